Source: an optimization exercise on an open RTL-to-GDS flow (aim: small area). Production flows keep margins and buffers that such runs may drop. At most, simulation tests tie the RTL to the original design; equivalence was not proved. Order is by start time. A run may have started before the one above it ended, and the first run may already hold edits. Some runs may be left out. An edit can pass the tests and still lose a function that they never use. The RTL of runs 3, 4 and 6 was laid out without a check of its function. No activity file was given, so power comes from the tool's default toggle rates.

==> flow/design.v <==
`timescale 1ns / 1ps
module RTL_crypto_hashblocks_sha256(
												input wire 			CLK,
                                    input	wire			RST,
                                    input	wire			start_in,
                                    input	wire	[511:0]	message_in,
                                    input	wire	[255:0]	digest_in,
                                    output	reg		[255:0]	digest_out,
                                    output	reg            	valid_out
);
    reg  [6:0] 		round_reg;
    reg				round_add;
    reg [511:0] 	message_reg;	
    wire [31:0] 	W0_wr, W1_wr, W2_wr, W3_wr, W4_wr, W5_wr, W6_wr, W7_wr, W8_wr, W9_wr, W10_wr, W11_wr, W12_wr, W13_wr, W14_wr, W15_wr, W16_wr;
    wire [31:0] 	a_wr, b_wr, c_wr, d_wr, e_wr, f_wr, g_wr, h_wr, a_new_wr, e_new_wr;
    reg [255:0] 	digest_reg;	
    reg [255:0] 	digest_init_reg;
    wire [31:0] 	sigma0_wr;
	wire [31:0] 	sigma1_wr;
	wire [31:0] 	SIGMA0_wr;
	wire [31:0] 	SIGMA1_wr;
	wire [31:0]  	Ch_wr;
	wire [31:0]  	Maj_wr;
    reg	 [31:0]		K_reg;
    always @ (posedge CLK)
    begin 
        if(RST == 1'b0) begin
            round_reg 			<= 7'b0;
            round_add			<= 1'b0;
        end
        else begin
            if(start_in) begin
                round_add			<= 1'b1;
                round_reg 			<= round_reg + 1'b1;
            end
            else if (round_reg == 7'd65) begin
                round_reg  		<= 7'b0;
                round_add		<= 1'b0;
            end
            else begin
                round_add			<= round_add;
                round_reg 			<= round_reg + round_add;
            end
        end
	end
	assign W0_wr  = (start_in) ? message_in[511:480] : message_reg[511:480];
	assign W1_wr  = (start_in) ? message_in[479:448] : message_reg[479:448];
	assign W2_wr  = (start_in) ? message_in[447:416] : message_reg[447:416];
	assign W3_wr  = (start_in) ? message_in[415:384] : message_reg[415:384];
	assign W4_wr  = (start_in) ? message_in[383:352] : message_reg[383:352];
	assign W5_wr  = (start_in) ? message_in[351:320] : message_reg[351:320];
	assign W6_wr  = (start_in) ? message_in[319:288] : message_reg[319:288];
	assign W7_wr  = (start_in) ? message_in[287:256] : message_reg[287:256];
	assign W8_wr  = (start_in) ? message_in[255:224] : message_reg[255:224];
	assign W9_wr  = (start_in) ? message_in[223:192] : message_reg[223:192];
	assign W10_wr = (start_in) ? message_in[191:160] : message_reg[191:160];
	assign W11_wr = (start_in) ? message_in[159:128] : message_reg[159:128];
	assign W12_wr = (start_in) ? message_in[127:96 ] : message_reg[127:96 ];
	assign W13_wr = (start_in) ? message_in[95:64  ] : message_reg[95:64  ];
	assign W14_wr = (start_in) ? message_in[63:32  ] : message_reg[63:32  ];
	assign W15_wr = (start_in) ? message_in[31:0   ] : message_reg[31:0   ];
    assign sigma0_wr = {W1_wr[6:0],W1_wr[31:7],W1_wr[6:0],W1_wr[31:7]}^{W1_wr[17:0],W1_wr[31:18],W1_wr[17:0],W1_wr[31:18]}^{3'b000,W1_wr[31:3],3'b000,W1_wr[31:3]};
	assign sigma1_wr = {W14_wr[16:0],W14_wr[31:17],W14_wr[16:0],W14_wr[31:17]}^{W14_wr[18:0],W14_wr[31:19],W14_wr[18:0],W14_wr[31:19]}^{10'b0000000000,W14_wr[31:10],10'b0000000000,W14_wr[31:10]};
	assign W16_wr = sigma0_wr + sigma1_wr + W0_wr + W9_wr; 
   always @(posedge CLK or negedge RST) 
	begin
		if(RST == 1'b0) begin
			message_reg 	<= 512'b0;
		end
		else begin
			message_reg <= {W1_wr, W2_wr, W3_wr, W4_wr, W5_wr, W6_wr, W7_wr, W8_wr, W9_wr, W10_wr, W11_wr, W12_wr, W13_wr, W14_wr, W15_wr, W16_wr};
		end
	end
    assign a_wr = (start_in) ? digest_in[255:224] : digest_reg[255:224];
	assign b_wr = (start_in) ? digest_in[223:192] : digest_reg[223:192];
	assign c_wr = (start_in) ? digest_in[191:160] : digest_reg[191:160];
	assign d_wr = (start_in) ? digest_in[159:128] : digest_reg[159:128];
	assign e_wr = (start_in) ? digest_in[127:96 ] : digest_reg[127:96 ];
	assign f_wr = (start_in) ? digest_in[95:64  ] : digest_reg[95:64  ];
	assign g_wr = (start_in) ? digest_in[63:32  ] : digest_reg[63:32  ];
	assign h_wr = (start_in) ? digest_in[31:0   ] : digest_reg[31:0   ];
    assign SIGMA1_wr 	= {e_wr[5:0],e_wr[31:6]} ^ {e_wr[10:0], e_wr[31:11]} ^ {e_wr[24:0], e_wr[31:25]};
	assign SIGMA0_wr 	= {a_wr[1:0], a_wr[31:2]} ^ {a_wr[12:0], a_wr[31:13]} ^ {a_wr[21:0], a_wr[31:22]};
	assign Ch_wr   	 	= (e_wr & f_wr) ^ ((~e_wr) & g_wr);
	assign Maj_wr	 	= (a_wr & b_wr) ^ (a_wr & c_wr) ^ (b_wr & c_wr);
	assign a_new_wr 		= SIGMA0_wr + Maj_wr + K_reg + W0_wr + h_wr + SIGMA1_wr + Ch_wr;
	assign e_new_wr 		= K_reg + W0_wr + h_wr + SIGMA1_wr + Ch_wr + d_wr;
    always @(posedge CLK or negedge RST)	
	begin
		if(RST == 1'b0) begin
			digest_reg			<= 256'h0;
			digest_init_reg	    <= 256'h0;
			digest_out			<= 256'h0;
			valid_out			<= 1'b0;
		end
		else begin
			digest_reg		<= {a_new_wr,a_wr,b_wr,c_wr,e_new_wr,e_wr,f_wr,g_wr};
			if(start_in) begin								
				digest_init_reg	    <= digest_in;
				digest_out			<= 256'h0;
				valid_out			<= 1'b0;
			end
			else if(round_reg == 7'd64) begin
				digest_out[255:224] <= digest_init_reg[255:224] + digest_reg[255:224];
				digest_out[223:192] <= digest_init_reg[223:192] + digest_reg[223:192];
				digest_out[191:160] <= digest_init_reg[191:160] + digest_reg[191:160];
				digest_out[159:128] <= digest_init_reg[159:128] + digest_reg[159:128];
				digest_out[127:96] 	<= digest_init_reg[127:96]  + digest_reg[127:96];
				digest_out[95:64] 	<= digest_init_reg[95:64]   + digest_reg[95:64];  
				digest_out[63:32]	<= digest_init_reg[63:32]   + digest_reg[63:32];  
				digest_out[31:0] 	<= digest_init_reg[31:0]    + digest_reg[31:0];   
				valid_out			<= 1'b1;
			end
			else begin				
				digest_init_reg	    <= digest_init_reg;				
				digest_out			<= digest_out;
				valid_out			<= 1'b0;
			end
		end
	end
    always @*
    begin
        case(round_reg)
            7'd00: K_reg <= 32'h428a2f98;
            7'd01: K_reg <= 32'h71374491;
            7'd02: K_reg <= 32'hb5c0fbcf;
            7'd03: K_reg <= 32'he9b5dba5;
            7'd04: K_reg <= 32'h3956c25b;
            7'd05: K_reg <= 32'h59f111f1;
            7'd06: K_reg <= 32'h923f82a4;
            7'd07: K_reg <= 32'hab1c5ed5;
            7'd08: K_reg <= 32'hd807aa98;
            7'd09: K_reg <= 32'h12835b01;
            7'd10: K_reg <= 32'h243185be;
            7'd11: K_reg <= 32'h550c7dc3;
            7'd12: K_reg <= 32'h72be5d74;
            7'd13: K_reg <= 32'h80deb1fe;
            7'd14: K_reg <= 32'h9bdc06a7;
            7'd15: K_reg <= 32'hc19bf174;
            7'd16: K_reg <= 32'he49b69c1;
            7'd17: K_reg <= 32'hefbe4786;
            7'd18: K_reg <= 32'h0fc19dc6;
            7'd19: K_reg <= 32'h240ca1cc;
            7'd20: K_reg <= 32'h2de92c6f;
            7'd21: K_reg <= 32'h4a7484aa;
            7'd22: K_reg <= 32'h5cb0a9dc;
            7'd23: K_reg <= 32'h76f988da;
            7'd24: K_reg <= 32'h983e5152;
            7'd25: K_reg <= 32'ha831c66d;
            7'd26: K_reg <= 32'hb00327c8;
            7'd27: K_reg <= 32'hbf597fc7;
            7'd28: K_reg <= 32'hc6e00bf3;
            7'd29: K_reg <= 32'hd5a79147;
            7'd30: K_reg <= 32'h06ca6351;
            7'd31: K_reg <= 32'h14292967;
            7'd32: K_reg <= 32'h27b70a85;
            7'd33: K_reg <= 32'h2e1b2138;
            7'd34: K_reg <= 32'h4d2c6dfc;
            7'd35: K_reg <= 32'h53380d13;
            7'd36: K_reg <= 32'h650a7354;
            7'd37: K_reg <= 32'h766a0abb;
            7'd38: K_reg <= 32'h81c2c92e;
            7'd39: K_reg <= 32'h92722c85;
            7'd40: K_reg <= 32'ha2bfe8a1;
            7'd41: K_reg <= 32'ha81a664b;
            7'd42: K_reg <= 32'hc24b8b70;
            7'd43: K_reg <= 32'hc76c51a3;
            7'd44: K_reg <= 32'hd192e819;
            7'd45: K_reg <= 32'hd6990624;
            7'd46: K_reg <= 32'hf40e3585;
            7'd47: K_reg <= 32'h106aa070;
            7'd48: K_reg <= 32'h19a4c116;
            7'd49: K_reg <= 32'h1e376c08;
            7'd50: K_reg <= 32'h2748774c;
            7'd51: K_reg <= 32'h34b0bcb5;
            7'd52: K_reg <= 32'h391c0cb3;
            7'd53: K_reg <= 32'h4ed8aa4a;
            7'd54: K_reg <= 32'h5b9cca4f;
            7'd55: K_reg <= 32'h682e6ff3;
            7'd56: K_reg <= 32'h748f82ee;
            7'd57: K_reg <= 32'h78a5636f;
            7'd58: K_reg <= 32'h84c87814;
            7'd59: K_reg <= 32'h8cc70208;
            7'd60: K_reg <= 32'h90befffa;
            7'd61: K_reg <= 32'ha4506ceb;
            7'd62: K_reg <= 32'hbef9a3f7;
            7'd63: K_reg <= 32'hc67178f2;
            default: K_reg <= 32'b0;
        endcase
    end
endmodule
`timescale 1ns/1ps
module sphincs_randomizer_R (
  input  wire         CLK,
  input  wire         RST,         
  input  wire         start,       
  input  wire [127:0] sk_prf,      
  input  wire [127:0] optrand,     
  input  wire [263:0] msg,         
  output reg  [127:0] R,           
  output reg          valid        
);
  localparam [255:0] SHA256_IV = {
    32'h6a09e667, 32'hbb67ae85, 32'h3c6ef372, 32'ha54ff53a,
    32'h510e527f, 32'h9b05688c, 32'h1f83d9ab, 32'h5be0cd19
  };
  localparam [511:0] IPAD64 = {64{8'h36}};
  localparam [511:0] OPAD64 = {64{8'h5c}};
  wire [511:0] Kp = {sk_prf, 384'b0};
  wire [511:0] inner_blk0 = Kp ^ IPAD64;
  wire [511:0] outer_blk0 = Kp ^ OPAD64;
  localparam [63:0] INNER_LEN_BITS = 64'd904;  
  wire [511:0] inner_blk1 = {optrand, msg, 8'h80, 48'h00_0000_0000_00, 64'h0000_0000_0000_0388};
  localparam [63:0] OUTER_LEN_BITS = 64'd768;  
  reg  [511:0] outer_blk1;
  reg         core_start;
  reg  [511:0] core_msg;
  reg  [255:0] core_digest_in;
  wire [255:0] core_digest_out;
  wire        core_valid_out;
  RTL_crypto_hashblocks_sha256 core (
    .CLK(CLK),
    .RST(RST),
    .start_in(core_start),
    .message_in(core_msg),
    .digest_in(core_digest_in),
    .digest_out(core_digest_out),
    .valid_out(core_valid_out)
  );
  localparam S_IDLE    = 4'd0;
  localparam S_I0_P    = 4'd1;   
  localparam S_I0_W    = 4'd2;   
  localparam S_I1_P    = 4'd3;   
  localparam S_I1_W    = 4'd4;   
  localparam S_O0_P    = 4'd5;   
  localparam S_O0_W    = 4'd6;   
  localparam S_O1_P    = 4'd7;   
  localparam S_O1_W    = 4'd8;   
  localparam S_DONE    = 4'd9;
  reg [3:0] state, state_n;
  reg [255:0] inner_digest;
  reg [255:0] outer_mid;
  always @* begin
    outer_blk1 = {inner_digest, 8'h80, 184'h0, 64'h0000_0000_0000_0300};
  end
  always @(posedge CLK or negedge RST) begin
    if (RST == 1'b0) begin
      state <= S_IDLE;
      inner_digest <= 256'b0;
      outer_mid    <= 256'b0;
      R            <= 128'b0;
      valid        <= 1'b0;
    end else begin
      state <= state_n;
      if (state == S_I1_W && core_valid_out) begin
        inner_digest <= core_digest_out;
      end
      if (state == S_O0_W && core_valid_out) begin
        outer_mid <= core_digest_out;
      end
      if (state == S_O1_W && core_valid_out) begin
        R     <= core_digest_out[255:128];
        valid <= 1'b1;
      end else begin
        valid <= 1'b0;
      end
    end
  end
  always @* begin
    state_n        = state;
    core_start     = 1'b0;
    core_msg       = 512'b0;
    core_digest_in = 256'b0;
    case (state)
      S_IDLE: begin
        if (start) begin
          core_start     = 1'b1;
          core_msg       = inner_blk0;
          core_digest_in = SHA256_IV;
          state_n        = S_I0_W;
        end
      end
      S_I0_W: begin
        if (core_valid_out) begin
          state_n        = S_I1_P;
        end
      end
      S_I1_P: begin
        core_start     = 1'b1;
        core_msg       = inner_blk1;
        core_digest_in = core_digest_out;  
        state_n        = S_I1_W;
      end
      S_I1_W: begin
        if (core_valid_out) begin
          state_n = S_O0_P;
        end
      end
      S_O0_P: begin
        core_start     = 1'b1;
        core_msg       = outer_blk0;
        core_digest_in = SHA256_IV;
        state_n        = S_O0_W;
      end
      S_O0_W: begin
        if (core_valid_out) begin
          state_n = S_O1_P;
        end
      end
      S_O1_P: begin
        core_start     = 1'b1;
        core_msg       = outer_blk1;       
        core_digest_in = core_digest_out;  
        state_n        = S_O1_W;
      end
      S_O1_W: begin
        if (core_valid_out) begin
          state_n = S_DONE;
        end
      end
      S_DONE: begin
        if (start) begin
          core_start     = 1'b1;
          core_msg       = inner_blk0;
          core_digest_in = SHA256_IV;
          state_n        = S_I0_W;
        end
      end
      default: begin
        state_n = S_IDLE;
      end
    endcase
  end
endmodule
==> flow/run.sh <==
#!/bin/bash
# synth_recipe.tcl (not shown) runs the flow's synth.tcl, then flattens the netlist and writes it again
# the make line also repeats each setting of config.mk as NAME=value (left out here)
make -C /OpenROAD-flow-scripts/flow DESIGN_CONFIG=/design/flow/config.mk WORK_HOME=/design/flow/orfs CLKGATE_MAP_FILE= SYNTH_SCRIPT=/design/flow/synth_recipe.tcl finish
==> flow/config.mk <==
export PLATFORM = sky130hd
export DESIGN_NAME = sphincs_randomizer_R
export DESIGN_NICKNAME = sphincs_randomizer_R
export VERILOG_FILES = /design/flow/design.v
export SDC_FILE = /design/flow/constraint.sdc
export NUM_CORES = 4
export LEC_CHECK = 0
export CAP_MARGIN = 20
export CORE_MARGIN = 2
export CORE_UTILIZATION = 40
export SLEW_MARGIN = 20
==> flow/constraint.sdc <==
create_clock -name core_clock -period 10.0 [get_ports {CLK}]
set_input_delay 2.0000 -clock core_clock [delete_from_list [all_inputs] [get_ports {CLK}]]
set_output_delay 2.0000 -clock core_clock [all_outputs]
set_load 0.01 [all_outputs]
==> qor.log, run 1 <==
qor: sta.fin_setup_tns 0 ns
qor: layout.net_count_final 11240
qor: cts.clkTransAtPathRegs 0.07 ns
qor: worst_setup_path.crit_type in2reg
qor: layout.fillers 21770
qor: detailed_routing.wire_per_inst 34.92 um
qor: worst_setup_path.worstSetupEndpointType flop
qor: floorplan.floorplan.die.width 488.7 um
qor: global_route.grt_pass1_wl 636300 um
qor: worst_setup_path.cp.arrival 9.52 ns
qor: global_route.grt.overflow.total 0
qor: layout.fin_area 112100 sq um
qor: sta.worst_clock_skew 0.06839 ns
qor: cts.cts_root_buffer sky130_fd_sc_hd__clkbuf_16
qor: cts.clock_sinks 1710
qor: detailed_routing.postRouteWirelength 465800 um
qor: placed_design.weighted_congestion_at_the_end_of_routability_driven_global_placement 1.018
qor: detailed_routing.detail_route.iter0.violations 10720
qor: floorplan.chipHeight 488.7 um
qor: cts.h-tree-depth 4
qor: layout.mostFrequentLayoutCells 1768 x sky130_fd_sc_hd__nand2_1, 1670 x sky130_fd_sc_hd__dfrtp_1, 650 x sky130_fd_sc_hd__clkdlybuf4s50_1
qor: placed_design.post-place-ws 0.5715 ns
qor: yosys.synth_seq_area_share 0.4532
qor: yosys.ys_ff_latch 1710
qor: yosys.syn_area 93970 sq um
qor: cts.numCtsBuffers 193
qor: sta.timing.final.ws_setup 1.297 ns
qor: yosys.async_reset_ff_frac 0.9766
qor: yosys.synth_top_cells_by_area sky130_fd_sc_hd__dfrtp_1 44%, sky130_fd_sc_hd__fa_1 7.3%, sky130_fd_sc_hd__nand2_1 7.1%
qor: yosys.synthDominantAreaCellType sky130_fd_sc_hd__dfrtp_1
qor: layout.stdcell_count 13340
qor: sta.worst_slew_pin_slew 1.276 ns
qor: cts.tritoncts_clock_tree yes
qor: global_route.via_count_of_the_first_global_routing_pass 78240
qor: floorplan.initial_utilization 0.4030
qor: yosys.synth_cells 9374
qor: layout.flow.area_growth_from_synthesis 19.29%
qor: sta.hold_violations 0
qor: layout.largest_reg_flops 512
qor: sta.layout_worst_path_cycle_share 0.8703
qor: cts.worst_skew_pair.late_latency 0.90 ns
qor: detailed_routing.firstDrtPassIters 10
qor: placed_design.post-dp-hpwl 363400 um
qor: yosys.synth_top_flop_cell sky130_fd_sc_hd__dfrtp_1
qor: layout.multi_input_area 47280 sq um
qor: worst_setup_path.cp.buffers_inverters 6
qor: floorplan.top_level_ports 652
qor: floorplan.fp.dieArea 238800 sq um
qor: yosys.yosysTopAreaCellShare 0.4447
qor: yosys.yosysUniqueCellTypes 94
qor: cts.post_cts_hold_buffer_count 0
qor: detailed_routing.ant_nets 0
qor: worst_setup_path.critical_path.top_delay_family adder cells
qor: worst_setup_path.crit_path_start_kind input port
qor: worst_setup_path.required 10.81 ns
qor: sta.slew-limit-headroom 0.1490
qor: sta.setup_viol 0
qor: cts.postCtsSetupRepairBufs 0
qor: layout.ratio_of_cells_with_drive_above_1_in_the_final_layout 0.09525
qor: global_route.grt_antenna_before_repair 57
qor: detailed_routing.via_per_inst 6.054
qor: placed_design.port_buffers 651
qor: sta.drv_slew 0
qor: worst_setup_path.cp_max_fo 13
qor: yosys.yosysWarningCount 2
qor: global_route.grt_max_degree 182
qor: yosys.edff_count_synth 0
qor: detailed_routing.routed-via-count 80750
qor: layout.leading_cell_type_in_the_layout_fill_and_taps_excluded sky130_fd_sc_hd__nand2_1
qor: sta.max_freq 0.1149 GHz
qor: worst_setup_path.crit_path_top_delay_cell sky130_fd_sc_hd__xnor2_1
qor: run.drv.max_cap_violation_count 0
qor: placed_design.dp_cells 12940
qor: detailed_routing.remaining_drc_errors 0
qor: sta.layout_min_cycle_time 8.703 ns
qor: run_status.status timing/DRC/antenna clean
qor: yosys.syn_area_per_cell 10.02 sq um
qor: placed_design.placedInstanceArea 105200 sq um
qor: global_route.grt_use_total 0.3842
qor: worst_setup_path.highest_cell_delay_on_the_worst_timing_path 0.63 ns
qor: sta.rsz0062_at_grt false
qor: layout.layout.area.seq 42590 sq um
qor: cts.clk_path_buf_depth 3
qor: cts.post_cts.resized_instances 0
qor: floorplan.rows 177
qor: hold_path.hp-class reg2reg
qor: floorplan.floorplan.core_area 233200 sq um
[layout make-up]
type | count | share of cell area
Antenna cell | 44 | 0.0009822
Clock buffer | 263 | 0.04892
Clock inverter | 89 | 0.01098
Inverter | 589 | 0.01975
Multi-Input combinational cell | 6548 | 0.4217
Sequential cell | 1710 | 0.3799
Tap cell | 3132 | 0.03496
Timing Repair Buffer | 964 | 0.08279
[metal layers]
| layer | global-route usage | vias to the layer above | routed length [um] |
|---|---|---|---|
| met5 | 0 | - | 130 |
| met4 | 0.2343 | 20 | 33540 |
| met3 | 0.1047 | 908 | 49740 |
| met2 | 0.5470 | 4557 | 193900 |
| met1 | 0.5191 | 41330 | 188500 |
| li1 | - | 33940 | - |
[through the flow]
| stage | utilization | hold WS, ns |
|---|---|---|
| global route | 0.4805 | 0.4574 |
| CTS | 0.4799 | 0.4176 |
| finish | 0.4807 | 0.4371 |
| floorplan | - | 0.4143 |
| detailed placement | 0.4511 | 0.4308 |
| global placement | 0.4511 | 0.4255 |
[cell usage after synthesis, types with 75 or more instances]
library cell,n
sky130_fd_sc_hd__a211oi_1,75
sky130_fd_sc_hd__a21o_1,220
sky130_fd_sc_hd__a21oi_1,611
sky130_fd_sc_hd__a221o_1,115
sky130_fd_sc_hd__a221oi_1,125
sky130_fd_sc_hd__a222oi_1,89
sky130_fd_sc_hd__a22o_1,225
sky130_fd_sc_hd__a22oi_1,107
sky130_fd_sc_hd__buf_1,90
sky130_fd_sc_hd__clkbuf_1,389
sky130_fd_sc_hd__dfrtp_1,1670
sky130_fd_sc_hd__fa_1,345
sky130_fd_sc_hd__ha_1,364
sky130_fd_sc_hd__inv_1,581
sky130_fd_sc_hd__mux2_2,265
sky130_fd_sc_hd__nand2_1,1773
sky130_fd_sc_hd__nand3_1,195
sky130_fd_sc_hd__nor2_1,325
sky130_fd_sc_hd__o211ai_1,87
sky130_fd_sc_hd__o21ai_0,251
sky130_fd_sc_hd__xnor2_1,394
sky130_fd_sc_hd__xor2_1,142
[tightest hold or removal path, cell delays in order (launching register included)]
cell and delay, ns:
sky130_fd_sc_hd__dfrtp_1 0.32, sky130_fd_sc_hd__nand2_1 0.05, sky130_fd_sc_hd__nand2_1 0.06
[path summary, 6_finish.rpt]
kind	startpoint	endpoint	slack (ns)	cells after the start
min reg2reg	core.message_reg[25]	core.message_reg[57]	0.44	2
max reg2reg	state[3]	core.digest_reg[251]	1.42	27
min in group asynchronous	RST	R[85]	1.01	1
max	start	core.digest_reg[251]	1.30	26
max in group asynchronous	RST	core.digest_init_reg[66]	5.05	6
min	core.message_reg[25]	core.message_reg[57]	0.44	2
[cells by family (layout without fill, tap and decap cells)]
| logic type | count (synthesis) | after routing | share of synthesized area |
|---|---|---|---|
| DFF | 1710 | 1710 | 0.4532 |
| other | 0 | 44 | 0 |
| adders and majority gates | 721 | 721 | 0.1232 |
| xor gates and xnor gates | 539 | 539 | 0.05067 |
| muxes | 292 | 292 | 0.03463 |
| buffers and inverters | 1116 | 1905 | 0.04530 |
| AOI/OAI and AO/OA | 2361 | 2361 | 0.1763 |
| and+or+nand+nor | 2635 | 2635 | 0.1166 |
Power of run 1 is not shown: default switching activity piles up to over one toggle a cycle in this logic, so the estimate is an artifact.
==> run 2, diff against run 1 <==
==> flow/design.v (replaced) <==
`timescale 1ns / 1ps
`timescale 1ns/1ps
module sphincs_randomizer_R (
  input  wire         CLK,
  input  wire         RST,
  input  wire         start,
  input  wire [127:0] sk_prf,
  input  wire [127:0] optrand,
  input  wire [263:0] msg,
  output wire [127:0] R,
  output reg          valid
);
  reg [127:0] ra;
  reg [127:0] re;
  reg [511:0] rw;
  reg [255:0] rc;
  reg [3:0] step;
  reg [6:0] cnt;
  reg       busy;
  wire p = cnt[0];
  function [15:0] rot16;    
    input [31:0] x;
    input integer n;
    reg [63:0] xx;
    begin
      xx = {x, x} >> n;
      rot16 = xx[15:0];
    end
  endfunction
  function [31:0] kword;
    input [5:0] t;
    begin
      case (t)
        6'd00: kword = 32'h428a2f98; 6'd01: kword = 32'h71374491;
        6'd02: kword = 32'hb5c0fbcf; 6'd03: kword = 32'he9b5dba5;
        6'd04: kword = 32'h3956c25b; 6'd05: kword = 32'h59f111f1;
        6'd06: kword = 32'h923f82a4; 6'd07: kword = 32'hab1c5ed5;
        6'd08: kword = 32'hd807aa98; 6'd09: kword = 32'h12835b01;
        6'd10: kword = 32'h243185be; 6'd11: kword = 32'h550c7dc3;
        6'd12: kword = 32'h72be5d74; 6'd13: kword = 32'h80deb1fe;
        6'd14: kword = 32'h9bdc06a7; 6'd15: kword = 32'hc19bf174;
        6'd16: kword = 32'he49b69c1; 6'd17: kword = 32'hefbe4786;
        6'd18: kword = 32'h0fc19dc6; 6'd19: kword = 32'h240ca1cc;
        6'd20: kword = 32'h2de92c6f; 6'd21: kword = 32'h4a7484aa;
        6'd22: kword = 32'h5cb0a9dc; 6'd23: kword = 32'h76f988da;
        6'd24: kword = 32'h983e5152; 6'd25: kword = 32'ha831c66d;
        6'd26: kword = 32'hb00327c8; 6'd27: kword = 32'hbf597fc7;
        6'd28: kword = 32'hc6e00bf3; 6'd29: kword = 32'hd5a79147;
        6'd30: kword = 32'h06ca6351; 6'd31: kword = 32'h14292967;
        6'd32: kword = 32'h27b70a85; 6'd33: kword = 32'h2e1b2138;
        6'd34: kword = 32'h4d2c6dfc; 6'd35: kword = 32'h53380d13;
        6'd36: kword = 32'h650a7354; 6'd37: kword = 32'h766a0abb;
        6'd38: kword = 32'h81c2c92e; 6'd39: kword = 32'h92722c85;
        6'd40: kword = 32'ha2bfe8a1; 6'd41: kword = 32'ha81a664b;
        6'd42: kword = 32'hc24b8b70; 6'd43: kword = 32'hc76c51a3;
        6'd44: kword = 32'hd192e819; 6'd45: kword = 32'hd6990624;
        6'd46: kword = 32'hf40e3585; 6'd47: kword = 32'h106aa070;
        6'd48: kword = 32'h19a4c116; 6'd49: kword = 32'h1e376c08;
        6'd50: kword = 32'h2748774c; 6'd51: kword = 32'h34b0bcb5;
        6'd52: kword = 32'h391c0cb3; 6'd53: kword = 32'h4ed8aa4a;
        6'd54: kword = 32'h5b9cca4f; 6'd55: kword = 32'h682e6ff3;
        6'd56: kword = 32'h748f82ee; 6'd57: kword = 32'h78a5636f;
        6'd58: kword = 32'h84c87814; 6'd59: kword = 32'h8cc70208;
        6'd60: kword = 32'h90befffa; 6'd61: kword = 32'ha4506ceb;
        6'd62: kword = 32'hbef9a3f7; default: kword = 32'hc67178f2;
      endcase
    end
  endfunction
  function [15:0] ivdig;
    input [3:0] pos;
    reg [31:0] w;
    begin
      case (pos[3:1])
        3'd0: w = 32'h5be0cd19; 3'd1: w = 32'h1f83d9ab;
        3'd2: w = 32'h9b05688c; 3'd3: w = 32'h510e527f;
        3'd4: w = 32'ha54ff53a; 3'd5: w = 32'h3c6ef372;
        3'd6: w = 32'hbb67ae85; default: w = 32'h6a09e667;
      endcase
      ivdig = pos[0] ? w[31:16] : w[15:0];
    end
  endfunction
  wire is_round = step[0] & (step[2:0] != 3'd7);
  wire is_ff    = (step[1:0] == 2'd2) | (step[2:0] == 3'd7);
  wire rm       = busy & is_round;
  wire last     = is_round ? (cnt == 7'd127) : (cnt[3:0] == 4'd15);
  wire        wrap2  = is_round ? (cnt[6:1] == 6'd63) : (cnt[3:1] == 3'd7);
  wire [3:0]  step2  = wrap2 ? step + 4'd1 : step;
  wire        busy2  = busy & ~(wrap2 & (step == 4'd15));
  wire [6:0]  cnt2   = wrap2 ? {6'd0, cnt[0]} : cnt + 7'd2;
  wire        p2     = cnt2[0];
  wire [5:0]  t2     = cnt2[6:1];
  wire        round2 = step2[0] & (step2[2:0] != 3'd7);
  wire        fi2    = (step2[1:0] == 2'd2);
  wire        fc2    = (step2[2:0] == 3'd7);
  wire [15:0] ad = ra[111:96], bd = ra[79:64], cd = ra[47:32], dd = ra[15:0];
  wire [15:0] ed = re[111:96], fd = re[79:64], gd = re[47:32], hd = re[15:0];
  wire [31:0] av = {p ? ra[95:80] : ra[127:112], ad};
  wire [31:0] ev = {p ? re[95:80] : re[127:112], ed};
  wire [15:0] S0d = rot16(av, 2) ^ rot16(av, 13) ^ rot16(av, 22);
  wire [15:0] S1d = rot16(ev, 6) ^ rot16(ev, 11) ^ rot16(ev, 25);
  wire [15:0] Chd = (ed & fd) ^ (~ed & gd);
  wire [15:0] Mjd = (ad & bd) | (ad & cd) | (bd & cd);
  wire [31:0] kw  = kword(cnt[6:1]);
  wire [15:0] Kd  = rm ? (p ? kw[31:16] : kw[15:0]) : 16'd0;
  wire [15:0] Wd  = rw[495:480];
  wire [15:0] hg  = hd  & {16{rm}};
  wire [15:0] Chg = Chd & {16{rm}};
  wire [15:0] S1g = S1d & {16{rm}};
  wire [31:0] v0 = {p ? rw[31:16]   : rw[63:48],   rw[47:32]};    
  wire [31:0] v1 = {p ? rw[447:432] : rw[479:464], rw[463:448]};  
  wire [15:0] s0d = rot16(v0, 7) ^ rot16(v0, 18) ^ (v0[18:3] & (p ? 16'h1fff : 16'hffff));
  wire [15:0] s1d = rot16(v1, 17) ^ rot16(v1, 19) ^ (v1[25:10] & (p ? 16'h003f : 16'hffff));
  wire [15:0] w15 = rw[15:0];      
  wire [15:0] w6  = rw[303:288];   
  reg  [11:0] cf;    
  wire [15:0] s1 = hg ^ Kd ^ Wd;
  wire [15:0] m1 = (hg & Kd) | (hg & Wd) | (Kd & Wd);
  wire [15:0] c1 = {m1[14:0], cf[0]};
  wire [15:0] s2 = s1 ^ c1 ^ Chg;
  wire [15:0] m2 = (s1 & c1) | (s1 & Chg) | (c1 & Chg);
  wire [15:0] c2 = {m2[14:0], cf[1]};
  wire [15:0] s3 = s2 ^ c2 ^ S1g;
  wire [15:0] m3 = (s2 & c2) | (s2 & S1g) | (c2 & S1g);
  wire [15:0] c3 = {m3[14:0], cf[2]};
  wire [15:0] s4e = s3 ^ c3 ^ dd;
  wire [15:0] m4e = (s3 & c3) | (s3 & dd) | (c3 & dd);
  wire [15:0] c4e = {m4e[14:0], cf[3]};
  wire [15:0] s4a = s3 ^ c3 ^ S0d;
  wire [15:0] m4a = (s3 & c3) | (s3 & S0d) | (c3 & S0d);
  wire [15:0] c4a = {m4a[14:0], cf[5]};
  wire [15:0] s5a = s4a ^ c4a ^ Mjd;
  wire [15:0] m5a = (s4a & c4a) | (s4a & Mjd) | (c4a & Mjd);
  wire [15:0] c5a = {m5a[14:0], cf[6]};
  wire [15:0] s1s = s1d ^ w6 ^ s0d;
  wire [15:0] m1s = (s1d & w6) | (s1d & s0d) | (w6 & s0d);
  wire [15:0] c1s = {m1s[14:0], cf[8]};
  wire [15:0] s2s = s1s ^ c1s ^ w15;
  wire [15:0] m2s = (s1s & c1s) | (s1s & w15) | (c1s & w15);
  wire [15:0] c2s = {m2s[14:0], cf[9]};
  reg [15:0] e_new, a_new, w_new;
  reg [16:0] ce, ca, cs;
  integer i;
  always @* begin
    ce[0] = cf[4]; ca[0] = cf[7]; cs[0] = cf[10];
    for (i = 0; i < 16; i = i + 1) begin
      e_new[i]  = s4e[i] ^ c4e[i] ^ ce[i];
      ce[i+1]   = (s4e[i] & c4e[i]) | (s4e[i] & ce[i]) | (c4e[i] & ce[i]);
      a_new[i]  = s5a[i] ^ c5a[i] ^ ca[i];
      ca[i+1]   = (s5a[i] & c5a[i]) | (s5a[i] & ca[i]) | (c5a[i] & ca[i]);
      w_new[i]  = s2s[i] ^ c2s[i] ^ cs[i];
      cs[i+1]   = (s2s[i] & c2s[i]) | (s2s[i] & cs[i]) | (c2s[i] & cs[i]);
    end
  end
  wire [11:0] cout = {1'b0, cs[16], m2s[15], m1s[15], ca[16], m5a[15], m4a[15],
                      ce[16], m4e[15], m3[15], m2[15], m1[15]};
  wire [511:0] key_blk = {sk_prf, 384'd0};
  wire [511:0] in1_blk = {optrand, msg, 8'h80, 48'h0, 64'h388};
  reg [15:0] mdig;
  reg [31:0] mw;
  always @* begin
    mdig = 16'd0;
    mw   = 32'd0;
    if (!step2[1]) begin
      mw = key_blk[511 - 32*t2[3:0] -: 32] ^ (step2[3] ? {4{8'h5c}} : {4{8'h36}});
      mdig = p2 ? mw[31:16] : mw[15:0];
    end else if (!step2[3]) begin
      mw = in1_blk[511 - 32*t2[3:0] -: 32];
      mdig = p2 ? mw[31:16] : mw[15:0];
    end else begin
      if (t2[3] == 1'b0) begin
        case (t2[1:0])
          2'd0: mdig = rc[15:0];
          2'd1: mdig = rc[207:192];
          2'd2: mdig = rc[143:128];
          default: mdig = rc[79:64];
        endcase
      end else if (t2[3:0] == 4'd8)
        mdig = p2 ? 16'h8000 : 16'h0000;
      else if (t2[3:0] == 4'd15)
        mdig = p2 ? 16'h0000 : 16'h0300;
      else
        mdig = 16'd0;
    end
  end
  reg [15:0] w_in;
  always @* begin
    if (!busy2)
      w_in = 16'd0;
    else if (round2)
      w_in = (t2[5:4] != 2'd0) ? w_new : mdig;
    else if (fi2)
      w_in = ivdig(cnt2[3:0] + 4'd8);
    else if (fc2)
      w_in = rc[175:160];
    else
      w_in = 16'd0;
  end
  wire [15:0] a_in = is_round ? a_new : (is_ff ? hd : ivdig(cnt[3:0]));
  wire [15:0] e_in = e_new;
  wire [15:0] c_in = (!is_round && !is_ff) ? hd : rc[15:0];
  always @(posedge CLK) begin
    ra <= {a_in, ra[127:16]};
    re <= {e_in, re[127:16]};
    rw <= {w_in, rw[511:16]};
    rc <= {c_in, rc[255:16]};
    cf <= p ? 12'd0 : cout;
  end
  always @(posedge CLK or negedge RST) begin
    if (!RST) begin
      step  <= 4'd0;
      cnt   <= 7'd0;
      busy  <= 1'b0;
      valid <= 1'b0;
    end else begin
      valid <= 1'b0;
      if (busy) begin
        if (last) begin
          cnt  <= 7'd0;
          step <= step + 4'd1;
          if (step == 4'd15) begin
            busy  <= 1'b0;
            valid <= 1'b1;
          end
        end else
          cnt <= cnt + 7'd1;
      end else begin
        cnt <= cnt + 7'd1;
        if (start) begin
          busy <= 1'b1;
          step <= 4'd0;
          cnt  <= 7'd0;
        end
      end
    end
  end
  assign R = ra;
endmodule
==> qor.log, run 2 <==
qor: sta.rsz0062_at_grt true
qor: global_route.grt.overflow.total 0 [unchanged]
qor: floorplan.rows 114 [-36%]
qor: sta.layout_min_cycle_time 9.813 ns [+1.110 ns]
qor: hold_path.hold_path_startpoint rc[237]
qor: run.drv.max_cap_violation_count 0 [unchanged]
qor: layout.flow.area_growth_from_synthesis 31.31%
qor: cts.h-tree-depth 3 [-1]
qor: hold_path.min_delay_path_depth 0 [-2]
qor: worst_setup_path.cp_max_fo 4 [-9]
qor: layout.net_count_final 4812 [-57%]
qor: cts.clk_path_buf_depth 3 [unchanged]
qor: global_route.grt_pass1_wl 214700 um [-66%]
qor: layout.ratio_of_cells_with_drive_above_1_in_the_final_layout 0.1327 [+0.03741]
qor: yosys.yosysWarningCount 1 [-1]
qor: detailed_routing.via_per_inst 5.436 [-10%]
qor: worst_setup_path.ff2ff_path_depth 36 [+33%]
qor: detailed_routing.firstDrtPassIters 13 [+3]
qor: cts.worst_skew_pair.late_latency 0.69 ns [-0.21 ns]
qor: cts.clkTransAtPathRegs 0.06 ns [about the same]
qor: worst_setup_path.required 10.54 ns [-0.27 ns]
qor: worst_setup_path.worstSetupEndpointType flop
qor: detailed_routing.routed-via-count 29580 [-63%]
qor: cts.clock_sinks 1048 [-39%]
qor: detailed_routing.wire_per_inst 28.17 um [-19%]
qor: run_status.status timing/DRC/antenna clean
qor: floorplan.floorplan.die.width 315.9 um [-35%]
qor: sta.worst_clock_skew 0.05060 ns [-0.01779 ns]
qor: yosys.edff_count_synth 0 [unchanged]
qor: cts.tritoncts_clock_tree yes
qor: cts.cts_root_buffer sky130_fd_sc_hd__clkbuf_16
qor: yosys.ys_ff_latch 1048 [-39%]
qor: worst_setup_path.cp_depth 36 [+38%]
qor: sta.hold_violations 0 [unchanged]
qor: global_route.grt_max_degree 65 [-64%]
qor: layout.fillers 8498 [-61%]
qor: yosys.syn_area_per_cell 11.49 sq um [+15%]
qor: yosys.synth_cells 3388 [-64%]
qor: detailed_routing.postRouteWirelength 153300 um [-67%]
qor: sta.layout_worst_path_cycle_share 0.9813 [+0.1110]
qor: placed_design.weighted_congestion_at_the_end_of_routability_driven_global_placement 0.9993 [-1.8%]
qor: sta.drv_slew 0 [unchanged]
qor: layout.mostFrequentLayoutCells 1035 x sky130_fd_sc_hd__dfxtp_1, 651 x sky130_fd_sc_hd__clkdlybuf4s50_1, 261 x sky130_fd_sc_hd__nand2_1
qor: detailed_routing.remaining_drc_errors 0 [unchanged]
qor: detailed_routing.detail_route.iter0.violations 3381 [-68%]
qor: yosys.syn_area 38920 sq um [-59%]
qor: worst_setup_path.worst_r2r_endpoint ra[127]
qor: worst_setup_path.cp.arrival 10.35 ns [+0.83 ns]
qor: floorplan.initial_utilization 0.4030 [about the same]
qor: yosys.yosysUniqueCellTypes 78 [-17%]
qor: cts.post_cts_hold_buffer_count 0 [unchanged]
qor: sta.setup_viol 0 [unchanged]
qor: worst_setup_path.critical_path.top_delay_family adder cells
qor: yosys.synthDominantAreaCellType sky130_fd_sc_hd__dfxtp_1
qor: floorplan.fp.dieArea 99810 sq um [-58%]
qor: worst_setup_path.worstReg2RegStart cnt[2]
qor: global_route.via_count_of_the_first_global_routing_pass 28920 [-63%]
qor: worst_setup_path.crit_path_start_kind flop
qor: worst_setup_path.cp.buffers_inverters 7 [+1]
qor: yosys.async_reset_ff_frac 0.01240 [-0.9642]
qor: worst_setup_path.rrSetupSlack 0.19 ns [-1.23 ns]
qor: yosys.synth_top_cells_by_area sky130_fd_sc_hd__dfxtp_1 53%, sky130_fd_sc_hd__fa_1 9.1%, sky130_fd_sc_hd__mux4_2 4.8%
qor: cts.numCtsBuffers 95 [-51%]
qor: worst_setup_path.crit_type reg2reg
qor: placed_design.port_buffers 651 [unchanged]
qor: yosys.synth_seq_area_share 0.5407 [+0.08753]
qor: sta.max_freq 0.1019 GHz [-11%]
qor: worst_setup_path.crit_path_top_delay_cell sky130_fd_sc_hd__mux4_2
qor: global_route.grt_antenna_before_repair 17 [-70%]
qor: floorplan.top_level_ports 652 [unchanged]
qor: yosys.synth_most_common_cell sky130_fd_sc_hd__dfxtp_1
qor: sta.worst_slew_pin_slew 1.116 ns [-0.1601 ns]
qor: hold_path.hp-class reg2reg
qor: sta.timing.final.ws_setup 0.1870 ns [-1.110 ns]
qor: global_route.grt_use_total 0.3022 [-0.08191]
qor: layout.leading_cell_type_in_the_layout_fill_and_taps_excluded sky130_fd_sc_hd__dfxtp_1
qor: layout.reg_top3 rw (512), rc (256)
qor: sta.slew-limit-headroom 0.2365 [+0.08749]
qor: yosys.yosysTopAreaCellShare 0.5324 [+0.08769]
qor: placed_design.post-dp-hpwl 120400 um [-67%]
qor: layout.largest_reg_flops 512 [unchanged]
qor: yosys.synth_top_flop_cell sky130_fd_sc_hd__dfxtp_1
qor: hold_path.hold-path-endpoint rc[221]
qor: worst_setup_path.critPathMostFrequentCell sky130_fd_sc_hd__fa_2
qor: detailed_routing.ant_nets 0 [unchanged]
qor: floorplan.chipHeight 315.9 um [-35%]
qor: placed_design.placedInstanceArea 47420 sq um [-55%]
qor: floorplan.floorplan.core_area 96570 sq um [-59%]
qor: worst_setup_path.highest_cell_delay_on_the_worst_timing_path 0.53 ns [-0.10 ns]
qor: placed_design.post-place-ws -0.1291 ns [-0.7006 ns]
qor: yosys.most_frequent_cells_after_synthesis 1035 x sky130_fd_sc_hd__dfxtp_1, 263 x sky130_fd_sc_hd__nand2_1, 180 x sky130_fd_sc_hd__a21oi_1
qor: layout.fin_area 51110 sq um [-54%]
[run 2: changes by cell type in the layout (fill, tap and decap cells not counted), sizes merged, moves of 224 or more]
cell | previous run | this run
ha | 364 | 32
a22o | 225 | 1
a21oi | 612 | 180
inv | 593 | 176
nand2 | 1774 | 263
xnor2 | 394 | 114
dfxtp | 40 | 1035
dfrtp | 1670 | 13
[run 2: cell type report]
cell class | count | area [sq um] | share of cell area
diodes | 4 | 10.01 | 0.0001959
inverters | 172 | 655.6 | 0.01283
well taps | 1276 | 1597 | 0.03124
repair buffers | 804 | 7701 | 0.1507
multi-input cells | 1960 | 16530 | 0.3235
clock buffers | 121 | 2685 | 0.05254
flip-flops and latches | 1048 | 21060 | 0.4121
clock inverters | 56 | 865.8 | 0.01694
[run 2: routing by layer]
layer | global-route usage | share of wire | vias up
li1 | - | - | 13120
met5 | 0 | 0.00025 | -
met2 | 0.4609 | 0.44 | 1529
met1 | 0.4255 | 0.43 | 14710
met3 | 0.08146 | 0.10 | 212
met4 | 0.07518 | 0.026 | 6
[run 2: cell families (layout without fill, tap and decap cells)]
family / Yosys count / count (layout) / share of synthesized area
and+or+nand+nor: 651 / 651 / 0.07468
DFF: 1048 / 1048 / 0.5407
buffers and inverters: 380 / 1153 / 0.03999
muxes: 224 / 224 / 0.08658
xor gates and xnor gates: 176 / 176 / 0.03961
adders and majority gates: 213 / 213 / 0.1021
other: 0 / 4 / 0
AOI/OAI and AO/OA: 696 / 696 / 0.1163
[run 2: per-stage QoR]
stage          instances  hold slack, ns  utilization  TNS (ns)
2_1_floorplan       3388          0.3096            -  -0.01250
3_5_place_dp        5255          0.3121       0.4911   -0.1291
5_1_grt             5437          0.2910       0.5291   -0.1501
3_3_place_gp        5255          0.3095       0.4911   -0.1084
6_report            5441          0.2859       0.5292         0
4_1_cts             5434          0.2882       0.5284         0
[run 2: worst register-to-register path: cells and delay by family (launching register included)]
kind	cells	cell delay (ns)
multiplexers	1	0.53
flip-flops	1	0.41
AND/OR/NAND/NOR	2	0.28
adder cells (fa/ha/maj)	22	7.62
buffers and inverters	7	0.45
AO/OA/AOI/OAI	4	0.44
[run 2: repair_timing]
item,in CTS,in global routing
hold endpoints to repair,0,0
buffers inserted,2,3
endpoints found under the setup margin,2,6
resized for setup,14,20
pin swaps,16,10
[run 2: worst max path at each step]
stage,slack [ns],to,startpoint
2_1_floorplan,-0.01,re[127],cnt[1]
3_3_place_gp,-0.11,re[127],cnt[1]
3_5_place_dp,-0.13,re[127],cnt[1]
4_1_cts,0.007,re[127],cnt[1]
5_1_grt,-0.14,ra[127],cnt[2]
6_report,0.19,ra[127],cnt[2]
Power of run 2 is not shown: the default activity estimate is doubtful for this run.
==> run 3, diff against run 2 <==
--- a/flow/design.v
+++ b/flow/design.v
@@ -156,44 +156,44 @@
   wire [511:0] key_blk = {sk_prf, 384'd0};
   wire [511:0] in1_blk = {optrand, msg, 8'h80, 48'h0, 64'h388};
-  reg [15:0] mdig;
-  reg [31:0] mw;
+  wire        kb    = ~step2[1];               
+  wire        b1    = step2[1] & ~step2[3];    
+  wire        b3    = step2[1] &  step2[3];    
+  wire        msgph = busy2 & round2 & (t2[5:4] == 2'd0);
+  wire [4:0]  j2    = {~t2[3:0], p2};          
+  reg  [31:0] dj;
+  integer k;
   always @* begin
-    mdig = 16'd0;
-    mw   = 32'd0;
-    if (!step2[1]) begin
-      mw = key_blk[511 - 32*t2[3:0] -: 32] ^ (step2[3] ? {4{8'h5c}} : {4{8'h36}});
-      mdig = p2 ? mw[31:16] : mw[15:0];
-    end else if (!step2[3]) begin
-      mw = in1_blk[511 - 32*t2[3:0] -: 32];
-      mdig = p2 ? mw[31:16] : mw[15:0];
-    end else begin
-      if (t2[3] == 1'b0) begin
-        case (t2[1:0])
-          2'd0: mdig = rc[15:0];
-          2'd1: mdig = rc[207:192];
-          2'd2: mdig = rc[143:128];
-          default: mdig = rc[79:64];
-        endcase
-      end else if (t2[3:0] == 4'd8)
-        mdig = p2 ? 16'h8000 : 16'h0000;
-      else if (t2[3:0] == 4'd15)
-        mdig = p2 ? 16'h0000 : 16'h0300;
-      else
-        mdig = 16'd0;
-    end
-  end
-  reg [15:0] w_in;
+    for (k = 0; k < 32; k = k + 1)
+      dj[k] = msgph & (j2 == k);
+  end
+  reg [15:0] acc;
+  reg [15:0] cst;
   always @* begin
-    if (!busy2)
-      w_in = 16'd0;
-    else if (round2)
-      w_in = (t2[5:4] != 2'd0) ? w_new : mdig;
-    else if (fi2)
-      w_in = ivdig(cnt2[3:0] + 4'd8);
-    else if (fc2)
-      w_in = rc[175:160];
-    else
-      w_in = 16'd0;
-  end
+    acc = 16'd0;
+    for (k = 24; k < 32; k = k + 1)
+      acc = acc | ({16{dj[k] & kb}} & key_blk[16*k +: 16]);
+    for (k = 7; k < 32; k = k + 1)
+      acc = acc | ({16{dj[k] & b1}} & in1_blk[16*k +: 16] & (k == 7 ? 16'hff00 : 16'hffff));
+    acc = acc | ({16{msgph & b3 & ~t2[3] & (t2[1:0] == 2'd0)}} & rc[15:0]);
+    acc = acc | ({16{msgph & b3 & ~t2[3] & (t2[1:0] == 2'd1)}} & rc[207:192]);
+    acc = acc | ({16{msgph & b3 & ~t2[3] & (t2[1:0] == 2'd2)}} & rc[143:128]);
+    acc = acc | ({16{msgph & b3 & ~t2[3] & (t2[1:0] == 2'd3)}} & rc[79:64]);
+    acc = acc | ({16{busy2 & fc2}} & rc[175:160]);
+    acc = acc | ({16{busy2 & round2 & (t2[5:4] != 2'd0)}} & w_new);
+    cst = 16'd0;
+    if (msgph & kb)
+      cst = step2[3] ? 16'h5c5c : 16'h3636;
+    else if (msgph & b1 & (j2 == 5'd7))
+      cst = 16'h0080;
+    else if (msgph & b1 & (j2 == 5'd0))
+      cst = 16'h0388;
+    else if (msgph & b3 & (t2[3:0] == 4'd8) & p2)
+      cst = 16'h8000;
+    else if (msgph & b3 & (t2[3:0] == 4'd15) & ~p2)
+      cst = 16'h0300;
+    else if (busy2 & fi2)
+      cst = ivdig(cnt2[3:0] + 4'd8);
+  end
+  wire [15:0] w_in = acc ^ cst;
   wire [15:0] a_in = is_round ? a_new : (is_ff ? hd : ivdig(cnt[3:0]));
   wire [15:0] e_in = e_new;
--- a/flow/config.mk
+++ b/flow/config.mk
@@ -6,6 +6,7 @@
 export NUM_CORES = 4
 export LEC_CHECK = 0
-export CAP_MARGIN = 20
+export CAP_MARGIN = 0
 export CORE_MARGIN = 2
-export CORE_UTILIZATION = 40
-export SLEW_MARGIN = 20
+export CORE_UTILIZATION = 60
+export CTS_BUF_LIST = sky130_fd_sc_hd__clkbuf_4 sky130_fd_sc_hd__clkbuf_8
+export SLEW_MARGIN = 0
==> qor.log, run 3 <==
qor: run_status.status did not finish
qor: run_status.failing_step global routing (5_1_grt)
qor: run_status.error_message [ERROR GRT-0116] Global routing finished with congestion. Check the congestion regions in the DRC Viewer.
qor: yosys.yosysWarningCount 1 [unchanged]
qor: placed_design.dp_cells 4831 [-8.1%]
qor: global_route.grt_max_degree 112
qor: yosys.most_frequent_cells_after_synthesis 1035 x sky130_fd_sc_hd__dfxtp_1, 230 x sky130_fd_sc_hd__nand2_1, 221 x sky130_fd_sc_hd__inv_1
qor: yosys.yosysTopAreaCellShare 0.5494 [+0.01705]
qor: yosys.synth_top_cells_by_area sky130_fd_sc_hd__dfxtp_1 55%, sky130_fd_sc_hd__fa_1 9.3%, sky130_fd_sc_hd__xnor2_1 2.6%
qor: yosys.syn_area 37710 sq um [-3.1%]
qor: yosys.ys_ff_latch 1048 [unchanged]
qor: yosys.synth_cells 3379 [-0.27%]
qor: floorplan.rows 91 [-20%]
qor: placed_design.post-dp-hpwl 135300 um [+12%]
qor: global_route.via_count_of_the_first_global_routing_pass 41030
qor: yosys.synth_top_flop_cell sky130_fd_sc_hd__dfxtp_1
qor: placed_design.port_buffers 651 [unchanged]
qor: floorplan.top_level_ports 652 [unchanged]
qor: yosys.syn_area_per_cell 11.16 sq um [-2.8%]
qor: yosys.synth_seq_area_share 0.5581 [+0.01731]
qor: global_route.grt_pass1_wl 324400 um
qor: floorplan.initial_utilization 0.6088 [+0.2058]
qor: global_route.grt.overflow.total 109
qor: yosys.synth_most_common_cell sky130_fd_sc_hd__dfxtp_1
qor: global_route.grt_use_total 0.7212
qor: yosys.edff_count_synth 0 [unchanged]
qor: cts.numCtsBuffers 151 [+59%]
qor: cts.h-tree-depth 4 [+1]
qor: placed_design.placedInstanceArea 45990 sq um [-3.0%]
qor: cts.clock_sinks 1048 [unchanged]
qor: placed_design.weighted_congestion_at_the_end_of_routability_driven_global_placement 1.129 [+13%]
qor: cts.clk_path_buf_depth 3 [unchanged]
qor: cts.cts_root_buffer sky130_fd_sc_hd__clkbuf_8
qor: yosys.synthDominantAreaCellType sky130_fd_sc_hd__dfxtp_1
qor: floorplan.floorplan.die.width 254.7 um [-19%]
qor: yosys.yosysUniqueCellTypes 90 [+15%]
qor: floorplan.chipHeight 254.7 um [-19%]
qor: yosys.async_reset_ff_frac 0.01240 [unchanged]
run 3: cell types whose count changed after synthesis, moves of 23 or more:
cell	previous run	this run
sky130_fd_sc_hd__nand4_1	4	27
sky130_fd_sc_hd__mux4_2	83	6
sky130_fd_sc_hd__nand2_1	263	230
sky130_fd_sc_hd__a222oi_1	26	58
sky130_fd_sc_hd__a22o_1	1	28
sky130_fd_sc_hd__inv_1	167	221
sky130_fd_sc_hd__mux2i_1	82	41
sky130_fd_sc_hd__a221oi_1	7	34
sky130_fd_sc_hd__a22oi_1	15	91
run 3: worst min-delay path by stage:
stage,to,slack (ns),cells past startpoint
after floorplan,rc[0],0.31,0
after global placement,rw[143],0.31,0
after CTS,re[33],0.31,0
after detailed placement,rc[79],0.31,0
run 3: routing by layer:
metal / GRT overflow / track usage
met4: 51 / 0.6690
met5: 0 / 0.3917
met2: 55 / 0.8755
met3: 2 / 0.6118
met1: 1 / 0.7102
run 3: cells by family after synthesis:
logic type | count (synthesis) | synth area share
flip-flops | 1048 | 0.5581
AND/OR/NAND/NOR | 644 | 0.08003
AO/OA/AOI/OAI | 788 | 0.1451
buffers and inverters | 418 | 0.04330
XOR/XNOR | 184 | 0.04273
multiplexers | 87 | 0.02641
adder cells (fa/ha/maj) | 210 | 0.1044
run 3: what timing repair did:
item                                    4_1_cts
gates resized for setup                      32
pin swaps                                    24
gates cloned                                  0
endpoints found under the setup margin        5
buffers inserted                              3
hold buffers                                  0
run 3: per-stage QoR:
step / setup WS [ns] / TNS (ns) / hold slack [ns]
CTS: -0.2084 / -0.3772 / 0.3117
detailed placement: -0.2826 / -0.6025 / 0.3121
global placement: -0.003498 / -0.003498 / 0.3096
floorplan: -0.09161 / -0.1725 / 0.3096
==> run 4, diff against run 3 <==
==> flow/flow/run.sh (new file) <==
#!/bin/bash
export BUFFER_PORTS_ARGS="-buffer_cell sky130_fd_sc_hd__buf_1"
export CTS_ARGS="-sink_clustering_enable -repair_clock_nets -dont_use_dummy_load -sink_clustering_size 12 -sink_clustering_max_diameter 40 -buf_list {sky130_fd_sc_hd__clkbuf_4 sky130_fd_sc_hd__clkbuf_8}"
export RECOVER_POWER=100
bash standard.sh > standard.log 2>&1
==> flow/standard.sh (new file) <==
#!/bin/bash
# synth_recipe.tcl (not shown) runs the flow's synth.tcl, then flattens the netlist and writes it again
# the make line also repeats each setting of config.mk as NAME=value (left out here)
make -C /OpenROAD-flow-scripts/flow DESIGN_CONFIG=/design/flow/config.mk WORK_HOME=/design/flow/orfs CLKGATE_MAP_FILE= SYNTH_SCRIPT=/design/flow/synth_recipe.tcl "${@:-finish}"
--- a/flow/config.mk
+++ b/flow/config.mk
@@ -8,5 +8,4 @@
 export CAP_MARGIN = 0
 export CORE_MARGIN = 2
-export CORE_UTILIZATION = 60
-export CTS_BUF_LIST = sky130_fd_sc_hd__clkbuf_4 sky130_fd_sc_hd__clkbuf_8
+export CORE_UTILIZATION = 45
 export SLEW_MARGIN = 0
removed: flow/run.sh
==> qor.log, run 4 <==
qor: run_status.status failed layout checks
qor: run_status.layout.failed_checks slew limit
qor: yosys.synth_compound_area_frac 0.1451 [unchanged]
qor: worst_setup_path.worstSetupEndpointType flop
qor: cts.clock_sinks 1048 [unchanged]
qor: yosys.synthDominantAreaCellType sky130_fd_sc_hd__dfxtp_1
qor: sta.drv_slew 1
qor: worst_setup_path.ff2ff_path_depth 40
qor: worst_setup_path.critical_path.top_delay_family adder cells
qor: yosys.yosysWarningCount 1 [unchanged]
qor: yosys.syn_area 37710 sq um [unchanged]
qor: yosys.edff_count_synth 0 [unchanged]
qor: hold_path.hold-path-endpoint rc[79]
qor: layout.leading_cell_type_in_the_layout_fill_and_taps_excluded sky130_fd_sc_hd__dfxtp_1
qor: placed_design.post-dp-hpwl 128600 um [-4.9%]
qor: global_route.grt_pass1_wl 217700 um
qor: layout.largest_reg_flops 512
qor: sta.slew-limit-headroom -0.01760
qor: yosys.async_reset_ff_frac 0.01240 [unchanged]
qor: worst_setup_path.crit_type reg2reg
qor: yosys.synth_most_common_cell sky130_fd_sc_hd__dfxtp_1
qor: floorplan.top_level_ports 652 [unchanged]
qor: detailed_routing.wire_per_inst 30.75 um
qor: yosys.most_frequent_cells_after_synthesis 1035 x sky130_fd_sc_hd__dfxtp_1, 230 x sky130_fd_sc_hd__nand2_1, 221 x sky130_fd_sc_hd__inv_1
qor: yosys.synth-xor-area-share 0.04273 [unchanged]
qor: sta.fin_worst_hold_slack 0.2570 ns
qor: worst_setup_path.cp.buffers_inverters 9
qor: yosys.synth_top_family_by_area compound AO/OA/AOI/OAI gates
qor: detailed_routing.postRouteWirelength 161300 um
qor: cts.h-tree-depth 3 [-1]
qor: detailed_routing.ant_nets 0
qor: yosys.yosysUniqueCellTypes 90 [unchanged]
qor: layout.mostFrequentLayoutCells 1035 x sky130_fd_sc_hd__dfxtp_1, 651 x sky130_fd_sc_hd__buf_1, 229 x sky130_fd_sc_hd__nand2_1
qor: global_route.grt_max_degree 67
qor: hold_path.hp-class reg2reg
qor: yosys.yosys.area_share.adder 0.1044 [unchanged]
qor: layout.net_count_final 4882
qor: yosys.synth_seq_area_share 0.5581 [unchanged]
qor: sta.worst_clock_skew 0.1399 ns
qor: placed_design.weighted_congestion_at_the_end_of_routability_driven_global_placement 1.032 [-8.5%]
qor: floorplan.floorplan.core_area 83290 sq um
qor: global_route.grt_use_total 0.3629
qor: floorplan.chipHeight 293.5 um [+15%]
qor: yosys.yosysTopAreaCellShare 0.5494 [unchanged]
qor: detailed_routing.detail_route.iter0.violations 3728
qor: hold_path.hold_path_startpoint rc[95]
qor: cts.clk_path_buf_depth 3 [unchanged]
qor: cts.tritoncts_clock_tree yes
qor: yosys.syn_area_per_cell 11.16 sq um [unchanged]
qor: sta.rsz0062_at_grt true
qor: global_route.grt.overflow.total 0
qor: worst_setup_path.critical_path.startpoint cnt[2]
qor: sta.hold_violations 0
qor: worst_setup_path.cp_max_fo 3
qor: worst_setup_path.highest_cell_delay_on_the_worst_timing_path 0.53 ns
qor: detailed_routing.via_per_inst 5.809
qor: global_route.via_count_of_the_first_global_routing_pass 28640
qor: yosys.synth_cells 3379 [unchanged]
qor: worst_setup_path.worst_r2r_endpoint ra[127]
qor: worst_setup_path.rrSetupSlack 0.10 ns
qor: cts.numCtsBuffers 114 [-25%]
qor: sta.layout_min_cycle_time 9.896 ns
qor: yosys.synth_top_flop_cell sky130_fd_sc_hd__dfxtp_1
qor: hold_path.min_delay_path_depth 0
qor: placed_design.port_buffers 651 [unchanged]
qor: worst_setup_path.crit_path_start_kind flop
qor: sta.setup_viol 0
qor: layout.flow.area_growth_from_synthesis 17.23%
qor: layout.ratio_of_cells_with_drive_above_1_in_the_final_layout 0.1110
qor: cts.cts_root_buffer sky130_fd_sc_hd__clkbuf_8
qor: floorplan.rows 106 [+16%]
qor: detailed_routing.routed-via-count 30480
qor: detailed_routing.remaining_drc_errors 0
qor: detailed_routing.firstDrtPassIters 12
qor: worst_setup_path.required 10.53 ns
qor: worst_setup_path.cp.arrival 10.43 ns
qor: yosys.ys_ff_latch 1048 [unchanged]
qor: cts.clkTransAtPathRegs 0.08 ns
qor: global_route.grt_antenna_before_repair 24
qor: cts.post_cts_hold_buffer_count 0 [unchanged]
qor: run.drv.max_cap_violation_count 0
qor: yosys.synth_top_cells_by_area sky130_fd_sc_hd__dfxtp_1 55%, sky130_fd_sc_hd__fa_1 9.3%, sky130_fd_sc_hd__xnor2_1 2.6%
qor: layout.finish.utilization 0.5308
qor: floorplan.initial_utilization 0.4528 [-0.1561]
qor: sta.worst_slew_pin_slew 1.526 ns
qor: worst_setup_path.worstReg2RegStart cnt[2]
qor: worst_setup_path.crit_path_top_delay_cell sky130_fd_sc_hd__fa_1
qor: floorplan.fp.dieArea 86130 sq um
qor: sta.layout_worst_path_cycle_share 0.9896
qor: floorplan.floorplan.die.width 293.5 um [+15%]
qor: worst_setup_path.critPathMostFrequentCell sky130_fd_sc_hd__fa_2
qor: yosys.synth-simple-area-share 0.08003 [unchanged]
qor: yosys.yosys-mux-area-fraction 0.02641 [unchanged]
qor: sta.max_freq 0.1011 GHz
qor: layout.reg_top3 rw (512), rc (256)
qor: cts.worst_skew_pair.late_latency 0.76 ns
==> run 4: metal layers <==
layer / vias to the layer above / routed length, um / global-route usage / share of wire
met2: 1824 / 66490 / 0.5177 / 0.41
li1: 13180 / - / - / -
met3: 407 / 18560 / 0.1325 / 0.12
met1: 15050 / 66870 / 0.4864 / 0.41
met4: 26 / 8763 / 0.1645 / 0.054
met5: - / 651 / 0.04424 / 0.0040
==> run 4: how the worst max path moves through the flow <==
| stage | endpoint | slack, ns | cells after the start |
|---|---|---|---|
| floorplan | ra[127] | -0.09 | 41 |
| detailed placement | re[127] | -0.20 | 35 |
| global route | ra[127] | -0.16 | 38 |
| global placement | re[127] | -0.17 | 36 |
| CTS | re[127] | 0.03 | 34 |
| finish | ra[127] | 0.10 | 40 |
==> run 4: cell type report <==
class	instances	area, sq um
tap	1080	1351
multi-input combinational	1913	15310
antenna	15	37.54
clock buffer	114	1569
fill	7697	39080
timing repair buffer	851	4016
sequential	1048	21060
inverter	226	859.6
==> run 4: cells by family (layout without fill, tap and decap cells) <==
family	Yosys count	count (layout)
compound gates	788	788
buf+inv	418	1191
fa+ha+maj	210	210
xor+xnor	184	184
other cells	0	15
flops	1048	1048
mux	87	87
simple gates	644	644
==> run 4: repair_timing <==
action,4_1_cts,5_1_grt
gates resized for setup,9,28
pin swaps,7,14
buffers inserted,4,10
setup endpoints to repair,3,5
==> run 4: per-stage QoR <==
| stage | setup WS (ns) | cell area (sq um) | setup TNS (ns) | std cells |
|---|---|---|---|---|
| floorplan | -0.09161 | 37880 | -0.1725 | 3379 |
| global placement | -0.1680 | 42390 | -0.2615 | 5105 |
| detailed placement | -0.1984 | 42390 | -0.4158 | 5105 |
| CTS | 0.02597 | 44010 | 0 | 5223 |
| global route | -0.1635 | 44200 | -0.3287 | 5242 |
| finish | 0.1044 | 44210 | 0 | 5247 |
Power of run 4 is not shown: the default activity estimate is doubtful for this run.
==> run 5, diff against run 4 <==
--- a/flow/design.v
+++ b/flow/design.v
@@ -114,12 +114,12 @@
   wire [15:0] w6  = rw[303:288];   
   reg  [11:0] cf;    
-  wire [15:0] s1 = hg ^ Kd ^ Wd;
-  wire [15:0] m1 = (hg & Kd) | (hg & Wd) | (Kd & Wd);
+  wire [15:0] s1 = hg ^ Wd ^ Chg;
+  wire [15:0] m1 = (hg & Wd) | (hg & Chg) | (Wd & Chg);
   wire [15:0] c1 = {m1[14:0], cf[0]};
-  wire [15:0] s2 = s1 ^ c1 ^ Chg;
-  wire [15:0] m2 = (s1 & c1) | (s1 & Chg) | (c1 & Chg);
+  wire [15:0] s2 = s1 ^ c1 ^ S1g;
+  wire [15:0] m2 = (s1 & c1) | (s1 & S1g) | (c1 & S1g);
   wire [15:0] c2 = {m2[14:0], cf[1]};
-  wire [15:0] s3 = s2 ^ c2 ^ S1g;
-  wire [15:0] m3 = (s2 & c2) | (s2 & S1g) | (c2 & S1g);
+  wire [15:0] s3 = s2 ^ c2 ^ Kd;
+  wire [15:0] m3 = (s2 & c2) | (s2 & Kd) | (c2 & Kd);
   wire [15:0] c3 = {m3[14:0], cf[2]};
   wire [15:0] s4e = s3 ^ c3 ^ dd;
==> flow/flow/run.sh (replaced) <==
#!/bin/bash
# Own layout flow: the standard ORFS flow (standard.sh) with two changes
# that only affect how the layout is built:
#  - the port buffers that buffer_ports inserts on every input and output are
#    the smallest buffer cell (sky130_fd_sc_hd__buf_1) instead of the default
#    clkdlybuf4s50_1;
#  - clock tree synthesis uses clkbuf_4/clkbuf_8 with small sink clusters and
#    no dummy loads.
# Each tool's full output lands in the ORFS log folder; the make output is
# kept in standard.log.
export BUFFER_PORTS_ARGS="-buffer_cell sky130_fd_sc_hd__buf_1"
export CTS_ARGS="-sink_clustering_enable -repair_clock_nets -dont_use_dummy_load -sink_clustering_size 12 -sink_clustering_max_diameter 40 -buf_list {sky130_fd_sc_hd__clkbuf_4 sky130_fd_sc_hd__clkbuf_8}"
bash standard.sh > standard.log 2>&1
--- a/flow/config.mk
+++ b/flow/config.mk
@@ -6,6 +6,6 @@
 export NUM_CORES = 4
 export LEC_CHECK = 0
-export CAP_MARGIN = 0
+export CAP_MARGIN = 20
 export CORE_MARGIN = 2
 export CORE_UTILIZATION = 45
-export SLEW_MARGIN = 0
+export SLEW_MARGIN = 20
==> qor.log, run 5 <==
qor: run_status.status timing/DRC/antenna clean
qor: sta.slew-limit-headroom 0.09460 [+0.1122]
qor: hold_path.hp-class reg2reg
qor: yosys.edff_count_synth 0 [unchanged]
qor: cts.tritoncts_clock_tree yes
qor: global_route.grt_max_degree 60 [-10%]
qor: worst_setup_path.cp_max_fo 4 [+1]
qor: floorplan.floorplan.die.width 292.5 um [-0.35%]
qor: placed_design.post-dp-hpwl 133600 um [+3.8%]
qor: detailed_routing.ant_nets 0 [unchanged]
qor: floorplan.chipHeight 292.5 um [-0.35%]
qor: global_route.via_count_of_the_first_global_routing_pass 29550 [+3.2%]
qor: worst_setup_path.worstSetupEndpointType flop
qor: layout.largest_reg_flops 512 [unchanged]
qor: detailed_routing.wire_per_inst 32.70 um [+6.3%]
qor: yosys.synth_top_flop_cell sky130_fd_sc_hd__dfxtp_1
qor: placed_design.port_buffers 651 [unchanged]
qor: sta.fin_setup_tns 0 ns [unchanged]
qor: global_route.grt_antenna_before_repair 44 [+83%]
qor: detailed_routing.routed-via-count 30460 [-0.066%]
qor: placed_design.placedInstanceArea 41960 sq um [-1.0%]
qor: yosys.synthDominantAreaCellType sky130_fd_sc_hd__dfxtp_1
qor: worst_setup_path.crit_type reg2reg
qor: global_route.grt_use_total 0.3856 [+0.02265]
qor: cts.worst_skew_pair.late_latency 0.79 ns [+0.03 ns]
qor: worst_setup_path.crit_path_top_delay_cell sky130_fd_sc_hd__fa_1
qor: sta.setup_viol 0 [unchanged]
qor: floorplan.initial_utilization 0.4553 [+0.002562]
qor: layout.fin_area 43630 sq um [-1.3%]
qor: sta.hold_violations 0 [unchanged]
qor: worst_setup_path.highest_cell_delay_on_the_worst_timing_path 0.56 ns [+0.03 ns]
qor: worst_setup_path.crit_path_start_kind flop
qor: layout.flow.area_growth_from_synthesis 16.50%
qor: yosys.most_frequent_cells_after_synthesis 1035 x sky130_fd_sc_hd__dfxtp_1, 207 x sky130_fd_sc_hd__inv_1, 206 x sky130_fd_sc_hd__nand2_1
qor: layout.reg_top3 rw (512), rc (256)
qor: sta.timing.final.ws_setup 0.2607 ns [+0.1563 ns]
qor: yosys.yosysTopAreaCellShare 0.5533 [+0.003874]
qor: yosys.synth_top_cells_by_area sky130_fd_sc_hd__dfxtp_1 55%, sky130_fd_sc_hd__fa_1 9.4%, sky130_fd_sc_hd__xnor2_1 2.7%
qor: sta.worst_clock_skew 0.1543 ns [+0.01434 ns]
qor: yosys.ys_ff_latch 1048 [unchanged]
qor: sta.fin_worst_hold_slack 0.2268 ns [-0.03020 ns]
qor: cts.clock_sinks 1048 [unchanged]
qor: layout.fillers 7438 [-3.4%]
qor: cts.clk_path_buf_depth 3 [unchanged]
qor: global_route.grt_pass1_wl 229500 um [+5.4%]
qor: sta.layout_min_cycle_time 9.739 ns [-0.1563 ns]
qor: worst_setup_path.critPathMostFrequentCell sky130_fd_sc_hd__fa_2
qor: detailed_routing.detail_route.iter0.violations 3844 [+3.1%]
qor: yosys.yosysUniqueCellTypes 90 [unchanged]
qor: floorplan.rows 105 [-0.94%]
qor: floorplan.fp.dieArea 85540 sq um [-0.69%]
qor: detailed_routing.via_per_inst 5.905 [+1.6%]
qor: detailed_routing.postRouteWirelength 168700 um [+4.6%]
qor: yosys.synth_most_common_cell sky130_fd_sc_hd__dfxtp_1
qor: yosys.syn_area 37450 sq um [-0.70%]
qor: cts.numCtsBuffers 112 [-1.8%]
qor: yosys.yosysWarningCount 1 [unchanged]
qor: worst_setup_path.cp.arrival 10.31 ns [-0.12 ns]
qor: sta.layout_worst_path_cycle_share 0.9739 [-0.01563]
qor: cts.h-tree-depth 3 [unchanged]
qor: yosys.syn_area_per_cell 11.27 sq um [+1.0%]
qor: placed_design.weighted_congestion_at_the_end_of_routability_driven_global_placement 1.031 [about the same]
qor: worst_setup_path.required 10.57 ns [+0.04 ns]
qor: layout.ratio_of_cells_with_drive_above_1_in_the_final_layout 0.09727 [-0.01376]
qor: yosys.synth_seq_area_share 0.5620 [+0.003934]
qor: layout.net_count_final 4791 [-1.9%]
qor: layout.mostFrequentLayoutCells 1035 x sky130_fd_sc_hd__dfxtp_1, 650 x sky130_fd_sc_hd__buf_1, 204 x sky130_fd_sc_hd__nand2_1
qor: cts.clkTransAtPathRegs 0.08 ns [about the same]
qor: placed_design.post-place-ws 0.02392 ns [+0.2223 ns]
qor: floorplan.top_level_ports 652 [unchanged]
qor: global_route.grt.overflow.total 0 [unchanged]
qor: detailed_routing.firstDrtPassIters 9 [-3]
qor: yosys.synth_cells 3322 [-1.7%]
qor: detailed_routing.remaining_drc_errors 0 [unchanged]
qor: sta.drv_slew 0 [-1]
qor: run.drv.max_cap_violation_count 0 [unchanged]
qor: cts.cts_root_buffer sky130_fd_sc_hd__clkbuf_8
qor: floorplan.floorplan.core_area 82240 sq um [-1.3%]
qor: yosys.async_reset_ff_frac 0.01240 [unchanged]
qor: sta.max_freq 0.1027 GHz [+1.6%]
qor: layout.leading_cell_type_in_the_layout_fill_and_taps_excluded sky130_fd_sc_hd__dfxtp_1
qor: sta.worst_slew_pin_slew 1.358 ns [-0.1683 ns]
-- run 5: changes by cell type after synthesis, sizes merged, moves of 11 or more --
cell / previous run / this run
a22oi: 91 / 76
a32oi: 18 / 6
and3: 19 / 35
clkbuf: 138 / 126
inv: 223 / 210
mux2: 40 / 22
mux2i: 41 / 53
nand2: 230 / 206
nand3: 57 / 71
o211ai: 34 / 23
o311ai: 4 / 23
-- run 5: layer usage --
layer,track usage,routed length (um),part of all wire,vias to the layer above
li1,-,-,-,13030
met1,0.5049,68350,0.41,15000
met2,0.5879,73900,0.44,1964
met3,0.08491,15710,0.093,457
met4,0.2260,10650,0.063,8
met5,0,63,0.00037,-
-- run 5: area by class of cell --
type                            instances  area, sq um  area share
Sequential cell                      1048        21060      0.4827
Multi-Input combinational cell       1880        15130      0.3468
Timing Repair Buffer                  808         3686     0.08449
Clock buffer                          112         1541     0.03533
Tap cell                             1070         1339     0.03069
Inverter                              213        802.0     0.01838
Antenna cell                           28        70.07    0.001606
-- run 5: cells by family (layout without fill, tap and decap cells) --
group	Yosys count	after routing	share of synthesized area
other cells	0	28	0
xor+xnor	184	184	0.04304
simple gates	649	649	0.08363
mux	80	80	0.02379
compound gates	760	760	0.1424
fa+ha+maj	207	207	0.1043
flops	1048	1048	0.5620
buf+inv	394	1133	0.04080
-- run 5: worst paths after layout --
path	slack, ns	to	depth (start not counted)	startpoint
setup / recovery	0.26	re[127]	30	step[1]
setup reg to reg	0.26	re[127]	30	step[1]
hold reg to reg	0.23	rw[226]	0	rw[242]
max in group asynchronous	8.28	cnt[4]	1	RST
hold / removal	0.23	rw[226]	0	rw[242]
min in group asynchronous	1.29	step[2]	1	RST
-- run 5: timing repair --
action,CTS,global route
resized for setup,0,15
pin swaps,1,23
setup buffers,0,2
setup endpoints to repair,1,3
hold buffers,0,0
-- run 5: per-stage QoR --
step	utilization	std cells
after floorplan	-	3322
after global placement	0.5101	5017
after detailed placement	0.5102	5017
after CTS	0.5289	5129
after global routing	0.5302	5150
final	0.5305	5159
-- run 5: worst max-delay path, delay by kind of cell (launching register included) --
| family | cells | cell delay [ns] |
|---|---|---|
| adder cells (fa/ha/maj) | 22 | 8.54 |
| flip-flops | 1 | 0.39 |
| AND/OR/NAND/NOR | 3 | 0.39 |
| buffers and inverters | 5 | 0.33 |
Power of run 5 is not shown: the default activity estimate is doubtful for this run.
==> run 6, diff against run 5 <==
--- a/flow/design.v
+++ b/flow/design.v
@@ -18,4 +18,5 @@
   reg [6:0] cnt;
   reg       busy;
+  reg       rmr;      
   wire p = cnt[0];
   function [15:0] rot16;    
@@ -80,7 +81,10 @@
     end
   endfunction
-  wire is_round = step[0] & (step[2:0] != 3'd7);
+  function rnd;
+    input [3:0] s;
+    begin rnd = s[0] & (s[2:0] != 3'd7); end
+  endfunction
+  wire is_round = rnd(step);
   wire is_ff    = (step[1:0] == 2'd2) | (step[2:0] == 3'd7);
-  wire rm       = busy & is_round;
   wire last     = is_round ? (cnt == 7'd127) : (cnt[3:0] == 4'd15);
   wire        wrap2  = is_round ? (cnt[6:1] == 6'd63) : (cnt[3:1] == 3'd7);
@@ -101,10 +105,10 @@
   wire [15:0] Chd = (ed & fd) ^ (~ed & gd);
   wire [15:0] Mjd = (ad & bd) | (ad & cd) | (bd & cd);
-  wire [31:0] kw  = kword(cnt[6:1]);
-  wire [15:0] Kd  = rm ? (p ? kw[31:16] : kw[15:0]) : 16'd0;
+  wire [31:0] kw  = kword(t2);
+  wire [15:0] Kx  = (busy2 & round2) ? (p2 ? kw[31:16] : kw[15:0]) : 16'd0;
   wire [15:0] Wd  = rw[495:480];
-  wire [15:0] hg  = hd  & {16{rm}};
-  wire [15:0] Chg = Chd & {16{rm}};
-  wire [15:0] S1g = S1d & {16{rm}};
+  wire [15:0] hg  = hd  & {16{rmr}};
+  wire [15:0] Chg = Chd & {16{rmr}};
+  wire [15:0] S1g = S1d & {16{rmr}};
   wire [31:0] v0 = {p ? rw[31:16]   : rw[63:48],   rw[47:32]};    
   wire [31:0] v1 = {p ? rw[447:432] : rw[479:464], rw[463:448]};  
@@ -117,10 +121,7 @@
   wire [15:0] m1 = (hg & Wd) | (hg & Chg) | (Wd & Chg);
   wire [15:0] c1 = {m1[14:0], cf[0]};
-  wire [15:0] s2 = s1 ^ c1 ^ S1g;
-  wire [15:0] m2 = (s1 & c1) | (s1 & S1g) | (c1 & S1g);
-  wire [15:0] c2 = {m2[14:0], cf[1]};
-  wire [15:0] s3 = s2 ^ c2 ^ Kd;
-  wire [15:0] m3 = (s2 & c2) | (s2 & Kd) | (c2 & Kd);
-  wire [15:0] c3 = {m3[14:0], cf[2]};
+  wire [15:0] s3 = s1 ^ c1 ^ S1g;
+  wire [15:0] m3 = (s1 & c1) | (s1 & S1g) | (c1 & S1g);
+  wire [15:0] c3 = {m3[14:0], cf[1]};
   wire [15:0] s4e = s3 ^ c3 ^ dd;
   wire [15:0] m4e = (s3 & c3) | (s3 & dd) | (c3 & dd);
@@ -139,19 +140,44 @@
   wire [15:0] c2s = {m2s[14:0], cf[9]};
   reg [15:0] e_new, a_new, w_new;
-  reg [16:0] ce, ca, cs;
+  reg [15:0] gk;
+  reg [16:0] ce, ca, cs, ck;
+  reg [16:8] ce0, ce1, ca0, ca1;    
+  reg [15:8] e0, e1, a0, a1;
   integer i;
   always @* begin
-    ce[0] = cf[4]; ca[0] = cf[7]; cs[0] = cf[10];
+    ce[0] = cf[4]; ca[0] = cf[7]; cs[0] = cf[10]; ck[0] = cf[2];
     for (i = 0; i < 16; i = i + 1) begin
+      w_new[i]  = s2s[i] ^ c2s[i] ^ cs[i];
+      cs[i+1]   = (s2s[i] & c2s[i]) | (s2s[i] & cs[i]) | (c2s[i] & cs[i]);
+      gk[i]     = re[32+i] ^ Kx[i] ^ ck[i];
+      ck[i+1]   = (re[32+i] & Kx[i]) | (re[32+i] & ck[i]) | (Kx[i] & ck[i]);
+    end
+    for (i = 0; i < 8; i = i + 1) begin
       e_new[i]  = s4e[i] ^ c4e[i] ^ ce[i];
       ce[i+1]   = (s4e[i] & c4e[i]) | (s4e[i] & ce[i]) | (c4e[i] & ce[i]);
       a_new[i]  = s5a[i] ^ c5a[i] ^ ca[i];
       ca[i+1]   = (s5a[i] & c5a[i]) | (s5a[i] & ca[i]) | (c5a[i] & ca[i]);
-      w_new[i]  = s2s[i] ^ c2s[i] ^ cs[i];
-      cs[i+1]   = (s2s[i] & c2s[i]) | (s2s[i] & cs[i]) | (c2s[i] & cs[i]);
+    end
+    ce0[8] = 1'b0; ce1[8] = 1'b1; ca0[8] = 1'b0; ca1[8] = 1'b1;
+    for (i = 8; i < 16; i = i + 1) begin
+      e0[i]     = s4e[i] ^ c4e[i] ^ ce0[i];
+      ce0[i+1]  = (s4e[i] & c4e[i]) | (s4e[i] & ce0[i]) | (c4e[i] & ce0[i]);
+      e1[i]     = s4e[i] ^ c4e[i] ^ ce1[i];
+      ce1[i+1]  = (s4e[i] & c4e[i]) | (s4e[i] & ce1[i]) | (c4e[i] & ce1[i]);
+      a0[i]     = s5a[i] ^ c5a[i] ^ ca0[i];
+      ca0[i+1]  = (s5a[i] & c5a[i]) | (s5a[i] & ca0[i]) | (c5a[i] & ca0[i]);
+      a1[i]     = s5a[i] ^ c5a[i] ^ ca1[i];
+      ca1[i+1]  = (s5a[i] & c5a[i]) | (s5a[i] & ca1[i]) | (c5a[i] & ca1[i]);
+    end
+    e_new[15:8] = ce[8] ? e1 : e0;
+    ce[16]      = ce[8] ? ce1[16] : ce0[16];
+    a_new[15:8] = ca[8] ? a1 : a0;
+    ca[16]      = ca[8] ? ca1[16] : ca0[16];
+    for (i = 9; i < 16; i = i + 1) begin
+      ce[i] = 1'b0; ca[i] = 1'b0;
     end
   end
   wire [11:0] cout = {1'b0, cs[16], m2s[15], m1s[15], ca[16], m5a[15], m4a[15],
-                      ce[16], m4e[15], m3[15], m2[15], m1[15]};
+                      ce[16], m4e[15], ck[16], m3[15], m1[15]};
   wire [511:0] key_blk = {sk_prf, 384'd0};
   wire [511:0] in1_blk = {optrand, msg, 8'h80, 48'h0, 64'h388};
@@ -167,18 +193,33 @@
       dj[k] = msgph & (j2 == k);
   end
-  reg [15:0] acc;
+  localparam NSRC = 8 + 25 + 4 + 1 + 1;
+  reg  [NSRC-1:0]    msel;
+  wire [16*NSRC-1:0] mdat;
+  genvar g;
+  generate
+    for (g = 0; g < 8; g = g + 1) begin : g_key
+      assign mdat[16*g +: 16] = key_blk[16*(g+24) +: 16];
+    end
+    for (g = 0; g < 25; g = g + 1) begin : g_in1
+      assign mdat[16*(g+8) +: 16] = in1_blk[16*(g+7) +: 16] & (g == 0 ? 16'hff00 : 16'hffff);
+    end
+  endgenerate
+  assign mdat[16*33 +: 16] = rc[15:0];
+  assign mdat[16*34 +: 16] = rc[207:192];
+  assign mdat[16*35 +: 16] = rc[143:128];
+  assign mdat[16*36 +: 16] = rc[79:64];
+  assign mdat[16*37 +: 16] = rc[175:160];
+  assign mdat[16*38 +: 16] = w_new;
+  always @* begin
+    for (k = 0; k < 8; k = k + 1)  msel[k]     = dj[k+24] & kb;
+    for (k = 0; k < 25; k = k + 1) msel[k+8]   = dj[k+7] & b1;
+    for (k = 0; k < 4; k = k + 1)  msel[k+33]  = msgph & b3 & ~t2[3] & (t2[1:0] == k);
+    msel[37] = busy2 & fc2;
+    msel[38] = busy2 & round2 & (t2[5:4] != 2'd0);
+  end
+  wire [15:0] acc;
+  sel_andor #(.N(NSRC)) u_msg (.sel(msel), .dat(mdat), .y(acc));
   reg [15:0] cst;
   always @* begin
-    acc = 16'd0;
-    for (k = 24; k < 32; k = k + 1)
-      acc = acc | ({16{dj[k] & kb}} & key_blk[16*k +: 16]);
-    for (k = 7; k < 32; k = k + 1)
-      acc = acc | ({16{dj[k] & b1}} & in1_blk[16*k +: 16] & (k == 7 ? 16'hff00 : 16'hffff));
-    acc = acc | ({16{msgph & b3 & ~t2[3] & (t2[1:0] == 2'd0)}} & rc[15:0]);
-    acc = acc | ({16{msgph & b3 & ~t2[3] & (t2[1:0] == 2'd1)}} & rc[207:192]);
-    acc = acc | ({16{msgph & b3 & ~t2[3] & (t2[1:0] == 2'd2)}} & rc[143:128]);
-    acc = acc | ({16{msgph & b3 & ~t2[3] & (t2[1:0] == 2'd3)}} & rc[79:64]);
-    acc = acc | ({16{busy2 & fc2}} & rc[175:160]);
-    acc = acc | ({16{busy2 & round2 & (t2[5:4] != 2'd0)}} & w_new);
     cst = 16'd0;
     if (msgph & kb)
@@ -201,5 +242,5 @@
   always @(posedge CLK) begin
     ra <= {a_in, ra[127:16]};
-    re <= {e_in, re[127:16]};
+    re <= {e_in, re[127:48], gk, re[31:16]};
     rw <= {w_in, rw[511:16]};
     rc <= {c_in, rc[255:16]};
@@ -212,4 +253,5 @@
       busy  <= 1'b0;
       valid <= 1'b0;
+      rmr   <= 1'b0;
     end else begin
       valid <= 1'b0;
@@ -218,4 +260,5 @@
           cnt  <= 7'd0;
           step <= step + 4'd1;
+          rmr  <= rnd(step + 4'd1);
           if (step == 4'd15) begin
             busy  <= 1'b0;
@@ -236,2 +279,14 @@
   assign R = ra;
 endmodule
+module sel_andor #(parameter N = 2) (
+  input  wire [N-1:0]    sel,
+  input  wire [16*N-1:0] dat,
+  output reg  [15:0]     y
+);
+  integer i;
+  always @* begin
+    y = 16'd0;
+    for (i = 0; i < N; i = i + 1)
+      y = y | ({16{sel[i]}} & dat[16*i +: 16]);
+  end
+endmodule
==> flow/flow/run.sh (replaced) <==
#!/bin/bash
# Own layout flow: the standard ORFS flow (standard.sh) with two changes
# that only affect how the layout is built:
#  - the port buffers that buffer_ports inserts on every input and output are
#    the smallest buffer cell (sky130_fd_sc_hd__buf_1) instead of the default
#    clkdlybuf4s50_1;
#  - clock tree synthesis uses clkbuf_4 with small sink clusters and
#    no dummy loads.
# Each tool's full output lands in the ORFS log folder; the make output is
# kept in standard.log.
export BUFFER_PORTS_ARGS="-buffer_cell sky130_fd_sc_hd__buf_1"
export CTS_ARGS="-sink_clustering_enable -repair_clock_nets -dont_use_dummy_load -sink_clustering_size 10 -sink_clustering_max_diameter 40 -buf_list {sky130_fd_sc_hd__clkbuf_4}"
bash standard.sh > standard.log 2>&1
--- a/flow/config.mk
+++ b/flow/config.mk
@@ -9,3 +9,5 @@
 export CORE_MARGIN = 2
 export CORE_UTILIZATION = 45
+export SETUP_SLACK_MARGIN = 0.2
 export SLEW_MARGIN = 20
+export SYNTH_HIERARCHICAL = 1
==> qor.log, run 6 <==
qor: placed_design.post-dp-hpwl 142900 um [+7.0%]
qor: yosys.async_reset_ff_frac 0.01335 [+0.0009415]
qor: cts.clock_sinks 1049 [+0.095%]
qor: global_route.grt_use_total 0.4201 [+0.03458]
qor: layout.fin_area 42760 sq um [-2.0%]
qor: placed_design.weighted_congestion_at_the_end_of_routability_driven_global_placement 1.044 [+1.2%]
qor: placed_design.placedInstanceArea 41460 sq um [-1.2%]
qor: sta.worst_clock_skew 0.1325 ns [-0.02176 ns]
qor: cts.cts_root_buffer sky130_fd_sc_hd__clkbuf_4
qor: global_route.via_count_of_the_first_global_routing_pass 29170 [-1.3%]
qor: run.drv.max_cap_violation_count 0 [unchanged]
qor: layout.stdcell_count 5034 [-2.4%]
qor: global_route.grt_max_degree 52 [-13%]
qor: layout.leading_cell_type_in_the_layout_fill_and_taps_excluded sky130_fd_sc_hd__dfxtp_1
qor: worst_setup_path.critPathMostFrequentCell sky130_fd_sc_hd__fa_2
qor: power.power.density 147.1 nW/um^2
qor: layout.net_count_final 4664 [-2.7%]
qor: detailed_routing.via_per_inst 6.067 [+2.7%]
qor: run_status.status timing/DRC/antenna clean
qor: layout.mostFrequentLayoutCells 1035 x sky130_fd_sc_hd__dfxtp_1, 651 x sky130_fd_sc_hd__buf_1, 195 x sky130_fd_sc_hd__a22oi_1
qor: power.p_leak 16.90 nW
qor: yosys.synth_cells 3164 [-4.8%]
qor: global_route.grt.overflow.total 0 [unchanged]
qor: sta.hold_violations 0 [unchanged]
qor: yosys.most_frequent_cells_after_synthesis 1035 x sky130_fd_sc_hd__dfxtp_1, 196 x sky130_fd_sc_hd__a22oi_1, 160 x sky130_fd_sc_hd__fa_1
qor: sta.layout_worst_path_cycle_share 0.9572 [-0.01677]
qor: cts.tritoncts_clock_tree yes
qor: worst_setup_path.required 10.91 ns [+0.34 ns]
qor: detailed_routing.wire_per_inst 36.14 um [+11%]
qor: yosys.yosysWarningCount 8 [+7]
qor: layout.fillers 7578 [+1.9%]
qor: detailed_routing.ant_nets 0 [unchanged]
qor: sta.fin_worst_hold_slack 0.2219 ns [-0.004863 ns]
qor: placed_design.post-place-ws 0.1094 ns [+0.08552 ns]
qor: detailed_routing.routed-via-count 30540 [+0.26%]
qor: yosys.synth_top_flop_cell sky130_fd_sc_hd__dfxtp_1
qor: floorplan.initial_utilization 0.4536 [-0.001706]
qor: worst_setup_path.crit_type reg2reg
qor: layout.flow.area_growth_from_synthesis 15.18%
qor: detailed_routing.firstDrtPassIters 8 [-1]
qor: power.vdd_ir_drop_max 0.1165 mV
qor: hold_path.hp-class reg2reg
qor: cts.clk_path_buf_depth 3 [unchanged]
qor: yosys.syn_area_per_cell 11.73 sq um [+4.1%]
qor: yosys.edff_count_synth 0 [unchanged]
qor: worst_setup_path.crit_path_top_delay_cell sky130_fd_sc_hd__or4_1
qor: worst_setup_path.highest_cell_delay_on_the_worst_timing_path 0.55 ns [about the same]
qor: floorplan.rows 105 [unchanged]
qor: yosys.synth_most_common_cell sky130_fd_sc_hd__dfxtp_1
qor: layout.ratio_of_cells_with_drive_above_1_in_the_final_layout 0.1112 [+0.01396]
qor: worst_setup_path.worstSetupEndpointType flop
qor: sta.timing.final.ws_setup 0.4284 ns [+0.1677 ns]
qor: yosys.synthDominantAreaCellType sky130_fd_sc_hd__dfxtp_1
qor: yosys.syn_area 37130 sq um [-0.85%]
qor: cts.clkTransAtPathRegs 0.10 ns [+0.02 ns]
qor: detailed_routing.remaining_drc_errors 0 [unchanged]
qor: sta.worst_slew_pin_slew 1.356 ns [-0.002444 ns]
qor: global_route.grt_pass1_wl 241900 um [+5.4%]
qor: floorplan.chipHeight 291.2 um [-0.42%]
qor: global_route.grt_antenna_before_repair 46 [+4.5%]
qor: sta.rsz0062_at_grt false
qor: worst_setup_path.cp.arrival 10.48 ns [+0.17 ns]
qor: yosys.yosysUniqueCellTypes 90 [unchanged]
qor: floorplan.fp.dieArea 84820 sq um [-0.84%]
qor: layout.multi_input_area 15260 sq um [+0.88%]
qor: floorplan.floorplan.core_area 81850 sq um [-0.48%]
qor: sta.drv_slew 0 [unchanged]
qor: floorplan.floorplan.die.width 291.2 um [-0.42%]
qor: layout.reg_top3 rw (512), rc (256)
qor: detailed_routing.postRouteWirelength 182000 um [+7.9%]
qor: yosys.yosysTopAreaCellShare 0.5581 [+0.004755]
qor: layout.largest_reg_flops 512 [unchanged]
qor: sta.setup_viol 0 [unchanged]
qor: placed_design.port_buffers 651 [unchanged]
qor: worst_setup_path.cp_max_fo 5 [+1]
qor: yosys.synth_top_cells_by_area sky130_fd_sc_hd__dfxtp_1 56%, sky130_fd_sc_hd__fa_1 8.6%, sky130_fd_sc_hd__a22oi_1 4.0%
qor: sta.layout_min_cycle_time 9.572 ns [-0.1677 ns]
qor: sta.fin_setup_tns 0 ns [unchanged]
qor: cts.worst_skew_pair.late_latency 1.06 ns [+0.27 ns]
qor: cts.h-tree-depth 4 [+1]
qor: sta.max_freq 0.1045 GHz [+1.8%]
qor: yosys.ys_ff_latch 1049 [+0.095%]
qor: detailed_routing.detail_route.iter0.violations 3626 [-5.7%]
qor: worst_setup_path.crit_path_start_kind flop
qor: floorplan.top_level_ports 652 [unchanged]
qor: layout.layout.area.seq 21070 sq um [about the same]
qor: cts.numCtsBuffers 140 [+25%]
qor: sta.slew-limit-headroom 0.09623 [+0.001630]
qor: placed_design.dp_cells 4849 [-3.3%]
qor: yosys.synth_seq_area_share 0.5675 [+0.005503]
[run 6: cell types whose count changed after synthesis, moves of 24 or more]
cell                       delta
sky130_fd_sc_hd__a22oi_1    +121
sky130_fd_sc_hd__nand2_1     -81
sky130_fd_sc_hd__a21oi_1     -42
sky130_fd_sc_hd__a222oi_1    -45
sky130_fd_sc_hd__and2_1      +24
sky130_fd_sc_hd__o21ai_0     -40
sky130_fd_sc_hd__nand4_1     +48
sky130_fd_sc_hd__inv_1      -156
[run 6: path summary, 6_finish.rpt]
check	start	to	slack (ns)	cells past startpoint
max in group asynchronous	RST	cnt[5]	8.77	2
min in group asynchronous	RST	cnt[0]	0.93	2
worst max-delay path	cnt[0]	rw[511]	0.43	28
worst max register to register	cnt[0]	rw[511]	0.43	28
worst min-delay path	rw[496]	rw[480]	0.22	0
worst min register to register	rw[496]	rw[480]	0.22	0
[run 6: through the flow]
stage / util / power, mW
finish: 0.5225 / 6.291
global route: 0.5222 / 6.489
CTS: 0.5196 / 6.301
detailed placement: 0.5066 / 4.417
global placement: 0.5065 / 4.418
floorplan: - / 4.273
[run 6: cell type report]
class                   instances  area share
diodes                         35    0.002048
clock buffers                 140     0.02458
inverters                      54    0.004886
multi-input cells            1864      0.3569
flip-flops and latches       1049      0.4928
well taps                    1070     0.03131
repair buffers                822     0.08754
[run 6: power breakdown]
group          leakage [nW]  internal [mW]  switching [mW]
clock                 0.644          0.643            1.31
combinational          7.53         0.0461           0.115
sequential             8.73           4.18               0
total                  16.9           4.86            1.43
[run 6: cells by family after synthesis]
logic type,after synthesis,synth area share
xor gates and xnor gates,205,0.04856
muxes,66,0.01847
and+or+nand+nor,583,0.07791
DFF,1049,0.5675
other,1,0.0001010
adders and majority gates,226,0.1074
AOI/OAI and AO/OA,776,0.1498
buffers and inverters,258,0.03023
[run 6: timing repair]
item	CTS	global route
resized for setup	5	14
endpoints found under the setup margin	2	3
buffers inserted	0	8
hold buffers	0	0
pin swaps	0	8
gates cloned	0	0
[run 6: routing by layer]
metal	part of all wire	wire length [um]	vias to the layer above	GRT usage
met3	0.12	21990	579	0.1524
met5	0.0010	187	-	0
met4	0.085	15490	28	0.3127
met2	0.42	76320	2202	0.6006
met1	0.37	67970	14920	0.5191
li1	-	-	12820	-
[run 6: worst max-delay path: cells and delay by family (launching register included)]
| kind | cells | cell delay [ns] |
|---|---|---|
| and+or+nand+nor | 3 | 0.70 |
| AOI/OAI and AO/OA | 2 | 0.31 |
| DFF | 1 | 0.52 |
| xor gates and xnor gates | 2 | 0.27 |
| adders and majority gates | 18 | 7.46 |
| buffers and inverters | 3 | 0.19 |
==> run 7, diff against run 6 <==
--- a/flow/design.v
+++ b/flow/design.v
@@ -142,38 +142,16 @@
   reg [15:0] gk;
   reg [16:0] ce, ca, cs, ck;
-  reg [16:8] ce0, ce1, ca0, ca1;    
-  reg [15:8] e0, e1, a0, a1;
   integer i;
   always @* begin
     ce[0] = cf[4]; ca[0] = cf[7]; cs[0] = cf[10]; ck[0] = cf[2];
     for (i = 0; i < 16; i = i + 1) begin
+      e_new[i]  = s4e[i] ^ c4e[i] ^ ce[i];
+      ce[i+1]   = (s4e[i] & c4e[i]) | (s4e[i] & ce[i]) | (c4e[i] & ce[i]);
+      a_new[i]  = s5a[i] ^ c5a[i] ^ ca[i];
+      ca[i+1]   = (s5a[i] & c5a[i]) | (s5a[i] & ca[i]) | (c5a[i] & ca[i]);
       w_new[i]  = s2s[i] ^ c2s[i] ^ cs[i];
       cs[i+1]   = (s2s[i] & c2s[i]) | (s2s[i] & cs[i]) | (c2s[i] & cs[i]);
       gk[i]     = re[32+i] ^ Kx[i] ^ ck[i];
       ck[i+1]   = (re[32+i] & Kx[i]) | (re[32+i] & ck[i]) | (Kx[i] & ck[i]);
-    end
-    for (i = 0; i < 8; i = i + 1) begin
-      e_new[i]  = s4e[i] ^ c4e[i] ^ ce[i];
-      ce[i+1]   = (s4e[i] & c4e[i]) | (s4e[i] & ce[i]) | (c4e[i] & ce[i]);
-      a_new[i]  = s5a[i] ^ c5a[i] ^ ca[i];
-      ca[i+1]   = (s5a[i] & c5a[i]) | (s5a[i] & ca[i]) | (c5a[i] & ca[i]);
-    end
-    ce0[8] = 1'b0; ce1[8] = 1'b1; ca0[8] = 1'b0; ca1[8] = 1'b1;
-    for (i = 8; i < 16; i = i + 1) begin
-      e0[i]     = s4e[i] ^ c4e[i] ^ ce0[i];
-      ce0[i+1]  = (s4e[i] & c4e[i]) | (s4e[i] & ce0[i]) | (c4e[i] & ce0[i]);
-      e1[i]     = s4e[i] ^ c4e[i] ^ ce1[i];
-      ce1[i+1]  = (s4e[i] & c4e[i]) | (s4e[i] & ce1[i]) | (c4e[i] & ce1[i]);
-      a0[i]     = s5a[i] ^ c5a[i] ^ ca0[i];
-      ca0[i+1]  = (s5a[i] & c5a[i]) | (s5a[i] & ca0[i]) | (c5a[i] & ca0[i]);
-      a1[i]     = s5a[i] ^ c5a[i] ^ ca1[i];
-      ca1[i+1]  = (s5a[i] & c5a[i]) | (s5a[i] & ca1[i]) | (c5a[i] & ca1[i]);
-    end
-    e_new[15:8] = ce[8] ? e1 : e0;
-    ce[16]      = ce[8] ? ce1[16] : ce0[16];
-    a_new[15:8] = ca[8] ? a1 : a0;
-    ca[16]      = ca[8] ? ca1[16] : ca0[16];
-    for (i = 9; i < 16; i = i + 1) begin
-      ce[i] = 1'b0; ca[i] = 1'b0;
     end
   end
--- a/flow/config.mk
+++ b/flow/config.mk
@@ -6,8 +6,9 @@
 export NUM_CORES = 4
 export LEC_CHECK = 0
-export CAP_MARGIN = 20
+export CAP_MARGIN = 5
 export CORE_MARGIN = 2
 export CORE_UTILIZATION = 45
+export GPL_TIMING_DRIVEN = 0
 export SETUP_SLACK_MARGIN = 0.2
-export SLEW_MARGIN = 20
+export SLEW_MARGIN = 5
 export SYNTH_HIERARCHICAL = 1
==> qor.log, run 7 <==
qor: yosys.syn_area 36700 sq um [-1.2%]
qor: yosys.synth_most_common_cell sky130_fd_sc_hd__dfxtp_1
qor: worst_setup_path.highest_cell_delay_on_the_worst_timing_path 0.63 ns [+0.08 ns]
qor: sta.fin_worst_hold_slack 0.2548 ns [+0.03283 ns]
qor: yosys.most_frequent_cells_after_synthesis 1035 x sky130_fd_sc_hd__dfxtp_1, 199 x sky130_fd_sc_hd__a22oi_1, 176 x sky130_fd_sc_hd__fa_1
qor: layout.reg_top3 rw (512), rc (256)
qor: floorplan.initial_utilization 0.4548 [+0.001212]
qor: placed_design.post-dp-hpwl 157400 um [+10%]
qor: worst_setup_path.crit_path_top_delay_cell sky130_fd_sc_hd__or4_4
qor: sta.fin_setup_tns 0 ns [unchanged]
qor: worst_setup_path.cp_max_fo 10 [+5]
qor: yosys.ys_ff_latch 1049 [unchanged]
qor: worst_setup_path.worstReg2RegStart cnt[0]
qor: floorplan.fp.dieArea 83850 sq um [-1.2%]
qor: sta.rsz0062_at_grt true
qor: worst_setup_path.ff2ff_path_depth 29 [+3.6%]
qor: cts.worst_skew_pair.late_latency 1.08 ns [+0.02 ns]
qor: sta.max_freq 0.1035 GHz [-0.97%]
qor: layout.leading_cell_type_in_the_layout_fill_and_taps_excluded sky130_fd_sc_hd__dfxtp_1
qor: floorplan.top_level_ports 652 [unchanged]
qor: yosys.async_reset_ff_frac 0.01335 [unchanged]
qor: global_route.grt.overflow.total 0 [unchanged]
qor: yosys.synthDominantAreaCellType sky130_fd_sc_hd__dfxtp_1
qor: layout.largest_reg_flops 512 [unchanged]
qor: cts.clock_sinks 1049 [unchanged]
qor: worst_setup_path.required 10.89 ns [-0.02 ns]
qor: sta.drv_slew 8 [+8]
qor: global_route.grt_use_total 0.4615 [+0.04138]
qor: layout.finish.utilization 0.5285 [+0.006010]
qor: hold_path.hp-class reg2reg
qor: worst_setup_path.cp-endpoint rw[511]
qor: detailed_routing.postRouteWirelength 198000 um [+8.8%]
qor: yosys.synth_cells 3070 [-3.0%]
qor: yosys.yosysWarningCount 8 [unchanged]
qor: worst_setup_path.worst_r2r_endpoint rw[511]
qor: floorplan.floorplan.core_area 80680 sq um [-1.4%]
qor: placed_design.port_buffers 651 [unchanged]
qor: detailed_routing.routed-via-count 31570 [+3.4%]
qor: cts.numCtsBuffers 138 [-1.4%]
qor: floorplan.chipHeight 289.6 um [-0.58%]
qor: layout.mostFrequentLayoutCells 1034 x sky130_fd_sc_hd__dfxtp_1, 658 x sky130_fd_sc_hd__buf_1, 199 x sky130_fd_sc_hd__a22oi_1
qor: detailed_routing.firstDrtPassIters 10 [+2]
qor: run_status.layout.failed_checks capacitance limit, slew limit
qor: floorplan.floorplan.die.width 289.6 um [-0.58%]
qor: detailed_routing.ant_nets 0 [unchanged]
qor: worst_setup_path.worstSetupEndpointType flop
qor: floorplan.rows 104 [-0.95%]
qor: cts.tritoncts_clock_tree yes
qor: layout.fillers 7301 [-3.7%]
qor: sta.hold_violations 0 [unchanged]
qor: worst_setup_path.cp.arrival 10.56 ns [+0.08 ns]
qor: layout.ratio_of_cells_with_drive_above_1_in_the_final_layout 0.1072 [-0.004026]
qor: yosys.synth_top_cells_by_area sky130_fd_sc_hd__dfxtp_1 56%, sky130_fd_sc_hd__fa_1 9.6%, sky130_fd_sc_hd__a22oi_1 4.1%
qor: yosys.yosysUniqueCellTypes 96 [+6.7%]
qor: detailed_routing.via_per_inst 6.338 [+4.5%]
qor: layout.layout.area.seq 21080 sq um [about the same]
qor: global_route.grt_max_degree 17 [-67%]
qor: worst_setup_path.critical_path.startpoint cnt[0]
qor: worst_setup_path.crit_type reg2reg
qor: cts.cts_root_buffer sky130_fd_sc_hd__clkbuf_4
qor: yosys.synth_top_flop_cell sky130_fd_sc_hd__dfxtp_1
qor: detailed_routing.remaining_drc_errors 0 [unchanged]
qor: sta.slew-limit-headroom -0.01023 [-0.1065]
qor: layout.multi_input_area 14980 sq um [-1.8%]
qor: global_route.grt_antenna_before_repair 43 [-6.5%]
qor: yosys.yosysTopAreaCellShare 0.5646 [+0.006584]
qor: yosys.edff_count_synth 0 [unchanged]
qor: detailed_routing.wire_per_inst 39.75 um [+10%]
qor: cts.clkTransAtPathRegs 0.11 ns [about the same]
qor: run.drv.max_cap_violation_count 2 [+2]
qor: placed_design.weighted_congestion_at_the_end_of_routability_driven_global_placement 1.089 [+4.3%]
qor: layout.net_count_final 4622 [-0.90%]
qor: layout.flow.area_growth_from_synthesis 16.20%
qor: global_route.via_count_of_the_first_global_routing_pass 30030 [+2.9%]
qor: run_status.status failed layout checks
qor: global_route.grt_pass1_wl 256200 um [+5.9%]
qor: worst_setup_path.critPathMostFrequentCell sky130_fd_sc_hd__fa_2
qor: yosys.synth_seq_area_share 0.5742 [+0.006695]
qor: sta.worst_clock_skew 0.1443 ns [+0.01175 ns]
qor: worst_setup_path.crit_path_start_kind flop
qor: worst_setup_path.rrSetupSlack 0.33 ns [-0.09 ns]
qor: cts.h-tree-depth 4 [unchanged]
qor: sta.layout_min_cycle_time 9.665 ns [+0.09351 ns]
qor: sta.setup_viol 0 [unchanged]
qor: detailed_routing.detail_route.iter0.violations 4412 [+22%]
qor: cts.clk_path_buf_depth 3 [unchanged]
qor: worst_setup_path.cp_depth 29 [+3.6%]
qor: cts.post_cts_hold_buffer_count 0 [unchanged]
qor: sta.layout_worst_path_cycle_share 0.9665 [+0.009351]
qor: worst_setup_path.cp.buffers_inverters 5 [+2]
qor: yosys.syn_area_per_cell 11.95 sq um [+1.9%]
qor: sta.worst_slew_pin_slew 1.510 ns [+0.1541 ns]
qor: worst_setup_path.critical_path.top_delay_family adder cells
[run 7: worst min-delay path by stage]
| stage | start | to | slack, ns | depth (start not counted) |
|---|---|---|---|---|
| 2_1_floorplan | rc[16] | rc[0] | 0.31 | 0 |
| 3_3_place_gp | rw[419] | rw[403] | 0.31 | 0 |
| 3_5_place_dp | rc[50] | rc[34] | 0.31 | 0 |
| 4_1_cts | rc[218] | rc[202] | 0.24 | 0 |
| 5_1_grt | rw[358] | rw[342] | 0.25 | 0 |
| 6_report | rc[218] | rc[202] | 0.25 | 0 |
[run 7: cell families after synthesis]
family | share of synthesized area
buffers and inverters | 0.03018
AO/OA/AOI/OAI | 0.1492
other | 0.0001022
flip-flops | 0.5742
AND/OR/NAND/NOR | 0.07331
multiplexers | 0.01698
XOR/XNOR | 0.04511
adder cells (fa/ha/maj) | 0.1110
[run 7: layout make-up]
cell class	instances	share of cell area
sequential	1049	0.4943
multi-input combinational	1778	0.3514
timing repair buffer	676	0.06209
tap	1060	0.03111
buffer	202	0.03043
clock buffer	138	0.02430
inverter	47	0.004548
antenna	31	0.001819
[run 7: repair_timing]
action / 4_1_cts / 5_1_grt
setup endpoints to repair: 19 / 8
gates resized for setup: 172 / 34
buffers inserted: 20 / 4
pin swaps: 23 / 35
[run 7: through the flow]
stage	instances	worst slack (ns)	instance area, sq um
6_report	4981	0.3349	42640
5_1_grt	4969	0.1910	42610
4_1_cts	4946	0.1991	42460
3_5_place_dp	4789	-2.287	40650
3_3_place_gp	4788	-2.466	40630
2_1_floorplan	3077	0.2047	36860
[run 7: routing by layer]
| layer | GRT usage | vias up | share of wire |
|---|---|---|---|
| met2 | 0.6447 | 2622 | 0.41 |
| met3 | 0.2380 | 715 | 0.15 |
| li1 | - | 12610 | - |
| met1 | 0.5505 | 15600 | 0.37 |
| met5 | 0.04375 | - | 0.0023 |
| met4 | 0.3023 | 32 | 0.079 |
Power of run 7 is not shown: default switching activity piles up to over one toggle a cycle in this logic, so the estimate is an artifact.
==> run 8, diff against run 7 <==
--- a/flow/config.mk
+++ b/flow/config.mk
@@ -6,9 +6,8 @@
 export NUM_CORES = 4
 export LEC_CHECK = 0
-export CAP_MARGIN = 5
+export CAP_MARGIN = 20
 export CORE_MARGIN = 2
-export CORE_UTILIZATION = 45
-export GPL_TIMING_DRIVEN = 0
+export CORE_UTILIZATION = 55
 export SETUP_SLACK_MARGIN = 0.2
-export SLEW_MARGIN = 5
+export SLEW_MARGIN = 20
 export SYNTH_HIERARCHICAL = 1
==> qor.log, run 8 <==
qor: yosys.synth_top_flop_cell sky130_fd_sc_hd__dfxtp_1
qor: detailed_routing.postRouteWirelength 188200 um [-5.0%]
qor: detailed_routing.detail_route.iter0.violations 5695 [+29%]
qor: detailed_routing.ant_nets 0 [unchanged]
qor: global_route.grt_pass1_wl 250600 um [-2.2%]
qor: yosys.async_reset_ff_frac 0.01335 [unchanged]
qor: worst_setup_path.worstSetupEndpointType flop
qor: yosys.synth_cells 3070 [unchanged]
qor: worst_setup_path.required 10.91 ns [+0.02 ns]
qor: cts.tritoncts_clock_tree yes
qor: yosys.syn_area 36700 sq um [unchanged]
qor: sta.slew-limit-headroom 0.1080 [+0.1182]
qor: layout.reg_top3 rw (512), rc (256)
qor: sta.worst_clock_skew 0.1424 ns [-0.001884 ns]
qor: placed_design.weighted_congestion_at_the_end_of_routability_driven_global_placement 1.140 [+4.7%]
qor: worst_setup_path.crit_type reg2reg
qor: detailed_routing.via_per_inst 6.765 [+6.7%]
qor: sta.rsz0062_at_grt true
qor: layout.multi_input_area 14890 sq um [-0.65%]
qor: yosys.synth_top_cells_by_area sky130_fd_sc_hd__dfxtp_1 56%, sky130_fd_sc_hd__fa_1 9.6%, sky130_fd_sc_hd__a22oi_1 4.1%
qor: layout.leading_cell_type_in_the_layout_fill_and_taps_excluded sky130_fd_sc_hd__dfxtp_1
qor: placed_design.port_buffers 651 [unchanged]
qor: sta.fin_setup_tns 0 ns [unchanged]
qor: floorplan.initial_utilization 0.5571 [+0.1023]
qor: layout.fin_area 42210 sq um [-1.0%]
qor: detailed_routing.remaining_drc_errors 0 [unchanged]
qor: detailed_routing.wire_per_inst 39.64 um [-0.26%]
qor: placed_design.post-dp-hpwl 143500 um [-8.8%]
qor: cts.post_cts_hold_buffer_count 0 [unchanged]
qor: yosys.edff_count_synth 0 [unchanged]
qor: cts.h-tree-depth 4 [unchanged]
qor: yosys.yosysTopAreaCellShare 0.5646 [unchanged]
qor: sta.setup_viol 0 [unchanged]
qor: cts.clock_sinks 1049 [unchanged]
qor: yosys.synthDominantAreaCellType sky130_fd_sc_hd__dfxtp_1
qor: sta.worst_slew_pin_slew 1.338 ns [-0.1717 ns]
qor: run_status.status timing/DRC/antenna clean
qor: layout.net_count_final 4579 [-0.93%]
qor: cts.worst_skew_pair.late_latency 1.11 ns [+0.03 ns]
qor: sta.hold_violations 0 [unchanged]
qor: cts.numCtsBuffers 137 [-0.72%]
qor: yosys.ys_ff_latch 1049 [unchanged]
qor: worst_setup_path.cp_max_fo 3 [-7]
qor: hold_path.hp-class reg2reg
qor: layout.largest_reg_flops 512 [unchanged]
qor: floorplan.floorplan.core_area 65860 sq um [-18%]
qor: layout.fillers 5117 [-30%]
qor: floorplan.floorplan.die.width 262.3 um [-9.4%]
qor: cts.clk_path_buf_depth 3 [unchanged]
qor: cts.clkTransAtPathRegs 0.10 ns [about the same]
qor: worst_setup_path.cp.arrival 10.54 ns [-0.02 ns]
qor: yosys.yosysUniqueCellTypes 96 [unchanged]
qor: global_route.grt_antenna_before_repair 47 [+9.3%]
qor: detailed_routing.firstDrtPassIters 10 [unchanged]
qor: floorplan.chipHeight 262.3 um [-9.4%]
qor: yosys.syn_area_per_cell 11.95 sq um [unchanged]
qor: layout.ratio_of_cells_with_drive_above_1_in_the_final_layout 0.1217 [+0.01446]
qor: global_route.grt_use_total 0.5327 [+0.07122]
qor: layout.layout.area.seq 21080 sq um [unchanged]
qor: run.drv.max_cap_violation_count 0 [-2]
qor: global_route.grt.overflow.total 0 [unchanged]
qor: floorplan.fp.dieArea 68800 sq um [-18%]
qor: sta.max_freq 0.1038 GHz [+0.34%]
qor: cts.cts_root_buffer sky130_fd_sc_hd__clkbuf_4
qor: placed_design.placedInstanceArea 40800 sq um [+0.39%]
qor: layout.flow.area_growth_from_synthesis 15.03%
qor: sta.fin_worst_hold_slack 0.1800 ns [-0.07474 ns]
qor: yosys.synth_most_common_cell sky130_fd_sc_hd__dfxtp_1
qor: detailed_routing.routed-via-count 32110 [+1.7%]
qor: global_route.grt_max_degree 53 [+36]
qor: floorplan.top_level_ports 652 [unchanged]
qor: sta.layout_min_cycle_time 9.632 ns [-0.03303 ns]
qor: yosys.yosysWarningCount 8 [unchanged]
qor: sta.drv_slew 0 [-8]
qor: floorplan.rows 94 [-9.6%]
qor: yosys.most_frequent_cells_after_synthesis 1035 x sky130_fd_sc_hd__dfxtp_1, 199 x sky130_fd_sc_hd__a22oi_1, 176 x sky130_fd_sc_hd__fa_1
qor: yosys.synth_seq_area_share 0.5742 [unchanged]
qor: sta.layout_worst_path_cycle_share 0.9632 [-0.003303]
qor: worst_setup_path.crit_path_start_kind flop
qor: layout.mostFrequentLayoutCells 1034 x sky130_fd_sc_hd__dfxtp_1, 651 x sky130_fd_sc_hd__buf_1, 198 x sky130_fd_sc_hd__a22oi_1
qor: global_route.via_count_of_the_first_global_routing_pass 31020 [+3.3%]
==> run 8: cell count changes in the layout (fill, tap and decap cells not counted), moves of 8 or more <==
cell	delta
sky130_fd_sc_hd__buf_4	+138
sky130_fd_sc_hd__clkbuf_1	-89
sky130_fd_sc_hd__buf_2	-45
sky130_fd_sc_hd__nor2_2	+32
sky130_fd_sc_hd__nor2_1	-25
sky130_fd_sc_hd__fa_1	+14
sky130_fd_sc_hd__fa_2	-14
sky130_fd_sc_hd__clkbuf_2	-9
sky130_fd_sc_hd__clkbuf_8	-8
==> run 8: stage by stage <==
| step | util | instances | setup slack [ns] |
|---|---|---|---|
| CTS | 0.6365 | 4699 | 0.2048 |
| floorplan | - | 3077 | 0.2047 |
| global placement | 0.6192 | 4559 | 0.08263 |
| finish | 0.6409 | 4746 | 0.3679 |
| detailed placement | 0.6195 | 4561 | -0.07066 |
| global route | 0.6399 | 4720 | 0.09505 |
==> run 8: logic make-up (layout without fill, tap and decap cells) <==
family	Yosys count	in the layout	synth area share
AOI/OAI and AO/OA	754	754	0.1492
xor gates and xnor gates	189	189	0.04511
adders and majority gates	223	223	0.1110
and+or+nand+nor	544	544	0.07331
DFF	1049	1049	0.5742
buffers and inverters	250	1020	0.03018
other	1	43	0.0001022
muxes	60	60	0.01698
==> run 8: cell type report <==
type | count | share of cell area
antenna | 35 | 0.002075
clock buffer | 137 | 0.02437
inverter | 47 | 0.004298
multi-input combinational | 1778 | 0.3527
sequential | 1049 | 0.4993
tap | 864 | 0.02561
timing repair buffer | 836 | 0.09168
==> run 8: per-layer routing <==
| layer | vias to the layer above | GRT usage | wire (um) |
|---|---|---|---|
| met5 | - | 0.05336 | 966 |
| met1 | 15450 | 0.5951 | 60340 |
| li1 | 12480 | - | - |
| met2 | 3183 | 0.7514 | 76480 |
| met4 | 48 | 0.4260 | 19770 |
| met3 | 947 | 0.2805 | 30590 |
==> run 8: final timing paths <==
check	endpoint	slack [ns]	cells after the start	startpoint
worst min-delay path	rw[378]	0.18	0	rw[394]
worst max register to register	cf[4]	0.37	25	cnt[0]
worst max-delay path	cf[4]	0.37	25	cnt[0]
min in group asynchronous	cnt[2]	1.07	1	RST
worst min register to register	rw[378]	0.18	0	rw[394]
max in group asynchronous	cnt[0]	8.23	1	RST
==> run 8: timing repair <==
action | in CTS | in global routing
resized for setup | 22 | 32
endpoints found under the hold margin | 0 | 0
endpoints found under the setup margin | 6 | 7
gates cloned | 0 | 0
buffers inserted | 1 | 4
pin swaps | 3 | 7
==> run 8: worst max-delay path, cell delays in order, from the launching register on <==
cell	delay, ns
sky130_fd_sc_hd__dfrtp_4	0.55
sky130_fd_sc_hd__buf_4	0.19
sky130_fd_sc_hd__mux2i_1	0.18
sky130_fd_sc_hd__xnor2_1	0.10
sky130_fd_sc_hd__and2_1	0.21
sky130_fd_sc_hd__fa_1	0.59
sky130_fd_sc_hd__inv_1	0.07
sky130_fd_sc_hd__fa_1	0.47
sky130_fd_sc_hd__inv_1	0.05
sky130_fd_sc_hd__fa_1	0.40
sky130_fd_sc_hd__fa_1	0.48
sky130_fd_sc_hd__fa_2	0.43
sky130_fd_sc_hd__fa_2	0.42
sky130_fd_sc_hd__fa_1	0.47
sky130_fd_sc_hd__fa_2	0.43
sky130_fd_sc_hd__fa_1	0.47
sky130_fd_sc_hd__fa_2	0.42
sky130_fd_sc_hd__fa_1	0.46
sky130_fd_sc_hd__fa_2	0.42
sky130_fd_sc_hd__fa_2	0.41
sky130_fd_sc_hd__fa_2	0.41
sky130_fd_sc_hd__fa_1	0.47
sky130_fd_sc_hd__fa_2	0.42
sky130_fd_sc_hd__fa_1	0.45
sky130_fd_sc_hd__fa_1	0.43
sky130_fd_sc_hd__nor2b_1	0.14
Power of run 8 is left out for the same reason.
==> run 9, diff against run 8 <==
--- a/flow/config.mk
+++ b/flow/config.mk
@@ -8,5 +8,5 @@
 export CAP_MARGIN = 20
 export CORE_MARGIN = 2
-export CORE_UTILIZATION = 55
+export CORE_UTILIZATION = 45
 export SETUP_SLACK_MARGIN = 0.2
 export SLEW_MARGIN = 20
==> qor.log, run 9 <==
qor: run_status.status timing/DRC/antenna clean
qor: placed_design.weighted_congestion_at_the_end_of_routability_driven_global_placement 1.056 [-7.3%]
qor: worst_setup_path.critical_path.top_delay_family adder cells
qor: sta.fin_setup_tns 0 ns [unchanged]
qor: cts.tritoncts_clock_tree yes
qor: placed_design.post-dp-hpwl 145700 um [+1.5%]
qor: worst_setup_path.required 10.91 ns [about the same]
qor: global_route.grt_max_degree 51 [-3.8%]
qor: yosys.synth_seq_area_share 0.5742 [unchanged]
qor: sta.setup_viol 0 [unchanged]
qor: detailed_routing.wire_per_inst 36.79 um [-7.2%]
qor: detailed_routing.ant_nets 0 [unchanged]
qor: sta.layout_min_cycle_time 9.592 ns [-0.04017 ns]
qor: worst_setup_path.worstSetupEndpointType flop
qor: layout.reg_top3 rw (512), rc (256)
qor: layout.mostFrequentLayoutCells 1033 x sky130_fd_sc_hd__dfxtp_1, 651 x sky130_fd_sc_hd__buf_1, 199 x sky130_fd_sc_hd__a22oi_1
qor: global_route.grt_antenna_before_repair 46 [-2.1%]
qor: yosys.synth_top_flop_cell sky130_fd_sc_hd__dfxtp_1
qor: worst_setup_path.crit_path_top_delay_cell sky130_fd_sc_hd__or4_4
qor: floorplan.initial_utilization 0.4548 [-0.1023]
qor: layout.fin_area 42580 sq um [+0.87%]
qor: worst_setup_path.critPathMostFrequentCell sky130_fd_sc_hd__fa_2
qor: worst_setup_path.cp_max_fo 4 [+1]
qor: yosys.most_frequent_cells_after_synthesis 1035 x sky130_fd_sc_hd__dfxtp_1, 199 x sky130_fd_sc_hd__a22oi_1, 176 x sky130_fd_sc_hd__fa_1
qor: yosys.edff_count_synth 0 [unchanged]
qor: sta.fin_worst_hold_slack 0.2481 ns [+0.06804 ns]
qor: run.drv.max_cap_violation_count 0 [unchanged]
qor: detailed_routing.postRouteWirelength 182400 um [-3.1%]
qor: detailed_routing.detail_route.iter0.violations 4062 [-29%]
qor: hold_path.hold_path_startpoint rw[342]
qor: worst_setup_path.cp.buffers_inverters 2 [-1]
qor: worst_setup_path.rrSetupSlack 0.41 ns [+0.04 ns]
qor: cts.clock_sinks 1049 [unchanged]
qor: sta.layout_worst_path_cycle_share 0.9592 [-0.004017]
qor: layout.ratio_of_cells_with_drive_above_1_in_the_final_layout 0.1251 [+0.003444]
qor: hold_path.hold-path-endpoint rw[326]
qor: yosys.synth_top_cells_by_area sky130_fd_sc_hd__dfxtp_1 56%, sky130_fd_sc_hd__fa_1 9.6%, sky130_fd_sc_hd__a22oi_1 4.1%
qor: worst_setup_path.crit_path_start_kind flop
qor: yosys.synthDominantAreaCellType sky130_fd_sc_hd__dfxtp_1
qor: floorplan.floorplan.core_area 80680 sq um [+22%]
qor: yosys.synth_cells 3070 [unchanged]
qor: cts.clk_path_buf_depth 3 [unchanged]
qor: placed_design.placedInstanceArea 41260 sq um [+1.1%]
qor: worst_setup_path.worstReg2RegStart cnt[0]
qor: global_route.grt.overflow.total 0 [unchanged]
qor: layout.largest_reg_flops 512 [unchanged]
qor: detailed_routing.via_per_inst 6.169 [-8.8%]
qor: hold_path.min_delay_path_depth 0 [unchanged]
qor: placed_design.port_buffers 651 [unchanged]
qor: sta.drv_slew 0 [unchanged]
qor: cts.worst_skew_pair.late_latency 1.02 ns [-0.09 ns]
qor: global_route.grt_use_total 0.4278 [-0.1049]
qor: detailed_routing.remaining_drc_errors 0 [unchanged]
qor: yosys.ys_ff_latch 1049 [unchanged]
qor: layout.net_count_final 4593 [+0.31%]
qor: layout.leading_cell_type_in_the_layout_fill_and_taps_excluded sky130_fd_sc_hd__dfxtp_1
qor: cts.clkTransAtPathRegs 0.11 ns [about the same]
qor: sta.rsz0062_at_grt true
qor: sta.worst_clock_skew 0.1223 ns [-0.02006 ns]
qor: floorplan.floorplan.die.width 289.6 um [+10%]
qor: sta.slew-limit-headroom 0.1583 [+0.05032]
qor: floorplan.rows 104 [+11%]
qor: floorplan.chipHeight 289.6 um [+10%]
qor: floorplan.fp.dieArea 83850 sq um [+22%]
qor: worst_setup_path.ff2ff_path_depth 26 [+4.0%]
qor: yosys.yosysTopAreaCellShare 0.5646 [unchanged]
qor: yosys.synth_most_common_cell sky130_fd_sc_hd__dfxtp_1
qor: yosys.syn_area 36700 sq um [unchanged]
qor: sta.max_freq 0.1043 GHz [+0.42%]
qor: detailed_routing.routed-via-count 30580 [-4.8%]
qor: cts.cts_root_buffer sky130_fd_sc_hd__clkbuf_4
qor: worst_setup_path.cp.arrival 10.50 ns [-0.04 ns]
qor: layout.finish.utilization 0.5277 [-0.1131]
qor: yosys.yosysUniqueCellTypes 96 [unchanged]
qor: cts.numCtsBuffers 137 [unchanged]
qor: layout.flow.area_growth_from_synthesis 16.03%
qor: worst_setup_path.crit_type reg2reg
qor: yosys.syn_area_per_cell 11.95 sq um [unchanged]
qor: detailed_routing.firstDrtPassIters 8 [-2]
qor: sta.hold_violations 0 [unchanged]
qor: cts.post_cts_hold_buffer_count 0 [unchanged]
qor: yosys.yosysWarningCount 8 [unchanged]
qor: floorplan.top_level_ports 652 [unchanged]
qor: worst_setup_path.worst_r2r_endpoint rw[511]
qor: worst_setup_path.highest_cell_delay_on_the_worst_timing_path 0.56 ns [-0.03 ns]
qor: cts.h-tree-depth 4 [unchanged]
qor: sta.worst_slew_pin_slew 1.263 ns [-0.07548 ns]
qor: global_route.grt_pass1_wl 240200 um [-4.1%]
qor: yosys.async_reset_ff_frac 0.01335 [unchanged]
qor: hold_path.hp-class reg2reg
qor: global_route.via_count_of_the_first_global_routing_pass 29230 [-5.7%]
run 9: layout make-up:
type / count / area, sq um
Multi-Input combinational cell: 1778 / 14890
Fill cell: 7350 / 38100
Tap cell: 1060 / 1326
Sequential cell: 1049 / 21080
Clock buffer: 137 / 1028
Inverter: 47 / 177.7
Antenna cell: 36 / 90.09
Timing Repair Buffer: 850 / 3991
run 9: logic make-up (layout without fill, tap and decap cells):
family | Yosys count | count (layout) | share of synthesized area
flip-flops | 1049 | 1049 | 0.5742
AO/OA/AOI/OAI | 754 | 754 | 0.1492
AND/OR/NAND/NOR | 544 | 544 | 0.07331
buffers and inverters | 250 | 1034 | 0.03018
adder cells (fa/ha/maj) | 223 | 223 | 0.1110
XOR/XNOR | 189 | 189 | 0.04511
multiplexers | 60 | 60 | 0.01698
other | 1 | 44 | 0.0001022
run 9: layer usage:
layer	vias up	global-route usage	wire length, um
met2	2412	0.6149	76570
met1	14980	0.5225	67950
met5	-	0.03636	525
li1	12560	-	-
met4	24	0.2844	13600
met3	603	0.1776	23720
run 9: worst max path at each step:
stage                        from  endpoint  cells past startpoint
after global routing      step[1]    re[31]                     30
after global placement     re[96]   ra[127]                     25
after detailed placement   re[96]   ra[127]                     25
final                      cnt[0]   rw[511]                     26
after CTS                  re[96]   ra[127]                     25
after floorplan            cnt[3]    re[31]                     31
run 9: metrics by stage:
stage          setup WS (ns)  cells
6_report              0.4081   4957
5_1_grt               0.1273   4945
4_1_cts               0.1997   4918
3_5_place_dp        0.001159   4779
3_3_place_gp          0.1107   4778
2_1_floorplan         0.2047   3077
run 9: timing repair:
item | CTS | global route
hold endpoints to repair | 0 | 0
pin swaps | 3 | 4
setup endpoints to repair | 6 | 8
gates resized for setup | 13 | 33
buffers inserted | 2 | 3
Power of run 9 is left out for the same reason.
==> run 10, diff against run 9 <==
--- a/flow/design.v
+++ b/flow/design.v
@@ -198,4 +198,6 @@
   wire [15:0] acc;
   sel_andor #(.N(NSRC)) u_msg (.sel(msel), .dat(mdat), .y(acc));
+  wire        xf_now = ~is_round & ~is_ff;
+  wire [15:0] ivd    = ivdig(xf_now ? cnt[3:0] : cnt2[3:0] + 4'd8);
   reg [15:0] cst;
   always @* begin
@@ -212,8 +214,8 @@
       cst = 16'h0300;
     else if (busy2 & fi2)
-      cst = ivdig(cnt2[3:0] + 4'd8);
+      cst = ivd;
   end
   wire [15:0] w_in = acc ^ cst;
-  wire [15:0] a_in = is_round ? a_new : (is_ff ? hd : ivdig(cnt[3:0]));
+  wire [15:0] a_in = is_round ? a_new : (is_ff ? hd : ivd);
   wire [15:0] e_in = e_new;
   wire [15:0] c_in = (!is_round && !is_ff) ? hd : rc[15:0];
==> qor.log, run 10 <==
qor: run_status.status timing/DRC/antenna clean
qor: yosys.synth_seq_area_share 0.5812 [+0.006975]
qor: worst_setup_path.crit_path_top_delay_cell sky130_fd_sc_hd__fa_1
qor: yosys.yosysTopAreaCellShare 0.5715 [+0.006859]
qor: yosys.syn_area 36250 sq um [-1.2%]
qor: cts.tritoncts_clock_tree yes
qor: sta.slew-limit-headroom 0.2270 [+0.06874]
qor: layout.leading_cell_type_in_the_layout_fill_and_taps_excluded sky130_fd_sc_hd__dfxtp_1
qor: detailed_routing.routed-via-count 29890 [-2.2%]
qor: cts.clkTransAtPathRegs 0.10 ns [about the same]
qor: placed_design.weighted_congestion_at_the_end_of_routability_driven_global_placement 1.094 [+3.6%]
qor: detailed_routing.ant_nets 0 [unchanged]
qor: global_route.grt_pass1_wl 236300 um [-1.6%]
qor: worst_setup_path.crit_path_start_kind flop
qor: worst_setup_path.required 10.87 ns [-0.04 ns]
qor: yosys.synth_top_cells_by_area sky130_fd_sc_hd__dfxtp_1 57%, sky130_fd_sc_hd__fa_1 9.7%, sky130_fd_sc_hd__a22oi_1 4.1%
qor: layout.fillers 7324 [-0.35%]
qor: yosys.ys_ff_latch 1049 [unchanged]
qor: yosys.synth_top_flop_cell sky130_fd_sc_hd__dfxtp_1
qor: worst_setup_path.cp_max_fo 2 [-2]
qor: global_route.via_count_of_the_first_global_routing_pass 27930 [-4.5%]
qor: global_route.grt_max_degree 56 [+9.8%]
qor: sta.drv_slew 0 [unchanged]
qor: floorplan.top_level_ports 652 [unchanged]
qor: cts.clk_path_buf_depth 3 [unchanged]
qor: global_route.grt.overflow.total 0 [unchanged]
qor: cts.h-tree-depth 4 [unchanged]
qor: sta.setup_viol 0 [unchanged]
qor: sta.layout_worst_path_cycle_share 0.9514 [-0.007765]
qor: layout.ratio_of_cells_with_drive_above_1_in_the_final_layout 0.1290 [+0.003927]
qor: yosys.synth_most_common_cell sky130_fd_sc_hd__dfxtp_1
qor: yosys.yosysWarningCount 8 [unchanged]
qor: detailed_routing.remaining_drc_errors 0 [unchanged]
qor: layout.largest_reg_flops 512 [unchanged]
qor: yosys.synthDominantAreaCellType sky130_fd_sc_hd__dfxtp_1
qor: cts.postCtsSetupRepairBufs 0 [-2]
qor: placed_design.port_buffers 651 [unchanged]
qor: layout.flow.area_growth_from_synthesis 16.40%
qor: layout.mostFrequentLayoutCells 1035 x sky130_fd_sc_hd__dfxtp_1, 651 x sky130_fd_sc_hd__buf_1, 205 x sky130_fd_sc_hd__buf_4
qor: worst_setup_path.cp.arrival 10.38 ns [-0.12 ns]
qor: worst_setup_path.cp.buffers_inverters 1 [-1]
qor: yosys.syn_area_per_cell 12.19 sq um [+2.0%]
qor: yosys.async_reset_ff_frac 0.01335 [unchanged]
qor: placed_design.post-dp-hpwl 139800 um [-4.0%]
qor: detailed_routing.wire_per_inst 36.98 um [+0.52%]
qor: worst_setup_path.worstSetupEndpointType flop
qor: floorplan.floorplan.die.width 287.8 um [-0.59%]
qor: detailed_routing.via_per_inst 6.128 [-0.66%]
qor: worst_setup_path.highest_cell_delay_on_the_worst_timing_path 0.52 ns [-0.04 ns]
qor: detailed_routing.detail_route.iter0.violations 4212 [+3.7%]
qor: floorplan.rows 104 [unchanged]
qor: hold_path.hold_path_startpoint rc[230]
qor: yosys.yosysUniqueCellTypes 96 [unchanged]
qor: detailed_routing.firstDrtPassIters 9 [+1]
qor: layout.reg_top3 rw (512), rc (256)
qor: yosys.most_frequent_cells_after_synthesis 1035 x sky130_fd_sc_hd__dfxtp_1, 196 x sky130_fd_sc_hd__a22oi_1, 176 x sky130_fd_sc_hd__fa_1
qor: hold_path.min_delay_path_depth 0 [unchanged]
qor: worst_setup_path.worst_r2r_endpoint ra[127]
qor: placed_design.dp_cells 4714 [-1.4%]
qor: cts.worst_skew_pair.late_latency 1.02 ns [about the same]
qor: worst_setup_path.critical_path.top_delay_family adder cells
qor: global_route.grt_antenna_before_repair 42 [-8.7%]
qor: placed_design.post-place-ws -0.1181 ns [-0.1192 ns]
qor: run.drv.max_cap_violation_count 0 [unchanged]
qor: layout.net_count_final 4517 [-1.7%]
qor: yosys.synth_cells 2975 [-3.1%]
qor: cts.numCtsBuffers 136 [-0.73%]
qor: worst_setup_path.rrSetupSlack 0.49 ns [+0.08 ns]
qor: layout.stdcell_count 4878 [-1.6%]
qor: sta.timing.final.ws_setup 0.4857 ns [+0.07765 ns]
qor: global_route.grt_use_total 0.4259 [-0.001913]
qor: sta.worst_clock_skew 0.1252 ns [+0.002846 ns]
qor: worst_setup_path.ff2ff_path_depth 25 [-3.8%]
qor: floorplan.fp.dieArea 82850 sq um [-1.2%]
qor: floorplan.chipHeight 287.8 um [-0.59%]
qor: floorplan.initial_utilization 0.4523 [-0.002541]
qor: yosys.edff_count_synth 0 [unchanged]
qor: sta.hold_violations 0 [unchanged]
qor: worst_setup_path.critPathMostFrequentCell sky130_fd_sc_hd__fa_2
qor: sta.rsz0062_at_grt false
qor: sta.max_freq 0.1051 GHz [+0.82%]
qor: worst_setup_path.crit_type reg2reg
qor: sta.fin_setup_tns 0 ns [unchanged]
qor: cts.clock_sinks 1049 [unchanged]
qor: sta.layout_min_cycle_time 9.514 ns [-0.07765 ns]
qor: hold_path.hp-class reg2reg
qor: hold_path.hold-path-endpoint rc[214]
qor: cts.cts_root_buffer sky130_fd_sc_hd__clkbuf_4
qor: worst_setup_path.worstReg2RegStart re[96]
qor: sta.worst_slew_pin_slew 1.159 ns [-0.1031 ns]
qor: floorplan.floorplan.core_area 80160 sq um [-0.65%]
qor: detailed_routing.postRouteWirelength 180400 um [-1.1%]
run 10: cell types whose count changed after synthesis, sizes merged, moves of 7 or more:
| cell | delta |
|---|---|
| a211oi | +12 |
| a21oi | -37 |
| clkbuf | -19 |
| nand2 | -8 |
| nand3 | +10 |
| nor2 | -35 |
| o211ai | +9 |
| or3 | +7 |
run 10: metrics by stage:
step	instance area, sq um	hold WS, ns	util
finish	42200	0.2317	0.5265
global route	42170	0.2132	0.5261
CTS	42060	0.2132	0.5247
detailed placement	41010	0.3121	0.5116
global placement	41010	0.3096	0.5116
floorplan	36410	0.3096	-
run 10: kinds of logic after synthesis:
logic type	count (synthesis)	synth area share
xor gates and xnor gates	192	0.04659
other	1	0.0001034
muxes	56	0.01612
adders and majority gates	219	0.1109
and+or+nand+nor	512	0.07175
DFF	1049	0.5812
AOI/OAI and AO/OA	717	0.1454
buffers and inverters	229	0.02806
run 10: what timing repair did:
action / in CTS / in global routing
cloned: 0 / 0
hold buffers: 0 / 0
resized for setup: 10 / 26
pin swaps: 2 / 9
endpoints found under the setup margin: 5 / 8
run 10: metal layers:
layer / wire length, um / vias up / GRT usage
met5: 221 / - / 0.01919
met4: 11580 / 22 / 0.2486
met3: 24640 / 542 / 0.2020
met2: 73360 / 2231 / 0.5795
met1: 70570 / 14850 / 0.5458
li1: - / 12250 / -
run 10: final cells by class:
type | instances | area, sq um | area share
antenna | 28 | 70.07 | 0.001660
clock buffer | 136 | 1021 | 0.02419
sequential | 1049 | 21080 | 0.4994
tap | 1060 | 1326 | 0.03143
timing repair buffer | 862 | 4085 | 0.09680
inverter | 39 | 147.6 | 0.003498
multi-input combinational | 1704 | 14480 | 0.3430
run 10: worst max path at each step:
stage / cells past startpoint / slack, ns / from / endpoint
3_5_place_dp: 25 / -0.12 / re[96] / ra[127]
5_1_grt: 28 / 0.20 / step[0] / re[31]
6_report: 25 / 0.49 / re[96] / ra[127]
2_1_floorplan: 30 / 0.17 / cnt[0] / rw[511]
4_1_cts: 25 / 0.20 / re[96] / ra[127]
3_3_place_gp: 25 / -0.04 / re[96] / ra[127]
Power of run 10 is not shown: the default activity estimate is doubtful for this run.
==> run 11, diff against run 10 <==
--- a/flow/design.v
+++ b/flow/design.v
@@ -68,4 +68,75 @@
     end
   endfunction
+  function [31:0] kwordn;
+    input [5:0] t;
+    begin
+      case (t)
+        6'd00: kwordn = 32'h71374491;
+        6'd01: kwordn = 32'hb5c0fbcf;
+        6'd02: kwordn = 32'he9b5dba5;
+        6'd03: kwordn = 32'h3956c25b;
+        6'd04: kwordn = 32'h59f111f1;
+        6'd05: kwordn = 32'h923f82a4;
+        6'd06: kwordn = 32'hab1c5ed5;
+        6'd07: kwordn = 32'hd807aa98;
+        6'd08: kwordn = 32'h12835b01;
+        6'd09: kwordn = 32'h243185be;
+        6'd10: kwordn = 32'h550c7dc3;
+        6'd11: kwordn = 32'h72be5d74;
+        6'd12: kwordn = 32'h80deb1fe;
+        6'd13: kwordn = 32'h9bdc06a7;
+        6'd14: kwordn = 32'hc19bf174;
+        6'd15: kwordn = 32'he49b69c1;
+        6'd16: kwordn = 32'hefbe4786;
+        6'd17: kwordn = 32'h0fc19dc6;
+        6'd18: kwordn = 32'h240ca1cc;
+        6'd19: kwordn = 32'h2de92c6f;
+        6'd20: kwordn = 32'h4a7484aa;
+        6'd21: kwordn = 32'h5cb0a9dc;
+        6'd22: kwordn = 32'h76f988da;
+        6'd23: kwordn = 32'h983e5152;
+        6'd24: kwordn = 32'ha831c66d;
+        6'd25: kwordn = 32'hb00327c8;
+        6'd26: kwordn = 32'hbf597fc7;
+        6'd27: kwordn = 32'hc6e00bf3;
+        6'd28: kwordn = 32'hd5a79147;
+        6'd29: kwordn = 32'h06ca6351;
+        6'd30: kwordn = 32'h14292967;
+        6'd31: kwordn = 32'h27b70a85;
+        6'd32: kwordn = 32'h2e1b2138;
+        6'd33: kwordn = 32'h4d2c6dfc;
+        6'd34: kwordn = 32'h53380d13;
+        6'd35: kwordn = 32'h650a7354;
+        6'd36: kwordn = 32'h766a0abb;
+        6'd37: kwordn = 32'h81c2c92e;
+        6'd38: kwordn = 32'h92722c85;
+        6'd39: kwordn = 32'ha2bfe8a1;
+        6'd40: kwordn = 32'ha81a664b;
+        6'd41: kwordn = 32'hc24b8b70;
+        6'd42: kwordn = 32'hc76c51a3;
+        6'd43: kwordn = 32'hd192e819;
+        6'd44: kwordn = 32'hd6990624;
+        6'd45: kwordn = 32'hf40e3585;
+        6'd46: kwordn = 32'h106aa070;
+        6'd47: kwordn = 32'h19a4c116;
+        6'd48: kwordn = 32'h1e376c08;
+        6'd49: kwordn = 32'h2748774c;
+        6'd50: kwordn = 32'h34b0bcb5;
+        6'd51: kwordn = 32'h391c0cb3;
+        6'd52: kwordn = 32'h4ed8aa4a;
+        6'd53: kwordn = 32'h5b9cca4f;
+        6'd54: kwordn = 32'h682e6ff3;
+        6'd55: kwordn = 32'h748f82ee;
+        6'd56: kwordn = 32'h78a5636f;
+        6'd57: kwordn = 32'h84c87814;
+        6'd58: kwordn = 32'h8cc70208;
+        6'd59: kwordn = 32'h90befffa;
+        6'd60: kwordn = 32'ha4506ceb;
+        6'd61: kwordn = 32'hbef9a3f7;
+        6'd62: kwordn = 32'hc67178f2;
+        default: kwordn = 32'h00000000;
+      endcase
+    end
+  endfunction
   function [15:0] ivdig;
     input [3:0] pos;
@@ -105,10 +176,9 @@
   wire [15:0] Chd = (ed & fd) ^ (~ed & gd);
   wire [15:0] Mjd = (ad & bd) | (ad & cd) | (bd & cd);
-  wire [31:0] kw  = kword(t2);
-  wire [15:0] Kx  = (busy2 & round2) ? (p2 ? kw[31:16] : kw[15:0]) : 16'd0;
+  wire [31:0] kw  = kwordn(cnt[6:1]);
+  wire        k0  = busy & ~is_round & (cnt[3:1] == 3'd7) & (step[1:0] != 2'd3) & (step[2:0] != 3'd6);
+  wire [15:0] Kx  = rmr ? (p ? kw[31:16] : kw[15:0])
+                  : (k0 ? (p ? 16'h428a : 16'h2f98) : 16'd0);
   wire [15:0] Wd  = rw[495:480];
-  wire [15:0] hg  = hd  & {16{rmr}};
-  wire [15:0] Chg = Chd & {16{rmr}};
-  wire [15:0] S1g = S1d & {16{rmr}};
   wire [31:0] v0 = {p ? rw[31:16]   : rw[63:48],   rw[47:32]};    
   wire [31:0] v1 = {p ? rw[447:432] : rw[479:464], rw[463:448]};  
@@ -118,9 +188,11 @@
   wire [15:0] w6  = rw[303:288];   
   reg  [11:0] cf;    
-  wire [15:0] s1 = hg ^ Wd ^ Chg;
-  wire [15:0] m1 = (hg & Wd) | (hg & Chg) | (Wd & Chg);
+  wire [15:0] s1 = hd ^ Chd ^ S1d;
+  wire [15:0] m1 = (hd & Chd) | (hd & S1d) | (Chd & S1d);
   wire [15:0] c1 = {m1[14:0], cf[0]};
-  wire [15:0] s3 = s1 ^ c1 ^ S1g;
-  wire [15:0] m3 = (s1 & c1) | (s1 & S1g) | (c1 & S1g);
+  wire [15:0] s1g = s1 & {16{rmr}};
+  wire [15:0] c1g = c1 & {16{rmr}};
+  wire [15:0] s3 = s1g ^ c1g ^ Wd;
+  wire [15:0] m3 = (s1g & c1g) | (s1g & Wd) | (c1g & Wd);
   wire [15:0] c3 = {m3[14:0], cf[1]};
   wire [15:0] s4e = s3 ^ c3 ^ dd;
@@ -216,4 +288,5 @@
       cst = ivd;
   end
+  wire        wsel = busy2 & round2 & (t2[5:4] != 2'd0);
   wire [15:0] w_in = acc ^ cst;
   wire [15:0] a_in = is_round ? a_new : (is_ff ? hd : ivd);
==> qor.log, run 11 <==
qor: detailed_routing.met3WireLength 15460 um [-37%]
qor: yosys.synth_top_flop_cell sky130_fd_sc_hd__dfxtp_1
qor: sta.fin_setup_tns 0 ns [unchanged]
qor: yosys.synth_seq_area_share 0.5832 [+0.001992]
qor: yosys.synth_cells 3023 [+1.6%]
qor: cts.post_cts_hold_buffer_count 0 [unchanged]
qor: layout.reg_top3 rw (512), rc (256)
qor: yosys.synthDominantAreaCellType sky130_fd_sc_hd__dfxtp_1
qor: layout.net_count_final 4461 [-1.2%]
qor: detailed_routing.firstDrtPassIters 6 [-3]
qor: run.drv.max_cap_violation_count 0 [unchanged]
qor: placed_design.post-dp-hpwl 129700 um [-7.3%]
qor: layout.finish.utilization 0.5208 [-0.005659]
qor: sta.timing.final.ws_setup 0.4163 ns [-0.06938 ns]
qor: floorplan.top_level_ports 652 [unchanged]
qor: sta.drv_slew 0 [unchanged]
qor: run_status.status timing/DRC/antenna clean
qor: yosys.most_frequent_cells_after_synthesis 1035 x sky130_fd_sc_hd__dfxtp_1, 199 x sky130_fd_sc_hd__a22oi_1, 176 x sky130_fd_sc_hd__fa_1
qor: worst_setup_path.ff2ff_path_depth 26 [+4.0%]
qor: cts.numCtsBuffers 138 [+1.5%]
qor: sta.max_freq 0.1043 GHz [-0.72%]
qor: placed_design.post-place-ws 0.09247 ns [+0.2105 ns]
qor: yosys.yosysUniqueCellTypes 84 [-13%]
qor: yosys.synth_most_common_cell sky130_fd_sc_hd__dfxtp_1
qor: detailed_routing.via_per_inst 5.858 [-4.4%]
qor: worst_setup_path.required 10.82 ns [-0.05 ns]
qor: hold_path.hp-class reg2reg
qor: cts.clkTransAtPathRegs 0.11 ns [about the same]
qor: yosys.yosysWarningCount 8 [unchanged]
qor: floorplan.floorplan.core_area 79260 sq um [-1.1%]
qor: sta.slew-limit-headroom 0.2070 [-0.02005]
qor: global_route.grt_use_total 0.3910 [-0.03492]
qor: detailed_routing.met2_length 72520 um [-1.1%]
qor: sta.rsz0062_at_grt true
qor: floorplan.fp.dieArea 82570 sq um [-0.34%]
qor: global_route.grt.overflow.total 0 [unchanged]
qor: detailed_routing.wire_per_inst 34.03 um [-8.0%]
qor: global_route.grt_pass1_wl 220300 um [-6.8%]
qor: yosys.yosysTopAreaCellShare 0.5735 [+0.001959]
qor: detailed_routing.ant_nets 0 [unchanged]
qor: sta.hold_violations 0 [unchanged]
qor: sta.setup_viol 0 [unchanged]
qor: yosys.syn_area_per_cell 11.95 sq um [-1.9%]
qor: detailed_routing.remaining_drc_errors 0 [unchanged]
qor: layout.largest_reg_flops 512 [unchanged]
qor: cts.clock_sinks 1049 [unchanged]
qor: hold_path.min_delay_path_depth 0 [unchanged]
qor: detailed_routing.routed-via-count 28170 [-5.8%]
qor: sta.worst_slew_pin_slew 1.183 ns [+0.02363 ns]
qor: worst_setup_path.crit_type reg2reg
qor: yosys.syn_area 36130 sq um [-0.34%]
qor: detailed_routing.top_signal_layer_used met5
qor: sta.layout_min_cycle_time 9.584 ns [+0.06938 ns]
qor: cts.cts_root_buffer sky130_fd_sc_hd__clkbuf_4
qor: yosys.async_reset_ff_frac 0.01335 [unchanged]
qor: placed_design.port_buffers 651 [unchanged]
qor: yosys.edff_count_synth 0 [unchanged]
qor: sta.layout_worst_path_cycle_share 0.9584 [+0.006938]
qor: layout.ratio_of_cells_with_drive_above_1_in_the_final_layout 0.09639 [-0.03264]
qor: sta.worst_clock_skew 0.1223 ns [-0.002915 ns]
qor: layout.mostFrequentLayoutCells 1034 x sky130_fd_sc_hd__dfxtp_1, 651 x sky130_fd_sc_hd__buf_1, 198 x sky130_fd_sc_hd__a22oi_1
qor: floorplan.floorplan.die.width 287.4 um [-0.17%]
qor: cts.tritoncts_clock_tree yes
qor: cts.worst_skew_pair.late_latency 1.04 ns [+0.02 ns]
qor: yosys.synth_top_cells_by_area sky130_fd_sc_hd__dfxtp_1 57%, sky130_fd_sc_hd__fa_1 9.8%, sky130_fd_sc_hd__a22oi_1 4.1%
qor: worst_setup_path.crit_path_start_kind flop
qor: detailed_routing.detail_route.iter0.violations 3206 [-24%]
qor: cts.clk_path_buf_depth 3 [unchanged]
qor: floorplan.chipHeight 287.4 um [-0.17%]
qor: yosys.ys_ff_latch 1049 [unchanged]
qor: detailed_routing.wl_met1 65590 um [-7.1%]
qor: global_route.via_count_of_the_first_global_routing_pass 27520 [-1.5%]
qor: worst_setup_path.cp_max_fo 5 [+3]
qor: global_route.grt_antenna_before_repair 34 [-19%]
qor: worst_setup_path.worstSetupEndpointType flop
qor: global_route.grt_max_degree 77 [+38%]
qor: detailed_routing.postRouteWirelength 163600 um [-9.3%]
qor: cts.h-tree-depth 4 [unchanged]
qor: floorplan.rows 103 [-0.96%]
qor: layout.leading_cell_type_in_the_layout_fill_and_taps_excluded sky130_fd_sc_hd__dfxtp_1
qor: worst_setup_path.cp.arrival 10.40 ns [+0.02 ns]
qor: placed_design.weighted_congestion_at_the_end_of_routability_driven_global_placement 1.042 [-4.8%]
qor: floorplan.initial_utilization 0.4559 [+0.003571]
qor: layout.flow.area_growth_from_synthesis 14.25%
==> run 11: cell types whose count changed after synthesis, sizes merged, moves of 10 or more <==
cell    previous run  this run
mux2i             37        47
o211ai            37        14
and2              37         9
nand2            107       127
a21oi             83        97
o22ai             20         8
buf               85        65
clkbuf           105       126
mux2              19         1
inv               38        96
nand2b             4        25
nand3             54        33
nor2             127       157
==> run 11: path summary, 6_finish.rpt <==
path	slack, ns	end	from
hold reg to reg	0.23	rw[495]	rw[511]
hold / removal	0.23	rw[495]	rw[511]
min in group asynchronous	0.99	rmr	RST
setup reg to reg	0.42	rw[511]	cnt[0]
max in group asynchronous	8.72	cnt[0]	RST
setup / recovery	0.42	rw[511]	cnt[0]
==> run 11: area by class of cell <==
cell class | count | area [sq um]
Antenna cell | 23 | 57.56
Tap cell | 1050 | 1314
Clock buffer | 138 | 1036
Fill cell | 7215 | 37980
Inverter | 97 | 364.1
Multi-Input combinational cell | 1693 | 14170
Sequential cell | 1049 | 21080
Timing Repair Buffer | 758 | 3259
==> run 11: per-stage QoR <==
step	hold WS [ns]	instances	cell area [sq um]
2_1_floorplan	0.3096	3030	36290
3_3_place_gp	0.3096	4644	40100
3_5_place_dp	0.3121	4644	40100
4_1_cts	0.2394	4784	41170
5_1_grt	0.2465	4800	41260
6_report	0.2278	4808	41280
==> run 11: kinds of logic (layout without fill, tap and decap cells) <==
logic type	after synthesis	after routing	share of synthesized area
XOR/XNOR	192	192	0.04654
AO/OA/AOI/OAI	682	682	0.1349
multiplexers	57	57	0.01905
other	1	31	0.0001038
flip-flops	1049	1049	0.5832
AND/OR/NAND/NOR	538	538	0.07265
buffers and inverters	288	993	0.03324
adder cells (fa/ha/maj)	216	216	0.1103
==> run 11: repair_timing <==
action                                  4_1_cts  5_1_grt
gates cloned                                  0        0
gates resized for setup                       1       13
endpoints found under the setup margin        1        6
setup buffers                                 2        1
pin swaps                                     3       18
==> run 11: layer usage <==
layer  global-route usage  vias to the layer above
li1                     -                    12030
met1               0.5119                    13900
met2               0.5990                     1776
met3              0.09532                      444
met4               0.2070                       18
met5                    0                        -
==> run 11: critical path, cell delays in order (launching register included) <==
cell,delay (ns)
sky130_fd_sc_hd__dfrtp_4,0.53
sky130_fd_sc_hd__nand2_1,0.08
sky130_fd_sc_hd__o21ai_0,0.09
sky130_fd_sc_hd__xnor2_1,0.29
sky130_fd_sc_hd__fa_1,0.48
sky130_fd_sc_hd__fa_1,0.49
sky130_fd_sc_hd__inv_1,0.05
sky130_fd_sc_hd__fa_1,0.40
sky130_fd_sc_hd__fa_2,0.40
sky130_fd_sc_hd__fa_2,0.36
sky130_fd_sc_hd__fa_2,0.41
sky130_fd_sc_hd__fa_2,0.41
sky130_fd_sc_hd__fa_2,0.41
sky130_fd_sc_hd__fa_2,0.38
sky130_fd_sc_hd__fa_2,0.41
sky130_fd_sc_hd__fa_2,0.41
sky130_fd_sc_hd__fa_2,0.41
sky130_fd_sc_hd__fa_2,0.41
sky130_fd_sc_hd__fa_2,0.41
sky130_fd_sc_hd__fa_2,0.39
sky130_fd_sc_hd__fa_2,0.37
sky130_fd_sc_hd__fa_2,0.40
sky130_fd_sc_hd__fa_2,0.47
sky130_fd_sc_hd__a22oi_2,0.14
sky130_fd_sc_hd__nand4_1,0.15
sky130_fd_sc_hd__or4_4,0.57
sky130_fd_sc_hd__xnor2_1,0.13
Power of run 11 is not shown: the default activity estimate is doubtful for this run.
==> run 12, diff against run 11 <==
--- a/flow/config.mk
+++ b/flow/config.mk
@@ -9,4 +9,5 @@
 export CORE_MARGIN = 2
 export CORE_UTILIZATION = 45
+export GPL_TIMING_DRIVEN = 0
 export SETUP_SLACK_MARGIN = 0.2
 export SLEW_MARGIN = 20
==> qor.log, run 12 <==
qor: worst_setup_path.crit_type reg2reg
qor: floorplan.floorplan.core_area 79260 sq um [unchanged]
qor: placed_design.post-dp-hpwl 142900 um [+10%]
qor: sta.fin_setup_tns 0 ns [unchanged]
qor: detailed_routing.detail_route.iter0.violations 4140 [+29%]
qor: hold_path.hp-class reg2reg
qor: sta.worst_clock_skew 0.1218 ns [-0.0004390 ns]
qor: detailed_routing.wire_per_inst 36.63 um [+7.6%]
qor: floorplan.fp.dieArea 82570 sq um [unchanged]
qor: yosys.synth_most_common_cell sky130_fd_sc_hd__dfxtp_1
qor: run_status.status timing/DRC/antenna clean
qor: sta.layout_min_cycle_time 9.703 ns [+0.1191 ns]
qor: global_route.grt.overflow.total 0 [unchanged]
qor: sta.drv_slew 0 [unchanged]
qor: worst_setup_path.worstSetupEndpointType flop
qor: detailed_routing.via_per_inst 6.063 [+3.5%]
qor: global_route.grt_pass1_wl 237600 um [+7.8%]
qor: yosys.async_reset_ff_frac 0.01335 [unchanged]
qor: cts.worst_skew_pair.late_latency 1.04 ns [about the same]
qor: yosys.yosysTopAreaCellShare 0.5735 [unchanged]
qor: sta.layout_worst_path_cycle_share 0.9703 [+0.01191]
qor: global_route.via_count_of_the_first_global_routing_pass 28530 [+3.7%]
qor: yosys.most_frequent_cells_after_synthesis 1035 x sky130_fd_sc_hd__dfxtp_1, 199 x sky130_fd_sc_hd__a22oi_1, 176 x sky130_fd_sc_hd__fa_1
qor: global_route.grt_max_degree 17 [-78%]
qor: sta.fin_worst_hold_slack 0.2644 ns [+0.03662 ns]
qor: floorplan.top_level_ports 652 [unchanged]
qor: detailed_routing.ant_nets 0 [unchanged]
qor: cts.cts_root_buffer sky130_fd_sc_hd__clkbuf_4
qor: yosys.synth_top_cells_by_area sky130_fd_sc_hd__dfxtp_1 57%, sky130_fd_sc_hd__fa_1 9.8%, sky130_fd_sc_hd__a22oi_1 4.1%
qor: global_route.grt_antenna_before_repair 29 [-15%]
qor: worst_setup_path.worst_r2r_endpoint ra[127]
qor: worst_setup_path.highest_cell_delay_on_the_worst_timing_path 0.56 ns [about the same]
qor: yosys.synth_cells 3023 [unchanged]
qor: yosys.synth_top_flop_cell sky130_fd_sc_hd__dfxtp_1
qor: layout.reg_top3 rw (512), rc (256)
qor: cts.tritoncts_clock_tree yes
qor: cts.clk_path_buf_depth 3 [unchanged]
qor: placed_design.port_buffers 651 [unchanged]
qor: sta.setup_viol 0 [unchanged]
qor: worst_setup_path.crit_path_top_delay_cell sky130_fd_sc_hd__fa_1
qor: sta.hold_violations 0 [unchanged]
qor: floorplan.chipHeight 287.4 um [unchanged]
qor: layout.net_count_final 4555 [+2.1%]
qor: worst_setup_path.worstReg2RegStart cnt[0]
qor: worst_setup_path.ff2ff_path_depth 31 [+19%]
qor: worst_setup_path.cp_max_fo 11 [+6]
qor: yosys.syn_area_per_cell 11.95 sq um [unchanged]
qor: floorplan.initial_utilization 0.4559 [unchanged]
qor: run.drv.max_cap_violation_count 0 [unchanged]
qor: worst_setup_path.cp.arrival 10.52 ns [+0.12 ns]
qor: yosys.synthDominantAreaCellType sky130_fd_sc_hd__dfxtp_1
qor: layout.leading_cell_type_in_the_layout_fill_and_taps_excluded sky130_fd_sc_hd__dfxtp_1
qor: hold_path.hold_path_startpoint rw[241]
qor: detailed_routing.firstDrtPassIters 9 [+3]
qor: worst_setup_path.rrSetupSlack 0.30 ns [-0.12 ns]
qor: worst_setup_path.crit_path_start_kind flop
qor: cts.h-tree-depth 4 [unchanged]
qor: global_route.grt_use_total 0.4285 [+0.03751]
qor: floorplan.rows 103 [unchanged]
qor: detailed_routing.remaining_drc_errors 0 [unchanged]
qor: layout.mostFrequentLayoutCells 1035 x sky130_fd_sc_hd__dfxtp_1, 665 x sky130_fd_sc_hd__buf_1, 198 x sky130_fd_sc_hd__a22oi_1
qor: layout.largest_reg_flops 512 [unchanged]
qor: sta.max_freq 0.1031 GHz [-1.2%]
qor: cts.clkTransAtPathRegs 0.11 ns [about the same]
qor: layout.flow.area_growth_from_synthesis 14.76%
qor: hold_path.hold-path-endpoint rw[225]
qor: cts.post_cts_hold_buffer_count 0 [unchanged]
qor: yosys.synth_seq_area_share 0.5832 [unchanged]
qor: worst_setup_path.critPathMostFrequentCell sky130_fd_sc_hd__fa_2
qor: sta.slew-limit-headroom 0.1344 [-0.07257]
qor: sta.worst_slew_pin_slew 1.298 ns [+0.1153 ns]
qor: cts.numCtsBuffers 131 [-5.1%]
qor: cts.clock_sinks 1049 [unchanged]
qor: yosys.syn_area 36130 sq um [unchanged]
qor: hold_path.min_delay_path_depth 0 [unchanged]
qor: floorplan.floorplan.die.width 287.4 um [unchanged]
qor: detailed_routing.routed-via-count 29730 [+5.5%]
qor: yosys.yosysWarningCount 8 [unchanged]
qor: detailed_routing.postRouteWirelength 179600 um [+9.8%]
qor: layout.ratio_of_cells_with_drive_above_1_in_the_final_layout 0.08253 [-0.01386]
qor: placed_design.weighted_congestion_at_the_end_of_routability_driven_global_placement 1.127 [+8.2%]
qor: sta.rsz0062_at_grt true
qor: yosys.ys_ff_latch 1049 [unchanged]
qor: worst_setup_path.required 10.82 ns [about the same]
qor: yosys.edff_count_synth 0 [unchanged]
qor: yosys.yosysUniqueCellTypes 84 [unchanged]
run 12: cell counts after synthesis:
No cell type changed its count.
run 12: how the worst max path moves through the flow:
| stage | end | start | depth (start not counted) | slack (ns) |
|---|---|---|---|---|
| global placement | rw[511] | cnt[0] | 27 | -1.47 |
| CTS | rw[511] | cnt[0] | 29 | 0.18 |
| floorplan | rw[511] | cnt[0] | 30 | 0.20 |
| detailed placement | rw[511] | cnt[0] | 27 | -1.50 |
| finish | ra[127] | cnt[0] | 31 | 0.30 |
| global route | ra[127] | cnt[0] | 31 | 0.11 |
run 12: routing by layer:
metal,GRT usage,share of wire,up-vias
met3,0.1163,0.11,555
li1,-,-,12220
met5,0,0.00022,-
met4,0.2578,0.071,6
met2,0.6519,0.44,2239
met1,0.5450,0.39,14710
run 12: cell type report:
cell class                 count  area [sq um]
clock buffer                 131         983.4
buffer                       189         960.9
sequential                  1049         21070
multi-input combinational   1693         14090
inverter                      97         370.4
timing repair buffer         670          2610
antenna                       24         60.06
tap                         1050          1314
fill                        7302         37790
run 12: repair_timing:
| item | in CTS | in global routing |
|---|---|---|
| buffers inserted | 6 | 10 |
| endpoints found under the setup margin | 16 | 10 |
| gates cloned | 0 | 1 |
| endpoints found under the hold margin | 0 | 0 |
| pin swaps | 41 | 25 |
| gates resized for setup | 47 | 25 |
run 12: cell families (layout without fill, tap and decap cells):
kind of cell | count (synthesis) | count (layout) | share of synthesized area
flip-flops | 1049 | 1049 | 0.5832
AO/OA/AOI/OAI | 682 | 682 | 0.1349
AND/OR/NAND/NOR | 538 | 538 | 0.07265
buffers and inverters | 288 | 1087 | 0.03324
adder cells (fa/ha/maj) | 216 | 216 | 0.1103
XOR/XNOR | 192 | 192 | 0.04654
multiplexers | 57 | 57 | 0.01905
other | 1 | 32 | 0.0001038
run 12: stage by stage:
stage	worst slack, ns	util	cells	cell area [sq um]
5_1_grt	0.1108	0.5227	4889	41430
3_3_place_gp	-1.472	0.5052	4731	40040
2_1_floorplan	0.2024	-	3030	36290
3_5_place_dp	-1.497	0.5056	4733	40070
6_report	0.2973	0.5232	4903	41460
4_1_cts	0.1826	0.5205	4869	41260
run 12: worst max-delay path, delay by kind of cell (launching register included):
kind	cells	cell delay (ns)
buffers and inverters	6	0.70
xor gates and xnor gates	1	0.16
muxes	1	0.19
adders and majority gates	20	7.86
and+or+nand+nor	2	0.13
DFF	1	0.41
AOI/OAI and AO/OA	1	0.08
Power of run 12 is not shown: the default activity estimate is doubtful for this run.
==> run 13, diff against run 12 <==
--- a/flow/flow/run.sh
+++ b/flow/flow/run.sh
@@ -10,4 +10,4 @@
 # kept in standard.log.
 export BUFFER_PORTS_ARGS="-buffer_cell sky130_fd_sc_hd__buf_1"
-export CTS_ARGS="-sink_clustering_enable -repair_clock_nets -dont_use_dummy_load -sink_clustering_size 10 -sink_clustering_max_diameter 40 -buf_list {sky130_fd_sc_hd__clkbuf_4}"
+export CTS_ARGS="-sink_clustering_enable -repair_clock_nets -dont_use_dummy_load -sink_clustering_size 9 -sink_clustering_max_diameter 40 -buf_list {sky130_fd_sc_hd__clkbuf_4}"
 bash standard.sh > standard.log 2>&1
--- a/flow/config.mk
+++ b/flow/config.mk
@@ -8,6 +8,5 @@
 export CAP_MARGIN = 20
 export CORE_MARGIN = 2
-export CORE_UTILIZATION = 45
-export GPL_TIMING_DRIVEN = 0
+export CORE_UTILIZATION = 50
 export SETUP_SLACK_MARGIN = 0.2
 export SLEW_MARGIN = 20
==> qor.log, run 13 <==
qor: floorplan.fp.dieArea 74430 sq um [-9.9%]
qor: detailed_routing.via_per_inst 6.223 [+2.6%]
qor: global_route.grt_pass1_wl 225600 um [-5.0%]
qor: worst_setup_path.worst_r2r_endpoint ra[127]
qor: detailed_routing.remaining_drc_errors 0 [unchanged]
qor: detailed_routing.detail_route.iter0.violations 3880 [-6.3%]
qor: worst_setup_path.cp-endpoint ra[127]
qor: run.drv.max_cap_violation_count 0 [unchanged]
qor: layout.flow.area_growth_from_synthesis 14.05%
qor: global_route.grt_use_total 0.4426 [+0.01409]
qor: yosys.yosysTopAreaCellShare 0.5735 [unchanged]
qor: yosys.yosysWarningCount 8 [unchanged]
qor: yosys.synth_top_cells_by_area sky130_fd_sc_hd__dfxtp_1 57%, sky130_fd_sc_hd__fa_1 9.8%, sky130_fd_sc_hd__a22oi_1 4.1%
qor: worst_setup_path.required 10.83 ns [about the same]
qor: sta.setup_viol 0 [unchanged]
qor: cts.h-tree-depth 4 [unchanged]
qor: layout.net_count_final 4461 [-2.1%]
qor: sta.worst_slew_pin_slew 1.229 ns [-0.06973 ns]
qor: worst_setup_path.ff2ff_path_depth 27 [-13%]
qor: detailed_routing.ant_nets 0 [unchanged]
qor: cts.cts_root_buffer sky130_fd_sc_hd__clkbuf_4
qor: sta.max_freq 0.1042 GHz [+1.1%]
qor: yosys.syn_area_per_cell 11.95 sq um [unchanged]
qor: sta.layout_worst_path_cycle_share 0.9602 [-0.01012]
qor: detailed_routing.postRouteWirelength 167300 um [-6.9%]
qor: worst_setup_path.rrSetupSlack 0.40 ns [+0.10 ns]
qor: placed_design.placedInstanceArea 39980 sq um [-0.24%]
qor: worst_setup_path.worstReg2RegStart cnt[0]
qor: detailed_routing.routed-via-count 29300 [-1.4%]
qor: yosys.syn_area 36130 sq um [unchanged]
qor: layout.finish.utilization 0.5765 [+0.05328]
qor: placed_design.port_buffers 651 [unchanged]
qor: sta.layout_min_cycle_time 9.602 ns [-0.1012 ns]
qor: floorplan.initial_utilization 0.5054 [+0.04956]
qor: global_route.grt_max_degree 75 [+58]
qor: floorplan.floorplan.die.width 272.8 um [-5.1%]
qor: floorplan.rows 98 [-4.9%]
qor: yosys.ys_ff_latch 1049 [unchanged]
qor: layout.reg_top3 rw (512), rc (256)
qor: floorplan.floorplan.core_area 71490 sq um [-9.8%]
qor: worst_setup_path.critical_path.startpoint cnt[0]
qor: yosys.synth_cells 3023 [unchanged]
qor: sta.fin_worst_hold_slack 0.2373 ns [-0.02717 ns]
qor: yosys.synth_seq_area_share 0.5832 [unchanged]
qor: cts.worst_skew_pair.late_latency 1.06 ns [+0.02 ns]
qor: layout.ratio_of_cells_with_drive_above_1_in_the_final_layout 0.09719 [+0.01466]
qor: global_route.grt_antenna_before_repair 36 [+24%]
qor: yosys.edff_count_synth 0 [unchanged]
qor: layout.fillers 5984 [-18%]
qor: floorplan.top_level_ports 652 [unchanged]
qor: sta.slew-limit-headroom 0.1809 [+0.04649]
qor: cts.clock_sinks 1049 [unchanged]
qor: hold_path.hp-class reg2reg
qor: cts.tritoncts_clock_tree yes
qor: run_status.status timing/DRC/antenna clean
qor: worst_setup_path.worstSetupEndpointType flop
qor: sta.drv_slew 0 [unchanged]
qor: yosys.yosysUniqueCellTypes 84 [unchanged]
qor: global_route.grt.overflow.total 0 [unchanged]
qor: cts.clk_path_buf_depth 3 [unchanged]
qor: yosys.most_frequent_cells_after_synthesis 1035 x sky130_fd_sc_hd__dfxtp_1, 199 x sky130_fd_sc_hd__a22oi_1, 176 x sky130_fd_sc_hd__fa_1
qor: worst_setup_path.crit_type reg2reg
qor: layout.mostFrequentLayoutCells 1035 x sky130_fd_sc_hd__dfxtp_1, 650 x sky130_fd_sc_hd__buf_1, 199 x sky130_fd_sc_hd__a22oi_1
qor: sta.hold_violations 0 [unchanged]
qor: global_route.via_count_of_the_first_global_routing_pass 28950 [+1.5%]
qor: placed_design.weighted_congestion_at_the_end_of_routability_driven_global_placement 1.139 [+0.98%]
qor: sta.worst_clock_skew 0.1905 ns [+0.06865 ns]
qor: yosys.synth_top_flop_cell sky130_fd_sc_hd__dfxtp_1
qor: yosys.synth_most_common_cell sky130_fd_sc_hd__dfxtp_1
qor: yosys.async_reset_ff_frac 0.01335 [unchanged]
qor: floorplan.chipHeight 272.8 um [-5.1%]
qor: sta.rsz0062_at_grt true
qor: layout.fin_area 41210 sq um [-0.62%]
qor: detailed_routing.wire_per_inst 35.52 um [-3.0%]
qor: layout.leading_cell_type_in_the_layout_fill_and_taps_excluded sky130_fd_sc_hd__dfxtp_1
qor: worst_setup_path.crit_path_start_kind flop
qor: worst_setup_path.cp.arrival 10.44 ns [-0.08 ns]
qor: placed_design.post-dp-hpwl 132000 um [-7.7%]
qor: cts.clkTransAtPathRegs 0.10 ns [about the same]
qor: yosys.synthDominantAreaCellType sky130_fd_sc_hd__dfxtp_1
qor: layout.largest_reg_flops 512 [unchanged]
qor: cts.numCtsBuffers 143 [+9.2%]
qor: worst_setup_path.cp_max_fo 2 [-9]
qor: detailed_routing.firstDrtPassIters 6 [-3]
-- run 13: layer usage --
metal  GRT usage  share of wire  vias to the layer above  routed length (um)
li1            -              -                    12040                   -
met1      0.5562           0.38                    14600               63560
met2      0.6733           0.45                     2169               74450
met3      0.1407           0.11                      480               18650
met4      0.2552          0.062                       22               10440
met5           0        0.00095                        -                 159
-- run 13: stage by stage --
step                      instances   TNS, ns  setup WS [ns]
after floorplan                3030         0         0.2024
after global placement         4540         0         0.1292
after detailed placement       4540  -0.05609       -0.05609
after CTS                      4684         0         0.2176
after global routing           4697         0         0.1846
final                          4709         0         0.3985
-- run 13: worst min-delay path by stage --
stage | startpoint | end | slack [ns] | cells after the start
after floorplan | rc[16] | rc[0] | 0.31 | 0
after global placement | rw[231] | rw[215] | 0.31 | 0
after detailed placement | rc[151] | rc[135] | 0.31 | 0
after CTS | rw[160] | rw[144] | 0.24 | 0
after global routing | rw[213] | rw[197] | 0.27 | 0
final | rw[160] | rw[144] | 0.24 | 0
-- run 13: critical path, stage by stage, from the launching register on --
cell and delay (ns):
sky130_fd_sc_hd__dfrtp_4 0.53, sky130_fd_sc_hd__mux2i_4 0.21, sky130_fd_sc_hd__xnor2_2 0.15, sky130_fd_sc_hd__fa_1 0.52
sky130_fd_sc_hd__nor2_2 0.05, sky130_fd_sc_hd__fa_1 0.48, sky130_fd_sc_hd__inv_1 0.07, sky130_fd_sc_hd__fa_1 0.47
sky130_fd_sc_hd__inv_1 0.06, sky130_fd_sc_hd__fa_1 0.51, sky130_fd_sc_hd__fa_2 0.38, sky130_fd_sc_hd__fa_2 0.35
sky130_fd_sc_hd__fa_2 0.38, sky130_fd_sc_hd__fa_2 0.40, sky130_fd_sc_hd__fa_2 0.36, sky130_fd_sc_hd__fa_2 0.40
sky130_fd_sc_hd__fa_2 0.40, sky130_fd_sc_hd__fa_2 0.41, sky130_fd_sc_hd__fa_2 0.40, sky130_fd_sc_hd__fa_2 0.40
sky130_fd_sc_hd__fa_2 0.39, sky130_fd_sc_hd__fa_2 0.36, sky130_fd_sc_hd__fa_2 0.40, sky130_fd_sc_hd__fa_2 0.34
sky130_fd_sc_hd__fa_2 0.37, sky130_fd_sc_hd__fa_1 0.49, sky130_fd_sc_hd__nand2_1 0.08, sky130_fd_sc_hd__o21ai_0 0.10
-- run 13: area by class of cell --
type | count | area, sq um | share of cell area
flip-flops and latches | 1049 | 21080 | 0.5116
multi-input cells | 1693 | 14190 | 0.3445
clock buffers | 143 | 1074 | 0.02605
well taps | 950 | 1189 | 0.02884
diodes | 24 | 60.06 | 0.001457
repair buffers | 753 | 3246 | 0.07876
inverters | 97 | 364.1 | 0.008836
-- run 13: kinds of logic after synthesis --
| family | after synthesis | synth area share |
|---|---|---|
| flops | 1049 | 0.5832 |
| compound gates | 682 | 0.1349 |
| simple gates | 538 | 0.07265 |
| buf+inv | 288 | 0.03324 |
| fa+ha+maj | 216 | 0.1103 |
| xor+xnor | 192 | 0.04654 |
| mux | 57 | 0.01905 |
| other cells | 1 | 0.0001038 |
-- run 13: timing repair --
action | 4_1_cts | 5_1_grt
resized for setup | 7 | 10
setup endpoints to repair | 4 | 5
buffers inserted | 1 | 0
hold buffers | 0 | 0
pin swaps | 4 | 11
Power of run 13 is not shown: the default activity estimate is doubtful for this run.
==> run 14, diff against run 13 <==
--- a/flow/config.mk
+++ b/flow/config.mk
@@ -8,5 +8,5 @@
 export CAP_MARGIN = 20
 export CORE_MARGIN = 2
-export CORE_UTILIZATION = 50
+export CORE_UTILIZATION = 45
 export SETUP_SLACK_MARGIN = 0.2
 export SLEW_MARGIN = 20
==> qor.log, run 14 <==
qor: run_status.status timing/DRC/antenna clean
qor: hold_path.hold-path-endpoint rw[495]
qor: worst_setup_path.highest_cell_delay_on_the_worst_timing_path 0.56 ns [+0.03 ns]
qor: yosys.yosysUniqueCellTypes 84 [unchanged]
qor: hold_path.hold_path_startpoint rw[511]
qor: layout.fin_area 41320 sq um [+0.26%]
qor: detailed_routing.detail_route.iter0.violations 3360 [-13%]
qor: cts.post_cts_hold_buffer_count 0 [unchanged]
qor: layout.net_count_final 4467 [+0.13%]
qor: cts.clkTransAtPathRegs 0.10 ns [about the same]
qor: floorplan.fp.dieArea 82570 sq um [+11%]
qor: placed_design.port_buffers 651 [unchanged]
qor: yosys.syn_area 36130 sq um [unchanged]
qor: sta.max_freq 0.1051 GHz [+0.94%]
qor: detailed_routing.routed-via-count 28020 [-4.4%]
qor: layout.ratio_of_cells_with_drive_above_1_in_the_final_layout 0.09757 [+0.0003787]
qor: sta.slew-limit-headroom 0.2240 [+0.04304]
qor: hold_path.min_delay_path_depth 0 [unchanged]
qor: yosys.yosysTopAreaCellShare 0.5735 [unchanged]
qor: sta.worst_slew_pin_slew 1.158 ns [-0.07087 ns]
qor: worst_setup_path.crit_type reg2reg
qor: detailed_routing.firstDrtPassIters 5 [-1]
qor: worst_setup_path.critical_path.top_delay_family adder cells
qor: detailed_routing.postRouteWirelength 163200 um [-2.5%]
qor: sta.drv_slew 0 [unchanged]
qor: floorplan.floorplan.die.width 287.4 um [+5.3%]
qor: detailed_routing.ant_nets 0 [unchanged]
qor: worst_setup_path.required 10.83 ns [about the same]
qor: yosys.synth_top_cells_by_area sky130_fd_sc_hd__dfxtp_1 57%, sky130_fd_sc_hd__fa_1 9.8%, sky130_fd_sc_hd__a22oi_1 4.1%
qor: worst_setup_path.worst_r2r_endpoint rw[511]
qor: yosys.synth_top_flop_cell sky130_fd_sc_hd__dfxtp_1
qor: placed_design.weighted_congestion_at_the_end_of_routability_driven_global_placement 1.042 [-8.5%]
qor: detailed_routing.remaining_drc_errors 0 [unchanged]
qor: floorplan.top_level_ports 652 [unchanged]
qor: placed_design.post-place-ws 0.09247 ns [+0.1486 ns]
qor: worst_setup_path.worstReg2RegStart rw[435]
qor: cts.cts_root_buffer sky130_fd_sc_hd__clkbuf_4
qor: floorplan.chipHeight 287.4 um [+5.3%]
qor: global_route.grt_antenna_before_repair 36 [unchanged]
qor: sta.timing.final.ws_setup 0.4877 ns [+0.08924 ns]
qor: yosys.synth_seq_area_share 0.5832 [unchanged]
qor: worst_setup_path.worstSetupEndpointType flop
qor: worst_setup_path.cp.buffers_inverters 1 [-1]
qor: hold_path.hp-class reg2reg
qor: sta.layout_worst_path_cycle_share 0.9512 [-0.008924]
qor: yosys.edff_count_synth 0 [unchanged]
qor: yosys.most_frequent_cells_after_synthesis 1035 x sky130_fd_sc_hd__dfxtp_1, 199 x sky130_fd_sc_hd__a22oi_1, 176 x sky130_fd_sc_hd__fa_1
qor: floorplan.floorplan.core_area 79260 sq um [+11%]
qor: layout.mostFrequentLayoutCells 1035 x sky130_fd_sc_hd__dfxtp_1, 651 x sky130_fd_sc_hd__buf_1, 198 x sky130_fd_sc_hd__a22oi_1
qor: global_route.grt.overflow.total 0 [unchanged]
qor: detailed_routing.wire_per_inst 33.88 um [-4.6%]
qor: cts.clock_sinks 1049 [unchanged]
qor: global_route.via_count_of_the_first_global_routing_pass 27570 [-4.8%]
qor: placed_design.dp_cells 4644 [+2.3%]
qor: layout.flow.area_growth_from_synthesis 14.35%
qor: placed_design.placedInstanceArea 40100 sq um [+0.32%]
qor: cts.numCtsBuffers 145 [+1.4%]
qor: cts.tritoncts_clock_tree yes
qor: global_route.grt_pass1_wl 220500 um [-2.3%]
qor: yosys.async_reset_ff_frac 0.01335 [unchanged]
qor: floorplan.initial_utilization 0.4559 [-0.04956]
qor: worst_setup_path.cp_max_fo 3 [+1]
qor: cts.worst_skew_pair.late_latency 1.05 ns [about the same]
qor: global_route.grt_use_total 0.3914 [-0.05124]
qor: yosys.synth_cells 3023 [unchanged]
qor: yosys.syn_area_per_cell 11.95 sq um [unchanged]
qor: yosys.ys_ff_latch 1049 [unchanged]
qor: placed_design.post-dp-hpwl 129700 um [-1.7%]
qor: sta.hold_violations 0 [unchanged]
qor: worst_setup_path.critPathMostFrequentCell sky130_fd_sc_hd__fa_2
qor: global_route.globalRouteMet2Util 0.6003 [-0.07302]
qor: cts.clk_path_buf_depth 3 [unchanged]
qor: global_route.met3_usage 0.09365 [-0.04702]
qor: layout.reg_top3 rw (512), rc (256)
qor: run.drv.max_cap_violation_count 0 [unchanged]
qor: layout.leading_cell_type_in_the_layout_fill_and_taps_excluded sky130_fd_sc_hd__dfxtp_1
qor: floorplan.rows 103 [+5.1%]
qor: yosys.synth_most_common_cell sky130_fd_sc_hd__dfxtp_1
qor: worst_setup_path.rrSetupSlack 0.49 ns [+0.09 ns]
qor: sta.rsz0062_at_grt true
qor: sta.worst_clock_skew 0.1172 ns [-0.07329 ns]
qor: worst_setup_path.crit_path_start_kind flop
qor: worst_setup_path.crit_path_top_delay_cell sky130_fd_sc_hd__or4_4
qor: yosys.yosysWarningCount 8 [unchanged]
qor: layout.stdcell_count 4816 [+2.3%]
qor: worst_setup_path.cp.arrival 10.34 ns [-0.10 ns]
qor: sta.layout_min_cycle_time 9.512 ns [-0.08924 ns]
qor: worst_setup_path.ff2ff_path_depth 27 [unchanged]
qor: layout.largest_reg_flops 512 [unchanged]
qor: global_route.grt_max_degree 77 [+2.7%]
qor: worst_setup_path.cp_depth 27 [unchanged]
qor: global_route.layer_with_the_highest_usage_after_global_routing met2
qor: detailed_routing.via_per_inst 5.817 [-6.5%]
qor: yosys.synthDominantAreaCellType sky130_fd_sc_hd__dfxtp_1
qor: cts.h-tree-depth 4 [unchanged]
qor: sta.fin_setup_tns 0 ns [unchanged]
qor: sta.setup_viol 0 [unchanged]
qor: global_route.use_met1 0.5133 [-0.04293]
==> run 14: cell type report <==
class	instances	area, sq um
antenna	25	62.56
clock buffer	145	1089
fill	7204	37940
inverter	97	364.1
multi-input combinational	1693	14170
sequential	1049	21080
tap	1050	1314
timing repair buffer	757	3239
==> run 14: worst max path at each step <==
stage	from	slack, ns	end
2_1_floorplan	cnt[0]	0.20	rw[511]
6_report	rw[435]	0.49	rw[511]
5_1_grt	cnt[0]	0.14	cf[4]
3_5_place_dp	cnt[0]	0.09	rw[511]
3_3_place_gp	cnt[0]	0.15	rw[511]
4_1_cts	cnt[0]	0.17	cf[4]
==> run 14: repair_timing <==
action	4_1_cts	5_1_grt
gates resized for setup	1	12
buffers inserted	1	1
pin swaps	2	14
setup endpoints to repair	1	6
hold endpoints to repair	0	0
==> run 14: metal layers <==
metal  routed length [um]  vias to the layer above
li1                     -                    12030
met1                66450                    13910
met2                73440                     1695
met3                14390                      370
met4                 8798                       10
met5                   73                        -
==> run 14: worst register-to-register path: cells and delay by family (launching register included) <==
| family | cells | cell delay [ns] |
|---|---|---|
| buf+inv | 1 | 0.05 |
| fa+ha+maj | 18 | 7.43 |
| flops | 1 | 0.35 |
| xor+xnor | 3 | 0.57 |
| simple gates | 3 | 0.75 |
| compound gates | 2 | 0.23 |
==> run 14: through the flow <==
step,hold slack [ns],util
2_1_floorplan,0.3096,-
3_3_place_gp,0.3096,0.5060
3_5_place_dp,0.3121,0.5060
4_1_cts,0.2261,0.5199
5_1_grt,0.2314,0.5212
6_report,0.2259,0.5213
==> run 14: kinds of logic after synthesis <==
kind of cell	after synthesis	share of synthesized area
xor+xnor	192	0.04654
flops	1049	0.5832
mux	57	0.01905
other cells	1	0.0001038
compound gates	682	0.1349
simple gates	538	0.07265
buf+inv	288	0.03324
fa+ha+maj	216	0.1103
Power of run 14 is not shown: the default activity estimate is doubtful for this run.
==> run 15, diff against run 14 <==
--- a/flow/design.v
+++ b/flow/design.v
@@ -161,5 +161,4 @@
   wire        wrap2  = is_round ? (cnt[6:1] == 6'd63) : (cnt[3:1] == 3'd7);
   wire [3:0]  step2  = wrap2 ? step + 4'd1 : step;
-  wire        busy2  = busy & ~(wrap2 & (step == 4'd15));
   wire [6:0]  cnt2   = wrap2 ? {6'd0, cnt[0]} : cnt + 7'd2;
   wire        p2     = cnt2[0];
@@ -235,5 +234,5 @@
   wire        b1    = step2[1] & ~step2[3];    
   wire        b3    = step2[1] &  step2[3];    
-  wire        msgph = busy2 & round2 & (t2[5:4] == 2'd0);
+  wire        msgph = round2 & (t2[5:4] == 2'd0);
   wire [4:0]  j2    = {~t2[3:0], p2};          
   reg  [31:0] dj;
@@ -265,6 +264,6 @@
     for (k = 0; k < 25; k = k + 1) msel[k+8]   = dj[k+7] & b1;
     for (k = 0; k < 4; k = k + 1)  msel[k+33]  = msgph & b3 & ~t2[3] & (t2[1:0] == k);
-    msel[37] = busy2 & fc2;
-    msel[38] = busy2 & round2 & (t2[5:4] != 2'd0);
+    msel[37] = fc2;
+    msel[38] = round2 & (t2[5:4] != 2'd0);
   end
   wire [15:0] acc;
@@ -285,8 +284,7 @@
     else if (msgph & b3 & (t2[3:0] == 4'd15) & ~p2)
       cst = 16'h0300;
-    else if (busy2 & fi2)
+    else if (fi2)
       cst = ivd;
   end
-  wire        wsel = busy2 & round2 & (t2[5:4] != 2'd0);
   wire [15:0] w_in = acc ^ cst;
   wire [15:0] a_in = is_round ? a_new : (is_ff ? hd : ivd);
==> qor.log, run 15 <==
qor: yosys.ys_ff_latch 1049 [unchanged]
qor: layout.largest_reg_flops 512 [unchanged]
qor: detailed_routing.remaining_drc_errors 0 [unchanged]
qor: layout.ratio_of_cells_with_drive_above_1_in_the_final_layout 0.1020 [+0.004402]
qor: layout.flow.area_growth_from_synthesis 14.32% [about the same]
qor: floorplan.rows 103 [unchanged]
qor: hold_path.hp-class reg2reg
qor: layout.leading_cell_type_in_the_layout_fill_and_taps_excluded sky130_fd_sc_hd__dfxtp_1
qor: floorplan.floorplan.core_area 79130 sq um [-0.16%]
qor: run_status.status timing/DRC/antenna clean
qor: yosys.async_reset_ff_frac 0.01335 [unchanged]
qor: yosys.yosysWarningCount 8 [unchanged]
qor: run.drv.max_cap_violation_count 0 [unchanged]
qor: worst_setup_path.required 10.89 ns [+0.06 ns]
qor: floorplan.initial_utilization 0.4556 [about the same]
qor: power.p_leak 16.11 nW
qor: floorplan.fp.dieArea 82400 sq um [-0.21%]
qor: yosys.synth_top_flop_cell sky130_fd_sc_hd__dfxtp_1
qor: power.power.density 152.6 nW/um^2
qor: detailed_routing.via_per_inst 5.902 [+1.5%]
qor: sta.worst_slew_pin_slew 1.200 ns [+0.04261 ns]
qor: cts.post_cts_hold_buffer_count 0 [unchanged]
qor: cts.tritoncts_clock_tree yes
qor: floorplan.top_level_ports 652 [unchanged]
qor: floorplan.floorplan.die.width 287.1 um [-0.10%]
qor: layout.reg_top3 rw (512), rc (256)
qor: placed_design.port_buffers 651 [unchanged]
qor: global_route.grt_antenna_before_repair 47 [+31%]
qor: yosys.synth_top_cells_by_area sky130_fd_sc_hd__dfxtp_1 57%, sky130_fd_sc_hd__fa_1 9.8%, sky130_fd_sc_hd__a22oi_1 4.1%
qor: sta.layout_worst_path_cycle_share 0.9566 [+0.005349]
qor: cts.clock_sinks 1049 [unchanged]
qor: layout.mostFrequentLayoutCells 1035 x sky130_fd_sc_hd__dfxtp_1, 651 x sky130_fd_sc_hd__buf_1, 195 x sky130_fd_sc_hd__a22oi_1
qor: worst_setup_path.crit_path_top_delay_cell sky130_fd_sc_hd__or4_4
qor: yosys.syn_area_per_cell 12.09 sq um [+1.2%]
qor: global_route.grt_use_total 0.4034 [+0.01204]
qor: sta.rsz0062_at_grt true
qor: detailed_routing.firstDrtPassIters 6 [+1]
qor: yosys.yosysUniqueCellTypes 90 [+7.1%]
qor: sta.layout_min_cycle_time 9.566 ns [+0.05349 ns]
qor: worst_setup_path.critical_path.top_delay_family adder cells
qor: global_route.grt.overflow.total 0 [unchanged]
qor: placed_design.weighted_congestion_at_the_end_of_routability_driven_global_placement 1.098 [+5.4%]
qor: global_route.use_met1 0.5360 [+0.02272]
qor: yosys.synth_most_common_cell sky130_fd_sc_hd__dfxtp_1
qor: worst_setup_path.highest_cell_delay_on_the_worst_timing_path 0.55 ns [about the same]
qor: cts.h-tree-depth 4 [unchanged]
qor: worst_setup_path.worstSetupEndpointType flop
qor: power.total_power 6.290 mW
qor: cts.cts_root_buffer sky130_fd_sc_hd__clkbuf_4
qor: detailed_routing.detail_route.iter0.violations 3489 [+3.8%]
qor: sta.drv_slew 0 [unchanged]
qor: placed_design.dp_cells 4610 [-0.73%]
qor: yosys.synthDominantAreaCellType sky130_fd_sc_hd__dfxtp_1
qor: sta.worst_clock_skew 0.1598 ns [+0.04259 ns]
qor: cts.clk_path_buf_depth 3 [unchanged]
qor: yosys.synth_cells 2982 [-1.4%]
qor: worst_setup_path.cp.buffers_inverters 2 [+1]
qor: detailed_routing.routed-via-count 28300 [+1.0%]
qor: yosys.syn_area 36050 sq um [-0.21%]
qor: layout.stdcell_count 4795 [-0.44%]
qor: global_route.via_count_of_the_first_global_routing_pass 27320 [-0.89%]
qor: worst_setup_path.crit_type reg2reg
qor: global_route.layer_with_the_highest_usage_after_global_routing met2
qor: global_route.met3_usage 0.1209 [+0.02722]
qor: cts.clkTransAtPathRegs 0.10 ns [about the same]
qor: cts.numCtsBuffers 145 [unchanged]
qor: power.vdd_ir_drop_max 0.1144 mV
qor: layout.net_count_final 4435 [-0.72%]
qor: global_route.grt_max_degree 80 [+3.9%]
qor: yosys.synth_seq_area_share 0.5844 [+0.001234]
qor: worst_setup_path.critPathMostFrequentCell sky130_fd_sc_hd__fa_2
qor: sta.hold_violations 0 [unchanged]
qor: placed_design.post-dp-hpwl 133800 um [+3.2%]
qor: worst_setup_path.crit_path_start_kind flop
qor: yosys.yosysTopAreaCellShare 0.5747 [+0.001214]
qor: sta.slew-limit-headroom 0.1954 [-0.02856]
qor: cts.worst_skew_pair.late_latency 1.01 ns [-0.04 ns]
qor: global_route.grt_pass1_wl 223600 um [+1.4%]
qor: sta.max_freq 0.1045 GHz [-0.56%]
qor: global_route.globalRouteMet2Util 0.6017 [+0.001386]
qor: worst_setup_path.cp.arrival 10.45 ns [+0.11 ns]
qor: detailed_routing.postRouteWirelength 168600 um [+3.4%]
qor: yosys.edff_count_synth 0 [unchanged]
qor: detailed_routing.wire_per_inst 35.17 um [+3.8%]
qor: sta.setup_viol 0 [unchanged]
qor: worst_setup_path.cp_max_fo 6 [+3]
qor: layout.fillers 7277 [+1.0%]
qor: detailed_routing.ant_nets 0 [unchanged]
qor: floorplan.chipHeight 287.1 um [-0.10%]
qor: sta.fin_setup_tns 0 ns [unchanged]
qor: yosys.most_frequent_cells_after_synthesis 1035 x sky130_fd_sc_hd__dfxtp_1, 195 x sky130_fd_sc_hd__a22oi_1, 176 x sky130_fd_sc_hd__fa_1
==> run 15: cell families (layout without fill, tap and decap cells) <==
group / count (synthesis) / count (layout) / synth area share
mux: 66 / 66 / 0.02034
flops: 1049 / 1049 / 0.5844
compound gates: 657 / 657 / 0.1324
xor+xnor: 189 / 189 / 0.04591
simple gates: 531 / 531 / 0.07329
other cells: 1 / 46 / 0.0001040
fa+ha+maj: 218 / 218 / 0.1113
buf+inv: 271 / 989 / 0.03231
==> run 15: what timing repair did <==
action	CTS	global route
setup endpoints to repair	3	5
setup buffers	1	1
resized for setup	2	9
pin swaps	4	18
==> run 15: area by class of cell <==
| cell class | instances | area, sq um | share of cell area |
|---|---|---|---|
| tap | 1050 | 1314 | 0.03188 |
| timing repair buffer | 747 | 3193 | 0.07747 |
| inverter | 97 | 364.1 | 0.008834 |
| multi-input combinational | 1669 | 14080 | 0.3416 |
| antenna | 38 | 95.09 | 0.002307 |
| sequential | 1049 | 21080 | 0.5115 |
| clock buffer | 145 | 1089 | 0.02641 |
==> run 15: stage by stage <==
| step | hold WS, ns | instance area (sq um) | util | setup slack, ns |
|---|---|---|---|---|
| after floorplan | 0.3096 | 36190 | - | 0.2011 |
| after global placement | 0.3096 | 39980 | 0.5053 | 0.2138 |
| after detailed placement | 0.3121 | 39980 | 0.5053 | 0.1168 |
| after CTS | 0.2536 | 41080 | 0.5191 | 0.2014 |
| after global routing | 0.2712 | 41180 | 0.5205 | 0.1706 |
| final | 0.2498 | 41220 | 0.5209 | 0.4342 |
==> run 15: final timing paths <==
check	startpoint	endpoint	slack, ns	depth (start not counted)
setup / recovery	cnt[0]	rw[511]	0.43	27
setup reg to reg	cnt[0]	rw[511]	0.43	27
hold reg to reg	re[54]	re[38]	0.25	0
min in group asynchronous	RST	cnt[0]	1.01	2
hold / removal	re[54]	re[38]	0.25	0
max in group asynchronous	RST	cnt[3]	8.67	2
==> run 15: layer usage <==
layer	vias to the layer above	wire [um]	part of all wire
met5	-	39	0.00023
met3	465	17840	0.11
met1	14010	68710	0.41
li1	11950	-	-
met2	1870	72800	0.43
met4	6	9233	0.055
==> run 15: power by group <==
part	leakage, nW	total (mW)	switching [mW]	internal [mW]
logic	6.73	0.151	0.105	0.0462
registers	8.72	4.17	0	4.17
clock network	0.667	1.96	1.30	0.666
total	16.1	6.29	1.40	4.89
==> run 16, diff against run 15 <==
--- a/flow/config.mk
+++ b/flow/config.mk
@@ -9,5 +9,5 @@
 export CORE_MARGIN = 2
 export CORE_UTILIZATION = 45
-export SETUP_SLACK_MARGIN = 0.2
+export SETUP_SLACK_MARGIN = 0.1
 export SLEW_MARGIN = 20
 export SYNTH_HIERARCHICAL = 1
==> qor.log, run 16 <==
qor: run_status.status timing/DRC/antenna clean
qor: sta.hold_violations 0 [unchanged]
qor: global_route.grt_pass1_wl 227400 um [+1.7%]
qor: detailed_routing.via_per_inst 5.951 [+0.82%]
qor: floorplan.chipHeight 287.1 um [unchanged]
qor: sta.max_freq 0.1036 GHz [-0.90%]
qor: worst_setup_path.crit_path_top_delay_cell sky130_fd_sc_hd__dfrtp_4
qor: layout.multi_input_area 14110 sq um [+0.23%]
qor: yosys.syn_area_per_cell 12.09 sq um [unchanged]
qor: floorplan.floorplan.core_area 79130 sq um [unchanged]
qor: detailed_routing.remaining_drc_errors 0 [unchanged]
qor: yosys.yosysWarningCount 8 [unchanged]
qor: layout.mostFrequentLayoutCells 1035 x sky130_fd_sc_hd__dfxtp_1, 650 x sky130_fd_sc_hd__buf_1, 194 x sky130_fd_sc_hd__a22oi_1
qor: yosys.async_reset_ff_frac 0.01335 [unchanged]
qor: detailed_routing.firstDrtPassIters 8 [+2]
qor: cts.numCtsBuffers 150 [+3.4%]
qor: worst_setup_path.crit_path_start_kind flop
qor: hold_path.hp-class reg2reg
qor: worst_setup_path.cp.arrival 10.52 ns [+0.07 ns]
qor: detailed_routing.routed-via-count 28450 [+0.53%]
qor: global_route.grt.overflow.total 0 [unchanged]
qor: layout.reg_top3 rw (512), rc (256)
qor: layout.layout.area.seq 21080 sq um [unchanged]
qor: run.drv.max_cap_violation_count 0 [unchanged]
qor: sta.rsz0062_at_grt true
qor: sta.setup_viol 0 [unchanged]
qor: cts.h-tree-depth 4 [unchanged]
qor: yosys.synth_cells 2982 [unchanged]
qor: detailed_routing.wire_per_inst 35.77 um [+1.7%]
qor: yosys.most_frequent_cells_after_synthesis 1035 x sky130_fd_sc_hd__dfxtp_1, 195 x sky130_fd_sc_hd__a22oi_1, 176 x sky130_fd_sc_hd__fa_1
qor: cts.tritoncts_clock_tree yes
qor: placed_design.port_buffers 651 [unchanged]
qor: yosys.syn_area 36050 sq um [unchanged]
qor: cts.worst_skew_pair.late_latency 1.04 ns [+0.03 ns]
qor: floorplan.fp.dieArea 82400 sq um [unchanged]
qor: global_route.grt_antenna_before_repair 47 [unchanged]
qor: sta.slew-limit-headroom 0.2210 [+0.02558]
qor: sta.layout_min_cycle_time 9.653 ns [+0.08711 ns]
qor: cts.cts_root_buffer sky130_fd_sc_hd__clkbuf_4
qor: cts.post_cts_hold_buffer_count 0 [unchanged]
qor: layout.ratio_of_cells_with_drive_above_1_in_the_final_layout 0.1032 [+0.001265]
qor: placed_design.post-dp-hpwl 135000 um [+0.94%]
qor: worst_setup_path.required 10.87 ns [-0.02 ns]
qor: floorplan.top_level_ports 652 [unchanged]
qor: floorplan.rows 103 [unchanged]
qor: worst_setup_path.critPathMostFrequentCell sky130_fd_sc_hd__fa_2
qor: yosys.yosysUniqueCellTypes 90 [unchanged]
qor: worst_setup_path.critical_path.top_delay_family adder cells
qor: floorplan.floorplan.die.width 287.1 um [unchanged]
qor: sta.layout_worst_path_cycle_share 0.9653 [+0.008711]
qor: yosys.yosysTopAreaCellShare 0.5747 [unchanged]
qor: yosys.synth_top_flop_cell sky130_fd_sc_hd__dfxtp_1
qor: layout.fillers 7268 [-0.12%]
qor: yosys.synth_top_cells_by_area sky130_fd_sc_hd__dfxtp_1 57%, sky130_fd_sc_hd__fa_1 9.8%, sky130_fd_sc_hd__a22oi_1 4.1%
qor: power.vdd_ir_drop_max 0.1052 mV [-8.0%]
qor: layout.net_count_final 4438 [+0.068%]
qor: power.power.density 153.3 nW/um^2 [+0.48%]
qor: yosys.edff_count_synth 0 [unchanged]
qor: yosys.ys_ff_latch 1049 [unchanged]
qor: layout.flow.area_growth_from_synthesis 14.34% [about the same]
qor: sta.worst_clock_skew 0.1853 ns [+0.02546 ns]
qor: detailed_routing.ant_nets 0 [unchanged]
qor: hold_path.hold_path_startpoint rw[238]
qor: sta.worst_slew_pin_slew 1.169 ns [-0.03183 ns]
qor: detailed_routing.postRouteWirelength 171000 um [+1.4%]
qor: detailed_routing.detail_route.iter0.violations 3315 [-5.0%]
qor: cts.postCtsSetupRepairBufs 0 [-1]
qor: global_route.grt_max_degree 85 [+6.3%]
qor: cts.clkTransAtPathRegs 0.09 ns [about the same]
qor: power.p_leak 16.13 nW [+0.11%]
qor: yosys.synthDominantAreaCellType sky130_fd_sc_hd__dfxtp_1
qor: worst_setup_path.worstReg2RegStart cnt[0]
qor: worst_setup_path.highest_cell_delay_on_the_worst_timing_path 0.56 ns [about the same]
qor: yosys.synth_seq_area_share 0.5844 [unchanged]
qor: worst_setup_path.critical_path.startpoint cnt[0]
qor: sta.drv_slew 0 [unchanged]
qor: floorplan.initial_utilization 0.4556 [unchanged]
qor: worst_setup_path.cp.buffers_inverters 2 [unchanged]
qor: sta.fin_worst_hold_slack 0.2558 ns [+0.006007 ns]
qor: cts.clock_sinks 1049 [unchanged]
qor: placed_design.weighted_congestion_at_the_end_of_routability_driven_global_placement 1.118 [+1.8%]
qor: worst_setup_path.worstSetupEndpointType flop
qor: layout.leading_cell_type_in_the_layout_fill_and_taps_excluded sky130_fd_sc_hd__dfxtp_1
qor: layout.finish.utilization 0.5210 [about the same]
qor: worst_setup_path.crit_type reg2reg
qor: layout.largest_reg_flops 512 [unchanged]
qor: global_route.grt_use_total 0.4097 [+0.006292]
qor: yosys.synth_most_common_cell sky130_fd_sc_hd__dfxtp_1
qor: worst_setup_path.cp_max_fo 8 [+2]
qor: cts.clk_path_buf_depth 3 [unchanged]
qor: global_route.via_count_of_the_first_global_routing_pass 27530 [+0.75%]
## run 16: changes by cell type in the layout (fill, tap and decap cells not counted), sizes merged
cell | previous run | this run
diode | 38 | 21
clkbuf | 145 | 151
buf | 747 | 744
## run 16: path summary, 6_finish.rpt
check / slack, ns / depth (start not counted) / to
max reg2reg: 0.35 / 27 / ra[127]
max in group asynchronous: 8.53 / 1 / step[1]
min: 0.26 / 0 / rw[222]
min reg2reg: 0.26 / 0 / rw[222]
max: 0.35 / 27 / ra[127]
min in group asynchronous: 0.99 / 1 / cnt[3]
## run 16: cell type report
| type | instances | area share |
|---|---|---|
| sequential | 1049 | 0.5113 |
| multi-input combinational | 1669 | 0.3423 |
| timing repair buffer | 745 | 0.07703 |
| tap | 1050 | 0.03187 |
| clock buffer | 150 | 0.02731 |
| inverter | 97 | 0.008832 |
| antenna | 21 | 0.001275 |
## run 16: report_power, final
group | switching [mW] | internal, mW
registers | 0 | 4.17
logic | 0.114 | 0.0459
clock network | 1.30 | 0.688
total | 1.41 | 4.91
## run 16: cells by family after synthesis
group / Yosys count / synth area share
AND/OR/NAND/NOR: 531 / 0.07329
buffers and inverters: 271 / 0.03231
multiplexers: 66 / 0.02034
adder cells (fa/ha/maj): 218 / 0.1113
flip-flops: 1049 / 0.5844
AO/OA/AOI/OAI: 657 / 0.1324
XOR/XNOR: 189 / 0.04591
other: 1 / 0.0001040
## run 16: per-layer routing
metal	vias to the layer above	GRT usage	wire length (um)
met1	14060	0.5413	68950
li1	11920	-	-
met5	-	0	108
met4	16	0.2128	10180
met3	486	0.1220	18430
met2	1971	0.6079	73350
## run 16: repair_timing
| item | 4_1_cts | 5_1_grt |
|---|---|---|
| pin swaps | 1 | 6 |
| setup endpoints to repair | 1 | 5 |
| resized for setup | 3 | 12 |
## run 16: metrics by stage
step                setup WS [ns]  cell area [sq um]  power (mW)  instances  setup TNS (ns)
global route              0.05507              41200       6.538       4770               0
finish                     0.3471              41230       6.322       4781               0
global placement           0.1130              39990       4.420       4609               0
floorplan                 0.09307              36180       4.273       2989               0
CTS                        0.1038              41120       6.351       4759               0
detailed placement      -0.006317              39990       4.417       4609       -0.006317
==> run 17, diff against run 16 <==
--- a/flow/config.mk
+++ b/flow/config.mk
@@ -9,5 +9,4 @@
 export CORE_MARGIN = 2
 export CORE_UTILIZATION = 45
-export SETUP_SLACK_MARGIN = 0.1
 export SLEW_MARGIN = 20
 export SYNTH_HIERARCHICAL = 1
==> qor.log, run 17 <==
qor: layout.mostFrequentLayoutCells 1034 x sky130_fd_sc_hd__dfxtp_1, 651 x sky130_fd_sc_hd__buf_1, 195 x sky130_fd_sc_hd__a22oi_1
qor: yosys.synth_cells 2982 [unchanged]
qor: layout.leading_cell_type_in_the_layout_fill_and_taps_excluded sky130_fd_sc_hd__dfxtp_1
qor: yosys.synth_top_cells_by_area sky130_fd_sc_hd__dfxtp_1 57%, sky130_fd_sc_hd__fa_1 9.8%, sky130_fd_sc_hd__a22oi_1 4.1%
qor: layout.stdcell_count 4804 [+0.48%]
qor: floorplan.chipHeight 287.1 um [unchanged]
qor: power.vdd_ir_drop_max 0.1051 mV [-0.12%]
qor: worst_setup_path.critPathMostFrequentCell sky130_fd_sc_hd__fa_2
qor: floorplan.top_level_ports 652 [unchanged]
qor: power.power.density 152.4 nW/um^2 [-0.62%]
qor: placed_design.dp_cells 4628 [+0.41%]
qor: run.drv.max_cap_violation_count 0 [unchanged]
qor: placed_design.weighted_congestion_at_the_end_of_routability_driven_global_placement 1.139 [+1.9%]
qor: worst_setup_path.crit_path_start_kind flop
qor: yosys.syn_area_per_cell 12.09 sq um [unchanged]
qor: layout.reg_top3 rw (512), rc (256)
qor: detailed_routing.firstDrtPassIters 10 [+2]
qor: yosys.async_reset_ff_frac 0.01335 [unchanged]
qor: detailed_routing.wire_per_inst 35.51 um [-0.73%]
qor: global_route.via_count_of_the_first_global_routing_pass 27510 [-0.058%]
qor: detailed_routing.detail_route.iter0.violations 3636 [+9.7%]
qor: sta.drv_slew 0 [unchanged]
qor: sta.slew-limit-headroom 0.2867 [+0.06577]
qor: sta.worst_clock_skew 0.1788 ns [-0.006424 ns]
qor: worst_setup_path.highest_cell_delay_on_the_worst_timing_path 0.51 ns [-0.05 ns]
qor: yosys.yosysUniqueCellTypes 90 [unchanged]
qor: detailed_routing.postRouteWirelength 170600 um [-0.25%]
qor: layout.ratio_of_cells_with_drive_above_1_in_the_final_layout 0.1042 [+0.0009825]
qor: cts.clock_sinks 1049 [unchanged]
qor: sta.setup_viol 0 [unchanged]
qor: detailed_routing.via_per_inst 5.964 [+0.23%]
qor: worst_setup_path.worstSetupEndpointType flop
qor: yosys.synth_most_common_cell sky130_fd_sc_hd__dfxtp_1
qor: yosys.syn_area 36050 sq um [unchanged]
qor: cts.postCtsSetupRepairBufs 0 [unchanged]
qor: placed_design.port_buffers 651 [unchanged]
qor: worst_setup_path.crit_path_top_delay_cell sky130_fd_sc_hd__dfrtp_4
qor: worst_setup_path.crit_type reg2reg
qor: global_route.grt_use_total 0.4071 [-0.002622]
qor: sta.layout_worst_path_cycle_share 0.9780 [+0.01267]
qor: yosys.synth_seq_area_share 0.5844 [unchanged]
qor: worst_setup_path.cp_max_fo 5 [-3]
qor: worst_setup_path.cp.arrival 10.63 ns [+0.11 ns]
qor: detailed_routing.routed-via-count 28650 [+0.71%]
qor: layout.largest_reg_flops 512 [unchanged]
qor: layout.flow.area_growth_from_synthesis 14.50%
qor: yosys.most_frequent_cells_after_synthesis 1035 x sky130_fd_sc_hd__dfxtp_1, 195 x sky130_fd_sc_hd__a22oi_1, 176 x sky130_fd_sc_hd__fa_1
qor: placed_design.post-place-ws -0.06897 ns [-0.06265 ns]
qor: yosys.ys_ff_latch 1049 [unchanged]
qor: cts.cts_root_buffer sky130_fd_sc_hd__clkbuf_4
qor: cts.clkTransAtPathRegs 0.10 ns [about the same]
qor: floorplan.floorplan.core_area 79130 sq um [unchanged]
qor: yosys.synthDominantAreaCellType sky130_fd_sc_hd__dfxtp_1
qor: cts.numCtsBuffers 145 [-3.3%]
qor: worst_setup_path.required 10.85 ns [-0.02 ns]
qor: layout.net_count_final 4451 [+0.29%]
qor: sta.hold_violations 0 [unchanged]
qor: sta.worst_slew_pin_slew 1.064 ns [-0.1044 ns]
qor: sta.max_freq 0.1023 GHz [-1.3%]
qor: power.total_power 6.291 mW [-0.49%]
qor: global_route.grt_pass1_wl 226100 um [-0.57%]
qor: run_status.status timing/DRC/antenna clean
qor: power.p_leak 16.19 nW [+0.37%]
qor: floorplan.rows 103 [unchanged]
qor: sta.rsz0062_at_grt false
qor: placed_design.post-dp-hpwl 135200 um [+0.14%]
qor: sta.layout_min_cycle_time 9.780 ns [+0.1267 ns]
qor: global_route.grt_antenna_before_repair 49 [+4.3%]
qor: cts.tritoncts_clock_tree yes
qor: hold_path.hp-class reg2reg
qor: sta.fin_worst_hold_slack 0.2195 ns [-0.03629 ns]
qor: cts.worst_skew_pair.late_latency 1.07 ns [+0.03 ns]
qor: detailed_routing.ant_nets 0 [unchanged]
qor: yosys.yosysWarningCount 8 [unchanged]
qor: detailed_routing.remaining_drc_errors 0 [unchanged]
qor: cts.clk_path_buf_depth 3 [unchanged]
qor: cts.h-tree-depth 4 [unchanged]
qor: yosys.synth_top_flop_cell sky130_fd_sc_hd__dfxtp_1
qor: floorplan.floorplan.die.width 287.1 um [unchanged]
qor: floorplan.fp.dieArea 82400 sq um [unchanged]
qor: yosys.yosysTopAreaCellShare 0.5747 [unchanged]
qor: global_route.grt.overflow.total 0 [unchanged]
qor: floorplan.initial_utilization 0.4556 [unchanged]
qor: yosys.edff_count_synth 0 [unchanged]
qor: global_route.grt_max_degree 80 [-5.9%]
qor: sta.timing.final.ws_setup 0.2204 ns [-0.1267 ns]
qor: layout.finish.utilization 0.5217 [+0.0006950]
qor: layout.fillers 7186 [-1.1%]
-- run 17: cell types whose count changed in the layout (fill, tap and decap cells not counted), moves of 3 or more --
cell,before,now
sky130_fd_sc_hd__clkbuf_4,150,145
sky130_fd_sc_hd__diode_2,21,31
sky130_fd_sc_hd__fa_1,140,145
sky130_fd_sc_hd__buf_4,92,111
sky130_fd_sc_hd__fa_2,36,31
sky130_fd_sc_hd__nor2_4,4,1
-- run 17: worst paths after layout --
kind | startpoint | to | slack, ns | cells past startpoint
min in group asynchronous | RST | cnt[3] | 1.03 | 2
hold / removal | rc[151] | rc[135] | 0.22 | 0
hold reg to reg | rc[151] | rc[135] | 0.22 | 0
setup / recovery | cnt[0] | ra[127] | 0.22 | 28
max in group asynchronous | RST | cnt[0] | 8.70 | 2
setup reg to reg | cnt[0] | ra[127] | 0.22 | 28
-- run 17: cell type report --
| cell class | instances | area, sq um | area share |
|---|---|---|---|
| flip-flops and latches | 1049 | 21080 | 0.5107 |
| multi-input cells | 1669 | 14060 | 0.3406 |
| repair buffers | 763 | 3297 | 0.07987 |
| well taps | 1050 | 1314 | 0.03182 |
| clock buffers | 145 | 1089 | 0.02637 |
| inverters | 97 | 364.1 | 0.008820 |
| diodes | 31 | 77.57 | 0.001879 |
-- run 17: worst max-delay path: cells and delay by family, from the launching register on --
| family | cells | cell delay [ns] |
|---|---|---|
| xor gates and xnor gates | 1 | 0.12 |
| DFF | 1 | 0.51 |
| and+or+nand+nor | 2 | 0.11 |
| muxes | 1 | 0.21 |
| buffers and inverters | 3 | 0.27 |
| adders and majority gates | 20 | 8.41 |
| AOI/OAI and AO/OA | 1 | 0.07 |
-- run 17: cell families (layout without fill, tap and decap cells) --
family,Yosys count,after routing,synth area share
other,1,39,0.0001040
buffers and inverters,271,1005,0.03231
AO/OA/AOI/OAI,657,657,0.1324
flip-flops,1049,1049,0.5844
AND/OR/NAND/NOR,531,531,0.07329
XOR/XNOR,189,189,0.04591
multiplexers,66,66,0.02034
adder cells (fa/ha/maj),218,218,0.1113
-- run 17: power breakdown --
part / switching, mW / internal [mW] / total [mW]
Combinational: 0.112 / 0.0462 / 0.158
Sequential: 0 / 4.17 / 4.17
Clock: 1.29 / 0.666 / 1.96
Total: 1.40 / 4.89 / 6.29
-- run 17: metrics by stage --
stage	setup TNS (ns)	cell area [sq um]
CTS	0	41180
global placement	0	40090
detailed placement	-0.1018	40090
global route	0	41260
floorplan	-0.01702	36170
finish	0	41280
-- run 17: timing repair --
item | 4_1_cts | 5_1_grt
endpoints found under the setup margin | 1 | 5
cloned | 0 | 0
pin swaps | 1 | 9
hold buffers | 0 | 0
gates resized for setup | 0 | 13
-- run 17: per-layer routing --
layer,up-vias,GRT usage,wire length (um)
met5,-,0,114
met4,14,0.1980,9140
met3,449,0.1215,18300
met2,1951,0.6071,73660
met1,14270,0.5401,69380
li1,11970,-,-

-- separate check: timing with driven ports --
The results above use ideal ports. As a check the final layouts listed here were re-extracted and re-timed, cells and wires unchanged. Step 1 assumes that a clkbuf_16 drives the clock port and a buf_2 every other input. Step 2 moves the port delays by t, midway between the first and last clock arrival at a register: inputs arrive t later, outputs are due t later. That takes back most of the time a late clock gives input paths. Slacks: ideal ports / drivers / drivers and shift; pairs: ideal ports / drivers.
run | t, ns | slack for setup (ns) | hold WS [ns]
run 1 | 0.960 | 1.297 / 1.373 / 0.413 | 0.437 / 0.437 / 0.437
run 2 | 0.724 | 0.187 / 0.187 / 0.187 | 0.286 / 0.286 / 0.286
run 4 | 0.754 | 0.104 / 0.104 / 0.104 | 0.257 / 0.257 / 0.257
run 5 | 0.772 | 0.261 / 0.261 / 0.261 | 0.227 / 0.227 / 0.227
run 6 | 1.058 | 0.428 / 0.428 / 0.428 | 0.222 / 0.222 / 0.222
run 7 | 1.057 | 0.335 / 0.335 / 0.335 | 0.255 / 0.255 / 0.255
run 8 | 1.040 | 0.368 / 0.368 / 0.368 | 0.180 / 0.180 / 0.180
run 9 | 1.036 | 0.408 / 0.408 / 0.408 | 0.248 / 0.248 / 0.248
run 10 | 1.015 | 0.486 / 0.486 / 0.486 | 0.232 / 0.232 / 0.232
run 11 | 1.044 | 0.416 / 0.416 / 0.416 | 0.228 / 0.228 / 0.228
run 12 | 1.036 | 0.297 / 0.297 / 0.297 | 0.264 / 0.264 / 0.264
run 13 | 1.026 | 0.398 / 0.398 / 0.398 | 0.237 / 0.237 / 0.237
run 14 | 1.063 | 0.488 / 0.488 / 0.488 | 0.226 / 0.226 / 0.226
run 15 | 1.005 | 0.434 / 0.434 / 0.434 | 0.250 / 0.250 / 0.250
run 16 | 1.016 | 0.347 / 0.347 / 0.347 | 0.256 / 0.256 / 0.256
run 17 | 1.048 | 0.220 / 0.220 / 0.220 | 0.220 / 0.220 / 0.220
For run 1, which loses most, drivers alone change the setup slack by +0.076 ns; drivers and shift together by -0.884 ns.
